This is an optimization exercise on Yosys and OpenROAD, whose aim is small area and a short achievable clock period, not a production implementation.
In this exercise RTL edits were held to simulation tests only and were not proved equivalent to the original.
The runs stand in the order in which they began. Some may have run side by side, so a run need not build on the results above it, and the first need not be the original design.
Not every run is shown, and edits may drop behaviour that the tests do not exercise.

`design/flow/design.v`:
```
`timescale 1ns / 1ps
module DilatedCausal1DConv #(
    parameter integer DILATION_FACTOR = 2,
    parameter integer KERNEL_SIZE = 3,
    parameter integer INPUT_CHANNELS = 16,
    parameter integer OUTPUT_CHANNELS = 16
)(
    input clk,
    input reset,
    input wire [INPUT_CHANNELS*8-1:0] x,  
    output reg [OUTPUT_CHANNELS*8-1:0] y,  
    input h_write,
    input [7:0] h_index_channel,
    input [7:0] h_index_filter,
    input [7:0] h_value    
    );
    localparam integer TAPS = DILATION_FACTOR*(KERNEL_SIZE-1) + 1;
    reg signed [7:0] h [0:INPUT_CHANNELS*KERNEL_SIZE-1];        
    reg signed [7:0] x_delay [0:INPUT_CHANNELS*TAPS-1];          
    reg signed [15:0] mul [0:INPUT_CHANNELS*KERNEL_SIZE-1];
    reg signed [15:0] sum [0:OUTPUT_CHANNELS-1];
    integer i,j;
    always @(posedge clk or posedge reset) begin
        if(reset) begin
        for(i = 0; i <= INPUT_CHANNELS-1; i= i+1) begin
            for (j = 0; j <= (DILATION_FACTOR*(KERNEL_SIZE-1)); j = j + 1) begin
                x_delay[i*TAPS+j] <= 8'sh0;
            end           
        end
    end
        else begin
        for(i = 0; i <= INPUT_CHANNELS-1; i= i+1) begin
            for(j=(DILATION_FACTOR*(KERNEL_SIZE-1)); j>0; j=j-1) begin
                x_delay[i*TAPS+j] <= x_delay[i*TAPS+j-1];
            end
            x_delay[i*TAPS] <= x[i*8 +: 8];
        end
    end
end
    always @ (posedge clk or posedge reset) begin  
        if(reset) begin
            for(i = 0; i <= INPUT_CHANNELS-1; i= i+1) begin
                for(j=0; j<KERNEL_SIZE; j=j+1) begin
                    h[i*KERNEL_SIZE+j] <= 8'd1 + j;
                end
            end
        end
        else begin
            for(i = 0; i <= INPUT_CHANNELS-1; i= i+1) begin
                for(j=0; j<KERNEL_SIZE; j=j+1) begin
                    if(h_write == 1 && h_index_channel == i && h_index_filter == j) begin
                        h[i*KERNEL_SIZE+j] <= h_value;
                    end
                end
            end
        end
    end    
always @(*) begin
    for(i = 0; i <= INPUT_CHANNELS-1; i= i+1) begin
        sum[i] = 0;
        for (j = 0; j < KERNEL_SIZE; j = j + 1) begin
            sum[i] = sum[i] + mul[i*KERNEL_SIZE+j];
        end
     end
end
always @(*) begin
    for(i = 0; i <= INPUT_CHANNELS-1; i= i+1) begin
        for(j=0; j< KERNEL_SIZE; j = j + 1) begin
            mul[i*KERNEL_SIZE+j] = x_delay[i*TAPS+DILATION_FACTOR * j] * h[i*KERNEL_SIZE+j];
        end
    end
end
always @(posedge clk or posedge reset) begin
    if (reset) begin
        for(i = 0; i <= OUTPUT_CHANNELS-1; i= i+1) begin
            y[i*8 +: 8] <= 8'sh0;
        end
    end
    else begin
        for(i = 0; i <= OUTPUT_CHANNELS-1; i= i+1) begin
            if(sum[i] >= 127) begin
                y[i*8 +: 8] <= 8'd127;
            end
            else if(sum[i] <=-128) begin
                y[i*8 +: 8] <= -8'd128;
            end
            else begin
                y[i*8 +: 8] <= sum[i][7:0];
            end
        end    
    end
end
endmodule
```
`design/flow/run.sh`:
```
#!/bin/bash
# synth_recipe.tcl (not shown) runs the flow's synth.tcl, then flattens the netlist and writes it again
# the make line also repeats each setting of config.mk as NAME=value (left out here)
make -C /OpenROAD-flow-scripts/flow DESIGN_CONFIG=/design/flow/config.mk WORK_HOME=/design/flow/orfs CLKGATE_MAP_FILE= SYNTH_SCRIPT=/design/flow/synth_recipe.tcl finish
```
`design/flow/config.mk`:
```
export PLATFORM = sky130hd
export DESIGN_NAME = DilatedCausal1DConv
export DESIGN_NICKNAME = DilatedCausal1DConv
export VERILOG_FILES = /design/flow/design.v
export SDC_FILE = /design/flow/constraint.sdc
export NUM_CORES = 4
export LEC_CHECK = 0
export CAP_MARGIN = 20
export CORE_MARGIN = 2
export CORE_UTILIZATION = 40
export SLEW_MARGIN = 20
```
`design/flow/constraint.sdc`:
```
create_clock -name core_clock -period 7.0 [get_ports {clk}]
set_input_delay 1.4000 -clock core_clock [delete_from_list [all_inputs] [get_ports {clk}]]
set_output_delay 1.4000 -clock core_clock [all_outputs]
set_load 0.01 [all_outputs]
```
==> summary.txt, run 1 <==
Global route
  • Vias in the first global route: roughly 110k
  • Grt ovf: 0
  • Largest net degree at the start of global routing: 140
  • First-pass GRT wire length: about 650,000 um
  • Initial antenna violation count: 32
  • GRT Total Usage: 20.36%

Clocking
  • Max clock buf depth: 4
  • Root Buffer: clkbuf_16
  • CTS buffer count: 165
  • Htree depth: 4
  • Reg clk slew, reported paths: 70 ps
  • Sink Count: between 1,000 and 1,500
  • Worst-Skew Late Latency: ~920 ps
  • CTS tree: yes
  • CTS Hold Bufs: 0

STA
  • Setup Viol. Count Final: 0
  • Final Hold Fails: 0
  • Max frequency: about 150 MHz
  • RSZ-0062 raised after global routing: yes
  • Period minus WS final: 6849 ps
  • Worst-margin pin slew: 1065 ps
  • Period Utilization, post-route: a little over nine tenths
  • Post-Route Skew: 44.62 ps
  • Hold slack: ~330 ps
  • Max-slew headroom: between 20% and 30%
  • Final max-slew violation count: 0

Route
  • WL final: roughly 400,000 um
  • 1st-pass router iterations: 5
  • Antenna-violating nets left: 0
  • # DRC: 0
  • DR WL/cell: around 18 um
  • DR iter-0 viols: 5,086
  • Vias: 101,400
  • Vias/cell: ~4.7

Finish
  • Commonest non-fill, non-tap cell in the layout: inv_1
  • Ratio of cells with drive above 1 in the final layout: 9.547%
  • # fillers: approximately 38,000
  • Layout area overhead: 12.16%
  • Most frequent cells in the layout: 4,115 x inv_1, 3,379 x fa_1, 1,620 x and2_1
  • Fin nets: about 21,000

Placed design
  • Final HPWL DP: 325,200 um
  • Port bufs: around 280
  • GP Congestion: 0.8546

Critical path
  • Setup crit start kind: flop
  • Worst setup EP type: flop
  • Crit Path Max Fanout: 9
  • Req. time, crit path: between 7000 and 8000 ps
  • CP arrival: between 7000 and 8000 ps
  • Critical path type: reg -> reg

Logic synthesis
  • Ys flop type: dfrtp_1
  • Synth Area per Inst: 10.52 um2
  • Syn Inst Count: about 15,000
  • Synthesized flop and latch total: 1,152
  • Post-synthesis cell type count: about 90
  • Post-synth EDFFs: 0
  • Asr flop ratio synth: between 90% and 100%
  • Ys Warns: 5
  • Seq/Total Area, Yosys: 18.12%
  • Mapped cell area: approximately 160,000 um2

Floorplan
  • FP Rows: about 230
  • Initial Util: between 40% and 50%
  • DIE AREA: a little over 400,000 um2
  • Die height: ~640 um
  • Die width: 635.5 um
  • CORE AREA: slightly below 400,000 um2
  • # IOs: approximately 280

Hold path
  • Worst hold path class: reg -> reg

Status
  • Status: no timing/DRC/antenna violations

Run
  • MaxCap Viol Count: 0
==> cell type report <==
cell class / count / area (um2) / area share (%)
Timing Repair Buffer: 787 / 6711 / 3.751
Antenna cell: 12 / 30.03 / 0.01678
Clock inverter: 84 / 937.1 / 0.5238
Multi-Input combinational cell: 9732 / 115400 / 64.48
Inverter: 4158 / 15660 / 8.755
Clock buffer: 217 / 4609 / 2.576
Tap cell: 5242 / 6559 / 3.666
Sequential cell: 1152 / 29030 / 16.23
==> routing by layer <==
metal,share of wire (%),up-vias,global-route usage [%]
li1,-,46090,-
met1,45,53060,28.38
met2,49,1800,34.25
met3,4.3,441,2.354
met4,2.5,4,4.377
met5,0.0056,-,0
==> flip-flops by register name, summed over array words and instances, names as in the netlist <==
signal and count:
x_delay 640, h 384, y 128
==> critical path, cell delays in order, from the launching register on <==
cell,delay (ps)
dfrtp_1,470
and2_1,190
fa_1,480
inv_1,50
fa_1,490
fa_1,550
inv_1,50
fa_1,500
inv_1,50
fa_1,490
fa_1,500
inv_1,50
fa_1,510
ha_2,280
or4_4,510
o21ai_2,80
or3_4,150
a21oi_2,40
or3b_4,360
or4_4,540
nor2b_4,160
or2_1,230
==> timing repair <==
action,CTS,global route
pin swaps,0,82
resized for setup,5,324
endpoints found under the setup margin,19,113
buffers inserted,0,80
==> synth_stat cells (all sizes together) (10+ instances only) <==
cell type,count,area (um2)
and2,1621,10140
or4,22,172.7
nor2b,38,245.2
nand2,1184,4444
xor2,87,762.0
mux2,356,4009
clkbuf,118,442.9
o31a,16,140.1
a21oi,127,639.4
o31ai,15,117.6
nor2,362,1359
a21o,59,449.2
o21a,66,496.7
o21ai,160,808.3
fa,3408,68230
or3,20,131.4
a31oi,13,81.33
o21bai,12,90.09
o211ai,16,120.1
clkinv,16,60.06
inv,4142,15550
xnor2,409,3582
nand4b,10,87.58
ha,1168,14610
nand2b,198,1239
dfrtp,1088,27230
dfstp,64,1682
nand3b,10,75.07
nor3,57,285.3
nor4,34,212.7
a211oi,27,212.7
nand3,46,230.2
nand4,22,137.6
and3,13,81.33
o22ai,14,87.58
==> worst paths after layout <==
path	start	to	slack, ps	cells past startpoint
setup / recovery	x_delay[20][2]	y[36]	150	21
max in group asynchronous	reset	y[26]	4300	4
setup reg to reg	x_delay[20][2]	y[36]	150	21
min in group asynchronous	reset	x_delay[63][0]	980	2
hold reg to reg	x_delay[61][1]	x_delay[62][1]	330	0
hold / removal	x_delay[61][1]	x_delay[62][1]	330	0
==> stage by stage <==
stage	area, um2	utilization, %	setup TNS, ps	instances	setup slack [ps]
after global routing	178900	45.11	-194.2	21380	-29.37
final	178900	45.12	0	21380	151.3
after detailed placement	171700	43.31	-91.10	20990	-31.47
after CTS	177300	44.71	0	21290	14.00
after global placement	171700	43.31	-46.37	20990	-14.36
after floorplan	159500	-	-	15160	-10250
==> cells by family (layout without fill, tap and decap cells) <==
group	Yosys count	count (layout)	synth area share [%]
compound gates	627	627	2.626
xor+xnor	496	496	2.723
fa+ha+maj	4576	4576	51.93
buf+inv	4276	5246	10.06
flops	1152	1152	18.12
mux	358	358	2.526
other cells	0	12	0
simple gates	3675	3675	12.00
Power of run 1 is not shown: the default activity estimate is doubtful for this run.
==> inputs of run 2 (changes only) <==
==> design/flow/design.v (replaced) <==
module DilatedCausal1DConv (
    input clk,
    input reset,
    input wire [127:0] x,
    output wire [127:0] y,
    input h_write,
    input [7:0] h_index_channel,
    input [7:0] h_index_filter,
    input [7:0] h_value
);
    reg [39:0] xd [0:15];      
    reg [23:0] h [0:15];       
    reg [7:0] ys [0:15];       
    reg [15:0] sg;             
    reg [15:0] ir;             
    wire [7:0] s8 [0:15];
    wire [15:0] sg_n, ir_n;
    integer i;
    always @(posedge clk or posedge reset) begin
        if (reset) begin
            for (i = 0; i < 16; i = i + 1) xd[i] <= 40'd0;
        end else begin
            for (i = 0; i < 16; i = i + 1) xd[i] <= {xd[i][31:0], x[8*i +: 8]};
        end
    end
    wire wr_ok = h_write && (h_index_channel[7:4] == 4'd0);
    always @(posedge clk or posedge reset) begin
        if (reset) begin
            for (i = 0; i < 16; i = i + 1) h[i] <= {8'd3, 8'd2, 8'd1};
        end else begin
            for (i = 0; i < 16; i = i + 1) begin
                if (wr_ok && h_index_channel[3:0] == i && h_index_filter == 8'd0) h[i][7:0]   <= h_value;
                if (wr_ok && h_index_channel[3:0] == i && h_index_filter == 8'd1) h[i][15:8]  <= h_value;
                if (wr_ok && h_index_channel[3:0] == i && h_index_filter == 8'd2) h[i][23:16] <= h_value;
            end
        end
    end
    genvar c;
    generate
        for (c = 0; c < 16; c = c + 1) begin : ch
            dc_mac u_mac (
                .a0(xd[c][7:0]), .a1(xd[c][23:16]), .a2(xd[c][39:32]),
                .b0(h[c][7:0]), .b1(h[c][15:8]), .b2(h[c][23:16]),
                .s8(s8[c]), .sg(sg_n[c]), .ir(ir_n[c])
            );
            assign y[8*c +: 8] = ir[c] ? ys[c] : {sg[c], {7{~sg[c]}}};
        end
    endgenerate
    always @(posedge clk or posedge reset) begin
        if (reset) begin
            for (i = 0; i < 16; i = i + 1) ys[i] <= 8'd0;
            sg <= 16'd0;
            ir <= 16'hffff;
        end else begin
            for (i = 0; i < 16; i = i + 1) ys[i] <= s8[i];
            sg <= sg_n;
            ir <= ir_n;
        end
    end
endmodule
module dc_mac (
    input  [7:0] a0, a1, a2,
    input  [7:0] b0, b1, b2,
    output [7:0] s8,
    output sg,
    output ir
);
    wire p1 = ~(a0[0] & b0[0]);
    wire p2 = ~(a0[0] & b0[1]);
    wire p3 = ~(a0[0] & b0[2]);
    wire p4 = ~(a0[0] & b0[3]);
    wire p5 = ~(a0[0] & b0[4]);
    wire p6 = ~(a0[0] & b0[5]);
    wire p7 = ~(a0[0] & b0[6]);
    wire p8 = a0[0] & b0[7];
    wire p9 = ~(a0[1] & b0[0]);
    wire p10 = ~(a0[1] & b0[1]);
    wire p11 = ~(a0[1] & b0[2]);
    wire p12 = ~(a0[1] & b0[3]);
    wire p13 = ~(a0[1] & b0[4]);
    wire p14 = ~(a0[1] & b0[5]);
    wire p15 = ~(a0[1] & b0[6]);
    wire p16 = a0[1] & b0[7];
    wire p17 = ~(a0[2] & b0[0]);
    wire p18 = ~(a0[2] & b0[1]);
    wire p19 = ~(a0[2] & b0[2]);
    wire p20 = ~(a0[2] & b0[3]);
    wire p21 = ~(a0[2] & b0[4]);
    wire p22 = ~(a0[2] & b0[5]);
    wire p23 = ~(a0[2] & b0[6]);
    wire p24 = a0[2] & b0[7];
    wire p25 = ~(a0[3] & b0[0]);
    wire p26 = ~(a0[3] & b0[1]);
    wire p27 = ~(a0[3] & b0[2]);
    wire p28 = ~(a0[3] & b0[3]);
    wire p29 = ~(a0[3] & b0[4]);
    wire p30 = ~(a0[3] & b0[5]);
    wire p31 = ~(a0[3] & b0[6]);
    wire p32 = a0[3] & b0[7];
    wire p33 = ~(a0[4] & b0[0]);
    wire p34 = ~(a0[4] & b0[1]);
    wire p35 = ~(a0[4] & b0[2]);
    wire p36 = ~(a0[4] & b0[3]);
    wire p37 = ~(a0[4] & b0[4]);
    wire p38 = ~(a0[4] & b0[5]);
    wire p39 = ~(a0[4] & b0[6]);
    wire p40 = a0[4] & b0[7];
    wire p41 = ~(a0[5] & b0[0]);
    wire p42 = ~(a0[5] & b0[1]);
    wire p43 = ~(a0[5] & b0[2]);
    wire p44 = ~(a0[5] & b0[3]);
    wire p45 = ~(a0[5] & b0[4]);
    wire p46 = ~(a0[5] & b0[5]);
    wire p47 = ~(a0[5] & b0[6]);
    wire p48 = a0[5] & b0[7];
    wire p49 = ~(a0[6] & b0[0]);
    wire p50 = ~(a0[6] & b0[1]);
    wire p51 = ~(a0[6] & b0[2]);
    wire p52 = ~(a0[6] & b0[3]);
    wire p53 = ~(a0[6] & b0[4]);
    wire p54 = ~(a0[6] & b0[5]);
    wire p55 = ~(a0[6] & b0[6]);
    wire p56 = a0[6] & b0[7];
    wire p57 = a0[7] & b0[0];
    wire p58 = a0[7] & b0[1];
    wire p59 = a0[7] & b0[2];
    wire p60 = a0[7] & b0[3];
    wire p61 = a0[7] & b0[4];
    wire p62 = a0[7] & b0[5];
    wire p63 = a0[7] & b0[6];
    wire p64 = ~(a0[7] & b0[7]);
    wire p65 = ~(a1[0] & b1[0]);
    wire p66 = ~(a1[0] & b1[1]);
    wire p67 = ~(a1[0] & b1[2]);
    wire p68 = ~(a1[0] & b1[3]);
    wire p69 = ~(a1[0] & b1[4]);
    wire p70 = ~(a1[0] & b1[5]);
    wire p71 = ~(a1[0] & b1[6]);
    wire p72 = a1[0] & b1[7];
    wire p73 = ~(a1[1] & b1[0]);
    wire p74 = ~(a1[1] & b1[1]);
    wire p75 = ~(a1[1] & b1[2]);
    wire p76 = ~(a1[1] & b1[3]);
    wire p77 = ~(a1[1] & b1[4]);
    wire p78 = ~(a1[1] & b1[5]);
    wire p79 = ~(a1[1] & b1[6]);
    wire p80 = a1[1] & b1[7];
    wire p81 = ~(a1[2] & b1[0]);
    wire p82 = ~(a1[2] & b1[1]);
    wire p83 = ~(a1[2] & b1[2]);
    wire p84 = ~(a1[2] & b1[3]);
    wire p85 = ~(a1[2] & b1[4]);
    wire p86 = ~(a1[2] & b1[5]);
    wire p87 = ~(a1[2] & b1[6]);
    wire p88 = a1[2] & b1[7];
    wire p89 = ~(a1[3] & b1[0]);
    wire p90 = ~(a1[3] & b1[1]);
    wire p91 = ~(a1[3] & b1[2]);
    wire p92 = ~(a1[3] & b1[3]);
    wire p93 = ~(a1[3] & b1[4]);
    wire p94 = ~(a1[3] & b1[5]);
    wire p95 = ~(a1[3] & b1[6]);
    wire p96 = a1[3] & b1[7];
    wire p97 = ~(a1[4] & b1[0]);
    wire p98 = ~(a1[4] & b1[1]);
    wire p99 = ~(a1[4] & b1[2]);
    wire p100 = ~(a1[4] & b1[3]);
    wire p101 = ~(a1[4] & b1[4]);
    wire p102 = ~(a1[4] & b1[5]);
    wire p103 = ~(a1[4] & b1[6]);
    wire p104 = a1[4] & b1[7];
    wire p105 = ~(a1[5] & b1[0]);
    wire p106 = ~(a1[5] & b1[1]);
    wire p107 = ~(a1[5] & b1[2]);
    wire p108 = ~(a1[5] & b1[3]);
    wire p109 = ~(a1[5] & b1[4]);
    wire p110 = ~(a1[5] & b1[5]);
    wire p111 = ~(a1[5] & b1[6]);
    wire p112 = a1[5] & b1[7];
    wire p113 = ~(a1[6] & b1[0]);
    wire p114 = ~(a1[6] & b1[1]);
    wire p115 = ~(a1[6] & b1[2]);
    wire p116 = ~(a1[6] & b1[3]);
    wire p117 = ~(a1[6] & b1[4]);
    wire p118 = ~(a1[6] & b1[5]);
    wire p119 = ~(a1[6] & b1[6]);
    wire p120 = a1[6] & b1[7];
    wire p121 = a1[7] & b1[0];
    wire p122 = a1[7] & b1[1];
    wire p123 = a1[7] & b1[2];
    wire p124 = a1[7] & b1[3];
    wire p125 = a1[7] & b1[4];
    wire p126 = a1[7] & b1[5];
    wire p127 = a1[7] & b1[6];
    wire p128 = ~(a1[7] & b1[7]);
    wire p129 = ~(a2[0] & b2[0]);
    wire p130 = ~(a2[0] & b2[1]);
    wire p131 = ~(a2[0] & b2[2]);
    wire p132 = ~(a2[0] & b2[3]);
    wire p133 = ~(a2[0] & b2[4]);
    wire p134 = ~(a2[0] & b2[5]);
    wire p135 = ~(a2[0] & b2[6]);
    wire p136 = a2[0] & b2[7];
    wire p137 = ~(a2[1] & b2[0]);
    wire p138 = ~(a2[1] & b2[1]);
    wire p139 = ~(a2[1] & b2[2]);
    wire p140 = ~(a2[1] & b2[3]);
    wire p141 = ~(a2[1] & b2[4]);
    wire p142 = ~(a2[1] & b2[5]);
    wire p143 = ~(a2[1] & b2[6]);
    wire p144 = a2[1] & b2[7];
    wire p145 = ~(a2[2] & b2[0]);
    wire p146 = ~(a2[2] & b2[1]);
    wire p147 = ~(a2[2] & b2[2]);
    wire p148 = ~(a2[2] & b2[3]);
    wire p149 = ~(a2[2] & b2[4]);
    wire p150 = ~(a2[2] & b2[5]);
    wire p151 = ~(a2[2] & b2[6]);
    wire p152 = a2[2] & b2[7];
    wire p153 = ~(a2[3] & b2[0]);
    wire p154 = ~(a2[3] & b2[1]);
    wire p155 = ~(a2[3] & b2[2]);
    wire p156 = ~(a2[3] & b2[3]);
    wire p157 = ~(a2[3] & b2[4]);
    wire p158 = ~(a2[3] & b2[5]);
    wire p159 = ~(a2[3] & b2[6]);
    wire p160 = a2[3] & b2[7];
    wire p161 = ~(a2[4] & b2[0]);
    wire p162 = ~(a2[4] & b2[1]);
    wire p163 = ~(a2[4] & b2[2]);
    wire p164 = ~(a2[4] & b2[3]);
    wire p165 = ~(a2[4] & b2[4]);
    wire p166 = ~(a2[4] & b2[5]);
    wire p167 = ~(a2[4] & b2[6]);
    wire p168 = a2[4] & b2[7];
    wire p169 = ~(a2[5] & b2[0]);
    wire p170 = ~(a2[5] & b2[1]);
    wire p171 = ~(a2[5] & b2[2]);
    wire p172 = ~(a2[5] & b2[3]);
    wire p173 = ~(a2[5] & b2[4]);
    wire p174 = ~(a2[5] & b2[5]);
    wire p175 = ~(a2[5] & b2[6]);
    wire p176 = a2[5] & b2[7];
    wire p177 = ~(a2[6] & b2[0]);
    wire p178 = ~(a2[6] & b2[1]);
    wire p179 = ~(a2[6] & b2[2]);
    wire p180 = ~(a2[6] & b2[3]);
    wire p181 = ~(a2[6] & b2[4]);
    wire p182 = ~(a2[6] & b2[5]);
    wire p183 = ~(a2[6] & b2[6]);
    wire p184 = a2[6] & b2[7];
    wire p185 = a2[7] & b2[0];
    wire p186 = a2[7] & b2[1];
    wire p187 = a2[7] & b2[2];
    wire p188 = a2[7] & b2[3];
    wire p189 = a2[7] & b2[4];
    wire p190 = a2[7] & b2[5];
    wire p191 = a2[7] & b2[6];
    wire p192 = ~(a2[7] & b2[7]);
    wire s193, c194;
    dc_fa u194 (.a(p1), .b(p65), .c(1'b1), .s(s193), .co(c194));
    wire s195, c196;
    dc_fa u196 (.a(p2), .b(p9), .c(p66), .s(s195), .co(c196));
    wire s197, c198;
    dc_fa u198 (.a(p73), .b(p130), .c(p137), .s(s197), .co(c198));
    wire s199, c200;
    dc_fa u200 (.a(c194), .b(s195), .c(1'b1), .s(s199), .co(c200));
    wire s201, c202;
    dc_fa u202 (.a(p3), .b(p10), .c(p17), .s(s201), .co(c202));
    wire s203, c204;
    dc_fa u204 (.a(p67), .b(p74), .c(p81), .s(s203), .co(c204));
    wire s205, c206;
    dc_fa u206 (.a(p131), .b(p138), .c(p145), .s(s205), .co(c206));
    wire s207, c208;
    dc_fa u208 (.a(c196), .b(c198), .c(s201), .s(s207), .co(c208));
    wire s209, c210;
    dc_fa u210 (.a(s203), .b(s205), .c(c200), .s(s209), .co(c210));
    wire s211, c212;
    dc_fa u212 (.a(p4), .b(p11), .c(p18), .s(s211), .co(c212));
    wire s213, c214;
    dc_fa u214 (.a(p25), .b(p68), .c(p75), .s(s213), .co(c214));
    wire s215, c216;
    dc_fa u216 (.a(p82), .b(p89), .c(p132), .s(s215), .co(c216));
    wire s217, c218;
    dc_fa u218 (.a(p139), .b(p146), .c(p153), .s(s217), .co(c218));
    wire s219, c220;
    dc_fa u220 (.a(c202), .b(c204), .c(c206), .s(s219), .co(c220));
    wire s221, c222;
    dc_fa u222 (.a(s211), .b(s213), .c(s215), .s(s221), .co(c222));
    wire s223, c224;
    dc_fa u224 (.a(s217), .b(c208), .c(s219), .s(s223), .co(c224));
    wire s225, c226;
    dc_fa u226 (.a(s221), .b(c210), .c(1'b1), .s(s225), .co(c226));
    wire s227, c228;
    dc_fa u228 (.a(p5), .b(p12), .c(p19), .s(s227), .co(c228));
    wire s229, c230;
    dc_fa u230 (.a(p26), .b(p33), .c(p69), .s(s229), .co(c230));
    wire s231, c232;
    dc_fa u232 (.a(p76), .b(p83), .c(p90), .s(s231), .co(c232));
    wire s233, c234;
    dc_fa u234 (.a(p97), .b(p133), .c(p140), .s(s233), .co(c234));
    wire s235, c236;
    dc_fa u236 (.a(p147), .b(p154), .c(p161), .s(s235), .co(c236));
    wire s237, c238;
    dc_fa u238 (.a(c212), .b(c214), .c(c216), .s(s237), .co(c238));
    wire s239, c240;
    dc_fa u240 (.a(c218), .b(s227), .c(s229), .s(s239), .co(c240));
    wire s241, c242;
    dc_fa u242 (.a(s231), .b(s233), .c(s235), .s(s241), .co(c242));
    wire s243, c244;
    dc_fa u244 (.a(c220), .b(c222), .c(s237), .s(s243), .co(c244));
    wire s245, c246;
    dc_fa u246 (.a(s239), .b(s241), .c(c224), .s(s245), .co(c246));
    wire s247, c248;
    dc_fa u248 (.a(s243), .b(c226), .c(1'b1), .s(s247), .co(c248));
    wire s249, c250;
    dc_fa u250 (.a(p6), .b(p13), .c(p20), .s(s249), .co(c250));
    wire s251, c252;
    dc_fa u252 (.a(p27), .b(p34), .c(p41), .s(s251), .co(c252));
    wire s253, c254;
    dc_fa u254 (.a(p70), .b(p77), .c(p84), .s(s253), .co(c254));
    wire s255, c256;
    dc_fa u256 (.a(p91), .b(p98), .c(p105), .s(s255), .co(c256));
    wire s257, c258;
    dc_fa u258 (.a(p134), .b(p141), .c(p148), .s(s257), .co(c258));
    wire s259, c260;
    dc_fa u260 (.a(p155), .b(p162), .c(p169), .s(s259), .co(c260));
    wire s261, c262;
    dc_fa u262 (.a(c228), .b(c230), .c(c232), .s(s261), .co(c262));
    wire s263, c264;
    dc_fa u264 (.a(c234), .b(c236), .c(s249), .s(s263), .co(c264));
    wire s265, c266;
    dc_fa u266 (.a(s251), .b(s253), .c(s255), .s(s265), .co(c266));
    wire s267, c268;
    dc_fa u268 (.a(s257), .b(s259), .c(c238), .s(s267), .co(c268));
    wire s269, c270;
    dc_fa u270 (.a(c240), .b(c242), .c(s261), .s(s269), .co(c270));
    wire s271, c272;
    dc_fa u272 (.a(s263), .b(s265), .c(c244), .s(s271), .co(c272));
    wire s273, c274;
    dc_fa u274 (.a(s267), .b(s269), .c(c246), .s(s273), .co(c274));
    wire s275, c276;
    dc_fa u276 (.a(s271), .b(c248), .c(1'b1), .s(s275), .co(c276));
    wire s277, c278;
    dc_fa u278 (.a(p7), .b(p14), .c(p21), .s(s277), .co(c278));
    wire s279, c280;
    dc_fa u280 (.a(p28), .b(p35), .c(p42), .s(s279), .co(c280));
    wire s281, c282;
    dc_fa u282 (.a(p49), .b(p71), .c(p78), .s(s281), .co(c282));
    wire s283, c284;
    dc_fa u284 (.a(p85), .b(p92), .c(p99), .s(s283), .co(c284));
    wire s285, c286;
    dc_fa u286 (.a(p106), .b(p113), .c(p135), .s(s285), .co(c286));
    wire s287, c288;
    dc_fa u288 (.a(p142), .b(p149), .c(p156), .s(s287), .co(c288));
    wire s289, c290;
    dc_fa u290 (.a(p163), .b(p170), .c(p177), .s(s289), .co(c290));
    wire s291, c292;
    dc_fa u292 (.a(c250), .b(c252), .c(c254), .s(s291), .co(c292));
    wire s293, c294;
    dc_fa u294 (.a(c256), .b(c258), .c(c260), .s(s293), .co(c294));
    wire s295, c296;
    dc_fa u296 (.a(s277), .b(s279), .c(s281), .s(s295), .co(c296));
    wire s297, c298;
    dc_fa u298 (.a(s283), .b(s285), .c(s287), .s(s297), .co(c298));
    wire s299, c300;
    dc_fa u300 (.a(s289), .b(c262), .c(c264), .s(s299), .co(c300));
    wire s301, c302;
    dc_fa u302 (.a(c266), .b(s291), .c(s293), .s(s301), .co(c302));
    wire s303, c304;
    dc_fa u304 (.a(s295), .b(s297), .c(c268), .s(s303), .co(c304));
    wire s305, c306;
    dc_fa u306 (.a(c270), .b(s299), .c(s301), .s(s305), .co(c306));
    wire s307, c308;
    dc_fa u308 (.a(c272), .b(s303), .c(s305), .s(s307), .co(c308));
    wire s309, c310;
    dc_fa u310 (.a(c274), .b(s307), .c(1'b1), .s(s309), .co(c310));
    wire s311, c312;
    dc_fa u312 (.a(p8), .b(p15), .c(p22), .s(s311), .co(c312));
    wire s313, c314;
    dc_fa u314 (.a(p29), .b(p36), .c(p43), .s(s313), .co(c314));
    wire s315, c316;
    dc_fa u316 (.a(p50), .b(p57), .c(p72), .s(s315), .co(c316));
    wire s317, c318;
    dc_fa u318 (.a(p79), .b(p86), .c(p93), .s(s317), .co(c318));
    wire s319, c320;
    dc_fa u320 (.a(p100), .b(p107), .c(p114), .s(s319), .co(c320));
    wire s321, c322;
    dc_fa u322 (.a(p121), .b(p136), .c(p143), .s(s321), .co(c322));
    wire s323, c324;
    dc_fa u324 (.a(p150), .b(p157), .c(p164), .s(s323), .co(c324));
    wire s325, c326;
    dc_fa u326 (.a(p171), .b(p178), .c(p185), .s(s325), .co(c326));
    wire s327, c328;
    dc_fa u328 (.a(c278), .b(c280), .c(c282), .s(s327), .co(c328));
    wire s329, c330;
    dc_fa u330 (.a(c284), .b(c286), .c(c288), .s(s329), .co(c330));
    wire s331, c332;
    dc_fa u332 (.a(c290), .b(s311), .c(s313), .s(s331), .co(c332));
    wire s333, c334;
    dc_fa u334 (.a(s315), .b(s317), .c(s319), .s(s333), .co(c334));
    wire s335, c336;
    dc_fa u336 (.a(s321), .b(s323), .c(s325), .s(s335), .co(c336));
    wire s337, c338;
    dc_fa u338 (.a(c292), .b(c294), .c(c296), .s(s337), .co(c338));
    wire s339, c340;
    dc_fa u340 (.a(c298), .b(s327), .c(s329), .s(s339), .co(c340));
    wire s341, c342;
    dc_fa u342 (.a(s331), .b(s333), .c(s335), .s(s341), .co(c342));
    wire s343, c344;
    dc_fa u344 (.a(c300), .b(c302), .c(s337), .s(s343), .co(c344));
    wire s345, c346;
    dc_fa u346 (.a(s339), .b(s341), .c(c304), .s(s345), .co(c346));
    wire s347, c348;
    dc_fa u348 (.a(c306), .b(s343), .c(s345), .s(s347), .co(c348));
    wire s349, c350;
    dc_fa u350 (.a(c308), .b(s347), .c(1'b1), .s(s349), .co(c350));
    wire s351, c352;
    dc_ha u352 (.a(p16), .b(p23), .s(s351), .co(c352));
    wire s353, c354;
    dc_fa u354 (.a(p30), .b(p37), .c(p44), .s(s353), .co(c354));
    wire s355, c356;
    dc_fa u356 (.a(p51), .b(p58), .c(p80), .s(s355), .co(c356));
    wire s357, c358;
    dc_fa u358 (.a(p87), .b(p94), .c(p101), .s(s357), .co(c358));
    wire s359, c360;
    dc_fa u360 (.a(p108), .b(p115), .c(p122), .s(s359), .co(c360));
    wire s361, c362;
    dc_fa u362 (.a(p144), .b(p151), .c(p158), .s(s361), .co(c362));
    wire s363, c364;
    dc_fa u364 (.a(p165), .b(p172), .c(p179), .s(s363), .co(c364));
    wire s365, c366;
    dc_fa u366 (.a(p186), .b(s351), .c(c312), .s(s365), .co(c366));
    wire s367, c368;
    dc_fa u368 (.a(c314), .b(c316), .c(c318), .s(s367), .co(c368));
    wire s369, c370;
    dc_fa u370 (.a(c320), .b(c322), .c(c324), .s(s369), .co(c370));
    wire s371, c372;
    dc_fa u372 (.a(c326), .b(s353), .c(s355), .s(s371), .co(c372));
    wire s373, c374;
    dc_fa u374 (.a(s357), .b(s359), .c(s361), .s(s373), .co(c374));
    wire s375, c376;
    dc_fa u376 (.a(s363), .b(c328), .c(c330), .s(s375), .co(c376));
    wire s377, c378;
    dc_fa u378 (.a(c332), .b(c334), .c(c336), .s(s377), .co(c378));
    wire s379, c380;
    dc_fa u380 (.a(s365), .b(s367), .c(s369), .s(s379), .co(c380));
    wire s381, c382;
    dc_fa u382 (.a(s371), .b(s373), .c(c338), .s(s381), .co(c382));
    wire s383, c384;
    dc_fa u384 (.a(c340), .b(s375), .c(c342), .s(s383), .co(c384));
    wire s385, c386;
    dc_fa u386 (.a(s377), .b(s379), .c(c344), .s(s385), .co(c386));
    wire s387, c388;
    dc_fa u388 (.a(s381), .b(s383), .c(c346), .s(s387), .co(c388));
    wire s389, c390;
    dc_fa u390 (.a(s385), .b(c348), .c(s387), .s(s389), .co(c390));
    wire s391, c392;
    dc_ha u392 (.a(p24), .b(p31), .s(s391), .co(c392));
    wire s393, c394;
    dc_fa u394 (.a(p38), .b(p45), .c(p52), .s(s393), .co(c394));
    wire s395, c396;
    dc_fa u396 (.a(p59), .b(p88), .c(p95), .s(s395), .co(c396));
    wire s397, c398;
    dc_fa u398 (.a(p102), .b(p109), .c(p116), .s(s397), .co(c398));
    wire s399, c400;
    dc_fa u400 (.a(p123), .b(p152), .c(p159), .s(s399), .co(c400));
    wire s401, c402;
    dc_fa u402 (.a(p166), .b(p173), .c(p180), .s(s401), .co(c402));
    wire s403, c404;
    dc_fa u404 (.a(p187), .b(c352), .c(s391), .s(s403), .co(c404));
    wire s405, c406;
    dc_fa u406 (.a(c354), .b(c356), .c(c358), .s(s405), .co(c406));
    wire s407, c408;
    dc_fa u408 (.a(c360), .b(c362), .c(c364), .s(s407), .co(c408));
    wire s409, c410;
    dc_fa u410 (.a(s393), .b(s395), .c(s397), .s(s409), .co(c410));
    wire s411, c412;
    dc_fa u412 (.a(s399), .b(s401), .c(s403), .s(s411), .co(c412));
    wire s413, c414;
    dc_fa u414 (.a(c366), .b(c368), .c(c370), .s(s413), .co(c414));
    wire s415, c416;
    dc_fa u416 (.a(c372), .b(c374), .c(s405), .s(s415), .co(c416));
    wire s417, c418;
    dc_fa u418 (.a(s407), .b(s409), .c(c376), .s(s417), .co(c418));
    wire s419, c420;
    dc_fa u420 (.a(s411), .b(c378), .c(c380), .s(s419), .co(c420));
    wire s421, c422;
    dc_fa u422 (.a(s413), .b(s415), .c(c382), .s(s421), .co(c422));
    wire s423, c424;
    dc_fa u424 (.a(s417), .b(c384), .c(s419), .s(s423), .co(c424));
    wire s425, c426;
    dc_fa u426 (.a(c386), .b(s421), .c(s423), .s(s425), .co(c426));
    wire s427, c428;
    dc_fa u428 (.a(c388), .b(s425), .c(1'b1), .s(s427), .co(c428));
    wire s429, c430;
    dc_fa u430 (.a(p32), .b(p39), .c(p46), .s(s429), .co(c430));
    wire s431, c432;
    dc_fa u432 (.a(p53), .b(p60), .c(p96), .s(s431), .co(c432));
    wire s433, c434;
    dc_fa u434 (.a(p103), .b(p110), .c(p117), .s(s433), .co(c434));
    wire s435, c436;
    dc_fa u436 (.a(p124), .b(p160), .c(p167), .s(s435), .co(c436));
    wire s437, c438;
    dc_fa u438 (.a(p174), .b(p181), .c(p188), .s(s437), .co(c438));
    wire s439, c440;
    dc_fa u440 (.a(c392), .b(c394), .c(c396), .s(s439), .co(c440));
    wire s441, c442;
    dc_fa u442 (.a(c398), .b(c400), .c(c402), .s(s441), .co(c442));
    wire s443, c444;
    dc_fa u444 (.a(s429), .b(s431), .c(s433), .s(s443), .co(c444));
    wire s445, c446;
    dc_fa u446 (.a(s435), .b(s437), .c(c404), .s(s445), .co(c446));
    wire s447, c448;
    dc_fa u448 (.a(c406), .b(c408), .c(c410), .s(s447), .co(c448));
    wire s449, c450;
    dc_fa u450 (.a(s439), .b(s441), .c(s443), .s(s449), .co(c450));
    wire s451, c452;
    dc_fa u452 (.a(c412), .b(s445), .c(c414), .s(s451), .co(c452));
    wire s453, c454;
    dc_fa u454 (.a(c416), .b(s447), .c(s449), .s(s453), .co(c454));
    wire s455, c456;
    dc_fa u456 (.a(c418), .b(c420), .c(s451), .s(s455), .co(c456));
    wire s457, c458;
    dc_fa u458 (.a(s453), .b(c422), .c(c424), .s(s457), .co(c458));
    wire s459, c460;
    dc_fa u460 (.a(s455), .b(c426), .c(s457), .s(s459), .co(c460));
    wire s461, c462;
    dc_fa u462 (.a(p40), .b(p47), .c(p54), .s(s461), .co(c462));
    wire s463, c464;
    dc_fa u464 (.a(p61), .b(p104), .c(p111), .s(s463), .co(c464));
    wire s465, c466;
    dc_fa u466 (.a(p118), .b(p125), .c(p168), .s(s465), .co(c466));
    wire s467, c468;
    dc_fa u468 (.a(p175), .b(p182), .c(p189), .s(s467), .co(c468));
    wire s469, c470;
    dc_fa u470 (.a(c430), .b(c432), .c(c434), .s(s469), .co(c470));
    wire s471, c472;
    dc_fa u472 (.a(c436), .b(c438), .c(s461), .s(s471), .co(c472));
    wire s473, c474;
    dc_fa u474 (.a(s463), .b(s465), .c(s467), .s(s473), .co(c474));
    wire s475, c476;
    dc_fa u476 (.a(c440), .b(c442), .c(c444), .s(s475), .co(c476));
    wire s477, c478;
    dc_fa u478 (.a(s469), .b(s471), .c(s473), .s(s477), .co(c478));
    wire s479, c480;
    dc_fa u480 (.a(c446), .b(c448), .c(c450), .s(s479), .co(c480));
    wire s481, c482;
    dc_fa u482 (.a(s475), .b(s477), .c(c452), .s(s481), .co(c482));
    wire s483, c484;
    dc_fa u484 (.a(c454), .b(s479), .c(s481), .s(s483), .co(c484));
    wire s485, c486;
    dc_fa u486 (.a(c456), .b(c458), .c(s483), .s(s485), .co(c486));
    wire s487, c488;
    dc_fa u488 (.a(p48), .b(p55), .c(p62), .s(s487), .co(c488));
    wire s489, c490;
    dc_fa u490 (.a(p112), .b(p119), .c(p126), .s(s489), .co(c490));
    wire s491, c492;
    dc_fa u492 (.a(p176), .b(p183), .c(p190), .s(s491), .co(c492));
    wire s493, c494;
    dc_fa u494 (.a(c462), .b(c464), .c(c466), .s(s493), .co(c494));
    wire s495, c496;
    dc_fa u496 (.a(c468), .b(s487), .c(s489), .s(s495), .co(c496));
    wire s497, c498;
    dc_fa u498 (.a(s491), .b(c470), .c(c472), .s(s497), .co(c498));
    wire s499, c500;
    dc_fa u500 (.a(c474), .b(s493), .c(s495), .s(s499), .co(c500));
    wire s501, c502;
    dc_fa u502 (.a(c476), .b(c478), .c(s497), .s(s501), .co(c502));
    wire s503, c504;
    dc_fa u504 (.a(s499), .b(c480), .c(s501), .s(s503), .co(c504));
    wire s505, c506;
    dc_fa u506 (.a(c482), .b(s503), .c(c484), .s(s505), .co(c506));
    wire s507, c508;
    dc_fa u508 (.a(p56), .b(p63), .c(p120), .s(s507), .co(c508));
    wire s509, c510;
    dc_fa u510 (.a(p127), .b(p184), .c(p191), .s(s509), .co(c510));
    wire s511, c512;
    dc_fa u512 (.a(c488), .b(c490), .c(c492), .s(s511), .co(c512));
    wire s513, c514;
    dc_fa u514 (.a(s507), .b(s509), .c(c494), .s(s513), .co(c514));
    wire s515, c516;
    dc_fa u516 (.a(c496), .b(s511), .c(c498), .s(s515), .co(c516));
    wire s517, c518;
    dc_fa u518 (.a(s513), .b(c500), .c(c502), .s(s517), .co(c518));
    wire s519, c520;
    dc_fa u520 (.a(s515), .b(c504), .c(s517), .s(s519), .co(c520));
    wire s521, c522;
    dc_fa u522 (.a(p64), .b(p128), .c(p192), .s(s521), .co(c522));
    wire s523, c524;
    dc_fa u524 (.a(c508), .b(c510), .c(s521), .s(s523), .co(c524));
    wire s525, c526;
    dc_fa u526 (.a(c512), .b(s523), .c(c514), .s(s525), .co(c526));
    wire s527, c528;
    dc_fa u528 (.a(c516), .b(s525), .c(c518), .s(s527), .co(c528));
    wire s529 = ~c522;
    wire s530 = ~(s529 ^ c524);
    wire s531 = ~(s530 ^ c526);
    wire [15:0] ra = {~c528, ~c520, ~c506, ~c486, ~c460, ~c428, ~c390, ~c350, ~c310, ~c276, ~s273, ~s245, ~s223, ~s207, ~s197, ~p129};
    wire [15:0] rb = {~s531, ~s527, ~s519, ~s505, ~s485, ~s459, ~s427, ~s389, ~s349, ~s309, ~s275, ~s247, ~s225, ~s209, ~s199, ~s193};
    wire [15:0] g = ra & rb;
    wire [15:0] p = ra ^ rb;
    wire [15:0] t = ra | rb;
    wire [7:0] cy;
    assign cy[0] = 1'b0;
    assign cy[1] = (g[0]);
    assign cy[2] = (g[1]) | (g[0] & p[1]);
    assign cy[3] = (g[2]) | (g[1] & p[2]) | (g[0] & p[1] & p[2]);
    assign cy[4] = (g[3]) | (g[2] & p[3]) | (g[1] & p[2] & p[3]) | (g[0] & p[1] & p[2] & p[3]);
    assign cy[5] = (g[4]) | (g[3] & p[4]) | (g[2] & p[3] & p[4]) | (g[1] & p[2] & p[3] & p[4]) | (g[0] & p[1] & p[2] & p[3] & p[4]);
    assign cy[6] = (g[5]) | (g[4] & p[5]) | (g[3] & p[4] & p[5]) | (g[2] & p[3] & p[4] & p[5]) | (g[1] & p[2] & p[3] & p[4] & p[5]) | (g[0] & p[1] & p[2] & p[3] & p[4] & p[5]);
    assign cy[7] = (g[6]) | (g[5] & p[6]) | (g[4] & p[5] & p[6]) | (g[3] & p[4] & p[5] & p[6]) | (g[2] & p[3] & p[4] & p[5] & p[6]) | (g[1] & p[2] & p[3] & p[4] & p[5] & p[6]) | (g[0] & p[1] & p[2] & p[3] & p[4] & p[5] & p[6]);
    assign s8 = p[7:0] ^ cy[7:0];
    wire gh = (g[14]) | (g[13] & p[14]) | (g[12] & p[13] & p[14]) | (g[11] & p[12] & p[13] & p[14]) | (g[10] & p[11] & p[12] & p[13] & p[14]) | (g[9] & p[10] & p[11] & p[12] & p[13] & p[14]) | (g[8] & p[9] & p[10] & p[11] & p[12] & p[13] & p[14]) | (g[7] & p[8] & p[9] & p[10] & p[11] & p[12] & p[13] & p[14]);
    wire ph = &p[14:7];
    assign sg = p[15] ^ (gh | (ph & cy[7]));
    wire e0 = (p[7] ~^ 1'b0) & (p[8] ~^ t[7]) & (p[9] ~^ t[8]) & (p[10] ~^ t[9]) & (p[11] ~^ t[10]) & (p[12] ~^ t[11]) & (p[13] ~^ t[12]) & (p[14] ~^ t[13]) & (p[15] ~^ t[14]);
    wire e1 = &p[15:7];
    wire e2 = (p[7] ~^ 1'b0) & (p[8] ^ t[7]) & (p[9] ^ g[8]) & (p[10] ^ g[9]) & (p[11] ^ g[10]) & (p[12] ^ g[11]) & (p[13] ^ g[12]) & (p[14] ^ g[13]) & (p[15] ^ g[14]);
    assign ir = cy[7] ? (e1 | e2) : (e0 | e1);
endmodule
module dc_fa (input a, input b, input c, output s, output co);
    assign s = a ^ b ^ c;
    assign co = (a & b) | (a & c) | (b & c);
endmodule
module dc_hn (input a, input b, output s, output co);
    assign s = ~(a ^ b);
    assign co = a | b;
endmodule
module dc_ha (input a, input b, output s, output co);
    assign s = a ^ b;
    assign co = a & b;
endmodule
--- a/design/flow/config.mk
+++ b/design/flow/config.mk
@@ -10,2 +10,3 @@
 export CORE_UTILIZATION = 40
 export SLEW_MARGIN = 20
+export SYNTH_HIERARCHICAL = 1
==> run 2 against run 1 <==
Against the previous run: wire length decreased by 17%; critical path depth decreased by 5; non-clock buffer count decreased by 465; still clean on timing, DRC and antenna; die area decreased by 26%; critical endpoint is now sg[7]; final cell count decreased by 34%.
==> summary.txt, run 2 <==
Finish
  • Most frequent cells in the layout: 2,688 x fa_1, 2,460 x nand2_1, 1,104 x dfrtp_1 (was 4,115 x inv_1, 3,379 x fa_1, 1,620 x and2_1)
  • # fillers: 26,960 (was 37,660)
  • Commonest non-fill, non-tap cell in the layout: fa_1 (was inv_1)
  • Fin nets: 13,340 (was 20,730)
  • Area occupied by registers: 29,730 um2 (was 29,030 um2)
  • Max reg flops: 640 (unchanged)
  • Layout area overhead: 10.51% (was 12.16%)
  • Regs by FF count: xd (640), h (384), ys (128) (was x_delay (640), h (384), y (128))
  • Top reg by flops: xd (was x_delay)
  • Multi-input gate area: 85,710 um2 (was 115,400 um2)
  • Ratio of cells with drive above 1 in the final layout: 8.110% (was 9.547%)

STA
  • Worst-margin pin slew: 1021 ps (was 1065 ps)
  • Setup Viol. Count Final: 0 (unchanged)
  • Final Hold Fails: 0 (unchanged)
  • Max-slew headroom: 31.43% (was 28.76%)
  • Final max-slew violation count: 0 (unchanged)
  • Post-Route Skew: 48.55 ps (was 44.62 ps)
  • RSZ-0062 raised after global routing: no (was yes)
  • Period minus WS final: 5824 ps (was 6849 ps)
  • Setup TNS: 0 ps (unchanged)
  • Period Utilization, post-route: 83.21% (was 97.84%)
  • Max frequency: 171.7 MHz (was 146.0 MHz)

Global route
  • First-pass GRT wire length: 521,000 um (was 646,000 um)
  • Grt ovf: 0 (unchanged)
  • Vias in the first global route: 85,360 (was 112,000)
  • Initial antenna violation count: 30 (was 32)
  • GRT Total Usage: 22.83% (was 20.36%)
  • Largest net degree at the start of global routing: 149 (was 140)

Logic synthesis
  • Most frequent cell after synthesis: fa_1 (was inv_1)
  • Top cell type's share of synthesized area: 45.50% (was 42.77%)
  • Post-synth EDFFs: 0 (unchanged)
  • Asr flop ratio synth: 100.0% (unchanged)
  • Synth Area per Inst: 12.12 um2 (was 10.52 um2)
  • Synth top cells by count: 2,688 x fa_1, 2,460 x nand2_1, 1,104 x dfrtp_1 (was 4,142 x inv_1, 3,408 x fa_1, 1,621 x and2_1)
  • Ys flop type: dfrtp_1 (unchanged)
  • Synthesized flop and latch total: 1,184 (was 1,152)
  • Mapped cell area: 118,300 um2 (was 159,500 um2)
  • Synth area leaders: fa_1 46%, dfrtp_1 23%, nand2_1 7.8% (was fa_1 43%, dfrtp_1 17%, inv_1 9.7%)
  • Ys Warns: 13 (was 5)
  • Synth area leader: fa_1 (unchanged)
  • Post-synthesis cell type count: 46 (was 89)
  • Syn Inst Count: 9,760 (was 15,160)
  • Seq/Total Area, Yosys: 25.14% (was 18.12%)

Clocking
  • Root Buffer: clkbuf_16 (unchanged)
  • Sink Count: 1,184 (was 1,152)
  • CTS tree: yes (unchanged)
  • Reg clk slew, reported paths: 60 ps (was 70 ps)
  • CTS Hold Bufs: 0 (unchanged)
  • CTS resizes: 0 (was 5)
  • Htree depth: 4 (unchanged)
  • Post CTS Setup Buffer Count: 0 (unchanged)
  • CTS buffer count: 152 (was 165)
  • Worst-Skew Late Latency: 840 ps (was 920 ps)
  • Max clock buf depth: 4 (unchanged)

Route
  • # DRC: 0 (unchanged)
  • 1st-pass router iterations: 6 (was 5)
  • WL final: 329,800 um (was 395,200 um)
  • DR iter-0 viols: 5,078 (was 5,086)
  • DR WL/cell: 23.46 um (was 18.48 um)
  • Vias: 73,750 (was 101,400)
  • Antenna-violating nets left: 0 (unchanged)
  • Vias/cell: 5.247 (was 4.742)

Status
  • Status: no timing/DRC/antenna violations (unchanged)

Run
  • MaxCap Viol Count: 0 (unchanged)

Critical path
  • CP max stage cell: fa_1 (unchanged)
  • Worst-path cell chain: and2_1 > fa_1 > fa_1 > fa_1 > fa_1 > fa_1 > fa_1 > fa_1 > inv_1 > ha_1 > ha_1 > a31oi_1 > o221ai_1 > nor2b_1 > a311oi_2 > xnor2_1 (was and2_1 > fa_1 > inv_1 > fa_1 > fa_1 > inv_1 > fa_1 > inv_1 > fa_1 > fa_1 > inv_1 > fa_1 > ha_2 > or4_4 > o21ai_2 > or3_4 > a21oi_2 > or3b_4 > or4_4 > nor2b_4 > or2_1)
  • Largest stage delay, worst path: 590 ps (was 550 ps)
  • Critical path type: reg -> reg (unchanged)
  • Req. time, crit path: 7730 ps (was 7790 ps)
  • Crit Path Max Fanout: 9 (unchanged)
  • CP arrival: 6560 ps (was 7640 ps)
  • Worst setup EP type: flop (unchanged)
  • Most common cell type on the critical path: fa_1 (unchanged)
  • Setup crit start kind: flop (unchanged)

Placed design
  • GP Congestion: 0.9567 (was 0.8546)
  • Final HPWL DP: 262,300 um (was 325,200 um)
  • Port bufs: 282 (unchanged)

Floorplan
  • CORE AREA: 294,100 um2 (was 396,500 um2)
  • Initial Util: 40.22% (about the same)
  • Die height: 547.8 um (was 635.5 um)
  • Die width: 547.8 um (was 635.5 um)
  • DIE AREA: 300,000 um2 (was 403,800 um2)
  • FP Rows: 199 (was 231)
  • # IOs: 283 (unchanged)

Hold path
  • Worst hold path class: reg -> reg (unchanged)
run 2: changes by cell type after synthesis, moves of 221 or more:
cell | previous run | this run
inv_1 | 4142 | 513
nand2_1 | 1184 | 2460
and2_1 | 1621 | 688
fa_1 | 3408 | 2688
ha_1 | 1168 | 496
nor2_1 | 362 | 84
clkbuf_1 | 118 | 339
run 2: path summary, 6_finish.rpt:
path	from	to	slack, ps	depth (start not counted)
worst max-delay path	xd[7][0]	sg[7]	1180	16
worst min-delay path	xd[13][27]	xd[13][35]	320	0
worst max register to register	xd[7][0]	sg[7]	1180	16
worst min register to register	xd[13][27]	xd[13][35]	320	0
max in group asynchronous	reset	ys[7][1]	4400	5
min in group asynchronous	reset	ys[6][6]	920	2
run 2: routing by layer:
metal	GRT usage, %	share of wire (%)	up-vias
li1	-	-	30650
met1	30.25	41	39860
met2	38.00	49	2567
met3	2.993	5.6	679
met4	9.372	4.5	6
met5	0	0.012	-
run 2: cell type report:
| class | count | share of cell area (%) |
|---|---|---|
| antenna | 14 | 0.02681 |
| sequential | 1184 | 22.75 |
| multi-input combinational | 7828 | 65.58 |
| clock inverter | 69 | 0.7295 |
| timing repair buffer | 322 | 2.451 |
| tap | 3919 | 3.752 |
| inverter | 513 | 1.476 |
| clock buffer | 207 | 3.239 |
run 2: worst max-delay path, delay by kind of cell (launching register included):
family / cells / cell delay [ps]
adders and majority gates: 9 / 4050
DFF: 1 / 550
AOI/OAI and AO/OA: 3 / 500
and+or+nand+nor: 2 / 430
xor gates and xnor gates: 1 / 170
buffers and inverters: 1 / 50
run 2: per-stage QoR:
stage          instances  area (um2)  hold WS [ps]  setup slack (ps)  util (%)
2_1_floorplan       9872      118700         331.2            -10690         -
3_3_place_gp       13770      125500         331.0              1204     42.66
3_5_place_dp       13770      125500         334.7              1185     42.66
4_1_cts            14040      130600         310.0              1190     44.43
5_1_grt            14050      130700         329.2             932.7     44.44
6_report           14060      130700         316.8              1176     44.44
run 2: Yosys stat by module (local to each module, per instance):
module               area [um2]  copies in the design  cells inside
dc_ha                     12.51                    32             1
dc_fa                     20.02                  2656             1
DilatedCausal1DConv       35990                     1          1872
dc_mac                     1794                    16           325
run 2: kinds of logic after synthesis:
kind of cell | Yosys count | synth area share, %
compound gates | 368 | 2.285
other cells | 16 | 0.05078
buf+inv | 860 | 2.749
simple gates | 3460 | 12.96
flops | 1184 | 25.14
fa+ha+maj | 3184 | 50.75
xor+xnor | 288 | 2.234
mux | 400 | 3.834
Power of run 2 is not shown: the default activity estimate is doubtful for this run.
==> inputs of run 3 (changes only) <==
--- a/design/flow/design.v
+++ b/design/flow/design.v
@@ -11,9 +11,6 @@
     reg [39:0] xd [0:15];      
     reg [23:0] h [0:15];       
-    reg [7:0] ys [0:15];       
-    reg [15:0] sg;             
-    reg [15:0] ir;             
-    wire [7:0] s8 [0:15];
-    wire [15:0] sg_n, ir_n;
+    reg [24:0] rv [0:15];   
+    wire [24:0] rn [0:15];
     integer i;
     always @(posedge clk or posedge reset) begin
@@ -36,4 +33,11 @@
         end
     end
+    always @(posedge clk or posedge reset) begin
+        if (reset) begin
+            for (i = 0; i < 16; i = i + 1) rv[i] <= 25'b0010101010101010100000011;
+        end else begin
+            for (i = 0; i < 16; i = i + 1) rv[i] <= rn[i];
+        end
+    end
     genvar c;
     generate
@@ -42,27 +46,14 @@
                 .a0(xd[c][7:0]), .a1(xd[c][23:16]), .a2(xd[c][39:32]),
                 .b0(h[c][7:0]), .b1(h[c][15:8]), .b2(h[c][23:16]),
-                .s8(s8[c]), .sg(sg_n[c]), .ir(ir_n[c])
+                .r(rn[c])
             );
-            assign y[8*c +: 8] = ir[c] ? ys[c] : {sg[c], {7{~sg[c]}}};
+            dc_out u_out (.r(rv[c]), .y(y[8*c +: 8]));
         end
     endgenerate
-    always @(posedge clk or posedge reset) begin
-        if (reset) begin
-            for (i = 0; i < 16; i = i + 1) ys[i] <= 8'd0;
-            sg <= 16'd0;
-            ir <= 16'hffff;
-        end else begin
-            for (i = 0; i < 16; i = i + 1) ys[i] <= s8[i];
-            sg <= sg_n;
-            ir <= ir_n;
-        end
-    end
 endmodule
 module dc_mac (
     input  [7:0] a0, a1, a2,
     input  [7:0] b0, b1, b2,
-    output [7:0] s8,
-    output sg,
-    output ir
+    output [24:0] r
 );
     wire p1 = ~(a0[0] & b0[0]);
@@ -259,87 +250,87 @@
     wire p192 = ~(a2[7] & b2[7]);
     wire s193, c194;
-    dc_fa u194 (.a(p1), .b(p65), .c(1'b1), .s(s193), .co(c194));
+    dc_fa u194 (.a(p65), .b(p1), .c(p129), .s(s193), .co(c194));
     wire s195, c196;
-    dc_fa u196 (.a(p2), .b(p9), .c(p66), .s(s195), .co(c196));
+    dc_fa u196 (.a(p2), .b(p73), .c(p9), .s(s195), .co(c196));
     wire s197, c198;
-    dc_fa u198 (.a(p73), .b(p130), .c(p137), .s(s197), .co(c198));
+    dc_fa u198 (.a(p66), .b(p130), .c(p137), .s(s197), .co(c198));
     wire s199, c200;
-    dc_fa u200 (.a(c194), .b(s195), .c(1'b1), .s(s199), .co(c200));
+    dc_fa u200 (.a(c194), .b(s195), .c(s197), .s(s199), .co(c200));
     wire s201, c202;
-    dc_fa u202 (.a(p3), .b(p10), .c(p17), .s(s201), .co(c202));
+    dc_fa u202 (.a(p3), .b(p10), .c(p67), .s(s201), .co(c202));
     wire s203, c204;
-    dc_fa u204 (.a(p67), .b(p74), .c(p81), .s(s203), .co(c204));
+    dc_fa u204 (.a(p81), .b(p131), .c(p17), .s(s203), .co(c204));
     wire s205, c206;
-    dc_fa u206 (.a(p131), .b(p138), .c(p145), .s(s205), .co(c206));
+    dc_fa u206 (.a(p74), .b(p138), .c(p145), .s(s205), .co(c206));
     wire s207, c208;
-    dc_fa u208 (.a(c196), .b(c198), .c(s201), .s(s207), .co(c208));
+    dc_fa u208 (.a(s201), .b(c196), .c(c198), .s(s207), .co(c208));
     wire s209, c210;
-    dc_fa u210 (.a(s203), .b(s205), .c(c200), .s(s209), .co(c210));
+    dc_fa u210 (.a(s203), .b(s205), .c(s207), .s(s209), .co(c210));
     wire s211, c212;
     dc_fa u212 (.a(p4), .b(p11), .c(p18), .s(s211), .co(c212));
     wire s213, c214;
-    dc_fa u214 (.a(p25), .b(p68), .c(p75), .s(s213), .co(c214));
+    dc_fa u214 (.a(p68), .b(p75), .c(p89), .s(s213), .co(c214));
     wire s215, c216;
-    dc_fa u216 (.a(p82), .b(p89), .c(p132), .s(s215), .co(c216));
+    dc_fa u216 (.a(p132), .b(p139), .c(p25), .s(s215), .co(c216));
     wire s217, c218;
-    dc_fa u218 (.a(p139), .b(p146), .c(p153), .s(s217), .co(c218));
+    dc_fa u218 (.a(p82), .b(p146), .c(p153), .s(s217), .co(c218));
     wire s219, c220;
-    dc_fa u220 (.a(c202), .b(c204), .c(c206), .s(s219), .co(c220));
+    dc_fa u220 (.a(c202), .b(s211), .c(s213), .s(s219), .co(c220));
     wire s221, c222;
-    dc_fa u222 (.a(s211), .b(s213), .c(s215), .s(s221), .co(c222));
+    dc_fa u222 (.a(c204), .b(c206), .c(s215), .s(s221), .co(c222));
     wire s223, c224;
-    dc_fa u224 (.a(s217), .b(c208), .c(s219), .s(s223), .co(c224));
+    dc_fa u224 (.a(s217), .b(s219), .c(c208), .s(s223), .co(c224));
     wire s225, c226;
-    dc_fa u226 (.a(s221), .b(c210), .c(1'b1), .s(s225), .co(c226));
+    dc_fa u226 (.a(s221), .b(c210), .c(s223), .s(s225), .co(c226));
     wire s227, c228;
     dc_fa u228 (.a(p5), .b(p12), .c(p19), .s(s227), .co(c228));
     wire s229, c230;
-    dc_fa u230 (.a(p26), .b(p33), .c(p69), .s(s229), .co(c230));
+    dc_fa u230 (.a(p26), .b(p69), .c(p76), .s(s229), .co(c230));
     wire s231, c232;
-    dc_fa u232 (.a(p76), .b(p83), .c(p90), .s(s231), .co(c232));
+    dc_fa u232 (.a(p83), .b(p97), .c(p133), .s(s231), .co(c232));
     wire s233, c234;
-    dc_fa u234 (.a(p97), .b(p133), .c(p140), .s(s233), .co(c234));
+    dc_fa u234 (.a(p140), .b(p147), .c(p33), .s(s233), .co(c234));
     wire s235, c236;
-    dc_fa u236 (.a(p147), .b(p154), .c(p161), .s(s235), .co(c236));
+    dc_fa u236 (.a(p90), .b(p154), .c(p161), .s(s235), .co(c236));
     wire s237, c238;
-    dc_fa u238 (.a(c212), .b(c214), .c(c216), .s(s237), .co(c238));
+    dc_fa u238 (.a(c212), .b(c214), .c(s227), .s(s237), .co(c238));
     wire s239, c240;
-    dc_fa u240 (.a(c218), .b(s227), .c(s229), .s(s239), .co(c240));
+    dc_fa u240 (.a(s229), .b(s231), .c(c216), .s(s239), .co(c240));
     wire s241, c242;
-    dc_fa u242 (.a(s231), .b(s233), .c(s235), .s(s241), .co(c242));
+    dc_fa u242 (.a(c218), .b(s233), .c(s235), .s(s241), .co(c242));
     wire s243, c244;
-    dc_fa u244 (.a(c220), .b(c222), .c(s237), .s(s243), .co(c244));
+    dc_fa u244 (.a(c220), .b(s237), .c(s239), .s(s243), .co(c244));
     wire s245, c246;
-    dc_fa u246 (.a(s239), .b(s241), .c(c224), .s(s245), .co(c246));
+    dc_fa u246 (.a(c222), .b(s241), .c(c224), .s(s245), .co(c246));
     wire s247, c248;
-    dc_fa u248 (.a(s243), .b(c226), .c(1'b1), .s(s247), .co(c248));
+    dc_fa u248 (.a(s243), .b(c226), .c(s245), .s(s247), .co(c248));
     wire s249, c250;
     dc_fa u250 (.a(p6), .b(p13), .c(p20), .s(s249), .co(c250));
     wire s251, c252;
-    dc_fa u252 (.a(p27), .b(p34), .c(p41), .s(s251), .co(c252));
+    dc_fa u252 (.a(p27), .b(p34), .c(p70), .s(s251), .co(c252));
     wire s253, c254;
-    dc_fa u254 (.a(p70), .b(p77), .c(p84), .s(s253), .co(c254));
+    dc_fa u254 (.a(p77), .b(p84), .c(p91), .s(s253), .co(c254));
     wire s255, c256;
-    dc_fa u256 (.a(p91), .b(p98), .c(p105), .s(s255), .co(c256));
+    dc_fa u256 (.a(p105), .b(p134), .c(p141), .s(s255), .co(c256));
     wire s257, c258;
-    dc_fa u258 (.a(p134), .b(p141), .c(p148), .s(s257), .co(c258));
+    dc_fa u258 (.a(p148), .b(p155), .c(p41), .s(s257), .co(c258));
     wire s259, c260;
-    dc_fa u260 (.a(p155), .b(p162), .c(p169), .s(s259), .co(c260));
+    dc_fa u260 (.a(p98), .b(p162), .c(p169), .s(s259), .co(c260));
     wire s261, c262;
     dc_fa u262 (.a(c228), .b(c230), .c(c232), .s(s261), .co(c262));
     wire s263, c264;
-    dc_fa u264 (.a(c234), .b(c236), .c(s249), .s(s263), .co(c264));
+    dc_fa u264 (.a(s249), .b(s251), .c(s253), .s(s263), .co(c264));
     wire s265, c266;
-    dc_fa u266 (.a(s251), .b(s253), .c(s255), .s(s265), .co(c266));
+    dc_fa u266 (.a(s255), .b(c234), .c(c236), .s(s265), .co(c266));
     wire s267, c268;
     dc_fa u268 (.a(s257), .b(s259), .c(c238), .s(s267), .co(c268));
     wire s269, c270;
-    dc_fa u270 (.a(c240), .b(c242), .c(s261), .s(s269), .co(c270));
+    dc_fa u270 (.a(s261), .b(s263), .c(c240), .s(s269), .co(c270));
     wire s271, c272;
-    dc_fa u272 (.a(s263), .b(s265), .c(c244), .s(s271), .co(c272));
+    dc_fa u272 (.a(s265), .b(c242), .c(s267), .s(s271), .co(c272));
     wire s273, c274;
-    dc_fa u274 (.a(s267), .b(s269), .c(c246), .s(s273), .co(c274));
+    dc_fa u274 (.a(c244), .b(s269), .c(c246), .s(s273), .co(c274));
     wire s275, c276;
-    dc_fa u276 (.a(s271), .b(c248), .c(1'b1), .s(s275), .co(c276));
+    dc_fa u276 (.a(s271), .b(s273), .c(c248), .s(s275), .co(c276));
     wire s277, c278;
     dc_fa u278 (.a(p7), .b(p14), .c(p21), .s(s277), .co(c278));
@@ -347,33 +338,33 @@
     dc_fa u280 (.a(p28), .b(p35), .c(p42), .s(s279), .co(c280));
     wire s281, c282;
-    dc_fa u282 (.a(p49), .b(p71), .c(p78), .s(s281), .co(c282));
+    dc_fa u282 (.a(p71), .b(p78), .c(p85), .s(s281), .co(c282));
     wire s283, c284;
-    dc_fa u284 (.a(p85), .b(p92), .c(p99), .s(s283), .co(c284));
+    dc_fa u284 (.a(p92), .b(p99), .c(p113), .s(s283), .co(c284));
     wire s285, c286;
-    dc_fa u286 (.a(p106), .b(p113), .c(p135), .s(s285), .co(c286));
+    dc_fa u286 (.a(p135), .b(p142), .c(p149), .s(s285), .co(c286));
     wire s287, c288;
-    dc_fa u288 (.a(p142), .b(p149), .c(p156), .s(s287), .co(c288));
+    dc_fa u288 (.a(p156), .b(p163), .c(p49), .s(s287), .co(c288));
     wire s289, c290;
-    dc_fa u290 (.a(p163), .b(p170), .c(p177), .s(s289), .co(c290));
+    dc_fa u290 (.a(p106), .b(p170), .c(p177), .s(s289), .co(c290));
     wire s291, c292;
     dc_fa u292 (.a(c250), .b(c252), .c(c254), .s(s291), .co(c292));
     wire s293, c294;
-    dc_fa u294 (.a(c256), .b(c258), .c(c260), .s(s293), .co(c294));
+    dc_fa u294 (.a(c256), .b(s277), .c(s279), .s(s293), .co(c294));
     wire s295, c296;
-    dc_fa u296 (.a(s277), .b(s279), .c(s281), .s(s295), .co(c296));
+    dc_fa u296 (.a(s281), .b(s283), .c(s285), .s(s295), .co(c296));
     wire s297, c298;
-    dc_fa u298 (.a(s283), .b(s285), .c(s287), .s(s297), .co(c298));
+    dc_fa u298 (.a(c258), .b(c260), .c(s287), .s(s297), .co(c298));
     wire s299, c300;
     dc_fa u300 (.a(s289), .b(c262), .c(c264), .s(s299), .co(c300));
     wire s301, c302;
-    dc_fa u302 (.a(c266), .b(s291), .c(s293), .s(s301), .co(c302));
+    dc_fa u302 (.a(s291), .b(s293), .c(s295), .s(s301), .co(c302));
     wire s303, c304;
-    dc_fa u304 (.a(s295), .b(s297), .c(c268), .s(s303), .co(c304));
+    dc_fa u304 (.a(c266), .b(s297), .c(c268), .s(s303), .co(c304));
     wire s305, c306;
-    dc_fa u306 (.a(c270), .b(s299), .c(s301), .s(s305), .co(c306));
+    dc_fa u306 (.a(s299), .b(c270), .c(s301), .s(s305), .co(c306));
     wire s307, c308;
     dc_fa u308 (.a(c272), .b(s303), .c(s305), .s(s307), .co(c308));
     wire s309, c310;
-    dc_fa u310 (.a(c274), .b(s307), .c(1'b1), .s(s309), .co(c310));
+    dc_fa u310 (.a(c274), .b(s307), .c(c276), .s(s309), .co(c310));
     wire s311, c312;
     dc_fa u312 (.a(p8), .b(p15), .c(p22), .s(s311), .co(c312));
@@ -381,31 +372,31 @@
     dc_fa u314 (.a(p29), .b(p36), .c(p43), .s(s313), .co(c314));
     wire s315, c316;
-    dc_fa u316 (.a(p50), .b(p57), .c(p72), .s(s315), .co(c316));
+    dc_fa u316 (.a(p50), .b(p72), .c(p79), .s(s315), .co(c316));
     wire s317, c318;
-    dc_fa u318 (.a(p79), .b(p86), .c(p93), .s(s317), .co(c318));
+    dc_fa u318 (.a(p86), .b(p93), .c(p100), .s(s317), .co(c318));
     wire s319, c320;
-    dc_fa u320 (.a(p100), .b(p107), .c(p114), .s(s319), .co(c320));
+    dc_fa u320 (.a(p107), .b(p121), .c(p136), .s(s319), .co(c320));
     wire s321, c322;
-    dc_fa u322 (.a(p121), .b(p136), .c(p143), .s(s321), .co(c322));
+    dc_fa u322 (.a(p143), .b(p150), .c(p157), .s(s321), .co(c322));
     wire s323, c324;
-    dc_fa u324 (.a(p150), .b(p157), .c(p164), .s(s323), .co(c324));
+    dc_fa u324 (.a(p164), .b(p171), .c(p57), .s(s323), .co(c324));
     wire s325, c326;
-    dc_fa u326 (.a(p171), .b(p178), .c(p185), .s(s325), .co(c326));
+    dc_fa u326 (.a(p114), .b(p178), .c(p185), .s(s325), .co(c326));
     wire s327, c328;
     dc_fa u328 (.a(c278), .b(c280), .c(c282), .s(s327), .co(c328));
     wire s329, c330;
-    dc_fa u330 (.a(c284), .b(c286), .c(c288), .s(s329), .co(c330));
+    dc_fa u330 (.a(c284), .b(c286), .c(s311), .s(s329), .co(c330));
     wire s331, c332;
-    dc_fa u332 (.a(c290), .b(s311), .c(s313), .s(s331), .co(c332));
+    dc_fa u332 (.a(s313), .b(s315), .c(s317), .s(s331), .co(c332));
     wire s333, c334;
-    dc_fa u334 (.a(s315), .b(s317), .c(s319), .s(s333), .co(c334));
+    dc_fa u334 (.a(s319), .b(s321), .c(c288), .s(s333), .co(c334));
     wire s335, c336;
-    dc_fa u336 (.a(s321), .b(s323), .c(s325), .s(s335), .co(c336));
+    dc_fa u336 (.a(c290), .b(s323), .c(s325), .s(s335), .co(c336));
     wire s337, c338;
     dc_fa u338 (.a(c292), .b(c294), .c(c296), .s(s337), .co(c338));
     wire s339, c340;
-    dc_fa u340 (.a(c298), .b(s327), .c(s329), .s(s339), .co(c340));
+    dc_fa u340 (.a(s327), .b(s329), .c(s331), .s(s339), .co(c340));
     wire s341, c342;
-    dc_fa u342 (.a(s331), .b(s333), .c(s335), .s(s341), .co(c342));
+    dc_fa u342 (.a(s333), .b(c298), .c(s335), .s(s341), .co(c342));
     wire s343, c344;
     dc_fa u344 (.a(c300), .b(c302), .c(s337), .s(s343), .co(c344));
@@ -425,31 +416,31 @@
     dc_fa u358 (.a(p87), .b(p94), .c(p101), .s(s357), .co(c358));
     wire s359, c360;
-    dc_fa u360 (.a(p108), .b(p115), .c(p122), .s(s359), .co(c360));
+    dc_fa u360 (.a(p108), .b(p115), .c(p144), .s(s359), .co(c360));
     wire s361, c362;
-    dc_fa u362 (.a(p144), .b(p151), .c(p158), .s(s361), .co(c362));
+    dc_fa u362 (.a(p151), .b(p158), .c(p165), .s(s361), .co(c362));
     wire s363, c364;
-    dc_fa u364 (.a(p165), .b(p172), .c(p179), .s(s363), .co(c364));
+    dc_fa u364 (.a(p172), .b(p179), .c(p122), .s(s363), .co(c364));
     wire s365, c366;
-    dc_fa u366 (.a(p186), .b(s351), .c(c312), .s(s365), .co(c366));
+    dc_fa u366 (.a(p186), .b(c312), .c(c314), .s(s365), .co(c366));
     wire s367, c368;
-    dc_fa u368 (.a(c314), .b(c316), .c(c318), .s(s367), .co(c368));
+    dc_fa u368 (.a(c316), .b(c318), .c(c320), .s(s367), .co(c368));
     wire s369, c370;
-    dc_fa u370 (.a(c320), .b(c322), .c(c324), .s(s369), .co(c370));
+    dc_fa u370 (.a(c322), .b(s351), .c(s353), .s(s369), .co(c370));
     wire s371, c372;
-    dc_fa u372 (.a(c326), .b(s353), .c(s355), .s(s371), .co(c372));
+    dc_fa u372 (.a(s355), .b(s357), .c(s359), .s(s371), .co(c372));
     wire s373, c374;
-    dc_fa u374 (.a(s357), .b(s359), .c(s361), .s(s373), .co(c374));
+    dc_fa u374 (.a(s361), .b(c324), .c(c326), .s(s373), .co(c374));
     wire s375, c376;
     dc_fa u376 (.a(s363), .b(c328), .c(c330), .s(s375), .co(c376));
     wire s377, c378;
-    dc_fa u378 (.a(c332), .b(c334), .c(c336), .s(s377), .co(c378));
+    dc_fa u378 (.a(c332), .b(s365), .c(s367), .s(s377), .co(c378));
     wire s379, c380;
-    dc_fa u380 (.a(s365), .b(s367), .c(s369), .s(s379), .co(c380));
+    dc_fa u380 (.a(s369), .b(s371), .c(c334), .s(s379), .co(c380));
     wire s381, c382;
-    dc_fa u382 (.a(s371), .b(s373), .c(c338), .s(s381), .co(c382));
+    dc_fa u382 (.a(s373), .b(c336), .c(c338), .s(s381), .co(c382));
     wire s383, c384;
-    dc_fa u384 (.a(c340), .b(s375), .c(c342), .s(s383), .co(c384));
+    dc_fa u384 (.a(c340), .b(s375), .c(s377), .s(s383), .co(c384));
     wire s385, c386;
-    dc_fa u386 (.a(s377), .b(s379), .c(c344), .s(s385), .co(c386));
+    dc_fa u386 (.a(s379), .b(c342), .c(c344), .s(s385), .co(c386));
     wire s387, c388;
     dc_fa u388 (.a(s381), .b(s383), .c(c346), .s(s387), .co(c388));
@@ -469,25 +460,25 @@
     dc_fa u402 (.a(p166), .b(p173), .c(p180), .s(s401), .co(c402));
     wire s403, c404;
-    dc_fa u404 (.a(p187), .b(c352), .c(s391), .s(s403), .co(c404));
+    dc_fa u404 (.a(p187), .b(c352), .c(c354), .s(s403), .co(c404));
     wire s405, c406;
-    dc_fa u406 (.a(c354), .b(c356), .c(c358), .s(s405), .co(c406));
+    dc_fa u406 (.a(c356), .b(c358), .c(c360), .s(s405), .co(c406));
     wire s407, c408;
-    dc_fa u408 (.a(c360), .b(c362), .c(c364), .s(s407), .co(c408));
+    dc_fa u408 (.a(c362), .b(s391), .c(s393), .s(s407), .co(c408));
     wire s409, c410;
-    dc_fa u410 (.a(s393), .b(s395), .c(s397), .s(s409), .co(c410));
+    dc_fa u410 (.a(s395), .b(s397), .c(s399), .s(s409), .co(c410));
     wire s411, c412;
-    dc_fa u412 (.a(s399), .b(s401), .c(s403), .s(s411), .co(c412));
+    dc_fa u412 (.a(s401), .b(c364), .c(c366), .s(s411), .co(c412));
     wire s413, c414;
-    dc_fa u414 (.a(c366), .b(c368), .c(c370), .s(s413), .co(c414));
+    dc_fa u414 (.a(c368), .b(c370), .c(c372), .s(s413), .co(c414));
     wire s415, c416;
-    dc_fa u416 (.a(c372), .b(c374), .c(s405), .s(s415), .co(c416));
+    dc_fa u416 (.a(s403), .b(s405), .c(s407), .s(s415), .co(c416));
     wire s417, c418;
-    dc_fa u418 (.a(s407), .b(s409), .c(c376), .s(s417), .co(c418));
+    dc_fa u418 (.a(s409), .b(c374), .c(c376), .s(s417), .co(c418));
     wire s419, c420;
-    dc_fa u420 (.a(s411), .b(c378), .c(c380), .s(s419), .co(c420));
+    dc_fa u420 (.a(c378), .b(s411), .c(s413), .s(s419), .co(c420));
     wire s421, c422;
-    dc_fa u422 (.a(s413), .b(s415), .c(c382), .s(s421), .co(c422));
+    dc_fa u422 (.a(c380), .b(s415), .c(c382), .s(s421), .co(c422));
     wire s423, c424;
-    dc_fa u424 (.a(s417), .b(c384), .c(s419), .s(s423), .co(c424));
+    dc_fa u424 (.a(c384), .b(s417), .c(s419), .s(s423), .co(c424));
     wire s425, c426;
     dc_fa u426 (.a(c386), .b(s421), .c(s423), .s(s425), .co(c426));
@@ -517,5 +508,5 @@
     dc_fa u450 (.a(s439), .b(s441), .c(s443), .s(s449), .co(c450));
     wire s451, c452;
-    dc_fa u452 (.a(c412), .b(s445), .c(c414), .s(s451), .co(c452));
+    dc_fa u452 (.a(c412), .b(c414), .c(s445), .s(s451), .co(c452));
     wire s453, c454;
     dc_fa u454 (.a(c416), .b(s447), .c(s449), .s(s453), .co(c454));
@@ -549,7 +540,7 @@
     dc_fa u482 (.a(s475), .b(s477), .c(c452), .s(s481), .co(c482));
     wire s483, c484;
-    dc_fa u484 (.a(c454), .b(s479), .c(s481), .s(s483), .co(c484));
+    dc_fa u484 (.a(c454), .b(s479), .c(c456), .s(s483), .co(c484));
     wire s485, c486;
-    dc_fa u486 (.a(c456), .b(c458), .c(s483), .s(s485), .co(c486));
+    dc_fa u486 (.a(s481), .b(c458), .c(s483), .s(s485), .co(c486));
     wire s487, c488;
     dc_fa u488 (.a(p48), .b(p55), .c(p62), .s(s487), .co(c488));
@@ -597,6 +588,13 @@
     wire s530 = ~(s529 ^ c524);
     wire s531 = ~(s530 ^ c526);
-    wire [15:0] ra = {~c528, ~c520, ~c506, ~c486, ~c460, ~c428, ~c390, ~c350, ~c310, ~c276, ~s273, ~s245, ~s223, ~s207, ~s197, ~p129};
-    wire [15:0] rb = {~s531, ~s527, ~s519, ~s505, ~s485, ~s459, ~s427, ~s389, ~s349, ~s309, ~s275, ~s247, ~s225, ~s209, ~s199, ~s193};
+    wire s532 = ~(s531 ^ c528);
+    assign r = {s532, s527, c520, s519, c506, s505, c486, s485, c460, s459, c428, s427, c390, s389, c350, s349, c310, s309, s275, s247, s225, s209, c200, s199, s193};
+endmodule
+module dc_out (
+    input  [24:0] r,
+    output [7:0] y
+);
+    wire [15:0] ra = {~r[24], ~r[22], ~r[20], ~r[18], ~r[16], ~r[14], ~r[12], ~r[10], ~r[8], ~r[7], ~r[6], ~r[5], ~r[4], ~r[2], ~r[1], ~r[0]};
+    wire [15:0] rb = {1'b0, ~r[23], ~r[21], ~r[19], ~r[17], ~r[15], ~r[13], ~r[11], ~r[9], 1'b0, 1'b0, 1'b0, 1'b0, ~r[3], 1'b0, 1'b0};
     wire [15:0] g = ra & rb;
     wire [15:0] p = ra ^ rb;
@@ -611,12 +609,13 @@
     assign cy[6] = (g[5]) | (g[4] & p[5]) | (g[3] & p[4] & p[5]) | (g[2] & p[3] & p[4] & p[5]) | (g[1] & p[2] & p[3] & p[4] & p[5]) | (g[0] & p[1] & p[2] & p[3] & p[4] & p[5]);
     assign cy[7] = (g[6]) | (g[5] & p[6]) | (g[4] & p[5] & p[6]) | (g[3] & p[4] & p[5] & p[6]) | (g[2] & p[3] & p[4] & p[5] & p[6]) | (g[1] & p[2] & p[3] & p[4] & p[5] & p[6]) | (g[0] & p[1] & p[2] & p[3] & p[4] & p[5] & p[6]);
-    assign s8 = p[7:0] ^ cy[7:0];
+    wire [7:0] s8 = p[7:0] ^ cy[7:0];
     wire gh = (g[14]) | (g[13] & p[14]) | (g[12] & p[13] & p[14]) | (g[11] & p[12] & p[13] & p[14]) | (g[10] & p[11] & p[12] & p[13] & p[14]) | (g[9] & p[10] & p[11] & p[12] & p[13] & p[14]) | (g[8] & p[9] & p[10] & p[11] & p[12] & p[13] & p[14]) | (g[7] & p[8] & p[9] & p[10] & p[11] & p[12] & p[13] & p[14]);
     wire ph = &p[14:7];
-    assign sg = p[15] ^ (gh | (ph & cy[7]));
+    wire sg = p[15] ^ (gh | (ph & cy[7]));
     wire e0 = (p[7] ~^ 1'b0) & (p[8] ~^ t[7]) & (p[9] ~^ t[8]) & (p[10] ~^ t[9]) & (p[11] ~^ t[10]) & (p[12] ~^ t[11]) & (p[13] ~^ t[12]) & (p[14] ~^ t[13]) & (p[15] ~^ t[14]);
     wire e1 = &p[15:7];
     wire e2 = (p[7] ~^ 1'b0) & (p[8] ^ t[7]) & (p[9] ^ g[8]) & (p[10] ^ g[9]) & (p[11] ^ g[10]) & (p[12] ^ g[11]) & (p[13] ^ g[12]) & (p[14] ^ g[13]) & (p[15] ^ g[14]);
-    assign ir = cy[7] ? (e1 | e2) : (e0 | e1);
+    wire ir = cy[7] ? (e1 | e2) : (e0 | e1);
+    assign y = ir ? s8 : {sg, {7{~sg}}};
 endmodule
 module dc_fa (input a, input b, input c, output s, output co);
@@ -624,8 +623,4 @@
     assign co = (a & b) | (a & c) | (b & c);
 endmodule
-module dc_hn (input a, input b, output s, output co);
-    assign s = ~(a ^ b);
-    assign co = a | b;
-endmodule
 module dc_ha (input a, input b, output s, output co);
     assign s = a ^ b;
==> run 3 against run 2 <==
Against the previous run: still clean; clock skew down 20 ps; core utilization shrank 1.0 points; final cell count fell by 0.51%; synthesized cell count up 1.8%; global-route usage is 1.2 points lower; worst hold slack improved by 16 ps; critical path type is now reg -> out.
==> summary.txt, run 3 <==
Logic synthesis
  • Largest family of logic cells by synthesized area: adder cells (unchanged)
  • Simple-gate share of the synthesized area: 12.16% (was 12.96%)
  • Asr flop ratio synth: 100.0% (unchanged)
  • Ys flop type: dfrtp_1 (unchanged)
  • Ys Warns: 13 (unchanged)
  • Seq/Total Area, Yosys: 28.54% (was 25.14%)
  • Mapped cell area: 125,800 um2 (was 118,300 um2)
  • Post-synth EDFFs: 0 (unchanged)
  • Synth area leader: fa_1 (unchanged)
  • XOR/XNOR Fraction of Synth Area: 1.654% (was 2.234%)
  • Mux share of post-synthesis cell area: 4.518% (was 3.834%)
  • Post-Synth Adder-Cell Area: 46.96% (was 50.75%)
  • Synth area leaders: fa_1 43%, dfrtp_1 24%, nand2_1 7.2% (was fa_1 46%, dfrtp_1 23%, nand2_1 7.8%)
  • Synth top cells by count: 2,672 x fa_1, 2,428 x nand2_1, 1,200 x dfrtp_1 (was 2,688 x fa_1, 2,460 x nand2_1, 1,104 x dfrtp_1)
  • Synth Area per Inst: 12.67 um2 (was 12.12 um2)
  • Syn Inst Count: 9,934 (was 9,760)
  • Synthesized flop and latch total: 1,424 (was 1,184)
  • Post-synthesis cell type count: 46 (unchanged)
  • Compound-Gate Fraction of Synth Area: 0.9704% (was 2.285%)
  • Top cell type's share of synthesized area: 42.51% (was 45.50%)
  • Most frequent cell after synthesis: fa_1 (unchanged)

Route
  • Vias: 73,200 (was 73,750)
  • Antenna-violating nets left: 0 (unchanged)
  • WL final: 330,600 um (was 329,800 um)
  • # DRC: 0 (unchanged)
  • DR iter-0 viols: 5,145 (was 5,078)
  • 1st-pass router iterations: 7 (was 6)
  • Vias/cell: 5.235 (was 5.247)
  • DR WL/cell: 23.64 um (was 23.46 um)

Global route
  • Largest net degree at the start of global routing: 161 (was 149)
  • First-pass GRT wire length: 522,800 um (was 521,000 um)
  • Vias in the first global route: 85,450 (was 85,360)
  • GRT Total Usage: 21.59% (was 22.83%)
  • Initial antenna violation count: 21 (was 30)
  • Grt ovf: 0 (unchanged)

Placed design
  • Port bufs: 282 (unchanged)
  • Placed cell count: 13,640 (was 13,770)
  • Final HPWL DP: 255,900 um (was 262,300 um)
  • GP Congestion: 0.9251 (was 0.9567)

Clocking
  • Max clock buf depth: 4 (unchanged)
  • Sink Count: 1,424 (was 1,184)
  • Root Buffer: clkbuf_16 (unchanged)
  • CTS buffer count: 176 (was 152)
  • Reg clk slew, reported paths: 60 ps (about the same)
  • Post CTS Setup Buffer Count: 0 (unchanged)
  • CTS Hold Bufs: 0 (unchanged)
  • CTS tree: yes (unchanged)
  • CTS resizes: 0 (unchanged)
  • Worst-Skew Late Latency: 850 ps (was 840 ps)
  • Htree depth: 4 (unchanged)

Status
  • Status: no timing/DRC/antenna violations (unchanged)

Critical path
  • CP max stage cell: xnor2_2 (was fa_1)
  • CP arrival: 4100 ps (was 6560 ps)
  • Worst Reg-to-Reg Cells: 8 (was 16)
  • Worst setup EP type: output port (was flop)
  • Register-to-register setup slack: 2530 ps (was 1180 ps)
  • Critical path type: reg -> out (was reg -> reg)
  • Setup crit start kind: flop (unchanged)
  • Worst-path cell chain: inv_1 > ha_1 > ha_1 > ha_1 > ha_1 > ha_1 > a221oi_1 > o21ai_1 > xnor2_2 > mux2_4 > clkdlybuf4s50_1 (was and2_1 > fa_1 > fa_1 > fa_1 > fa_1 > fa_1 > fa_1 > fa_1 > inv_1 > ha_1 > ha_1 > a31oi_1 > o221ai_1 > nor2b_1 > a311oi_2 > xnor2_1)
  • R2r endpoint: rv[7][13] (was sg[7])
  • Worst flop-to-flop path startpoint: xd[7][6] (was xd[7][0])
  • Req. time, crit path: 5600 ps (was 7730 ps)
  • Most common cell type on the critical path: ha_1 (was fa_1)
  • Largest stage delay, worst path: 610 ps (was 590 ps)
  • CP startpoint: rv[13][2] (was xd[7][0])
  • Crit Path Max Fanout: 8 (was 9)

Floorplan
  • Die height: 564.9 um (was 547.8 um)
  • # IOs: 283 (unchanged)
  • FP Rows: 205 (was 199)
  • Initial Util: 40.28% (was 40.22%)
  • DIE AREA: 319,100 um2 (was 300,000 um2)
  • CORE AREA: 312,400 um2 (was 294,100 um2)
  • Die width: 564.9 um (was 547.8 um)

Finish
  • Max reg flops: 640 (unchanged)
  • Final Util: 43.43% (was 44.44%)
  • Regs by FF count: xd (640), rv (400), h (384) (was xd (640), h (384), ys (128))
  • Top reg by flops: xd (unchanged)
  • Non-filler cells, final: 13,980 (was 14,060)
  • Fin nets: 12,950 (was 13,340)
  • Layout area overhead: 7.814% (was 10.51%)
  • Ratio of cells with drive above 1 in the final layout: 11.15% (was 8.110%)
  • Most frequent cells in the layout: 2,672 x fa_1, 2,428 x nand2_1, 1,200 x dfrtp_1 (was 2,688 x fa_1, 2,460 x nand2_1, 1,104 x dfrtp_1)
  • Commonest non-fill, non-tap cell in the layout: fa_1 (unchanged)

STA
  • Worst-margin pin slew: 1107 ps (was 1021 ps)
  • Final Hold Fails: 0 (unchanged)
  • Max-slew headroom: 26.22% (was 31.43%)
  • Period minus WS final: 5502 ps (was 5824 ps)
  • Final max-slew violation count: 0 (unchanged)
  • Post-Route Skew: 28.50 ps (was 48.55 ps)
  • Setup Viol. Count Final: 0 (unchanged)
  • Period Utilization, post-route: 78.60% (was 83.21%)
  • Setup TNS: 0 ps (unchanged)
  • Max frequency: 181.7 MHz (was 171.7 MHz)
  • RSZ-0062 raised after global routing: no (unchanged)

Run
  • MaxCap Viol Count: 0 (unchanged)

Hold path
  • Hold Path Depth: 0 (unchanged)
  • Hold Startpoint: xd[9][29] (was xd[13][27])
  • Hold EP: xd[9][37] (was xd[13][35])
  • Worst hold path class: reg -> reg (unchanged)
## run 3: cell types whose count changed after synthesis, sizes merged, moves of 37 or more
cell	delta
nor2	-63
dfrtp	+96
xnor2	-144
clkbuf	-299
nor2b	-37
dfstp	+144
a21o	-112
ha	-48
xor2	+80
inv	-80
mux2i	+112
buf	+724
## run 3: routing by layer
metal,vias up,wire [um],global-route usage (%)
met5,-,68,0
met2,2920,160400,35.38
met4,8,15840,9.404
li1,29720,-,-
met1,39790,132000,28.36
met3,771,22300,3.624
## run 3: area by class of cell
type	count	area, um2
clock buffers	232	4867
repair buffers	323	3218
inverters	433	1629
flip-flops and latches	1424	35910
fillers	28420	176700
diodes	16	40.04
multi-input cells	7321	83530
well taps	4140	5180
clock inverters	95	1291
## run 3: worst max-delay path: cells and delay by family (launching register included)
kind / cells / cell delay (ps)
AOI/OAI and AO/OA: 2 / 460
xor gates and xnor gates: 1 / 610
adders and majority gates: 5 / 1010
buffers and inverters: 2 / 580
DFF: 1 / 320
muxes: 1 / 280
## run 3: kinds of logic after synthesis
family / Yosys count
other: 16
xor gates and xnor gates: 224
buffers and inverters: 1205
adders and majority gates: 3120
DFF: 1424
and+or+nand+nor: 3305
AOI/OAI and AO/OA: 128
muxes: 512
## run 3: worst max path at each step
stage	to	slack (ps)	cells after the start
floorplan	h[0][10]	-13930	1
global placement	h[10][22]	1790	6
detailed placement	y[111]	2230	11
CTS	y[111]	1290	11
global route	y[111]	1180	11
finish	y[111]	1500	11
## run 3: stage by stage
step | instance area, um2 | hold slack [ps] | worst slack, ps
after global routing | 135700 | 335.0 | 1182
after floorplan | 125900 | 331.2 | -13930
after CTS | 135600 | 327.8 | 1293
after global placement | 129400 | 331.1 | 1794
after detailed placement | 129500 | 334.7 | 2225
final | 135700 | 333.1 | 1498
## run 3: modules after synthesis (local to each module, per instance)
module               cells  area (um2)  flip-flops and latches  copies in the design
DilatedCausal1DConv   1950       41320                    1424                     1
dc_mac                 241        1144                       0                    16
dc_out                  90       790.8                       0                    16
dc_fa                    1       20.02                       0                  2656
dc_ha                    1       12.51                       0                    32
Power of run 3 is not shown: the default activity estimate is doubtful for this run.
==> inputs of run 4 (changes only) <==
==> design/flow/design.v (replaced) <==
module DilatedCausal1DConv (
    input clk,
    input reset,
    input wire [127:0] x,
    output wire [127:0] y,
    input h_write,
    input [7:0] h_index_channel,
    input [7:0] h_index_filter,
    input [7:0] h_value
);
    reg [39:0] xd [0:15];      
    reg [23:0] h [0:15];       
    reg [24:0] rv [0:15];   
    wire [24:0] rn [0:15];
    integer i;
    always @(posedge clk or posedge reset) begin
        if (reset) begin
            for (i = 0; i < 16; i = i + 1) xd[i] <= 40'd0;
        end else begin
            for (i = 0; i < 16; i = i + 1) xd[i] <= {xd[i][31:0], x[8*i +: 8]};
        end
    end
    localparam [23:0] HINV = {8'd3, 8'd2, 8'd1};
    wire wr_ok = h_write && (h_index_channel[7:4] == 4'd0);
    always @(posedge clk or posedge reset) begin
        if (reset) begin
            for (i = 0; i < 16; i = i + 1) h[i] <= 24'd0;
        end else begin
            for (i = 0; i < 16; i = i + 1) begin
                if (wr_ok && h_index_channel[3:0] == i && h_index_filter == 8'd0) h[i][7:0]   <= h_value ^ HINV[7:0];
                if (wr_ok && h_index_channel[3:0] == i && h_index_filter == 8'd1) h[i][15:8]  <= h_value ^ HINV[15:8];
                if (wr_ok && h_index_channel[3:0] == i && h_index_filter == 8'd2) h[i][23:16] <= h_value ^ HINV[23:16];
            end
        end
    end
    always @(posedge clk or posedge reset) begin
        if (reset) begin
            for (i = 0; i < 16; i = i + 1) rv[i] <= 25'd0;
        end else begin
            for (i = 0; i < 16; i = i + 1) rv[i] <= rn[i];
        end
    end
    genvar c;
    generate
        for (c = 0; c < 16; c = c + 1) begin : ch
            dc_mac u_mac (
                .a0(xd[c][7:0]), .a1(xd[c][23:16]), .a2(xd[c][39:32]),
                .b0(h[c][7:0]), .b1(h[c][15:8]), .b2(h[c][23:16]),
                .r(rn[c])
            );
            dc_out u_out (.r(rv[c]), .y(y[8*c +: 8]));
        end
    endgenerate
endmodule
module dc_mac (
    input  [7:0] a0, a1, a2,
    input  [7:0] b0, b1, b2,
    output [24:0] r
);
    wire p1 = ~(a0[0] & ~b0[0]);
    wire p2 = ~(a0[0] & b0[1]);
    wire p3 = ~(a0[0] & b0[2]);
    wire p4 = ~(a0[0] & b0[3]);
    wire p5 = ~(a0[0] & b0[4]);
    wire p6 = ~(a0[0] & b0[5]);
    wire p7 = ~(a0[0] & b0[6]);
    wire p8 = a0[0] & b0[7];
    wire p9 = ~(a0[1] & ~b0[0]);
    wire p10 = ~(a0[1] & b0[1]);
    wire p11 = ~(a0[1] & b0[2]);
    wire p12 = ~(a0[1] & b0[3]);
    wire p13 = ~(a0[1] & b0[4]);
    wire p14 = ~(a0[1] & b0[5]);
    wire p15 = ~(a0[1] & b0[6]);
    wire p16 = a0[1] & b0[7];
    wire p17 = ~(a0[2] & ~b0[0]);
    wire p18 = ~(a0[2] & b0[1]);
    wire p19 = ~(a0[2] & b0[2]);
    wire p20 = ~(a0[2] & b0[3]);
    wire p21 = ~(a0[2] & b0[4]);
    wire p22 = ~(a0[2] & b0[5]);
    wire p23 = ~(a0[2] & b0[6]);
    wire p24 = a0[2] & b0[7];
    wire p25 = ~(a0[3] & ~b0[0]);
    wire p26 = ~(a0[3] & b0[1]);
    wire p27 = ~(a0[3] & b0[2]);
    wire p28 = ~(a0[3] & b0[3]);
    wire p29 = ~(a0[3] & b0[4]);
    wire p30 = ~(a0[3] & b0[5]);
    wire p31 = ~(a0[3] & b0[6]);
    wire p32 = a0[3] & b0[7];
    wire p33 = ~(a0[4] & ~b0[0]);
    wire p34 = ~(a0[4] & b0[1]);
    wire p35 = ~(a0[4] & b0[2]);
    wire p36 = ~(a0[4] & b0[3]);
    wire p37 = ~(a0[4] & b0[4]);
    wire p38 = ~(a0[4] & b0[5]);
    wire p39 = ~(a0[4] & b0[6]);
    wire p40 = a0[4] & b0[7];
    wire p41 = ~(a0[5] & ~b0[0]);
    wire p42 = ~(a0[5] & b0[1]);
    wire p43 = ~(a0[5] & b0[2]);
    wire p44 = ~(a0[5] & b0[3]);
    wire p45 = ~(a0[5] & b0[4]);
    wire p46 = ~(a0[5] & b0[5]);
    wire p47 = ~(a0[5] & b0[6]);
    wire p48 = a0[5] & b0[7];
    wire p49 = ~(a0[6] & ~b0[0]);
    wire p50 = ~(a0[6] & b0[1]);
    wire p51 = ~(a0[6] & b0[2]);
    wire p52 = ~(a0[6] & b0[3]);
    wire p53 = ~(a0[6] & b0[4]);
    wire p54 = ~(a0[6] & b0[5]);
    wire p55 = ~(a0[6] & b0[6]);
    wire p56 = a0[6] & b0[7];
    wire p57 = a0[7] & ~b0[0];
    wire p58 = a0[7] & b0[1];
    wire p59 = a0[7] & b0[2];
    wire p60 = a0[7] & b0[3];
    wire p61 = a0[7] & b0[4];
    wire p62 = a0[7] & b0[5];
    wire p63 = a0[7] & b0[6];
    wire p64 = ~(a0[7] & b0[7]);
    wire p65 = ~(a1[0] & b1[0]);
    wire p66 = ~(a1[0] & ~b1[1]);
    wire p67 = ~(a1[0] & b1[2]);
    wire p68 = ~(a1[0] & b1[3]);
    wire p69 = ~(a1[0] & b1[4]);
    wire p70 = ~(a1[0] & b1[5]);
    wire p71 = ~(a1[0] & b1[6]);
    wire p72 = a1[0] & b1[7];
    wire p73 = ~(a1[1] & b1[0]);
    wire p74 = ~(a1[1] & ~b1[1]);
    wire p75 = ~(a1[1] & b1[2]);
    wire p76 = ~(a1[1] & b1[3]);
    wire p77 = ~(a1[1] & b1[4]);
    wire p78 = ~(a1[1] & b1[5]);
    wire p79 = ~(a1[1] & b1[6]);
    wire p80 = a1[1] & b1[7];
    wire p81 = ~(a1[2] & b1[0]);
    wire p82 = ~(a1[2] & ~b1[1]);
    wire p83 = ~(a1[2] & b1[2]);
    wire p84 = ~(a1[2] & b1[3]);
    wire p85 = ~(a1[2] & b1[4]);
    wire p86 = ~(a1[2] & b1[5]);
    wire p87 = ~(a1[2] & b1[6]);
    wire p88 = a1[2] & b1[7];
    wire p89 = ~(a1[3] & b1[0]);
    wire p90 = ~(a1[3] & ~b1[1]);
    wire p91 = ~(a1[3] & b1[2]);
    wire p92 = ~(a1[3] & b1[3]);
    wire p93 = ~(a1[3] & b1[4]);
    wire p94 = ~(a1[3] & b1[5]);
    wire p95 = ~(a1[3] & b1[6]);
    wire p96 = a1[3] & b1[7];
    wire p97 = ~(a1[4] & b1[0]);
    wire p98 = ~(a1[4] & ~b1[1]);
    wire p99 = ~(a1[4] & b1[2]);
    wire p100 = ~(a1[4] & b1[3]);
    wire p101 = ~(a1[4] & b1[4]);
    wire p102 = ~(a1[4] & b1[5]);
    wire p103 = ~(a1[4] & b1[6]);
    wire p104 = a1[4] & b1[7];
    wire p105 = ~(a1[5] & b1[0]);
    wire p106 = ~(a1[5] & ~b1[1]);
    wire p107 = ~(a1[5] & b1[2]);
    wire p108 = ~(a1[5] & b1[3]);
    wire p109 = ~(a1[5] & b1[4]);
    wire p110 = ~(a1[5] & b1[5]);
    wire p111 = ~(a1[5] & b1[6]);
    wire p112 = a1[5] & b1[7];
    wire p113 = ~(a1[6] & b1[0]);
    wire p114 = ~(a1[6] & ~b1[1]);
    wire p115 = ~(a1[6] & b1[2]);
    wire p116 = ~(a1[6] & b1[3]);
    wire p117 = ~(a1[6] & b1[4]);
    wire p118 = ~(a1[6] & b1[5]);
    wire p119 = ~(a1[6] & b1[6]);
    wire p120 = a1[6] & b1[7];
    wire p121 = a1[7] & b1[0];
    wire p122 = a1[7] & ~b1[1];
    wire p123 = a1[7] & b1[2];
    wire p124 = a1[7] & b1[3];
    wire p125 = a1[7] & b1[4];
    wire p126 = a1[7] & b1[5];
    wire p127 = a1[7] & b1[6];
    wire p128 = ~(a1[7] & b1[7]);
    wire p129 = ~(a2[0] & ~b2[0]);
    wire p130 = ~(a2[0] & ~b2[1]);
    wire p131 = ~(a2[0] & b2[2]);
    wire p132 = ~(a2[0] & b2[3]);
    wire p133 = ~(a2[0] & b2[4]);
    wire p134 = ~(a2[0] & b2[5]);
    wire p135 = ~(a2[0] & b2[6]);
    wire p136 = a2[0] & b2[7];
    wire p137 = ~(a2[1] & ~b2[0]);
    wire p138 = ~(a2[1] & ~b2[1]);
    wire p139 = ~(a2[1] & b2[2]);
    wire p140 = ~(a2[1] & b2[3]);
    wire p141 = ~(a2[1] & b2[4]);
    wire p142 = ~(a2[1] & b2[5]);
    wire p143 = ~(a2[1] & b2[6]);
    wire p144 = a2[1] & b2[7];
    wire p145 = ~(a2[2] & ~b2[0]);
    wire p146 = ~(a2[2] & ~b2[1]);
    wire p147 = ~(a2[2] & b2[2]);
    wire p148 = ~(a2[2] & b2[3]);
    wire p149 = ~(a2[2] & b2[4]);
    wire p150 = ~(a2[2] & b2[5]);
    wire p151 = ~(a2[2] & b2[6]);
    wire p152 = a2[2] & b2[7];
    wire p153 = ~(a2[3] & ~b2[0]);
    wire p154 = ~(a2[3] & ~b2[1]);
    wire p155 = ~(a2[3] & b2[2]);
    wire p156 = ~(a2[3] & b2[3]);
    wire p157 = ~(a2[3] & b2[4]);
    wire p158 = ~(a2[3] & b2[5]);
    wire p159 = ~(a2[3] & b2[6]);
    wire p160 = a2[3] & b2[7];
    wire p161 = ~(a2[4] & ~b2[0]);
    wire p162 = ~(a2[4] & ~b2[1]);
    wire p163 = ~(a2[4] & b2[2]);
    wire p164 = ~(a2[4] & b2[3]);
    wire p165 = ~(a2[4] & b2[4]);
    wire p166 = ~(a2[4] & b2[5]);
    wire p167 = ~(a2[4] & b2[6]);
    wire p168 = a2[4] & b2[7];
    wire p169 = ~(a2[5] & ~b2[0]);
    wire p170 = ~(a2[5] & ~b2[1]);
    wire p171 = ~(a2[5] & b2[2]);
    wire p172 = ~(a2[5] & b2[3]);
    wire p173 = ~(a2[5] & b2[4]);
    wire p174 = ~(a2[5] & b2[5]);
    wire p175 = ~(a2[5] & b2[6]);
    wire p176 = a2[5] & b2[7];
    wire p177 = ~(a2[6] & ~b2[0]);
    wire p178 = ~(a2[6] & ~b2[1]);
    wire p179 = ~(a2[6] & b2[2]);
    wire p180 = ~(a2[6] & b2[3]);
    wire p181 = ~(a2[6] & b2[4]);
    wire p182 = ~(a2[6] & b2[5]);
    wire p183 = ~(a2[6] & b2[6]);
    wire p184 = a2[6] & b2[7];
    wire p185 = a2[7] & ~b2[0];
    wire p186 = a2[7] & ~b2[1];
    wire p187 = a2[7] & b2[2];
    wire p188 = a2[7] & b2[3];
    wire p189 = a2[7] & b2[4];
    wire p190 = a2[7] & b2[5];
    wire p191 = a2[7] & b2[6];
    wire p192 = ~(a2[7] & b2[7]);
    wire s193, c194;
    dc_fa u194 (.a(p1), .b(p65), .c(p129), .s(s193), .co(c194));
    wire s195, c196;
    dc_fa u196 (.a(p2), .b(p9), .c(p66), .s(s195), .co(c196));
    wire s197, c198;
    dc_fa u198 (.a(p73), .b(p130), .c(p137), .s(s197), .co(c198));
    wire s199, c200;
    dc_fa u200 (.a(c194), .b(s195), .c(s197), .s(s199), .co(c200));
    wire s201, c202;
    dc_fa u202 (.a(p3), .b(p10), .c(p17), .s(s201), .co(c202));
    wire s203, c204;
    dc_fa u204 (.a(p67), .b(p74), .c(p81), .s(s203), .co(c204));
    wire s205, c206;
    dc_fa u206 (.a(p131), .b(p138), .c(p145), .s(s205), .co(c206));
    wire s207, c208;
    dc_fa u208 (.a(c196), .b(c198), .c(s201), .s(s207), .co(c208));
    wire s209, c210;
    dc_fa u210 (.a(s203), .b(s205), .c(c200), .s(s209), .co(c210));
    wire s211, c212;
    dc_fa u212 (.a(s207), .b(s209), .c(1'b1), .s(s211), .co(c212));
    wire s213, c214;
    dc_fa u214 (.a(p4), .b(p11), .c(p18), .s(s213), .co(c214));
    wire s215, c216;
    dc_fa u216 (.a(p25), .b(p68), .c(p75), .s(s215), .co(c216));
    wire s217, c218;
    dc_fa u218 (.a(p82), .b(p89), .c(p132), .s(s217), .co(c218));
    wire s219, c220;
    dc_fa u220 (.a(p139), .b(p146), .c(p153), .s(s219), .co(c220));
    wire s221, c222;
    dc_fa u222 (.a(c202), .b(c204), .c(c206), .s(s221), .co(c222));
    wire s223, c224;
    dc_fa u224 (.a(s213), .b(s215), .c(s217), .s(s223), .co(c224));
    wire s225, c226;
    dc_fa u226 (.a(s219), .b(c208), .c(s221), .s(s225), .co(c226));
    wire s227, c228;
    dc_fa u228 (.a(s223), .b(c210), .c(s225), .s(s227), .co(c228));
    wire s229, c230;
    dc_fa u230 (.a(c212), .b(s227), .c(1'b1), .s(s229), .co(c230));
    wire s231, c232;
    dc_fa u232 (.a(p5), .b(p12), .c(p19), .s(s231), .co(c232));
    wire s233, c234;
    dc_fa u234 (.a(p26), .b(p33), .c(p69), .s(s233), .co(c234));
    wire s235, c236;
    dc_fa u236 (.a(p76), .b(p83), .c(p90), .s(s235), .co(c236));
    wire s237, c238;
    dc_fa u238 (.a(p97), .b(p133), .c(p140), .s(s237), .co(c238));
    wire s239, c240;
    dc_fa u240 (.a(p147), .b(p154), .c(p161), .s(s239), .co(c240));
    wire s241, c242;
    dc_fa u242 (.a(c214), .b(c216), .c(c218), .s(s241), .co(c242));
    wire s243, c244;
    dc_fa u244 (.a(c220), .b(s231), .c(s233), .s(s243), .co(c244));
    wire s245, c246;
    dc_fa u246 (.a(s235), .b(s237), .c(s239), .s(s245), .co(c246));
    wire s247, c248;
    dc_fa u248 (.a(c222), .b(c224), .c(s241), .s(s247), .co(c248));
    wire s249, c250;
    dc_fa u250 (.a(s243), .b(s245), .c(c226), .s(s249), .co(c250));
    wire s251, c252;
    dc_fa u252 (.a(s247), .b(c228), .c(s249), .s(s251), .co(c252));
    wire s253, c254;
    dc_fa u254 (.a(c230), .b(s251), .c(1'b1), .s(s253), .co(c254));
    wire s255, c256;
    dc_fa u256 (.a(p6), .b(p13), .c(p20), .s(s255), .co(c256));
    wire s257, c258;
    dc_fa u258 (.a(p27), .b(p34), .c(p41), .s(s257), .co(c258));
    wire s259, c260;
    dc_fa u260 (.a(p70), .b(p77), .c(p84), .s(s259), .co(c260));
    wire s261, c262;
    dc_fa u262 (.a(p91), .b(p98), .c(p105), .s(s261), .co(c262));
    wire s263, c264;
    dc_fa u264 (.a(p134), .b(p141), .c(p148), .s(s263), .co(c264));
    wire s265, c266;
    dc_fa u266 (.a(p155), .b(p162), .c(p169), .s(s265), .co(c266));
    wire s267, c268;
    dc_fa u268 (.a(c232), .b(c234), .c(c236), .s(s267), .co(c268));
    wire s269, c270;
    dc_fa u270 (.a(c238), .b(c240), .c(s255), .s(s269), .co(c270));
    wire s271, c272;
    dc_fa u272 (.a(s257), .b(s259), .c(s261), .s(s271), .co(c272));
    wire s273, c274;
    dc_fa u274 (.a(s263), .b(s265), .c(c242), .s(s273), .co(c274));
    wire s275, c276;
    dc_fa u276 (.a(c244), .b(c246), .c(s267), .s(s275), .co(c276));
    wire s277, c278;
    dc_fa u278 (.a(s269), .b(s271), .c(c248), .s(s277), .co(c278));
    wire s279, c280;
    dc_fa u280 (.a(s273), .b(s275), .c(c250), .s(s279), .co(c280));
    wire s281, c282;
    dc_fa u282 (.a(s277), .b(c252), .c(s279), .s(s281), .co(c282));
    wire s283, c284;
    dc_fa u284 (.a(c254), .b(s281), .c(1'b1), .s(s283), .co(c284));
    wire s285, c286;
    dc_fa u286 (.a(p7), .b(p14), .c(p21), .s(s285), .co(c286));
    wire s287, c288;
    dc_fa u288 (.a(p28), .b(p35), .c(p42), .s(s287), .co(c288));
    wire s289, c290;
    dc_fa u290 (.a(p49), .b(p71), .c(p78), .s(s289), .co(c290));
    wire s291, c292;
    dc_fa u292 (.a(p85), .b(p92), .c(p99), .s(s291), .co(c292));
    wire s293, c294;
    dc_fa u294 (.a(p106), .b(p113), .c(p135), .s(s293), .co(c294));
    wire s295, c296;
    dc_fa u296 (.a(p142), .b(p149), .c(p156), .s(s295), .co(c296));
    wire s297, c298;
    dc_fa u298 (.a(p163), .b(p170), .c(p177), .s(s297), .co(c298));
    wire s299, c300;
    dc_fa u300 (.a(c256), .b(c258), .c(c260), .s(s299), .co(c300));
    wire s301, c302;
    dc_fa u302 (.a(c262), .b(c264), .c(c266), .s(s301), .co(c302));
    wire s303, c304;
    dc_fa u304 (.a(s285), .b(s287), .c(s289), .s(s303), .co(c304));
    wire s305, c306;
    dc_fa u306 (.a(s291), .b(s293), .c(s295), .s(s305), .co(c306));
    wire s307, c308;
    dc_fa u308 (.a(s297), .b(c268), .c(c270), .s(s307), .co(c308));
    wire s309, c310;
    dc_fa u310 (.a(c272), .b(s299), .c(s301), .s(s309), .co(c310));
    wire s311, c312;
    dc_fa u312 (.a(s303), .b(s305), .c(c274), .s(s311), .co(c312));
    wire s313, c314;
    dc_fa u314 (.a(c276), .b(s307), .c(s309), .s(s313), .co(c314));
    wire s315, c316;
    dc_fa u316 (.a(c278), .b(s311), .c(s313), .s(s315), .co(c316));
    wire s317, c318;
    dc_fa u318 (.a(c280), .b(s315), .c(c282), .s(s317), .co(c318));
    wire s319, c320;
    dc_fa u320 (.a(p8), .b(p15), .c(p22), .s(s319), .co(c320));
    wire s321, c322;
    dc_fa u322 (.a(p29), .b(p36), .c(p43), .s(s321), .co(c322));
    wire s323, c324;
    dc_fa u324 (.a(p50), .b(p57), .c(p72), .s(s323), .co(c324));
    wire s325, c326;
    dc_fa u326 (.a(p79), .b(p86), .c(p93), .s(s325), .co(c326));
    wire s327, c328;
    dc_fa u328 (.a(p100), .b(p107), .c(p114), .s(s327), .co(c328));
    wire s329, c330;
    dc_fa u330 (.a(p121), .b(p136), .c(p143), .s(s329), .co(c330));
    wire s331, c332;
    dc_fa u332 (.a(p150), .b(p157), .c(p164), .s(s331), .co(c332));
    wire s333, c334;
    dc_fa u334 (.a(p171), .b(p178), .c(p185), .s(s333), .co(c334));
    wire s335, c336;
    dc_fa u336 (.a(c286), .b(c288), .c(c290), .s(s335), .co(c336));
    wire s337, c338;
    dc_fa u338 (.a(c292), .b(c294), .c(c296), .s(s337), .co(c338));
    wire s339, c340;
    dc_fa u340 (.a(c298), .b(s319), .c(s321), .s(s339), .co(c340));
    wire s341, c342;
    dc_fa u342 (.a(s323), .b(s325), .c(s327), .s(s341), .co(c342));
    wire s343, c344;
    dc_fa u344 (.a(s329), .b(s331), .c(s333), .s(s343), .co(c344));
    wire s345, c346;
    dc_fa u346 (.a(c300), .b(c302), .c(c304), .s(s345), .co(c346));
    wire s347, c348;
    dc_fa u348 (.a(c306), .b(s335), .c(s337), .s(s347), .co(c348));
    wire s349, c350;
    dc_fa u350 (.a(s339), .b(s341), .c(s343), .s(s349), .co(c350));
    wire s351, c352;
    dc_fa u352 (.a(c308), .b(c310), .c(s345), .s(s351), .co(c352));
    wire s353, c354;
    dc_fa u354 (.a(s347), .b(s349), .c(c312), .s(s353), .co(c354));
    wire s355, c356;
    dc_fa u356 (.a(c314), .b(s351), .c(s353), .s(s355), .co(c356));
    wire s357, c358;
    dc_fa u358 (.a(c316), .b(s355), .c(1'b1), .s(s357), .co(c358));
    wire s359, c360;
    dc_ha u360 (.a(p16), .b(p23), .s(s359), .co(c360));
    wire s361, c362;
    dc_fa u362 (.a(p30), .b(p37), .c(p44), .s(s361), .co(c362));
    wire s363, c364;
    dc_fa u364 (.a(p51), .b(p58), .c(p80), .s(s363), .co(c364));
    wire s365, c366;
    dc_fa u366 (.a(p87), .b(p94), .c(p101), .s(s365), .co(c366));
    wire s367, c368;
    dc_fa u368 (.a(p108), .b(p115), .c(p122), .s(s367), .co(c368));
    wire s369, c370;
    dc_fa u370 (.a(p144), .b(p151), .c(p158), .s(s369), .co(c370));
    wire s371, c372;
    dc_fa u372 (.a(p165), .b(p172), .c(p179), .s(s371), .co(c372));
    wire s373, c374;
    dc_fa u374 (.a(p186), .b(c320), .c(c322), .s(s373), .co(c374));
    wire s375, c376;
    dc_fa u376 (.a(c324), .b(c326), .c(c328), .s(s375), .co(c376));
    wire s377, c378;
    dc_fa u378 (.a(c330), .b(c332), .c(c334), .s(s377), .co(c378));
    wire s379, c380;
    dc_fa u380 (.a(s359), .b(s361), .c(s363), .s(s379), .co(c380));
    wire s381, c382;
    dc_fa u382 (.a(s365), .b(s367), .c(s369), .s(s381), .co(c382));
    wire s383, c384;
    dc_fa u384 (.a(s371), .b(c336), .c(c338), .s(s383), .co(c384));
    wire s385, c386;
    dc_fa u386 (.a(c340), .b(c342), .c(c344), .s(s385), .co(c386));
    wire s387, c388;
    dc_fa u388 (.a(s373), .b(s375), .c(s377), .s(s387), .co(c388));
    wire s389, c390;
    dc_fa u390 (.a(s379), .b(s381), .c(c346), .s(s389), .co(c390));
    wire s391, c392;
    dc_fa u392 (.a(c348), .b(s383), .c(c350), .s(s391), .co(c392));
    wire s393, c394;
    dc_fa u394 (.a(s385), .b(s387), .c(c352), .s(s393), .co(c394));
    wire s395, c396;
    dc_fa u396 (.a(s389), .b(s391), .c(c354), .s(s395), .co(c396));
    wire s397, c398;
    dc_fa u398 (.a(s393), .b(c356), .c(s395), .s(s397), .co(c398));
    wire s399, c400;
    dc_ha u400 (.a(p24), .b(p31), .s(s399), .co(c400));
    wire s401, c402;
    dc_fa u402 (.a(p38), .b(p45), .c(p52), .s(s401), .co(c402));
    wire s403, c404;
    dc_fa u404 (.a(p59), .b(p88), .c(p95), .s(s403), .co(c404));
    wire s405, c406;
    dc_fa u406 (.a(p102), .b(p109), .c(p116), .s(s405), .co(c406));
    wire s407, c408;
    dc_fa u408 (.a(p123), .b(p152), .c(p159), .s(s407), .co(c408));
    wire s409, c410;
    dc_fa u410 (.a(p166), .b(p173), .c(p180), .s(s409), .co(c410));
    wire s411, c412;
    dc_fa u412 (.a(p187), .b(c360), .c(c362), .s(s411), .co(c412));
    wire s413, c414;
    dc_fa u414 (.a(c364), .b(c366), .c(c368), .s(s413), .co(c414));
    wire s415, c416;
    dc_fa u416 (.a(c370), .b(c372), .c(s399), .s(s415), .co(c416));
    wire s417, c418;
    dc_fa u418 (.a(s401), .b(s403), .c(s405), .s(s417), .co(c418));
    wire s419, c420;
    dc_fa u420 (.a(s407), .b(s409), .c(c374), .s(s419), .co(c420));
    wire s421, c422;
    dc_fa u422 (.a(c376), .b(c378), .c(c380), .s(s421), .co(c422));
    wire s423, c424;
    dc_fa u424 (.a(c382), .b(s411), .c(s413), .s(s423), .co(c424));
    wire s425, c426;
    dc_fa u426 (.a(s415), .b(s417), .c(c384), .s(s425), .co(c426));
    wire s427, c428;
    dc_fa u428 (.a(c386), .b(c388), .c(s419), .s(s427), .co(c428));
    wire s429, c430;
    dc_fa u430 (.a(s421), .b(s423), .c(c390), .s(s429), .co(c430));
    wire s431, c432;
    dc_fa u432 (.a(s425), .b(c392), .c(s427), .s(s431), .co(c432));
    wire s433, c434;
    dc_fa u434 (.a(c394), .b(s429), .c(s431), .s(s433), .co(c434));
    wire s435, c436;
    dc_fa u436 (.a(c396), .b(s433), .c(1'b1), .s(s435), .co(c436));
    wire s437, c438;
    dc_fa u438 (.a(p32), .b(p39), .c(p46), .s(s437), .co(c438));
    wire s439, c440;
    dc_fa u440 (.a(p53), .b(p60), .c(p96), .s(s439), .co(c440));
    wire s441, c442;
    dc_fa u442 (.a(p103), .b(p110), .c(p117), .s(s441), .co(c442));
    wire s443, c444;
    dc_fa u444 (.a(p124), .b(p160), .c(p167), .s(s443), .co(c444));
    wire s445, c446;
    dc_fa u446 (.a(p174), .b(p181), .c(p188), .s(s445), .co(c446));
    wire s447, c448;
    dc_fa u448 (.a(c400), .b(c402), .c(c404), .s(s447), .co(c448));
    wire s449, c450;
    dc_fa u450 (.a(c406), .b(c408), .c(c410), .s(s449), .co(c450));
    wire s451, c452;
    dc_fa u452 (.a(s437), .b(s439), .c(s441), .s(s451), .co(c452));
    wire s453, c454;
    dc_fa u454 (.a(s443), .b(s445), .c(c412), .s(s453), .co(c454));
    wire s455, c456;
    dc_fa u456 (.a(c414), .b(c416), .c(c418), .s(s455), .co(c456));
    wire s457, c458;
    dc_fa u458 (.a(s447), .b(s449), .c(s451), .s(s457), .co(c458));
    wire s459, c460;
    dc_fa u460 (.a(c420), .b(c422), .c(c424), .s(s459), .co(c460));
    wire s461, c462;
    dc_fa u462 (.a(s453), .b(s455), .c(s457), .s(s461), .co(c462));
    wire s463, c464;
    dc_fa u464 (.a(c426), .b(c428), .c(s459), .s(s463), .co(c464));
    wire s465, c466;
    dc_fa u466 (.a(s461), .b(c430), .c(c432), .s(s465), .co(c466));
    wire s467, c468;
    dc_fa u468 (.a(s463), .b(c434), .c(s465), .s(s467), .co(c468));
    wire s469, c470;
    dc_fa u470 (.a(p40), .b(p47), .c(p54), .s(s469), .co(c470));
    wire s471, c472;
    dc_fa u472 (.a(p61), .b(p104), .c(p111), .s(s471), .co(c472));
    wire s473, c474;
    dc_fa u474 (.a(p118), .b(p125), .c(p168), .s(s473), .co(c474));
    wire s475, c476;
    dc_fa u476 (.a(p175), .b(p182), .c(p189), .s(s475), .co(c476));
    wire s477, c478;
    dc_fa u478 (.a(c438), .b(c440), .c(c442), .s(s477), .co(c478));
    wire s479, c480;
    dc_fa u480 (.a(c444), .b(c446), .c(s469), .s(s479), .co(c480));
    wire s481, c482;
    dc_fa u482 (.a(s471), .b(s473), .c(s475), .s(s481), .co(c482));
    wire s483, c484;
    dc_fa u484 (.a(c448), .b(c450), .c(c452), .s(s483), .co(c484));
    wire s485, c486;
    dc_fa u486 (.a(s477), .b(s479), .c(s481), .s(s485), .co(c486));
    wire s487, c488;
    dc_fa u488 (.a(c454), .b(c456), .c(c458), .s(s487), .co(c488));
    wire s489, c490;
    dc_fa u490 (.a(s483), .b(s485), .c(c460), .s(s489), .co(c490));
    wire s491, c492;
    dc_fa u492 (.a(c462), .b(s487), .c(c464), .s(s491), .co(c492));
    wire s493, c494;
    dc_fa u494 (.a(s489), .b(c466), .c(s491), .s(s493), .co(c494));
    wire s495, c496;
    dc_fa u496 (.a(p48), .b(p55), .c(p62), .s(s495), .co(c496));
    wire s497, c498;
    dc_fa u498 (.a(p112), .b(p119), .c(p126), .s(s497), .co(c498));
    wire s499, c500;
    dc_fa u500 (.a(p176), .b(p183), .c(p190), .s(s499), .co(c500));
    wire s501, c502;
    dc_fa u502 (.a(c470), .b(c472), .c(c474), .s(s501), .co(c502));
    wire s503, c504;
    dc_fa u504 (.a(c476), .b(s495), .c(s497), .s(s503), .co(c504));
    wire s505, c506;
    dc_fa u506 (.a(s499), .b(c478), .c(c480), .s(s505), .co(c506));
    wire s507, c508;
    dc_fa u508 (.a(c482), .b(s501), .c(s503), .s(s507), .co(c508));
    wire s509, c510;
    dc_fa u510 (.a(c484), .b(c486), .c(s505), .s(s509), .co(c510));
    wire s511, c512;
    dc_fa u512 (.a(s507), .b(c488), .c(s509), .s(s511), .co(c512));
    wire s513, c514;
    dc_fa u514 (.a(c490), .b(s511), .c(c492), .s(s513), .co(c514));
    wire s515, c516;
    dc_fa u516 (.a(p56), .b(p63), .c(p120), .s(s515), .co(c516));
    wire s517, c518;
    dc_fa u518 (.a(p127), .b(p184), .c(p191), .s(s517), .co(c518));
    wire s519, c520;
    dc_fa u520 (.a(c496), .b(c498), .c(c500), .s(s519), .co(c520));
    wire s521, c522;
    dc_fa u522 (.a(s515), .b(s517), .c(c502), .s(s521), .co(c522));
    wire s523, c524;
    dc_fa u524 (.a(c504), .b(s519), .c(c506), .s(s523), .co(c524));
    wire s525, c526;
    dc_fa u526 (.a(s521), .b(c508), .c(c510), .s(s525), .co(c526));
    wire s527, c528;
    dc_fa u528 (.a(s523), .b(c512), .c(s525), .s(s527), .co(c528));
    wire s529, c530;
    dc_fa u530 (.a(p64), .b(p128), .c(p192), .s(s529), .co(c530));
    wire s531, c532;
    dc_fa u532 (.a(c516), .b(c518), .c(s529), .s(s531), .co(c532));
    wire s533, c534;
    dc_fa u534 (.a(c520), .b(s531), .c(c522), .s(s533), .co(c534));
    wire s535, c536;
    dc_fa u536 (.a(c524), .b(s533), .c(c526), .s(s535), .co(c536));
    wire s537 = ~c530;
    wire s538 = ~(s537 ^ c532);
    wire s539 = ~(s538 ^ c534);
    wire s540 = ~(s539 ^ c536);
    assign r = {s540, s535, ~c528, s527, ~c514, s513, ~c494, s493, ~c468, s467, ~c436, s435, ~c398, s397, ~c358, s357, ~c318, s317, c284, ~s283, ~s253, ~s229, ~s211, ~s199, ~s193};
endmodule
module dc_out (
    input  [24:0] r,
    output [7:0] y
);
    wire [15:0] ra = {~r[24], r[22], r[20], r[18], r[16], r[14], r[12], r[10], r[8], ~r[6], r[5], r[4], r[3], r[2], r[1], r[0]};
    wire [15:0] rb = {1'b0, ~r[23], ~r[21], ~r[19], ~r[17], ~r[15], ~r[13], ~r[11], ~r[9], ~r[7], 1'b0, 1'b0, 1'b0, 1'b0, 1'b0, 1'b0};
    wire [15:0] g = ra & rb;
    wire [15:0] p = ra ^ rb;
    wire [15:0] t = ra | rb;
    wire [7:0] cy;
    assign cy[0] = 1'b0;
    assign cy[1] = (g[0]);
    assign cy[2] = (g[1]) | (g[0] & p[1]);
    assign cy[3] = (g[2]) | (g[1] & p[2]) | (g[0] & p[1] & p[2]);
    assign cy[4] = (g[3]) | (g[2] & p[3]) | (g[1] & p[2] & p[3]) | (g[0] & p[1] & p[2] & p[3]);
    assign cy[5] = (g[4]) | (g[3] & p[4]) | (g[2] & p[3] & p[4]) | (g[1] & p[2] & p[3] & p[4]) | (g[0] & p[1] & p[2] & p[3] & p[4]);
    assign cy[6] = (g[5]) | (g[4] & p[5]) | (g[3] & p[4] & p[5]) | (g[2] & p[3] & p[4] & p[5]) | (g[1] & p[2] & p[3] & p[4] & p[5]) | (g[0] & p[1] & p[2] & p[3] & p[4] & p[5]);
    assign cy[7] = (g[6]) | (g[5] & p[6]) | (g[4] & p[5] & p[6]) | (g[3] & p[4] & p[5] & p[6]) | (g[2] & p[3] & p[4] & p[5] & p[6]) | (g[1] & p[2] & p[3] & p[4] & p[5] & p[6]) | (g[0] & p[1] & p[2] & p[3] & p[4] & p[5] & p[6]);
    wire [7:0] s8 = p[7:0] ^ cy[7:0];
    wire gh = (g[14]) | (g[13] & p[14]) | (g[12] & p[13] & p[14]) | (g[11] & p[12] & p[13] & p[14]) | (g[10] & p[11] & p[12] & p[13] & p[14]) | (g[9] & p[10] & p[11] & p[12] & p[13] & p[14]) | (g[8] & p[9] & p[10] & p[11] & p[12] & p[13] & p[14]) | (g[7] & p[8] & p[9] & p[10] & p[11] & p[12] & p[13] & p[14]);
    wire ph = &p[14:7];
    wire sg = p[15] ^ (gh | (ph & cy[7]));
    wire e0 = (p[7] ~^ 1'b0) & (p[8] ~^ t[7]) & (p[9] ~^ t[8]) & (p[10] ~^ t[9]) & (p[11] ~^ t[10]) & (p[12] ~^ t[11]) & (p[13] ~^ t[12]) & (p[14] ~^ t[13]) & (p[15] ~^ t[14]);
    wire e1 = &p[15:7];
    wire e2 = (p[7] ~^ 1'b0) & (p[8] ^ t[7]) & (p[9] ^ g[8]) & (p[10] ^ g[9]) & (p[11] ^ g[10]) & (p[12] ^ g[11]) & (p[13] ^ g[12]) & (p[14] ^ g[13]) & (p[15] ^ g[14]);
    wire ir = cy[7] ? (e1 | e2) : (e0 | e1);
    assign y = ir ? s8 : {sg, {7{~sg}}};
endmodule
module dc_fa (input a, input b, input c, output s, output co);
    assign s = a ^ b ^ c;
    assign co = (a & b) | (a & c) | (b & c);
endmodule
module dc_ha (input a, input b, output s, output co);
    assign s = a ^ b;
    assign co = a & b;
endmodule
==> run 4 against run 3 <==
Against the previous run: still clean; clock-buffer cell count decreased by 8; synthesized cell count increased by 2.2%; fmax increased by 3.4%; worst setup slack improved by 180 ps; first-iteration DRC count increased by 9.0%; worst hold slack got worse by 18 ps; critical path type unchanged.
==> summary.txt, run 4 <==
Status
  • Status: no timing/DRC/antenna violations (unchanged)

Finish
  • Commonest non-fill, non-tap cell in the layout: fa_1 (unchanged)
  • Layout area overhead: 9.281% (was 7.814%)
  • Ratio of cells with drive above 1 in the final layout: 9.216% (was 11.15%)
  • Top reg by flops: xd (unchanged)
  • Max reg flops: 640 (unchanged)
  • Regs by FF count: xd (640), rv (400), h (384) (unchanged)
  • # fillers: 29,010 (was 28,420)
  • Multi-input gate area: 87,490 um2 (was 83,530 um2)
  • Area occupied by registers: 35,630 um2 (was 35,910 um2)
  • Final Util: 43.94% (was 43.43%)
  • Most frequent cells in the layout: 2,736 x fa_1, 2,032 x nand2_1, 1,424 x dfrtp_1 (was 2,672 x fa_1, 2,428 x nand2_1, 1,200 x dfrtp_1)
  • Fin nets: 13,520 (was 12,950)

STA
  • Worst-margin pin slew: 1079 ps (was 1107 ps)
  • Post-Route Skew: 47.83 ps (was 28.50 ps)
  • Max-slew headroom: 28.05% (was 26.22%)
  • Final max-slew violation count: 0 (unchanged)
  • Setup TNS: 0 ps (unchanged)
  • Setup Viol. Count Final: 0 (unchanged)
  • RSZ-0062 raised after global routing: no (unchanged)
  • Period Utilization, post-route: 76.05% (was 78.60%)
  • Period minus WS final: 5324 ps (was 5502 ps)
  • Max frequency: 187.8 MHz (was 181.7 MHz)
  • Setup ws final: 1676 ps (was 1498 ps)
  • Final Hold Fails: 0 (unchanged)

Clocking
  • Worst-Skew Late Latency: 870 ps (was 850 ps)
  • Htree depth: 4 (unchanged)
  • Max clock buf depth: 4 (unchanged)
  • CTS buffer count: 174 (was 176)
  • CTS tree: yes (unchanged)
  • CTS resizes: 0 (unchanged)
  • CTS Hold Bufs: 0 (unchanged)
  • Reg clk slew, reported paths: 50 ps (was 60 ps)
  • Post CTS Setup Buffer Count: 0 (unchanged)
  • Root Buffer: clkbuf_16 (unchanged)
  • Sink Count: 1,424 (unchanged)

Route
  • Vias/cell: 5.279 (was 5.235)
  • DR WL/cell: 23.50 um (was 23.64 um)
  • # DRC: 0 (unchanged)
  • Vias: 76,990 (was 73,200)
  • Antenna-violating nets left: 0 (unchanged)
  • 1st-pass router iterations: 6 (was 7)
  • WL final: 342,800 um (was 330,600 um)
  • DR iter-0 viols: 5,607 (was 5,145)

Critical path
  • Worst flop-to-flop path startpoint: xd[13][3] (was xd[7][6])
  • Crit Path Max Fanout: 11 (was 8)
  • CP startpoint: rv[7][18] (was rv[13][2])
  • Setup crit start kind: flop (unchanged)
  • Register-to-register setup slack: 2570 ps (was 2530 ps)
  • Setup crit end: y[63] (was y[111])
  • Worst setup EP type: output port (unchanged)
  • Worst Reg-to-Reg Cells: 8 (unchanged)
  • Critical path type: reg -> out (unchanged)
  • CP arrival: 3920 ps (was 4100 ps)
  • Req. time, crit path: 5600 ps (about the same)
  • R2r endpoint: rv[13][13] (was rv[7][13])

Global route
  • GRT Total Usage: 21.93% (was 21.59%)
  • Vias in the first global route: 89,270 (was 85,450)
  • First-pass GRT wire length: 541,800 um (was 522,800 um)
  • Largest net degree at the start of global routing: 157 (was 161)
  • Initial antenna violation count: 30 (was 21)
  • Grt ovf: 0 (unchanged)

Logic synthesis
  • Top cell type's share of synthesized area: 42.83% (was 42.51%)
  • Syn Inst Count: 10,150 (was 9,934)
  • Synth area leader: fa_1 (unchanged)
  • Synthesized flop and latch total: 1,424 (unchanged)
  • Synth top cells by count: 2,736 x fa_1, 2,032 x nand2_1, 1,424 x dfrtp_1 (was 2,672 x fa_1, 2,428 x nand2_1, 1,200 x dfrtp_1)
  • Seq/Total Area, Yosys: 27.86% (was 28.54%)
  • Ys flop type: dfrtp_1 (unchanged)
  • Ys Warns: 13 (unchanged)
  • Post-synth EDFFs: 0 (unchanged)
  • Asr flop ratio synth: 100.0% (unchanged)
  • Synth Area per Inst: 12.60 um2 (was 12.67 um2)
  • Mapped cell area: 127,900 um2 (was 125,800 um2)
  • Post-synthesis cell type count: 61 (was 46)
  • Most frequent cell after synthesis: fa_1 (unchanged)
  • Synth area leaders: fa_1 43%, dfrtp_1 28%, nand2_1 6.0% (was fa_1 43%, dfrtp_1 24%, nand2_1 7.2%)

Floorplan
  • Initial Util: 40.21% (was 40.28%)
  • DIE AREA: 324,300 um2 (was 319,100 um2)
  • CORE AREA: 318,100 um2 (was 312,400 um2)
  • Die height: 569.4 um (was 564.9 um)
  • Die width: 569.4 um (was 564.9 um)
  • # IOs: 283 (unchanged)
  • FP Rows: 207 (was 205)

Placed design
  • Pre-CTS setup slack: 2560 ps (was 2225 ps)
  • Final HPWL DP: 268,100 um (was 255,900 um)
  • Port bufs: 282 (unchanged)
  • GP Congestion: 0.9667 (was 0.9251)

Hold path
  • Worst hold path class: reg -> reg (unchanged)
  • Hold Startpoint: xd[7][29] (was xd[9][29])

Run
  • MaxCap Viol Count: 0 (unchanged)
==> run 4: critical path, stage by stage (launching register included) <==
cell and delay (ps):
dfrtp_1 350, inv_1 50, ha_1 350, xnor2_1 150, or3_1 320, nor3_2 770
and3b_1 260, or3_1 350, clkdlybuf4s50_1 500
==> run 4: cell families (layout without fill, tap and decap cells) <==
kind of cell | Yosys count | count (layout) | share of synthesized area [%]
adders and majority gates | 3120 | 3120 | 46.59
AOI/OAI and AO/OA | 308 | 308 | 1.581
muxes | 342 | 342 | 3.010
buffers and inverters | 1030 | 1183 | 3.960
other | 16 | 117 | 0.04696
DFF | 1424 | 1424 | 27.86
and+or+nand+nor | 3719 | 3719 | 15.64
xor gates and xnor gates | 192 | 192 | 1.315
==> run 4: how the worst min path moves through the flow <==
stage | end | slack, ps | depth (start not counted)
finish | xd[7][37] | 320 | 0
global route | xd[7][37] | 330 | 0
CTS | xd[7][37] | 320 | 0
detailed placement | xd[10][17] | 330 | 0
global placement | xd[9][38] | 330 | 0
floorplan | xd[0][16] | 330 | 0
==> run 4: area by class of cell <==
type                       count  share of cell area [%]
antenna                       21                 0.03760
multi-input combinational   7777                   62.60
timing repair buffer         318                   2.303
clock buffer                 224                   3.458
tap                         4180                   3.742
clock inverter                90                  0.8783
sequential                  1424                   25.50
inverter                     551                   1.483
==> run 4: per-layer routing <==
| layer | global-route usage (%) | routed length, um |
|---|---|---|
| met1 | 28.89 | 137200 |
| met2 | 35.67 | 165400 |
| met3 | 3.791 | 23900 |
| met4 | 9.621 | 16250 |
| met5 | 0 | 13 |
==> run 4: stage by stage <==
step,cell area [um2],cells,hold slack [ps]
after global placement,133600,14250,331.0
after detailed placement,133600,14250,334.7
final,139800,14590,315.1
after floorplan,128200,10230,331.2
after global routing,139800,14580,326.2
after CTS,139700,14560,317.3
==> run 4: Yosys stat by module, one instance, submodules excluded <==
module | times used | flip-flops and latches | area [um2] | cells
DilatedCausal1DConv | 1 | 1424 | 41090 | 2039
dc_mac | 16 | 0 | 1116 | 232
dc_out | 16 | 0 | 880.8 | 103
dc_fa | 2720 | 0 | 20.02 | 1
dc_ha | 32 | 0 | 12.51 | 1
Power of run 4 is not shown: the default activity estimate is doubtful for this run.
==> inputs of run 5 (changes only) <==
--- a/design/flow/config.mk
+++ b/design/flow/config.mk
@@ -9,4 +9,5 @@
 export CORE_MARGIN = 2
 export CORE_UTILIZATION = 40
+export SETUP_SLACK_MARGIN = 2.5
 export SLEW_MARGIN = 20
 export SYNTH_HIERARCHICAL = 1
==> run 5 against run 4 <==
Against the previous run: the layout now fails its checks (antenna violations); synthesized cell count did not move; global-route usage rose by 0.26 points; sequential share of layout area fell by 0.69 points; largest cell class unchanged; die area did not move; final cell count rose by 1.5%; core utilization rose by 1.2 points; worst hold slack barely moved; non-clock buffer count rose by 211.
==> summary.txt, run 5 <==
STA
  • Worst-margin pin slew: 1094 ps (was 1079 ps)
  • Final Hold Fails: 0 (unchanged)
  • Setup Viol. Count Final: 0 (unchanged)
  • Final max-slew violation count: 0 (unchanged)
  • Max-slew headroom: 27.10% (was 28.05%)
  • Max frequency: 207.4 MHz (was 187.8 MHz)
  • Post-Route Skew: 45.30 ps (was 47.83 ps)
  • RSZ-0062 raised after global routing: yes (was no)
  • Setup TNS: 0 ps (unchanged)
  • Period minus WS final: 4821 ps (was 5324 ps)
  • Period Utilization, post-route: 68.88% (was 76.05%)

Logic synthesis
  • Post-synth EDFFs: 0 (unchanged)
  • Ys Warns: 13 (unchanged)
  • Ys flop type: dfrtp_1 (unchanged)
  • Syn Inst Count: 10,150 (unchanged)
  • Post-synthesis cell type count: 61 (unchanged)
  • Synthesized flop and latch total: 1,424 (unchanged)
  • Synth area leader: fa_1 (unchanged)
  • Synth area leaders: fa_1 43%, dfrtp_1 28%, nand2_1 6.0% (unchanged)
  • Synth top cells by count: 2,736 x fa_1, 2,032 x nand2_1, 1,424 x dfrtp_1 (unchanged)
  • Asr flop ratio synth: 100.0% (unchanged)
  • Most frequent cell after synthesis: fa_1 (unchanged)
  • Mapped cell area: 127,900 um2 (unchanged)
  • Synth Area per Inst: 12.60 um2 (unchanged)
  • Top cell type's share of synthesized area: 42.83% (unchanged)
  • Seq/Total Area, Yosys: 27.86% (unchanged)

Finish
  • Top reg by flops: xd (unchanged)
  • Regs by FF count: xd (640), rv (400), h (384) (unchanged)
  • Fin nets: 13,730 (was 13,520)
  • Commonest non-fill, non-tap cell in the layout: fa_1 (unchanged)
  • Ratio of cells with drive above 1 in the final layout: 13.56% (was 9.216%)
  • Layout area overhead: 12.33% (was 9.281%)
  • Most frequent cells in the layout: 2,736 x fa_1, 2,017 x nand2_1, 1,416 x dfrtp_1 (was 2,736 x fa_1, 2,032 x nand2_1, 1,424 x dfrtp_1)
  • Max reg flops: 640 (unchanged)

Critical path
  • CP max stage cell: or4b_4 (was nor3_2)
  • Worst-path cell chain: inv_1 > ha_2 > inv_2 > fa_1 > and4bb_2 > nand2_2 > nor3_4 > buf_12 > or4b_4 > buf_6 > nand4_4 > buf_6 (was inv_1 > ha_1 > xnor2_1 > or3_1 > nor3_2 > and3b_1 > or3_1 > clkdlybuf4s50_1)
  • Req. time, crit path: 5600 ps (about the same)
  • Largest stage delay, worst path: 590 ps (was 770 ps)
  • Crit path max-delay family: simple AND/OR/NAND/NOR gates (unchanged)
  • Crit Path Max Fanout: 5 (was 11)
  • WP buf/inv: 5 (was 2)
  • Critical path type: reg -> out (unchanged)
  • Most common cell type on the critical path: buf_6 (was or3_1)
  • CP arrival: 3420 ps (was 3920 ps)
  • Setup crit start kind: flop (unchanged)
  • Worst setup EP type: output port (unchanged)

Placed design
  • Final HPWL DP: 268,100 um (unchanged)
  • GP Congestion: 0.9667 (unchanged)
  • Port bufs: 282 (unchanged)

Global route
  • Vias in the first global route: 90,570 (was 89,270)
  • Grt ovf: 0 (unchanged)
  • GRT Total Usage: 22.18% (was 21.93%)
  • First-pass GRT wire length: 548,600 um (was 541,800 um)
  • Largest net degree at the start of global routing: 157 (unchanged)
  • Initial antenna violation count: 30 (unchanged)

Route
  • Met2 wire len: 169,000 um (was 165,400 um)
  • WL met1: 138,800 um (was 137,200 um)
  • Antenna-violating nets left: 1 (was 0)
  • Vias/cell: 5.277 (was 5.279)
  • WL final: 347,400 um (was 342,800 um)
  • Max layer used: met5 (unchanged)
  • Vias: 78,110 (was 76,990)
  • DR iter-0 viols: 5,724 (was 5,607)
  • Met3 WL: 23,440 um (was 23,900 um)
  • 1st-pass router iterations: 6 (unchanged)
  • # DRC: 0 (unchanged)
  • DR WL/cell: 23.47 um (was 23.50 um)

Floorplan
  • Die height: 569.4 um (unchanged)
  • Die width: 569.4 um (unchanged)
  • # IOs: 283 (unchanged)
  • Initial Util: 40.21% (unchanged)
  • FP Rows: 207 (unchanged)
  • DIE AREA: 324,300 um2 (unchanged)
  • CORE AREA: 318,100 um2 (unchanged)

Clocking
  • Reg clk slew, reported paths: 60 ps (was 50 ps)
  • Root Buffer: clkbuf_16 (unchanged)
  • Sink Count: 1,424 (unchanged)
  • Htree depth: 4 (unchanged)
  • CTS tree: yes (unchanged)
  • Worst-Skew Late Latency: 870 ps (about the same)
  • Max clock buf depth: 4 (unchanged)
  • CTS buffer count: 174 (unchanged)

Hold path
  • Worst hold path class: reg -> reg (unchanged)

Status
  • Failed Checks: antenna violations
  • Status: failed layout checks (was no timing/DRC/antenna violations)

Run
  • MaxCap Viol Count: 0 (unchanged)
-- run 5: cell counts after synthesis --
No cell type changed its count.
-- run 5: per-module statistics from Yosys, one instance, submodules excluded --
| module | cells | copies in the design |
|---|---|---|
| dc_out | 103 | 16 |
| dc_mac | 232 | 16 |
| dc_fa | 1 | 2720 |
| dc_ha | 1 | 32 |
| DilatedCausal1DConv | 2039 | 1 |
-- run 5: worst paths after layout --
path	startpoint	to	slack, ps	cells past startpoint
hold / removal	xd[7][29]	xd[7][37]	320	0
min in group asynchronous	reset	xd[3][9]	1040	2
setup / recovery	rv[11][21]	y[91]	2180	12
max in group asynchronous	reset	xd[14][1]	4280	4
setup reg to reg	xd[2][3]	rv[2][13]	2620	8
hold reg to reg	xd[7][29]	xd[7][37]	320	0
-- run 5: cells by family after synthesis --
| logic type | after synthesis | synth area share (%) |
|---|---|---|
| muxes | 342 | 3.010 |
| xor gates and xnor gates | 192 | 1.315 |
| AOI/OAI and AO/OA | 308 | 1.581 |
| buffers and inverters | 1030 | 3.960 |
| other | 16 | 0.04696 |
| adders and majority gates | 3120 | 46.59 |
| DFF | 1424 | 27.86 |
| and+or+nand+nor | 3719 | 15.64 |
-- run 5: layout make-up --
type                            instances  area, um2
Tap cell                             4180       5230
Inverter                              551       2072
Antenna cell                           29      72.57
Sequential cell                      1424      35640
Multi-Input combinational cell       7777      89250
Timing Repair Buffer                  529       5330
Clock inverter                         90       1227
Fill cell                           28660     174400
Clock buffer                          224       4833
-- run 5: what timing repair did --
| action | in CTS | in global routing |
|---|---|---|
| hold buffers | 0 | 0 |
| hold endpoints to repair | 0 | 0 |
| pin swaps | 132 | 86 |
| resized for setup | 808 | 183 |
| buffers inserted | 163 | 48 |
| endpoints found under the setup margin | 128 | 132 |
-- run 5: per-layer routing --
| layer | vias to the layer above | global-route usage [%] |
|---|---|---|
| li1 | 32050 | - |
| met1 | 42390 | 29.10 |
| met2 | 2909 | 36.19 |
| met3 | 765 | 3.882 |
| met4 | 2 | 9.740 |
| met5 | - | 0 |
-- run 5: through the flow --
stage,setup slack [ps],hold WS [ps],instances,area [um2],util [%]
after floorplan,-14110,331.2,10230,128200,-
after global placement,2570,331.0,14250,133600,42.01
after detailed placement,2560,334.7,14250,133600,42.02
after CTS,2097,317.3,14730,142400,44.76
after global routing,2054,326.2,14790,143600,45.16
final,2179,315.2,14800,143700,45.17
-- run 5: worst reg2reg max path, cell delays in order, from the launching register on --
cell and delay (ps):
dfrtp_1 680, nand2_1 170, fa_1 530, fa_1 410
fa_1 470, fa_1 580, fa_1 430, fa_1 520
fa_1 410
Power of run 5 is not shown: the default activity estimate is doubtful for this run.
==> inputs of run 6 (changes only) <==
--- a/design/flow/design.v
+++ b/design/flow/design.v
@@ -598,5 +598,23 @@
     wire s539 = ~(s538 ^ c534);
     wire s540 = ~(s539 ^ c536);
-    assign r = {s540, s535, ~c528, s527, ~c514, s513, ~c494, s493, ~c468, s467, ~c436, s435, ~c398, s397, ~c358, s357, ~c318, s317, c284, ~s283, ~s253, ~s229, ~s211, ~s199, ~s193};
+    wire pp541, nt542;
+    dc_ha u542 (.a(c284), .b(s317), .s(pp541), .co(nt542));
+    wire pp543, nt544;
+    dc_ha u544 (.a(c318), .b(s357), .s(pp543), .co(nt544));
+    wire pp545, nt546;
+    dc_ha u546 (.a(c358), .b(s397), .s(pp545), .co(nt546));
+    wire pp547, nt548;
+    dc_ha u548 (.a(c398), .b(s435), .s(pp547), .co(nt548));
+    wire pp549, nt550;
+    dc_ha u550 (.a(c436), .b(s467), .s(pp549), .co(nt550));
+    wire pp551, nt552;
+    dc_ha u552 (.a(c468), .b(s493), .s(pp551), .co(nt552));
+    wire pp553, nt554;
+    dc_ha u554 (.a(c494), .b(s513), .s(pp553), .co(nt554));
+    wire pp555, nt556;
+    dc_ha u556 (.a(c514), .b(s527), .s(pp555), .co(nt556));
+    wire pp557, nt558;
+    dc_ha u558 (.a(c528), .b(s535), .s(pp557), .co(nt558));
+    assign r = {s540, nt558, ~pp557, nt556, ~pp555, nt554, ~pp553, nt552, ~pp551, nt550, ~pp549, nt548, ~pp547, nt546, ~pp545, nt544, ~pp543, nt542, pp541, ~s283, ~s253, ~s229, ~s211, ~s199, ~s193};
 endmodule
 module dc_out (
@@ -604,10 +622,9 @@
     output [7:0] y
 );
-    wire [15:0] ra = {~r[24], r[22], r[20], r[18], r[16], r[14], r[12], r[10], r[8], ~r[6], r[5], r[4], r[3], r[2], r[1], r[0]};
-    wire [15:0] rb = {1'b0, ~r[23], ~r[21], ~r[19], ~r[17], ~r[15], ~r[13], ~r[11], ~r[9], ~r[7], 1'b0, 1'b0, 1'b0, 1'b0, 1'b0, 1'b0};
-    wire [15:0] g = ra & rb;
-    wire [15:0] p = ra ^ rb;
-    wire [15:0] t = ra | rb;
+    wire [15:0] g = {1'b0, (~r[23] & ~~r[22]), (~r[21] & ~~r[20]), (~r[19] & ~~r[18]), (~r[17] & ~~r[16]), (~r[15] & ~~r[14]), (~r[13] & ~~r[12]), (~r[11] & ~~r[10]), (~r[9] & ~~r[8]), (~r[7] & ~r[6]), 1'b0, 1'b0, 1'b0, 1'b0, 1'b0, 1'b0};
+    wire [15:0] p = {~r[24], ~r[22], ~r[20], ~r[18], ~r[16], ~r[14], ~r[12], ~r[10], ~r[8], r[6], r[5], r[4], r[3], r[2], r[1], r[0]};
+    wire [15:0] t = {~r[24], ~r[23], ~r[21], ~r[19], ~r[17], ~r[15], ~r[13], ~r[11], ~r[9], ~r[7], r[5], r[4], r[3], r[2], r[1], r[0]};
     wire [7:0] cy;
+    wire c15, ir;
     assign cy[0] = 1'b0;
     assign cy[1] = (g[0]);
@@ -618,12 +635,14 @@
     assign cy[6] = (g[5]) | (g[4] & p[5]) | (g[3] & p[4] & p[5]) | (g[2] & p[3] & p[4] & p[5]) | (g[1] & p[2] & p[3] & p[4] & p[5]) | (g[0] & p[1] & p[2] & p[3] & p[4] & p[5]);
     assign cy[7] = (g[6]) | (g[5] & p[6]) | (g[4] & p[5] & p[6]) | (g[3] & p[4] & p[5] & p[6]) | (g[2] & p[3] & p[4] & p[5] & p[6]) | (g[1] & p[2] & p[3] & p[4] & p[5] & p[6]) | (g[0] & p[1] & p[2] & p[3] & p[4] & p[5] & p[6]);
-    wire [7:0] s8 = p[7:0] ^ cy[7:0];
     wire gh = (g[14]) | (g[13] & p[14]) | (g[12] & p[13] & p[14]) | (g[11] & p[12] & p[13] & p[14]) | (g[10] & p[11] & p[12] & p[13] & p[14]) | (g[9] & p[10] & p[11] & p[12] & p[13] & p[14]) | (g[8] & p[9] & p[10] & p[11] & p[12] & p[13] & p[14]) | (g[7] & p[8] & p[9] & p[10] & p[11] & p[12] & p[13] & p[14]);
     wire ph = &p[14:7];
-    wire sg = p[15] ^ (gh | (ph & cy[7]));
+    assign c15 = gh | (ph & cy[7]);
+    wire c7 = cy[7];
     wire e0 = (p[7] ~^ 1'b0) & (p[8] ~^ t[7]) & (p[9] ~^ t[8]) & (p[10] ~^ t[9]) & (p[11] ~^ t[10]) & (p[12] ~^ t[11]) & (p[13] ~^ t[12]) & (p[14] ~^ t[13]) & (p[15] ~^ t[14]);
     wire e1 = &p[15:7];
     wire e2 = (p[7] ~^ 1'b0) & (p[8] ^ t[7]) & (p[9] ^ g[8]) & (p[10] ^ g[9]) & (p[11] ^ g[10]) & (p[12] ^ g[11]) & (p[13] ^ g[12]) & (p[14] ^ g[13]) & (p[15] ^ g[14]);
-    wire ir = cy[7] ? (e1 | e2) : (e0 | e1);
+    assign ir = c7 ? (e1 | e2) : (e0 | e1);
+    wire [7:0] s8 = p[7:0] ^ cy[7:0];
+    wire sg = p[15] ^ c15;
     assign y = ir ? s8 : {sg, {7{~sg}}};
 endmodule
==> design/flow/flow/run.sh (new file) <==
#!/bin/bash
set -euo pipefail
export BUFFER_PORTS_ARGS="-buffer_cell sky130_fd_sc_hd__buf_4"
bash standard.sh finish > standard.log 2>&1
==> design/flow/standard.sh (new file) <==
#!/bin/bash
# synth_recipe.tcl (not shown) runs the flow's synth.tcl, then flattens the netlist and writes it again
# the make line also repeats each setting of config.mk as NAME=value (left out here)
make -C /OpenROAD-flow-scripts/flow DESIGN_CONFIG=/design/flow/config.mk WORK_HOME=/design/flow/orfs CLKGATE_MAP_FILE= SYNTH_SCRIPT=/design/flow/synth_recipe.tcl "${@:-finish}"
--- a/design/flow/config.mk
+++ b/design/flow/config.mk
@@ -9,5 +9,4 @@
 export CORE_MARGIN = 2
 export CORE_UTILIZATION = 40
-export SETUP_SLACK_MARGIN = 2.5
 export SLEW_MARGIN = 20
 export SYNTH_HIERARCHICAL = 1
removed: design/flow/run.sh
==> run 6 against run 5 <==
Against the previous run: the run now finishes clean; critical path type unchanged; final cell count down 5.2%; die area down 3.8%; sequential share of layout area up 1.7 points; fmax up 2.0%; cell area down 6.5%; synthesized area down 3.8%.
==> summary.txt, run 6 <==
Logic synthesis
  • Post-synthesis cell type count: 59 (was 61)
  • Ys Warns: 13 (unchanged)
  • Most frequent cell after synthesis: fa_1 (unchanged)
  • XOR/XNOR Fraction of Synth Area: 1.367% (was 1.315%)
  • Seq/Total Area, Yosys: 28.97% (was 27.86%)
  • Synth area leaders: fa_1 44%, dfrtp_1 29%, nand2_1 6.1% (was fa_1 43%, dfrtp_1 28%, nand2_1 6.0%)
  • Simple-gate share of the synthesized area: 13.90% (was 15.64%)
  • Compound-Gate Fraction of Synth Area: 2.523% (was 1.581%)
  • Top cell type's share of synthesized area: 44.27% (was 42.83%)
  • Synth area leader: fa_1 (unchanged)
  • Syn Inst Count: 9,639 (was 10,150)
  • Post-synth EDFFs: 0 (unchanged)
  • Mux share of post-synthesis cell area: 3.130% (was 3.010%)
  • Ys flop type: dfrtp_1 (unchanged)
  • Synthesized flop and latch total: 1,424 (unchanged)
  • Asr flop ratio synth: 100.0% (unchanged)
  • Post-Synth Adder-Cell Area: 46.87% (was 46.59%)
  • Mapped cell area: 123,000 um2 (was 127,900 um2)
  • Synth Area per Inst: 12.76 um2 (was 12.60 um2)
  • Synth top cells by count: 2,720 x fa_1, 2,000 x nand2_1, 1,424 x dfrtp_1 (was 2,736 x fa_1, 2,032 x nand2_1, 1,424 x dfrtp_1)
  • Largest family of logic cells by synthesized area: adder cells (unchanged)

Finish
  • Commonest non-fill, non-tap cell in the layout: fa_1 (unchanged)
  • Max reg flops: 640 (unchanged)
  • Layout area overhead: 9.192% (was 12.33%)
  • Top reg by flops: xd (unchanged)
  • # fillers: 28,060 (was 28,660)
  • Ratio of cells with drive above 1 in the final layout: 10.91% (was 13.56%)
  • Most frequent cells in the layout: 2,720 x fa_1, 2,000 x nand2_1, 1,424 x dfrtp_1 (was 2,736 x fa_1, 2,017 x nand2_1, 1,416 x dfrtp_1)
  • Fin nets: 12,910 (was 13,730)
  • Final Util: 43.92% (was 45.17%)
  • Regs by FF count: xd (640), rv (400), h (384) (unchanged)

Route
  • # DRC: 0 (unchanged)
  • WL met1: 132,900 um (was 138,800 um)
  • Max layer used: met5 (unchanged)
  • Met2 wire len: 154,900 um (was 169,000 um)
  • DR iter-0 viols: 5,225 (was 5,724)
  • Met3 WL: 20,720 um (was 23,440 um)
  • Vias: 73,360 (was 78,110)
  • Vias/cell: 5.230 (was 5.277)
  • 1st-pass router iterations: 6 (unchanged)
  • DR WL/cell: 23.23 um (was 23.47 um)
  • Antenna-violating nets left: 0 (was 1)
  • WL final: 325,800 um (was 347,400 um)

Floorplan
  • # IOs: 283 (unchanged)
  • Die width: 558.5 um (was 569.4 um)
  • DIE AREA: 312,000 um2 (was 324,300 um2)
  • FP Rows: 203 (was 207)
  • Die height: 558.5 um (was 569.4 um)
  • CORE AREA: 305,800 um2 (was 318,100 um2)
  • Initial Util: 40.22% (was 40.21%)

STA
  • Final Hold Fails: 0 (unchanged)
  • Max frequency: 211.6 MHz (was 207.4 MHz)
  • Period Utilization, post-route: 67.53% (was 68.88%)
  • Hold slack: 287.9 ps (was 315.2 ps)
  • Final max-slew violation count: 0 (unchanged)
  • Setup TNS: 0 ps (unchanged)
  • Setup Viol. Count Final: 0 (unchanged)
  • Worst-margin pin slew: 1145 ps (was 1094 ps)
  • Post-Route Skew: 60.96 ps (was 45.30 ps)
  • Setup ws final: 2273 ps (was 2179 ps)
  • Max-slew headroom: 23.48% (was 27.10%)
  • RSZ-0062 raised after global routing: no (was yes)
  • Period minus WS final: 4727 ps (was 4821 ps)

Placed design
  • GP Congestion: 0.9420 (was 0.9667)
  • Final HPWL DP: 259,200 um (was 268,100 um)
  • Port bufs: 282 (unchanged)
  • Pre-CTS setup slack: 2163 ps (was 2560 ps)

Clocking
  • CTS tree: yes (unchanged)
  • Worst-Skew Late Latency: 870 ps (about the same)
  • CTS buffer count: 173 (was 174)
  • Reg clk slew, reported paths: 60 ps (about the same)
  • Max clock buf depth: 4 (unchanged)
  • CTS resizes: 0 (was 808)
  • CTS Hold Bufs: 0 (unchanged)
  • Htree depth: 4 (unchanged)
  • Sink Count: 1,424 (unchanged)
  • Root Buffer: clkbuf_16 (unchanged)
  • Post CTS Setup Buffer Count: 0 (was 163)

Run
  • MaxCap Viol Count: 0 (unchanged)

Global route
  • Grt ovf: 0 (unchanged)
  • Largest net degree at the start of global routing: 156 (was 157)
  • Vias in the first global route: 85,360 (was 90,570)
  • Initial antenna violation count: 34 (was 30)
  • First-pass GRT wire length: 518,600 um (was 548,600 um)
  • GRT Total Usage: 21.91% (was 22.18%)

Critical path
  • Critical path type: reg -> out (unchanged)
  • Req. time, crit path: 5600 ps (about the same)
  • Setup crit start kind: flop (unchanged)
  • Worst Reg-to-Reg Cells: 9 (was 8)
  • Worst setup EP type: output port (unchanged)
  • CP arrival: 3330 ps (was 3420 ps)
  • Crit Path Max Fanout: 8 (was 5)

Hold path
  • Hold Path Depth: 0 (unchanged)
  • Worst hold path class: reg -> reg (unchanged)

Status
  • Status: no timing/DRC/antenna violations (was failed layout checks)
-- run 6: cell count changes after synthesis, sizes merged, moves of 112 or more --
cell / change
inv: -208
nand3b: -112
o21ai: -128
nor2: +112
ha: -128
a21o: +144
-- run 6: cell type report --
cell class              instances  area, um2  area share (%)
diodes                         14      35.03         0.02608
clock inverters                86       1150          0.8561
flip-flops and latches       1424      35630           26.53
multi-input cells            7521      83750           62.35
clock buffers                 225       4835           3.600
well taps                    4100       5130           3.819
inverters                     343       1291          0.9614
repair buffers                315       2490           1.854
-- run 6: final timing paths --
kind | from | to | slack, ps
setup / recovery | rv[7][18] | y[63] | 2270
hold / removal | xd[2][12] | xd[2][20] | 290
setup reg to reg | h[13][2] | rv[13][6] | 2320
hold reg to reg | xd[2][12] | xd[2][20] | 290
max in group asynchronous | reset | rv[9][23] | 4600
min in group asynchronous | reset | h[2][11] | 630
-- run 6: worst max-delay path: stages, from the launching register on --
cell and delay (ps):
dfrtp_1 440, inv_1 130, ha_1 230, or2_0 200, a221o_1 270, o211ai_2 180, a211o_2 160, a21oi_2 120
a21oi_1 540, buf_4 240
-- run 6: per-module statistics from Yosys (local to each module, per instance) --
| module | cells | area [um2] | copies in the design | flip-flops and latches |
|---|---|---|---|---|
| dc_out | 62 | 462.9 | 16 | 0 |
| dc_ha | 1 | 12.51 | 176 | 0 |
| dc_mac | 232 | 1116 | 16 | 0 |
| DilatedCausal1DConv | 2039 | 41090 | 1 | 1424 |
| dc_fa | 1 | 20.02 | 2720 | 0 |
-- run 6: kinds of logic (layout without fill, tap and decap cells) --
logic type               count (synthesis)  after routing
flip-flops                            1424           1424
AND/OR/NAND/NOR                       3543           3543
XOR/XNOR                               192            192
adder cells (fa/ha/maj)               2976           2976
buffers and inverters                  774            969
multiplexers                           342            342
other                                   16            110
AO/OA/AOI/OAI                          372            372
-- run 6: per-layer routing --
layer  up-vias  global-route usage [%]
li1      30030                       -
met1     39950                   29.53
met2      2709                   34.90
met3       667                   3.422
met4         8                   10.30
met5         -                       0
-- run 6: metrics by stage --
stage	instance area [um2]	std cells
6_report	134300	14030
5_1_grt	134300	14030
4_1_cts	134300	14010
3_5_place_dp	128300	13700
3_3_place_gp	128300	13700
2_1_floorplan	123300	9719
Power of run 6 is not shown: the default activity estimate is doubtful for this run.
==> inputs of run 7 (changes only) <==
--- a/design/flow/design.v
+++ b/design/flow/design.v
@@ -36,5 +36,5 @@
     always @(posedge clk or posedge reset) begin
         if (reset) begin
-            for (i = 0; i < 16; i = i + 1) rv[i] <= 25'd0;
+            for (i = 0; i < 16; i = i + 1) rv[i] <= 25'b0000000000000000000111111;
         end else begin
             for (i = 0; i < 16; i = i + 1) rv[i] <= rn[i];
@@ -616,5 +616,5 @@
     wire pp557, nt558;
     dc_ha u558 (.a(c528), .b(s535), .s(pp557), .co(nt558));
-    assign r = {s540, nt558, ~pp557, nt556, ~pp555, nt554, ~pp553, nt552, ~pp551, nt550, ~pp549, nt548, ~pp547, nt546, ~pp545, nt544, ~pp543, nt542, pp541, ~s283, ~s253, ~s229, ~s211, ~s199, ~s193};
+    assign r = {s540, nt558, ~pp557, nt556, ~pp555, nt554, ~pp553, nt552, ~pp551, nt550, ~pp549, nt548, ~pp547, nt546, ~pp545, nt544, ~pp543, nt542, pp541, s283, s253, s229, s211, s199, s193};
 endmodule
 module dc_out (
@@ -623,6 +623,6 @@
 );
     wire [15:0] g = {1'b0, (~r[23] & ~~r[22]), (~r[21] & ~~r[20]), (~r[19] & ~~r[18]), (~r[17] & ~~r[16]), (~r[15] & ~~r[14]), (~r[13] & ~~r[12]), (~r[11] & ~~r[10]), (~r[9] & ~~r[8]), (~r[7] & ~r[6]), 1'b0, 1'b0, 1'b0, 1'b0, 1'b0, 1'b0};
-    wire [15:0] p = {~r[24], ~r[22], ~r[20], ~r[18], ~r[16], ~r[14], ~r[12], ~r[10], ~r[8], r[6], r[5], r[4], r[3], r[2], r[1], r[0]};
-    wire [15:0] t = {~r[24], ~r[23], ~r[21], ~r[19], ~r[17], ~r[15], ~r[13], ~r[11], ~r[9], ~r[7], r[5], r[4], r[3], r[2], r[1], r[0]};
+    wire [15:0] p = {~r[24], ~r[22], ~r[20], ~r[18], ~r[16], ~r[14], ~r[12], ~r[10], ~r[8], r[6], ~r[5], ~r[4], ~r[3], ~r[2], ~r[1], ~r[0]};
+    wire [15:0] t = {~r[24], ~r[23], ~r[21], ~r[19], ~r[17], ~r[15], ~r[13], ~r[11], ~r[9], ~r[7], ~r[5], ~r[4], ~r[3], ~r[2], ~r[1], ~r[0]};
     wire [7:0] cy;
     wire c15, ir;
--- a/design/flow/config.mk
+++ b/design/flow/config.mk
@@ -9,4 +9,5 @@
 export CORE_MARGIN = 2
 export CORE_UTILIZATION = 40
+export SETUP_SLACK_MARGIN = 2.5
 export SLEW_MARGIN = 20
 export SYNTH_HIERARCHICAL = 1
==> run 7 against run 6 <==
Against the previous run: synthesized area up 0.41%; core utilization up 1.6 points; die area up 0.41%; still clean; final cell count up 3.6%.
==> summary.txt, run 7 <==
Placed design
  • Pre-CTS setup slack: 2339 ps (was 2163 ps)
  • GP Congestion: 0.9383 (was 0.9420)
  • Final HPWL DP: 263,000 um (was 259,200 um)
  • Port bufs: 282 (unchanged)
  • Placed cell count: 13,720 (was 13,700)

Clocking
  • Worst-Skew Late Latency: 880 ps (was 870 ps)
  • Max clock buf depth: 4 (unchanged)
  • CTS buffer count: 176 (was 173)
  • CTS tree: yes (unchanged)
  • Htree depth: 4 (unchanged)
  • Reg clk slew, reported paths: 60 ps (about the same)
  • Root Buffer: clkbuf_16 (unchanged)
  • Sink Count: 1,424 (unchanged)

Hold path
  • Worst hold path class: reg -> reg (unchanged)

STA
  • Final Hold Fails: 0 (unchanged)
  • Period minus WS final: 4479 ps (was 4727 ps)
  • Post-Route Skew: 63.75 ps (was 60.96 ps)
  • Period Utilization, post-route: 63.98% (was 67.53%)
  • Worst-margin pin slew: 1219 ps (was 1145 ps)
  • Max-slew headroom: 18.29% (was 23.48%)
  • RSZ-0062 raised after global routing: yes (was no)
  • Setup ws final: 2521 ps (was 2273 ps)
  • Final max-slew violation count: 0 (unchanged)
  • Setup Viol. Count Final: 0 (unchanged)
  • Max frequency: 223.3 MHz (was 211.6 MHz)
  • Setup TNS: 0 ps (unchanged)

Route
  • 1st-pass router iterations: 6 (unchanged)
  • Vias/cell: 5.212 (was 5.230)
  • DR iter-0 viols: 5,382 (was 5,225)
  • DR WL/cell: 23.45 um (was 23.23 um)
  • # DRC: 0 (unchanged)
  • WL final: 340,600 um (was 325,800 um)
  • Antenna-violating nets left: 0 (unchanged)
  • Vias: 75,720 (was 73,360)

Finish
  • Regs by FF count: xd (640), rv (400), h (384) (unchanged)
  • Fin nets: 13,380 (was 12,910)
  • Ratio of cells with drive above 1 in the final layout: 25.64% (was 10.91%)
  • Max reg flops: 640 (unchanged)
  • Most frequent cells in the layout: 2,515 x fa_1, 2,025 x nand2_1, 721 x dfrtp_2 (was 2,720 x fa_1, 2,000 x nand2_1, 1,424 x dfrtp_1)
  • Commonest non-fill, non-tap cell in the layout: fa_1 (unchanged)
  • Layout area overhead: 13.62% (was 9.192%)
  • Top reg by flops: xd (unchanged)
  • Non-filler cells, final: 14,530 (was 14,030)

Global route
  • Largest net degree at the start of global routing: 144 (was 156)
  • Vias in the first global route: 85,860 (was 85,360)
  • First-pass GRT wire length: 529,300 um (was 518,600 um)
  • Grt ovf: 0 (unchanged)
  • Initial antenna violation count: 39 (was 34)
  • GRT Total Usage: 22.06% (was 21.91%)

Critical path
  • Setup crit start kind: flop (unchanged)
  • Register-to-register setup slack: 2520 ps (was 2320 ps)
  • Crit Path Max Fanout: 7 (was 8)
  • Critical path type: reg -> reg (was reg -> out)
  • Worst setup EP type: flop (was output port)
  • CP arrival: 5190 ps (was 3330 ps)
  • Req. time, crit path: 7710 ps (was 5600 ps)

Logic synthesis
  • Post-synth EDFFs: 0 (unchanged)
  • Synth Area per Inst: 12.71 um2 (was 12.76 um2)
  • Syn Inst Count: 9,719 (was 9,639)
  • Synth area leader: fa_1 (unchanged)
  • Ys flop type: dfrtp_1 (unchanged)
  • Seq/Total Area, Yosys: 28.95% (was 28.97%)
  • Synth top cells by count: 2,720 x fa_1, 2,032 x nand2_1, 1,328 x dfrtp_1 (was 2,720 x fa_1, 2,000 x nand2_1, 1,424 x dfrtp_1)
  • Top cell type's share of synthesized area: 44.09% (was 44.27%)
  • Most frequent cell after synthesis: fa_1 (unchanged)
  • Ys Warns: 13 (unchanged)
  • Mapped cell area: 123,500 um2 (was 123,000 um2)
  • Synthesized flop and latch total: 1,424 (unchanged)
  • Asr flop ratio synth: 100.0% (unchanged)
  • Post-synthesis cell type count: 60 (was 59)
  • Synth area leaders: fa_1 44%, dfrtp_1 27%, nand2_1 6.2% (was fa_1 44%, dfrtp_1 29%, nand2_1 6.1%)

Status
  • Status: no timing/DRC/antenna violations (unchanged)

Floorplan
  • CORE AREA: 308,100 um2 (was 305,800 um2)
  • Initial Util: 40.09% (was 40.22%)
  • FP Rows: 204 (was 203)
  • # IOs: 283 (unchanged)
  • Die width: 559.7 um (was 558.5 um)
  • DIE AREA: 313,200 um2 (was 312,000 um2)
  • Die height: 559.7 um (was 558.5 um)

Run
  • MaxCap Viol Count: 0 (unchanged)
[run 7: cell count changes after synthesis, sizes merged, moves of 32 or more]
| cell | change |
|---|---|
| a21o | -144 |
| buf | +96 |
| dfrtp | -96 |
| dfstp | +96 |
| inv | -96 |
| nand2 | +32 |
| nor2 | +32 |
| o21ai | +112 |
[run 7: kinds of logic after synthesis]
| group | count (synthesis) | share of synthesized area (%) |
|---|---|---|
| adder cells (fa/ha/maj) | 2976 | 46.68 |
| other | 16 | 0.04863 |
| XOR/XNOR | 192 | 1.362 |
| flip-flops | 1424 | 28.95 |
| multiplexers | 342 | 3.117 |
| buffers and inverters | 774 | 3.469 |
| AND/OR/NAND/NOR | 3639 | 14.13 |
| AO/OA/AOI/OAI | 356 | 2.237 |
[run 7: metal layers]
layer  GRT usage, %  share of wire (%)  vias up
li1               -                  -    31130
met1          29.75                 40    40940
met2          36.02                 49     2916
met3          3.312                6.6      708
met4          8.583                4.5       18
met5              0              0.036        -
[run 7: worst paths after layout]
| check | from | endpoint | cells past startpoint |
|---|---|---|---|
| setup / recovery | xd[7][0] | rv[7][12] | 10 |
| hold / removal | xd[14][27] | xd[14][35] | 0 |
| setup reg to reg | xd[7][0] | rv[7][12] | 10 |
| hold reg to reg | xd[14][27] | xd[14][35] | 0 |
| max in group asynchronous | reset | xd[15][5] | 4 |
| min in group asynchronous | reset | xd[2][0] | 2 |
[run 7: through the flow]
stage | utilization, % | instance area (um2) | hold slack, ps
6_report | 45.55 | 140300 | 332.5
5_1_grt | 45.55 | 140300 | 333.8
4_1_cts | 44.02 | 135600 | 331.0
3_5_place_dp | 41.62 | 128200 | 334.7
3_3_place_gp | 41.62 | 128200 | 331.4
2_1_floorplan | - | 123800 | 331.2
[run 7: worst max-delay path, stage by stage, from the launching register on]
cell and delay, ps:
dfrtp_2 450, and2_1 200, fa_2 630, fa_2 460
fa_1 440, fa_1 400, fa_1 540, fa_1 440
fa_1 470, ha_1 280, inv_1 30
[run 7: per-module statistics from Yosys, one instance, submodules excluded]
module / copies in the design / flops+latches / cell area, um2
DilatedCausal1DConv: 1 / 1424 / 41210
dc_fa: 2720 / 0 / 20.02
dc_ha: 176 / 0 / 12.51
dc_mac: 16 / 0 / 1139
dc_out: 16 / 0 / 464.2
[run 7: area by class of cell]
class                           count  area (um2)
Multi-Input combinational cell   7601       84930
Tap cell                         4120        5155
Fill cell                       27610      167700
Sequential cell                  1424       36660
Timing Repair Buffer              801        6454
Inverter                          247       930.9
Clock inverter                     80        1105
Antenna cell                       15       37.54
Clock buffer                      240        5067
[run 7: timing repair]
item / 4_1_cts / 5_1_grt
resized for setup: 461 / 664
setup buffers: 68 / 406
endpoints found under the setup margin: 107 / 204
pin swaps: 7 / 120
hold buffers: 0 / 0
Power of run 7 is not shown: the default activity estimate is doubtful for this run.
==> inputs of run 8 (changes only) <==
--- a/design/flow/config.mk
+++ b/design/flow/config.mk
@@ -12,2 +12,3 @@
 export SLEW_MARGIN = 20
 export SYNTH_HIERARCHICAL = 1
+export TNS_END_PERCENT = 0
==> run 8 against run 7 <==
Against the previous run: synthesized cell count is the same; wire length shrank 2.6%; sequential share of layout area grew 0.61 points; core utilization shrank 1.3 points; via count shrank 2.5%; fmax shrank 0.67%; worst hold slack gained 4.2 ps; global-route usage shrank 0.14 points; critical endpoint is now rv[9][12]; largest cell class unchanged.
==> summary.txt, run 8 <==
Status
  • Status: no timing/DRC/antenna violations (unchanged)

Global route
  • Largest net degree at the start of global routing: 144 (unchanged)
  • Vias in the first global route: 85,470 (was 85,860)
  • Initial antenna violation count: 37 (was 39)
  • First-pass GRT wire length: 526,400 um (was 529,300 um)
  • Grt ovf: 0 (unchanged)
  • GRT Total Usage: 21.92% (was 22.06%)

Logic synthesis
  • Mapped cell area: 123,500 um2 (unchanged)
  • Most frequent cell after synthesis: fa_1 (unchanged)
  • Ys Warns: 13 (unchanged)
  • Synth Area per Inst: 12.71 um2 (unchanged)
  • Seq/Total Area, Yosys: 28.95% (unchanged)
  • Synth top cells by count: 2,720 x fa_1, 2,032 x nand2_1, 1,328 x dfrtp_1 (unchanged)
  • Syn Inst Count: 9,719 (unchanged)
  • Post-synthesis cell type count: 60 (unchanged)
  • Top cell type's share of synthesized area: 44.09% (unchanged)
  • Ys flop type: dfrtp_1 (unchanged)
  • Synth area leaders: fa_1 44%, dfrtp_1 27%, nand2_1 6.2% (unchanged)
  • Synth area leader: fa_1 (unchanged)
  • Synthesized flop and latch total: 1,424 (unchanged)
  • Asr flop ratio synth: 100.0% (unchanged)
  • Post-synth EDFFs: 0 (unchanged)

Route
  • Vias: 73,850 (was 75,720)
  • Antenna-violating nets left: 0 (unchanged)
  • Max layer used: met5 (unchanged)
  • Vias/cell: 5.218 (was 5.212)
  • WL met1: 134,600 um (was 137,400 um)
  • WL final: 331,900 um (was 340,600 um)
  • 1st-pass router iterations: 6 (unchanged)
  • DR iter-0 viols: 5,282 (was 5,382)
  • Met2 wire len: 161,800 um (was 165,500 um)
  • Met3 WL: 20,910 um (was 22,350 um)
  • DR WL/cell: 23.45 um (about the same)
  • # DRC: 0 (unchanged)

Finish
  • # fillers: 27,880 (was 27,610)
  • Most frequent cells in the layout: 2,687 x fa_1, 2,029 x nand2_1, 779 x dfrtp_1 (was 2,515 x fa_1, 2,025 x nand2_1, 721 x dfrtp_2)
  • Commonest non-fill, non-tap cell in the layout: fa_1 (unchanged)
  • Final Util: 44.24% (was 45.55%)
  • Fin nets: 13,010 (was 13,380)
  • Max reg flops: 640 (unchanged)
  • Layout area overhead: 10.36% (was 13.62%)
  • Top reg by flops: xd (unchanged)
  • Regs by FF count: xd (640), rv (400), h (384) (unchanged)
  • Ratio of cells with drive above 1 in the final layout: 18.91% (was 25.64%)
  • Area occupied by registers: 36,440 um2 (was 36,660 um2)
  • Multi-input gate area: 84,130 um2 (was 84,930 um2)
  • Post-layout instance area: 136,300 um2 (was 140,300 um2)

Floorplan
  • Die height: 559.7 um (unchanged)
  • Initial Util: 40.09% (unchanged)
  • Die width: 559.7 um (unchanged)
  • FP Rows: 204 (unchanged)
  • CORE AREA: 308,100 um2 (unchanged)
  • # IOs: 283 (unchanged)
  • DIE AREA: 313,200 um2 (unchanged)

Clocking
  • CTS buffer count: 176 (unchanged)
  • Max clock buf depth: 4 (unchanged)
  • Worst-Skew Late Latency: 880 ps (about the same)
  • CTS tree: yes (unchanged)
  • Htree depth: 4 (unchanged)
  • Reg clk slew, reported paths: 60 ps (about the same)
  • Sink Count: 1,424 (unchanged)
  • CTS Hold Bufs: 0 (unchanged)
  • Root Buffer: clkbuf_16 (unchanged)

STA
  • RSZ-0062 raised after global routing: yes (unchanged)
  • Worst-margin pin slew: 1218 ps (was 1219 ps)
  • Period minus WS final: 4509 ps (was 4479 ps)
  • Final max-slew violation count: 0 (unchanged)
  • Period Utilization, post-route: 64.41% (was 63.98%)
  • Post-Route Skew: 61.16 ps (was 63.75 ps)
  • Setup Viol. Count Final: 0 (unchanged)
  • Max-slew headroom: 18.34% (was 18.29%)
  • Setup ws final: 2491 ps (was 2521 ps)
  • Setup TNS: 0 ps (unchanged)
  • Final Hold Fails: 0 (unchanged)
  • Max frequency: 221.8 MHz (was 223.3 MHz)

Critical path
  • CP arrival: 5260 ps (was 5190 ps)
  • Critical path type: reg -> reg (unchanged)
  • Setup crit start kind: flop (unchanged)
  • Req. time, crit path: 7760 ps (was 7710 ps)
  • Worst setup EP type: flop (unchanged)
  • Crit Path Max Fanout: 9 (was 7)

Placed design
  • Port bufs: 282 (unchanged)
  • Post-DP Area: 128,200 um2 (unchanged)
  • GP Congestion: 0.9383 (unchanged)
  • Final HPWL DP: 263,000 um (unchanged)
  • Pre-CTS setup slack: 2339 ps (unchanged)

Hold path
  • Worst hold path class: reg -> reg (unchanged)

Run
  • MaxCap Viol Count: 0 (unchanged)
run 8: Yosys stat by module, one instance, submodules excluded:
| module | times used | cell area (um2) |
|---|---|---|
| dc_ha | 176 | 12.51 |
| DilatedCausal1DConv | 1 | 41210 |
| dc_mac | 16 | 1139 |
| dc_out | 16 | 464.2 |
| dc_fa | 2720 | 20.02 |
run 8: what timing repair did:
item                                    4_1_cts  5_1_grt
hold endpoints to repair                      0        0
buffers inserted                              4       94
gates resized for setup                      34      632
endpoints found under the setup margin      107      280
pin swaps                                     2        5
run 8: metrics by stage:
| stage | instances | hold slack, ps |
|---|---|---|
| 2_1_floorplan | 9799 | 331.2 |
| 3_3_place_gp | 13720 | 331.4 |
| 3_5_place_dp | 13720 | 334.7 |
| 4_1_cts | 14040 | 331.1 |
| 5_1_grt | 14150 | 333.8 |
| 6_report | 14150 | 336.8 |
run 8: kinds of logic after synthesis:
family	share of synthesized area, %
other	0.04863
muxes	3.117
adders and majority gates	46.68
and+or+nand+nor	14.13
buffers and inverters	3.469
xor gates and xnor gates	1.362
AOI/OAI and AO/OA	2.237
DFF	28.95
run 8: routing by layer:
layer  global-route usage [%]  vias to the layer above
met4                    8.460                       18
met3                    3.253                      637
li1                         -                    30360
met1                    29.62                    40120
met5                        0                        -
met2                    35.79                     2711
run 8: worst paths after layout:
path,startpoint,end,slack (ps),cells past startpoint
setup / recovery,h[9][21],rv[9][12],2490,10
hold / removal,xd[3][28],xd[3][36],340,0
setup reg to reg,h[9][21],rv[9][12],2490,10
hold reg to reg,xd[3][28],xd[3][36],340,0
max in group asynchronous,reset,xd[15][5],4540,4
min in group asynchronous,reset,xd[2][0],710,2
run 8: final cells by class:
| type | instances | share of cell area [%] |
|---|---|---|
| inverters | 247 | 0.6830 |
| multi-input cells | 7601 | 61.72 |
| clock buffers | 240 | 3.718 |
| well taps | 4120 | 3.782 |
| repair buffers | 425 | 2.523 |
| flip-flops and latches | 1424 | 26.74 |
| diodes | 15 | 0.02754 |
| clock inverters | 80 | 0.8105 |
run 8: worst max-delay path: stages (launching register included):
cell and delay [ps]:
dfrtp_1 550, nand2_1 150, fa_1 540, fa_1 450
fa_1 410, fa_1 610, fa_1 450, fa_1 520
fa_1 430, ha_1 280, inv_1 40
Power of run 8 is not shown: the default activity estimate is doubtful for this run.
==> inputs of run 9 (changes only) <==
--- a/design/flow/config.mk
+++ b/design/flow/config.mk
@@ -8,5 +8,6 @@
 export CAP_MARGIN = 20
 export CORE_MARGIN = 2
-export CORE_UTILIZATION = 40
+export CORE_UTILIZATION = 55
+export PLACE_DENSITY = 0.65
 export SETUP_SLACK_MARGIN = 2.5
 export SLEW_MARGIN = 20
==> run 9 against run 8 <==
Against the previous run: still clean on timing, DRC and antenna; sequential share of layout area grew 0.41 points; core utilization increased by 16 points; global-route usage grew 7.0 points; register-to-register slack hardly changed; via count is 0.18% lower; fmax is 0.27% higher; critical path depth stayed put; clock skew is 22 ps lower; non-clock buffer count shrank 19; worst setup slack better by 12 ps; worst hold slack lost 7.3 ps; critical endpoint is now rv[11][12]; largest cell class unchanged; highest routed layer unchanged.
==> summary.txt, run 9 <==
Status
  • Status: no timing/DRC/antenna violations (unchanged)

Logic synthesis
  • Asr flop ratio synth: 100.0% (unchanged)
  • Synthesized flop and latch total: 1,424 (unchanged)
  • Top cell type's share of synthesized area: 44.09% (unchanged)
  • Ys Warns: 13 (unchanged)
  • Seq/Total Area, Yosys: 28.95% (unchanged)
  • Post-synthesis cell type count: 60 (unchanged)
  • Most frequent cell after synthesis: fa_1 (unchanged)
  • Post-synth EDFFs: 0 (unchanged)
  • Synth area leaders: fa_1 44%, dfrtp_1 27%, nand2_1 6.2% (unchanged)
  • Synth area leader: fa_1 (unchanged)
  • Synth top cells by count: 2,720 x fa_1, 2,032 x nand2_1, 1,328 x dfrtp_1 (unchanged)
  • Syn Inst Count: 9,719 (unchanged)
  • Mapped cell area: 123,500 um2 (unchanged)
  • Synth Area per Inst: 12.71 um2 (unchanged)
  • Ys flop type: dfrtp_1 (unchanged)

Finish
  • Layout area overhead: 8.731% (was 10.36%)
  • Commonest non-fill, non-tap cell in the layout: fa_1 (unchanged)
  • Regs by FF count: xd (640), rv (400), h (384) (unchanged)
  • Max reg flops: 640 (unchanged)
  • Multi-input gate area: 84,040 um2 (was 84,130 um2)
  • # fillers: 17,650 (was 27,880)
  • Area occupied by registers: 36,460 um2 (was 36,440 um2)
  • Most frequent cells in the layout: 2,707 x fa_1, 2,031 x nand2_1, 767 x dfrtp_1 (was 2,687 x fa_1, 2,029 x nand2_1, 779 x dfrtp_1)
  • Non-filler cells, final: 12,970 (was 14,150)
  • Top reg by flops: xd (unchanged)
  • Fin nets: 12,980 (was 13,010)
  • Ratio of cells with drive above 1 in the final layout: 18.45% (was 18.91%)

STA
  • Worst-margin pin slew: 1191 ps (was 1218 ps)
  • Setup Viol. Count Final: 0 (unchanged)
  • Final max-slew violation count: 0 (unchanged)
  • Max-slew headroom: 20.40% (was 18.34%)
  • Final Hold Fails: 0 (unchanged)
  • RSZ-0062 raised after global routing: yes (unchanged)
  • Post-Route Skew: 39.00 ps (was 61.16 ps)
  • Period minus WS final: 4497 ps (was 4509 ps)
  • Max frequency: 222.4 MHz (was 221.8 MHz)
  • Period Utilization, post-route: 64.24% (was 64.41%)
  • Setup TNS: 0 ps (unchanged)

Floorplan
  • CORE AREA: 222,700 um2 (was 308,100 um2)
  • DIE AREA: 228,400 um2 (was 313,200 um2)
  • Die height: 477.9 um (was 559.7 um)
  • FP Rows: 173 (was 204)
  • Initial Util: 55.45% (was 40.09%)
  • # IOs: 283 (unchanged)
  • Die width: 477.9 um (was 559.7 um)

Route
  • Vias: 73,710 (was 73,850)
  • Antenna-violating nets left: 0 (unchanged)
  • Vias/cell: 5.684 (was 5.218)
  • DR iter-0 viols: 5,720 (was 5,282)
  • WL final: 314,800 um (was 331,900 um)
  • DR WL/cell: 24.27 um (was 23.45 um)
  • # DRC: 0 (unchanged)
  • 1st-pass router iterations: 7 (was 6)

Critical path
  • CP max stage cell: fa_1 (unchanged)
  • Setup crit start kind: flop (unchanged)
  • Largest stage delay, worst path: 560 ps (was 610 ps)
  • CP startpoint: xd[11][0] (was h[9][21])
  • Crit path max-delay family: adder cells (unchanged)
  • Worst-path cell chain: and2_1 > fa_1 > fa_1 > fa_1 > fa_1 > fa_1 > fa_1 > fa_1 > ha_1 > inv_1 (was nand2_1 > fa_1 > fa_1 > fa_1 > fa_1 > fa_1 > fa_1 > fa_1 > ha_1 > inv_1)
  • Critical path type: reg -> reg (unchanged)
  • Req. time, crit path: 7740 ps (was 7760 ps)
  • Worst flop-to-flop path startpoint: xd[11][0] (was h[9][21])
  • CP arrival: 5240 ps (was 5260 ps)
  • WP buf/inv: 1 (unchanged)
  • Worst setup EP type: flop (unchanged)
  • Most common cell type on the critical path: fa_1 (unchanged)
  • Crit Path Max Fanout: 9 (unchanged)

Placed design
  • Port bufs: 282 (unchanged)
  • GP Congestion: 0.9624 (was 0.9383)
  • Final HPWL DP: 246,200 um (was 263,000 um)
  • Placed cell count: 12,560 (was 13,720)

Clocking
  • Root Buffer: clkbuf_16 (unchanged)
  • Max clock buf depth: 3 (was 4)
  • CTS buffer count: 165 (was 176)
  • Htree depth: 4 (unchanged)
  • Reg clk slew, reported paths: 60 ps (about the same)
  • CTS tree: yes (unchanged)
  • Sink Count: 1,424 (unchanged)
  • Worst-Skew Late Latency: 860 ps (was 880 ps)

Hold path
  • Hold Startpoint: xd[3][15] (was xd[3][28])
  • Worst hold path class: reg -> reg (unchanged)

Global route
  • Grt ovf: 0 (unchanged)
  • Initial antenna violation count: 35 (was 37)
  • Largest net degree at the start of global routing: 160 (was 144)
  • GRT Total Usage: 28.90% (was 21.92%)
  • First-pass GRT wire length: 500,100 um (was 526,400 um)
  • Vias in the first global route: 84,040 (was 85,470)

Run
  • MaxCap Viol Count: 0 (unchanged)
-- run 9: cell counts after synthesis --
Identical to the previous run, type by type.
-- run 9: logic make-up after synthesis --
group / after synthesis / synth area share [%]
fa+ha+maj: 2976 / 46.68
other cells: 16 / 0.04863
buf+inv: 774 / 3.469
simple gates: 3639 / 14.13
mux: 342 / 3.117
xor+xnor: 192 / 1.362
flops: 1424 / 28.95
compound gates: 356 / 2.237
-- run 9: worst paths after layout --
check	endpoint	slack [ps]	cells past startpoint
min in group asynchronous	xd[2][0]	530	2
hold reg to reg	xd[3][23]	330	0
hold / removal	xd[3][23]	330	0
setup / recovery	rv[11][12]	2500	10
setup reg to reg	rv[11][12]	2500	10
max in group asynchronous	xd[15][33]	4600	4
-- run 9: Yosys stat by module (local to each module, per instance) --
module / flip-flops and latches / cells / copies in the design
DilatedCausal1DConv: 1424 / 2039 / 1
dc_mac: 0 / 232 / 16
dc_out: 0 / 67 / 16
dc_fa: 0 / 1 / 2720
dc_ha: 0 / 1 / 176
-- run 9: area by class of cell --
cell class / count / area share, %
diodes: 15 / 0.02795
flip-flops and latches: 1424 / 27.15
inverters: 247 / 0.6932
clock inverters: 84 / 0.9364
clock buffers: 217 / 3.445
repair buffers: 406 / 2.398
multi-input cells: 7601 / 62.58
well taps: 2975 / 2.772
-- run 9: through the flow --
stage	utilization (%)	hold WS (ps)	setup slack, ps	instance area [um2]
after global placement	56.86	331.1	2364	126700
final	60.29	329.5	2503	134300
after detailed placement	56.86	334.7	2299	126700
after CTS	59.51	333.7	2367	132600
after floorplan	-	331.2	-14030	123800
after global routing	60.29	338.1	2388	134300
-- run 9: repair_timing --
item,CTS,global route
pin swaps,0,8
hold buffers,0,0
gates resized for setup,22,625
hold endpoints to repair,0,0
buffers inserted,0,93
endpoints found under the setup margin,88,263
-- run 9: per-layer routing --
layer | vias up | track usage, % | share of wire [%]
met4 | 22 | 12.32 | 4.8
met1 | 39920 | 40.15 | 40
met2 | 2743 | 45.62 | 48
met3 | 746 | 4.834 | 6.7
met5 | - | 0 | 0.050
li1 | 30280 | - | -
Power of run 9 is not shown: the default activity estimate is doubtful for this run.
==> inputs of run 10 (changes only) <==
--- a/design/flow/config.mk
+++ b/design/flow/config.mk
@@ -10,5 +10,5 @@
 export CORE_UTILIZATION = 55
 export PLACE_DENSITY = 0.65
-export SETUP_SLACK_MARGIN = 2.5
+export SETUP_SLACK_MARGIN = 3.0
 export SLEW_MARGIN = 20
 export SYNTH_HIERARCHICAL = 1
==> run 10 against run 9 <==
Against the previous run: still clean on timing, DRC and antenna; first-iteration DRC count rose by 9.8%; sequential share of layout area fell by 0.86 points; global-route usage rose by 1.2 points; synthesized cell count did not move; wire length rose by 4.1%; clock-buffer cell count did not move; cell area rose by 3.8%; worst hold slack improved by 0.80 ps; critical path type unchanged; critical endpoint is now rv[10][6]; largest cell class unchanged.
==> summary.txt, run 10 <==
Route
  • DR iter-0 viols: 6,283 (was 5,720)
  • Antenna-violating nets left: 0 (unchanged)
  • Vias: 76,210 (was 73,710)
  • Vias/cell: 5.667 (was 5.684)
  • WL final: 327,800 um (was 314,800 um)
  • DR WL/cell: 24.38 um (was 24.27 um)
  • 1st-pass router iterations: 6 (was 7)
  • # DRC: 0 (unchanged)

Logic synthesis
  • Syn Inst Count: 9,719 (unchanged)
  • Post-synth EDFFs: 0 (unchanged)
  • Synth area leaders: fa_1 44%, dfrtp_1 27%, nand2_1 6.2% (unchanged)
  • Post-synthesis cell type count: 60 (unchanged)
  • Asr flop ratio synth: 100.0% (unchanged)
  • Most frequent cell after synthesis: fa_1 (unchanged)
  • Ys Warns: 13 (unchanged)
  • Seq/Total Area, Yosys: 28.95% (unchanged)
  • Synthesized flop and latch total: 1,424 (unchanged)
  • Ys flop type: dfrtp_1 (unchanged)
  • Top cell type's share of synthesized area: 44.09% (unchanged)
  • Mapped cell area: 123,500 um2 (unchanged)
  • Synth Area per Inst: 12.71 um2 (unchanged)
  • Synth top cells by count: 2,720 x fa_1, 2,032 x nand2_1, 1,328 x dfrtp_1 (unchanged)
  • Synth area leader: fa_1 (unchanged)

Finish
  • Top reg by flops: xd (unchanged)
  • Ratio of cells with drive above 1 in the final layout: 26.71% (was 18.45%)
  • Fin nets: 13,450 (was 12,980)
  • Regs by FF count: xd (640), rv (400), h (384) (unchanged)
  • Commonest non-fill, non-tap cell in the layout: fa_1 (unchanged)
  • Most frequent cells in the layout: 2,453 x fa_1, 2,029 x nand2_1, 799 x buf_4 (was 2,707 x fa_1, 2,031 x nand2_1, 767 x dfrtp_1)
  • Max reg flops: 640 (unchanged)
  • Layout area overhead: 12.89% (was 8.731%)
  • Non-filler cells, final: 13,450 (was 12,970)

Placed design
  • Placed cell count: 12,560 (unchanged)
  • Pre-CTS setup slack: 2299 ps (unchanged)
  • Final HPWL DP: 246,200 um (unchanged)
  • Port bufs: 282 (unchanged)
  • GP Congestion: 0.9624 (unchanged)

Floorplan
  • # IOs: 283 (unchanged)
  • Initial Util: 55.45% (unchanged)
  • Die height: 477.9 um (unchanged)
  • CORE AREA: 222,700 um2 (unchanged)
  • FP Rows: 173 (unchanged)
  • DIE AREA: 228,400 um2 (unchanged)
  • Die width: 477.9 um (unchanged)

Critical path
  • Setup crit start kind: flop (unchanged)
  • R2r endpoint: rv[10][6] (was rv[11][12])
  • CP arrival: 5150 ps (was 5240 ps)
  • Req. time, crit path: 7740 ps (about the same)
  • Worst setup EP type: flop (unchanged)
  • Worst Reg-to-Reg Cells: 10 (unchanged)
  • Register-to-register setup slack: 2580 ps (was 2500 ps)
  • Critical path type: reg -> reg (unchanged)
  • Worst flop-to-flop path startpoint: h[10][0] (was xd[11][0])
  • Crit Path Max Fanout: 5 (was 9)

Clocking
  • Sink Count: 1,424 (unchanged)
  • CTS Hold Bufs: 0 (unchanged)
  • Root Buffer: clkbuf_16 (unchanged)
  • Worst-Skew Late Latency: 860 ps (about the same)
  • Max clock buf depth: 3 (unchanged)
  • CTS tree: yes (unchanged)
  • CTS buffer count: 165 (unchanged)
  • Reg clk slew, reported paths: 60 ps (about the same)
  • Htree depth: 4 (unchanged)

STA
  • Period Utilization, post-route: 63.11% (was 64.24%)
  • Max-slew headroom: 22.06% (was 20.40%)
  • Setup TNS: 0 ps (unchanged)
  • Final max-slew violation count: 0 (unchanged)
  • Period minus WS final: 4418 ps (was 4497 ps)
  • Worst-margin pin slew: 1167 ps (was 1191 ps)
  • RSZ-0062 raised after global routing: yes (unchanged)
  • Final Hold Fails: 0 (unchanged)
  • Hold slack: 330.3 ps (was 329.5 ps)
  • Setup Viol. Count Final: 0 (unchanged)
  • Post-Route Skew: 37.20 ps (was 39.00 ps)
  • Max frequency: 226.4 MHz (was 222.4 MHz)
  • Setup ws final: 2582 ps (was 2503 ps)

Global route
  • Grt ovf: 0 (unchanged)
  • First-pass GRT wire length: 518,600 um (was 500,100 um)
  • Largest net degree at the start of global routing: 160 (unchanged)
  • Vias in the first global route: 87,080 (was 84,040)
  • GRT Total Usage: 30.09% (was 28.90%)
  • Initial antenna violation count: 33 (was 35)

Hold path
  • Hold EP: xd[3][23] (unchanged)
  • Worst hold path class: reg -> reg (unchanged)
  • Hold Startpoint: xd[3][15] (unchanged)
  • Hold Path Depth: 0 (unchanged)

Run
  • MaxCap Viol Count: 0 (unchanged)

Status
  • Status: no timing/DRC/antenna violations (unchanged)
[run 10: how the worst max path moves through the flow]
stage          slack (ps)         to  cells after the start  startpoint
2_1_floorplan      -14030    h[0][0]                      1       reset
3_3_place_gp         2360  rv[6][12]                     10    xd[6][0]
3_5_place_dp         2300  rv[0][12]                     10    xd[0][0]
4_1_cts              2630      y[92]                      9  rv[11][18]
5_1_grt              2500   rv[7][6]                     10     h[7][0]
6_report             2580  rv[10][6]                     10    h[10][0]
[run 10: layer usage]
layer	up-vias	share of wire [%]	track usage, %
li1	31240	-	-
met1	41180	40	41.22
met4	14	4.9	13.04
met5	-	0.031	0
met2	2997	48	47.63
met3	784	7.1	5.532
[run 10: repair_timing]
action                                  in CTS  in global routing
setup buffers                              502                 66
pin swaps                                  119                 27
gates resized for setup                   1128                 65
endpoints found under the setup margin     421                444
[run 10: modules after synthesis (local to each module, per instance)]
module / cell area (um2) / times used / flops+latches / cells
dc_out: 464.2 / 16 / 0 / 67
dc_ha: 12.51 / 176 / 0 / 1
DilatedCausal1DConv: 41210 / 1 / 1424 / 2039
dc_mac: 1139 / 16 / 0 / 232
dc_fa: 20.02 / 2720 / 0 / 1
[run 10: kinds of logic (layout without fill, tap and decap cells)]
| logic type | Yosys count | after routing | share of synthesized area, % |
|---|---|---|---|
| simple gates | 3639 | 3639 | 14.13 |
| fa+ha+maj | 2976 | 2976 | 46.68 |
| flops | 1424 | 1424 | 28.95 |
| buf+inv | 774 | 1429 | 3.469 |
| compound gates | 356 | 356 | 2.237 |
| mux | 342 | 342 | 3.117 |
| xor+xnor | 192 | 192 | 1.362 |
| other cells | 16 | 115 | 0.04863 |
[run 10: cell type report]
cell class,instances,area (um2)
Clock inverter,84,1257
Timing Repair Buffer,881,7109
Inverter,247,930.9
Antenna cell,19,47.55
Fill cell,17200,83310
Tap cell,2975,3722
Sequential cell,1424,36650
Clock buffer,217,4626
Multi-Input combinational cell,7601,85080
[run 10: through the flow]
stage                     instance area [um2]  utilization [%]
after floorplan                        123800                -
after global placement                 126700            56.86
after detailed placement               126700            56.86
after CTS                              138700            62.28
after global routing                   139400            62.59
final                                  139400            62.60
[run 10: critical path, cell delays in order (launching register included)]
cell and delay (ps):
dfrtp_2 450, buf_2 180, nand2b_1 160, fa_1 420, fa_1 570, fa_1 440, fa_1 420, fa_1 500
fa_1 430, fa_1 440, ha_1 300
Power of run 10 is not shown: the default activity estimate is doubtful for this run.
==> inputs of run 11 (changes only) <==
==> design/flow/flow/run.sh (replaced) <==
#!/bin/bash
set -euo pipefail
export BUFFER_PORTS_ARGS="-buffer_cell sky130_fd_sc_hd__buf_2"
bash standard.sh finish > standard.log 2>&1
--- a/design/flow/config.mk
+++ b/design/flow/config.mk
@@ -8,7 +8,7 @@
 export CAP_MARGIN = 20
 export CORE_MARGIN = 2
-export CORE_UTILIZATION = 55
-export PLACE_DENSITY = 0.65
-export SETUP_SLACK_MARGIN = 3.0
+export CORE_UTILIZATION = 62
+export PLACE_DENSITY = 0.72
+export SETUP_SLACK_MARGIN = 2.5
 export SLEW_MARGIN = 20
 export SYNTH_HIERARCHICAL = 1
==> run 11 against run 10 <==
Against the previous run: critical path depth did not move; register-to-register slack got worse by 120 ps; worst setup slack worse by 120 ps; wire length decreased by 4.0%; cell area decreased by 5.1%; still clean; critical path type unchanged; sequential share of layout area up 1.1 points; flip-flop and latch count is the same; highest routed layer unchanged; synthesized cell count unchanged.
==> summary.txt, run 11 <==
Critical path
  • CP arrival: 5250 ps (was 5150 ps)
  • R2r endpoint: rv[6][12] (was rv[10][6])
  • Setup crit start kind: flop (unchanged)
  • Register-to-register setup slack: 2460 ps (was 2580 ps)
  • Crit Path Max Fanout: 9 (was 5)
  • CP startpoint: xd[6][22] (was h[10][0])
  • Worst setup EP type: flop (unchanged)
  • Critical path type: reg -> reg (unchanged)
  • Worst Reg-to-Reg Cells: 10 (unchanged)
  • Req. time, crit path: 7710 ps (was 7740 ps)
  • Worst flop-to-flop path startpoint: xd[6][22] (was h[10][0])

Logic synthesis
  • Synth Area per Inst: 12.71 um2 (unchanged)
  • Synth area leader: fa_1 (unchanged)
  • Ys flop type: dfrtp_1 (unchanged)
  • Syn Inst Count: 9,719 (unchanged)
  • Asr flop ratio synth: 100.0% (unchanged)
  • Ys Warns: 13 (unchanged)
  • Synth top cells by count: 2,720 x fa_1, 2,032 x nand2_1, 1,328 x dfrtp_1 (unchanged)
  • Post-synthesis cell type count: 60 (unchanged)
  • Synth area leaders: fa_1 44%, dfrtp_1 27%, nand2_1 6.2% (unchanged)
  • Synthesized flop and latch total: 1,424 (unchanged)
  • Post-synth EDFFs: 0 (unchanged)
  • Most frequent cell after synthesis: fa_1 (unchanged)
  • Top cell type's share of synthesized area: 44.09% (unchanged)
  • Seq/Total Area, Yosys: 28.95% (unchanged)
  • Mapped cell area: 123,500 um2 (unchanged)

Placed design
  • GP Congestion: 0.9655 (was 0.9624)
  • Port bufs: 282 (unchanged)
  • Final HPWL DP: 245,600 um (was 246,200 um)

Global route
  • Initial antenna violation count: 41 (was 33)
  • First-pass GRT wire length: 502,400 um (was 518,600 um)
  • Met3 usage: 6.136% (was 5.532%)
  • Vias in the first global route: 85,520 (was 87,080)
  • Largest net degree at the start of global routing: 139 (was 160)
  • GRT Total Usage: 32.85% (was 30.09%)
  • Busiest grt layer: met2 (unchanged)
  • Global routing met2 resource utilization: 52.34% (was 47.63%)
  • Grt ovf: 0 (unchanged)
  • Met1 global-route usage: 43.62% (was 41.22%)

Hold path
  • Worst hold path class: reg -> reg (unchanged)
  • Hold Startpoint: xd[4][24] (was xd[3][15])
  • Hold Path Depth: 0 (unchanged)
  • Hold EP: xd[4][32] (was xd[3][23])

Floorplan
  • FP Rows: 163 (was 173)
  • # IOs: 283 (unchanged)
  • Die height: 450.3 um (was 477.9 um)
  • DIE AREA: 202,800 um2 (was 228,400 um2)
  • Die width: 450.3 um (was 477.9 um)
  • Initial Util: 62.50% (was 55.45%)
  • CORE AREA: 197,600 um2 (was 222,700 um2)

STA
  • Setup Viol. Count Final: 0 (unchanged)
  • Final max-slew violation count: 0 (unchanged)
  • Max-slew headroom: 24.51% (was 22.06%)
  • Period Utilization, post-route: 64.85% (was 63.11%)
  • Final Hold Fails: 0 (unchanged)
  • Worst-margin pin slew: 1130 ps (was 1167 ps)
  • Period minus WS final: 4540 ps (was 4418 ps)
  • Post-Route Skew: 39.59 ps (was 37.20 ps)
  • Max frequency: 220.3 MHz (was 226.4 MHz)
  • RSZ-0062 raised after global routing: yes (unchanged)
  • Setup TNS: 0 ps (unchanged)

Finish
  • Layout area overhead: 7.157% (was 12.89%)
  • Top reg by flops: xd (unchanged)
  • Regs by FF count: xd (640), rv (400), h (384) (unchanged)
  • Most frequent cells in the layout: 2,714 x fa_1, 2,030 x nand2_1, 912 x dfrtp_1 (was 2,453 x fa_1, 2,029 x nand2_1, 799 x buf_4)
  • Ratio of cells with drive above 1 in the final layout: 16.41% (was 26.71%)
  • Max reg flops: 640 (unchanged)
  • Multi-input gate area: 83,980 um2 (was 85,080 um2)
  • Area occupied by registers: 36,270 um2 (was 36,650 um2)
  • # fillers: 14,310 (was 17,200)
  • Fin nets: 12,930 (was 13,450)
  • Commonest non-fill, non-tap cell in the layout: fa_1 (unchanged)

Route
  • DR WL/cell: 24.98 um (was 24.38 um)
  • DR iter-0 viols: 6,061 (was 6,283)
  • # DRC: 0 (unchanged)
  • WL final: 314,800 um (was 327,800 um)
  • Vias/cell: 5.899 (was 5.667)
  • Antenna-violating nets left: 0 (unchanged)
  • Vias: 74,340 (was 76,210)
  • 1st-pass router iterations: 8 (was 6)

Status
  • Status: no timing/DRC/antenna violations (unchanged)

Run
  • MaxCap Viol Count: 0 (unchanged)

Clocking
  • Root Buffer: clkbuf_16 (unchanged)
  • Reg clk slew, reported paths: 60 ps (about the same)
  • CTS Hold Bufs: 0 (unchanged)
  • Max clock buf depth: 3 (unchanged)
  • Sink Count: 1,424 (unchanged)
  • Htree depth: 4 (unchanged)
  • CTS buffer count: 159 (was 165)
  • CTS tree: yes (unchanged)
  • Worst-Skew Late Latency: 840 ps (was 860 ps)
[run 11: cell count changes in the layout (fill, tap and decap cells not counted), moves of 256 or more]
cell     before   now
buf_4       799    85
dfrtp_2     718   416
dfrtp_1     610   912
fa_2        267     6
fa_1       2453  2714
buf_2        18   274
[run 11: worst max-delay path by stage]
stage / endpoint / cells after the start
after floorplan: h[0][0] / 1
after global placement: rv[10][12] / 10
after detailed placement: rv[5][12] / 10
after CTS: y[49] / 10
after global routing: y[101] / 10
final: rv[6][12] / 10
[run 11: kinds of logic after synthesis]
family / synth area share [%]
buffers and inverters: 3.469
adders and majority gates: 46.68
xor gates and xnor gates: 1.362
muxes: 3.117
DFF: 28.95
AOI/OAI and AO/OA: 2.237
and+or+nand+nor: 14.13
other: 0.04863
[run 11: cell type report]
cell class / instances / share of cell area (%)
multi-input combinational: 7601 / 63.45
sequential: 1424 / 27.41
clock buffer: 206 / 3.337
tap: 2640 / 2.496
timing repair buffer: 368 / 1.643
clock inverter: 88 / 0.9057
inverter: 247 / 0.7034
antenna: 27 / 0.05105
[run 11: what timing repair did]
action / 4_1_cts / 5_1_grt
setup endpoints to repair: 93 / 259
gates cloned: 0 / 0
pin swaps: 0 / 4
resized for setup: 38 / 452
buffers inserted: 0 / 47
[run 11: through the flow]
stage	worst slack, ps	util (%)	hold WS, ps	instances	instance area, um2
after floorplan	-14030	-	331.2	9799	123800
after detailed placement	2325	63.54	334.7	12230	125600
after global routing	2362	66.96	318.5	12600	132300
after global placement	2354	63.54	331.5	12230	125600
after CTS	2385	66.39	316.0	12530	131200
final	2460	66.97	323.2	12600	132300
[run 11: critical path, cell delays in order, from the launching register on]
cell	delay, ps
dfrtp_1	600
nand2_1	140
fa_1	530
fa_1	450
fa_1	470
fa_1	480
fa_1	540
fa_1	440
fa_1	470
ha_1	280
inv_1	30
[run 11: Yosys stat by module, one instance, submodules excluded]
module / copies in the design / flops+latches / area (um2) / cells inside
DilatedCausal1DConv: 1 / 1424 / 41210 / 2039
dc_ha: 176 / 0 / 12.51 / 1
dc_mac: 16 / 0 / 1139 / 232
dc_out: 16 / 0 / 464.2 / 67
dc_fa: 2720 / 0 / 20.02 / 1
[run 11: routing by layer]
| layer | up-vias | part of all wire [%] | routed length (um) |
|---|---|---|---|
| li1 | 30210 | - | - |
| met3 | 814 | 7.3 | 23060 |
| met1 | 40040 | 38 | 119000 |
| met2 | 3267 | 49 | 154700 |
| met4 | 10 | 5.7 | 17940 |
| met5 | - | 0.020 | 64 |
Power of run 11 is not shown: the default activity estimate is doubtful for this run.
==> inputs of run 12 (changes only) <==
==> design/flow/flow/run.sh (replaced) <==
#!/bin/bash
set -euo pipefail
export BUFFER_PORTS_ARGS="-buffer_cell sky130_fd_sc_hd__buf_4"
bash standard.sh finish > standard.log 2>&1
--- a/design/flow/config.mk
+++ b/design/flow/config.mk
@@ -8,7 +8,7 @@
 export CAP_MARGIN = 20
 export CORE_MARGIN = 2
-export CORE_UTILIZATION = 62
-export PLACE_DENSITY = 0.72
-export SETUP_SLACK_MARGIN = 2.5
+export CORE_UTILIZATION = 55
+export PLACE_DENSITY = 0.65
+export SETUP_SLACK_MARGIN = 2.2
 export SLEW_MARGIN = 20
 export SYNTH_HIERARCHICAL = 1
==> run 12 against run 11 <==
Against the previous run: still clean on timing, DRC and antenna; core utilization shrank 7.4 points; cell area rose by 0.19%; clock skew fell by 2.8 ps; worst hold slack improved by 3.9 ps; non-clock buffer count decreased by 55; die area grew 13%; highest routed layer unchanged; largest cell class unchanged.
==> summary.txt, run 12 <==
Logic synthesis
  • Ys flop type: dfrtp_1 (unchanged)
  • Post-Synth Adder-Cell Area: 46.68% (unchanged)
  • Synth top cells by count: 2,720 x fa_1, 2,032 x nand2_1, 1,328 x dfrtp_1 (unchanged)
  • Synth area leaders: fa_1 44%, dfrtp_1 27%, nand2_1 6.2% (unchanged)
  • Post-synth EDFFs: 0 (unchanged)
  • Ys Warns: 13 (unchanged)
  • Most frequent cell after synthesis: fa_1 (unchanged)
  • Largest family of logic cells by synthesized area: adder cells (unchanged)
  • Synth area leader: fa_1 (unchanged)
  • Compound-Gate Fraction of Synth Area: 2.237% (unchanged)
  • Synthesized flop and latch total: 1,424 (unchanged)
  • Post-synthesis cell type count: 60 (unchanged)
  • Synth Area per Inst: 12.71 um2 (unchanged)
  • Mux share of post-synthesis cell area: 3.117% (unchanged)
  • Simple-gate share of the synthesized area: 14.13% (unchanged)
  • Top cell type's share of synthesized area: 44.09% (unchanged)
  • XOR/XNOR Fraction of Synth Area: 1.362% (unchanged)
  • Syn Inst Count: 9,719 (unchanged)
  • Asr flop ratio synth: 100.0% (unchanged)
  • Mapped cell area: 123,500 um2 (unchanged)
  • Seq/Total Area, Yosys: 28.95% (unchanged)

Clocking
  • CTS tree: yes (unchanged)
  • Reg clk slew, reported paths: 60 ps (about the same)
  • Worst-Skew Late Latency: 860 ps (was 840 ps)
  • Root Buffer: clkbuf_16 (unchanged)
  • Max clock buf depth: 3 (unchanged)
  • Sink Count: 1,424 (unchanged)
  • CTS buffer count: 165 (was 159)
  • Htree depth: 4 (unchanged)
  • Post CTS Setup Buffer Count: 0 (unchanged)

STA
  • Period Utilization, post-route: 67.98% (was 64.85%)
  • RSZ-0062 raised after global routing: yes (unchanged)
  • Post-Route Skew: 36.77 ps (was 39.59 ps)
  • Setup Viol. Count Final: 0 (unchanged)
  • Period minus WS final: 4759 ps (was 4540 ps)
  • Worst-margin pin slew: 1209 ps (was 1130 ps)
  • Hold slack: 327.1 ps (was 323.2 ps)
  • Final max-slew violation count: 0 (unchanged)
  • Max-slew headroom: 19.21% (was 24.51%)
  • Setup TNS: 0 ps (unchanged)
  • Max frequency: 210.1 MHz (was 220.3 MHz)
  • Final Hold Fails: 0 (unchanged)

Hold path
  • Hold Startpoint: xd[3][15] (was xd[4][24])
  • Worst hold path class: reg -> reg (unchanged)

Finish
  • Ratio of cells with drive above 1 in the final layout: 11.34% (was 16.41%)
  • Regs by FF count: xd (640), rv (400), h (384) (unchanged)
  • Commonest non-fill, non-tap cell in the layout: fa_1 (unchanged)
  • # fillers: 17,840 (was 14,310)
  • Non-filler cells, final: 12,880 (was 12,600)
  • Top reg by flops: xd (unchanged)
  • Most frequent cells in the layout: 2,720 x fa_1, 2,032 x nand2_1, 1,328 x dfrtp_1 (was 2,714 x fa_1, 2,030 x nand2_1, 912 x dfrtp_1)
  • Final Util: 59.53% (was 66.97%)
  • Max reg flops: 640 (unchanged)
  • Layout area overhead: 7.356% (was 7.157%)
  • Fin nets: 12,880 (was 12,930)

Critical path
  • Worst setup EP type: output port (was flop)
  • WP buf/inv: 1 (unchanged)
  • Critical path type: reg -> out (was reg -> reg)
  • CP arrival: 3360 ps (was 5250 ps)
  • Largest stage delay, worst path: 700 ps (was 600 ps)
  • Req. time, crit path: 5600 ps (was 7710 ps)
  • CP max stage cell: o21ai_0 (was dfrtp_1)
  • Worst flop-to-flop path startpoint: xd[0][0] (was xd[6][22])
  • Worst-path cell chain: xor2_1 > nand3_1 > o21a_2 > o41ai_4 > nor2_1 > o21ai_0 > buf_4 (was nand2_1 > fa_1 > fa_1 > fa_1 > fa_1 > fa_1 > fa_1 > fa_1 > ha_1 > inv_1)
  • CP startpoint: rv[11][24] (was xd[6][22])
  • Crit Path Max Fanout: 7 (was 9)
  • Crit path max-delay family: compound AO/OA/AOI/OAI gates (was adder cells)
  • Setup crit start kind: flop (unchanged)

Global route
  • Vias in the first global route: 84,030 (was 85,520)
  • Largest net degree at the start of global routing: 160 (was 139)
  • Grt ovf: 0 (unchanged)
  • First-pass GRT wire length: 500,100 um (was 502,400 um)
  • Initial antenna violation count: 36 (was 41)
  • GRT Total Usage: 28.91% (was 32.85%)

Placed design
  • Placed cell count: 12,560 (was 12,230)
  • Final HPWL DP: 246,200 um (was 245,600 um)
  • Port bufs: 282 (unchanged)
  • GP Congestion: 0.9624 (was 0.9655)

Run
  • MaxCap Viol Count: 0 (unchanged)

Route
  • Antenna-violating nets left: 0 (unchanged)
  • Vias/cell: 5.693 (was 5.899)
  • DR iter-0 viols: 5,880 (was 6,061)
  • DR WL/cell: 24.30 um (was 24.98 um)
  • 1st-pass router iterations: 6 (was 8)
  • # DRC: 0 (unchanged)
  • WL final: 312,900 um (was 314,800 um)
  • Vias: 73,330 (was 74,340)

Floorplan
  • # IOs: 283 (unchanged)
  • Die width: 477.9 um (was 450.3 um)
  • Die height: 477.9 um (was 450.3 um)
  • FP Rows: 173 (was 163)
  • Initial Util: 55.45% (was 62.50%)
  • CORE AREA: 222,700 um2 (was 197,600 um2)
  • DIE AREA: 228,400 um2 (was 202,800 um2)

Status
  • Status: no timing/DRC/antenna violations (unchanged)
[run 12: cell counts after synthesis]
Identical to the previous run, type by type.
[run 12: layout make-up]
type / instances / area, um2 / share of cell area [%]
Antenna cell: 18 / 45.04 / 0.03397
Clock buffer: 217 / 4626 / 3.489
Clock inverter: 84 / 1257 / 0.9484
Inverter: 247 / 930.9 / 0.7021
Multi-Input combinational cell: 7601 / 83790 / 63.20
Sequential cell: 1424 / 35750 / 26.97
Tap cell: 2975 / 3722 / 2.807
Timing Repair Buffer: 313 / 2462 / 1.857
[run 12: worst paths after layout]
check | depth (start not counted) | slack [ps] | to
hold reg to reg | 0 | 330 | xd[3][23]
setup reg to reg | 10 | 2350 | rv[0][12]
min in group asynchronous | 2 | 530 | xd[2][0]
hold / removal | 0 | 330 | xd[3][23]
max in group asynchronous | 4 | 4620 | h[15][8]
setup / recovery | 7 | 2240 | y[90]
[run 12: what timing repair did]
action                                 CTS  global route
hold buffers                             0             0
endpoints found under the hold margin    0             0
setup endpoints to repair                0            15
resized for setup                        0             2
[run 12: routing by layer]
metal | GRT usage (%) | up-vias | routed length (um)
li1 | - | 30100 | -
met1 | 40.15 | 39840 | 127200
met2 | 45.62 | 2643 | 150800
met3 | 4.842 | 723 | 19800
met4 | 12.32 | 22 | 14940
met5 | 0 | - | 152
[run 12: metrics by stage]
stage	instance area [um2]	setup WS [ps]
final	132600	2241
after global routing	132600	2136
after CTS	132500	2284
after detailed placement	126700	2299
after global placement	126700	2364
after floorplan	123800	-14030
[run 12: modules after synthesis, one instance, submodules excluded]
module	area, um2	flops+latches	cells
dc_out	464.2	0	67
DilatedCausal1DConv	41210	1424	2039
dc_fa	20.02	0	1
dc_mac	1139	0	232
dc_ha	12.51	0	1
[run 12: kinds of logic (layout without fill, tap and decap cells)]
group                      after synthesis  count (layout)
xor gates and xnor gates               192             192
buffers and inverters                  774             861
AOI/OAI and AO/OA                      356             356
muxes                                  342             342
DFF                                   1424            1424
adders and majority gates             2976            2976
other                                   16             114
and+or+nand+nor                       3639            3639
Power of run 12 is not shown: the default activity estimate is doubtful for this run.
==> inputs of run 13 (changes only) <==
--- a/design/flow/design.v
+++ b/design/flow/design.v
@@ -598,23 +598,32 @@
     wire s539 = ~(s538 ^ c534);
     wire s540 = ~(s539 ^ c536);
-    wire pp541, nt542;
-    dc_ha u542 (.a(c284), .b(s317), .s(pp541), .co(nt542));
-    wire pp543, nt544;
-    dc_ha u544 (.a(c318), .b(s357), .s(pp543), .co(nt544));
-    wire pp545, nt546;
-    dc_ha u546 (.a(c358), .b(s397), .s(pp545), .co(nt546));
-    wire pp547, nt548;
-    dc_ha u548 (.a(c398), .b(s435), .s(pp547), .co(nt548));
-    wire pp549, nt550;
-    dc_ha u550 (.a(c436), .b(s467), .s(pp549), .co(nt550));
-    wire pp551, nt552;
-    dc_ha u552 (.a(c468), .b(s493), .s(pp551), .co(nt552));
-    wire pp553, nt554;
-    dc_ha u554 (.a(c494), .b(s513), .s(pp553), .co(nt554));
-    wire pp555, nt556;
-    dc_ha u556 (.a(c514), .b(s527), .s(pp555), .co(nt556));
-    wire pp557, nt558;
-    dc_ha u558 (.a(c528), .b(s535), .s(pp557), .co(nt558));
-    assign r = {s540, nt558, ~pp557, nt556, ~pp555, nt554, ~pp553, nt552, ~pp551, nt550, ~pp549, nt548, ~pp547, nt546, ~pp545, nt544, ~pp543, nt542, pp541, s283, s253, s229, s211, s199, s193};
+    wire pp541, gg542;
+    dc_xor u542 (.a(c284), .b(s317), .y(pp541));
+    dc_nor u543 (.a(c284), .b(s317), .y(gg542));
+    wire pp544, gg545;
+    dc_xor u545 (.a(c318), .b(s357), .y(pp544));
+    dc_nor u546 (.a(c318), .b(s357), .y(gg545));
+    wire pp547, gg548;
+    dc_xor u548 (.a(c358), .b(s397), .y(pp547));
+    dc_nor u549 (.a(c358), .b(s397), .y(gg548));
+    wire pp550, gg551;
+    dc_xor u551 (.a(c398), .b(s435), .y(pp550));
+    dc_nor u552 (.a(c398), .b(s435), .y(gg551));
+    wire pp553, gg554;
+    dc_xor u554 (.a(c436), .b(s467), .y(pp553));
+    dc_nor u555 (.a(c436), .b(s467), .y(gg554));
+    wire pp556, gg557;
+    dc_xor u557 (.a(c468), .b(s493), .y(pp556));
+    dc_nor u558 (.a(c468), .b(s493), .y(gg557));
+    wire pp559, gg560;
+    dc_xor u560 (.a(c494), .b(s513), .y(pp559));
+    dc_nor u561 (.a(c494), .b(s513), .y(gg560));
+    wire pp562, gg563;
+    dc_xor u563 (.a(c514), .b(s527), .y(pp562));
+    dc_nor u564 (.a(c514), .b(s527), .y(gg563));
+    wire pp565, gg566;
+    dc_xor u566 (.a(c528), .b(s535), .y(pp565));
+    dc_nor u567 (.a(c528), .b(s535), .y(gg566));
+    assign r = {~s540, gg566, pp565, gg563, pp562, gg560, pp559, gg557, pp556, gg554, pp553, gg551, pp550, gg548, pp547, gg545, pp544, gg542, pp541, s283, s253, s229, s211, s199, s193};
 endmodule
 module dc_out (
@@ -622,7 +631,7 @@
     output [7:0] y
 );
-    wire [15:0] g = {1'b0, (~r[23] & ~~r[22]), (~r[21] & ~~r[20]), (~r[19] & ~~r[18]), (~r[17] & ~~r[16]), (~r[15] & ~~r[14]), (~r[13] & ~~r[12]), (~r[11] & ~~r[10]), (~r[9] & ~~r[8]), (~r[7] & ~r[6]), 1'b0, 1'b0, 1'b0, 1'b0, 1'b0, 1'b0};
-    wire [15:0] p = {~r[24], ~r[22], ~r[20], ~r[18], ~r[16], ~r[14], ~r[12], ~r[10], ~r[8], r[6], ~r[5], ~r[4], ~r[3], ~r[2], ~r[1], ~r[0]};
-    wire [15:0] t = {~r[24], ~r[23], ~r[21], ~r[19], ~r[17], ~r[15], ~r[13], ~r[11], ~r[9], ~r[7], ~r[5], ~r[4], ~r[3], ~r[2], ~r[1], ~r[0]};
+    wire [15:0] g = {1'b0, r[23], r[21], r[19], r[17], r[15], r[13], r[11], r[9], r[7], 1'b0, 1'b0, 1'b0, 1'b0, 1'b0, 1'b0};
+    wire [15:0] p = {r[24], r[22], r[20], r[18], r[16], r[14], r[12], r[10], r[8], r[6], ~r[5], ~r[4], ~r[3], ~r[2], ~r[1], ~r[0]};
+    wire [15:0] t = {r[24], (r[22] | r[23]), (r[20] | r[21]), (r[18] | r[19]), (r[16] | r[17]), (r[14] | r[15]), (r[12] | r[13]), (r[10] | r[11]), (r[8] | r[9]), (r[6] | r[7]), ~r[5], ~r[4], ~r[3], ~r[2], ~r[1], ~r[0]};
     wire [7:0] cy;
     wire c15, ir;
@@ -655,2 +664,8 @@
     assign co = a & b;
 endmodule
+module dc_xor (input a, input b, output y);
+    assign y = a ^ b;
+endmodule
+module dc_nor (input a, input b, output y);
+    assign y = ~(a | b);
+endmodule
--- a/design/flow/config.mk
+++ b/design/flow/config.mk
@@ -10,5 +10,5 @@
 export CORE_UTILIZATION = 55
 export PLACE_DENSITY = 0.65
-export SETUP_SLACK_MARGIN = 2.2
+export SETUP_SLACK_MARGIN = 2.5
 export SLEW_MARGIN = 20
 export SYNTH_HIERARCHICAL = 1
==> run 13 against run 12 <==
Against the previous run: still clean on timing, DRC and antenna; cell area about the same; worst hold slack improved by 5.8 ps; clock-buffer cell count decreased by 5; global-route usage about the same; fmax increased by 4.2%; via count increased by 0.29%; register-to-register slack improved by 80 ps; core utilization decreased by 0.45 points; clock skew decreased by 8.7 ps; final cell count decreased by 0.85%; highest routed layer unchanged.
==> summary.txt, run 13 <==
Status
  • Status: no timing/DRC/antenna violations (unchanged)

Clocking
  • CTS buffer count: 162 (was 165)
  • Root Buffer: clkbuf_16 (unchanged)
  • Sink Count: 1,424 (unchanged)
  • Max clock buf depth: 3 (unchanged)
  • Reg clk slew, reported paths: 60 ps (about the same)
  • Htree depth: 4 (unchanged)
  • CTS tree: yes (unchanged)
  • Worst-Skew Late Latency: 820 ps (was 860 ps)

Critical path
  • Crit path max-delay family: adder cells (was compound AO/OA/AOI/OAI gates)
  • Req. time, crit path: 7690 ps (was 5600 ps)
  • CP arrival: 5260 ps (was 3360 ps)
  • Largest stage delay, worst path: 560 ps (was 700 ps)
  • Setup crit start kind: flop (unchanged)
  • WP buf/inv: 0 (was 1)
  • Critical path type: reg -> reg (was reg -> out)
  • Most common cell type on the critical path: fa_1
  • Crit Path Max Fanout: 9 (was 7)
  • Worst setup EP type: flop (was output port)
  • CP max stage cell: fa_1 (was o21ai_0)
  • Worst-path cell chain: and2_1 > fa_1 > fa_1 > fa_1 > fa_1 > fa_1 > fa_1 > fa_1 > xor2_1 (was xor2_1 > nand3_1 > o21a_2 > o41ai_4 > nor2_1 > o21ai_0 > buf_4)

Finish
  • Max reg flops: 640 (unchanged)
  • Most frequent cells in the layout: 2,720 x fa_1, 2,032 x nand2_1, 1,320 x dfrtp_1 (was 2,720 x fa_1, 2,032 x nand2_1, 1,328 x dfrtp_1)
  • Final Util: 59.08% (was 59.53%)
  • Post-layout instance area: 132,500 um2 (was 132,600 um2)
  • Top reg by flops: xd (unchanged)
  • # fillers: 17,890 (was 17,840)
  • Commonest non-fill, non-tap cell in the layout: fa_1 (unchanged)
  • Regs by FF count: xd (640), rv (400), h (384) (unchanged)
  • Fin nets: 12,620 (was 12,880)
  • Layout area overhead: 7.109% (was 7.356%)
  • Ratio of cells with drive above 1 in the final layout: 12.25% (was 11.34%)

STA
  • RSZ-0062 raised after global routing: yes (unchanged)
  • Setup Viol. Count Final: 0 (unchanged)
  • Setup TNS: 0 ps (unchanged)
  • Final max-slew violation count: 0 (unchanged)
  • Worst-margin pin slew: 1155 ps (was 1209 ps)
  • Post-Route Skew: 28.07 ps (was 36.77 ps)
  • Period minus WS final: 4565 ps (was 4759 ps)
  • Max-slew headroom: 22.97% (was 19.21%)
  • Period Utilization, post-route: 65.22% (was 67.98%)
  • Max frequency: 219.0 MHz (was 210.1 MHz)
  • Final Hold Fails: 0 (unchanged)

Route
  • WL final: 312,900 um (about the same)
  • Vias: 73,540 (was 73,330)
  • Vias/cell: 5.759 (was 5.693)
  • Antenna-violating nets left: 0 (unchanged)
  • 1st-pass router iterations: 6 (unchanged)
  • # DRC: 0 (unchanged)
  • DR WL/cell: 24.50 um (was 24.30 um)
  • DR iter-0 viols: 5,941 (was 5,880)

Logic synthesis
  • Seq/Total Area, Yosys: 28.91% (was 28.95%)
  • Synth top cells by count: 2,720 x fa_1, 2,032 x nand2_1, 1,328 x dfrtp_1 (unchanged)
  • Ys flop type: dfrtp_1 (unchanged)
  • Top cell type's share of synthesized area: 44.02% (was 44.09%)
  • Ys Warns: 13 (unchanged)
  • Most frequent cell after synthesis: fa_1 (unchanged)
  • Synth area leaders: fa_1 44%, dfrtp_1 27%, nand2_1 6.2% (unchanged)
  • Post-synth EDFFs: 0 (unchanged)
  • Mapped cell area: 123,700 um2 (was 123,500 um2)
  • Asr flop ratio synth: 100.0% (unchanged)
  • Synth area leader: fa_1 (unchanged)
  • Post-synthesis cell type count: 56 (was 60)
  • Synth Area per Inst: 12.79 um2 (was 12.71 um2)
  • Synthesized flop and latch total: 1,424 (unchanged)
  • Syn Inst Count: 9,671 (was 9,719)

Floorplan
  • # IOs: 283 (unchanged)
  • Die height: 478.2 um (was 477.9 um)
  • FP Rows: 174 (was 173)
  • CORE AREA: 224,200 um2 (was 222,700 um2)
  • DIE AREA: 228,700 um2 (was 228,400 um2)
  • Die width: 478.2 um (was 477.9 um)
  • Initial Util: 55.16% (was 55.45%)

Run
  • MaxCap Viol Count: 0 (unchanged)

Placed design
  • Port bufs: 282 (unchanged)
  • Post-DP Area: 126,200 um2 (was 126,700 um2)
  • Final HPWL DP: 245,400 um (was 246,200 um)
  • GP Congestion: 0.9587 (was 0.9624)

Global route
  • First-pass GRT wire length: 500,700 um (was 500,100 um)
  • Initial antenna violation count: 25 (was 36)
  • Largest net degree at the start of global routing: 152 (was 160)
  • Vias in the first global route: 84,260 (was 84,030)
  • Grt ovf: 0 (unchanged)
  • GRT Total Usage: 28.91% (about the same)

Hold path
  • Worst hold path class: reg -> reg (unchanged)
-- run 13: layout make-up --
class	count	area, um2	area share, %
inverter	39	150.1	0.1133
multi-input combinational	7665	84290	63.62
clock buffer	212	4578	3.456
sequential	1424	35760	27.00
antenna	18	45.04	0.03400
timing repair buffer	328	2675	2.019
clock inverter	91	1234	0.9312
tap	2992	3744	2.826
-- run 13: through the flow --
stage | setup WS (ps) | cells | hold slack [ps]
floorplan | -14030 | 9751 | 331.2
global placement | 2430 | 12430 | 331.3
detailed placement | 2437 | 12430 | 334.7
CTS | 2374 | 12740 | 329.1
global route | 2336 | 12760 | 327.5
finish | 2435 | 12770 | 332.9
-- run 13: kinds of logic (layout without fill, tap and decap cells) --
kind of cell               after synthesis  after routing  share of synthesized area, %
AOI/OAI and AO/OA                      356            356                         2.169
xor gates and xnor gates               240            240                         1.699
adders and majority gates             2848           2848                         45.32
buffers and inverters                  662            670                         3.415
DFF                                   1424           1424                         28.91
muxes                                  470            470                         4.213
other                                   16            114                       0.04856
and+or+nand+nor                       3655           3655                         14.23
-- run 13: repair_timing --
| action | in CTS | in global routing |
|---|---|---|
| hold buffers | 0 | 0 |
| pin swaps | 3 | 7 |
| buffers inserted | 2 | 12 |
| setup endpoints to repair | 74 | 197 |
| gates resized for setup | 13 | 39 |
-- run 13: routing by layer --
metal  track usage (%)  up-vias  routed length, um
met3             5.207      761              21680
met2             45.76     2943             152000
met4             12.93       14              15290
li1                  -    29990                  -
met5                 0        -                 90
met1             39.53    39830             123800
-- run 13: worst paths after layout --
| path | from | endpoint | slack [ps] | cells past startpoint |
|---|---|---|---|---|
| hold reg to reg | xd[4][10] | xd[4][18] | 330 | 0 |
| setup / recovery | xd[8][0] | rv[8][12] | 2430 | 9 |
| max in group asynchronous | reset | rv[12][23] | 4590 | 4 |
| min in group asynchronous | reset | xd[3][5] | 700 | 2 |
| setup reg to reg | xd[8][0] | rv[8][12] | 2430 | 9 |
| hold / removal | xd[4][10] | xd[4][18] | 330 | 0 |
-- run 13: modules after synthesis, one instance, submodules excluded --
module	flops+latches	area (um2)	times used	cells inside
dc_nor	0	3.754	144	1
dc_fa	0	20.02	2720	1
DilatedCausal1DConv	1424	41210	1	2039
dc_xor	0	8.758	144	1
dc_out	0	452.9	16	56
dc_mac	0	1161	16	231
dc_ha	0	12.51	32	1
-- run 13: worst reg2reg max path, cell delays in order (launching register included) --
cell     delay (ps)
dfrtp_1         530
and2_1          260
fa_1            560
fa_1            460
fa_1            470
fa_1            560
fa_1            420
fa_1            490
fa_1            520
xor2_1          180
Power of run 13 is not shown: the default activity estimate is doubtful for this run.
==> inputs of run 14 (changes only) <==
==> design/flow/flow/run.sh (replaced) <==
#!/bin/bash
set -euo pipefail
export BUFFER_PORTS_ARGS="-buffer_cell sky130_fd_sc_hd__buf_2"
bash standard.sh finish > standard.log 2>&1
--- a/design/flow/config.mk
+++ b/design/flow/config.mk
@@ -8,7 +8,7 @@
 export CAP_MARGIN = 20
 export CORE_MARGIN = 2
-export CORE_UTILIZATION = 55
-export PLACE_DENSITY = 0.65
-export SETUP_SLACK_MARGIN = 2.5
+export CORE_UTILIZATION = 60
+export PLACE_DENSITY = 0.7
+export SETUP_SLACK_MARGIN = 2.7
 export SLEW_MARGIN = 20
 export SYNTH_HIERARCHICAL = 1
==> run 14 against run 13 <==
Against the previous run: non-clock buffer count is 54 higher; cell area is 0.16% higher; synthesized cell count stayed put; via count is 0.17% higher; synthesized area stayed put.
==> summary.txt, run 14 <==
Logic synthesis
  • Most frequent cell after synthesis: fa_1 (unchanged)
  • Top cell type's share of synthesized area: 44.02% (unchanged)
  • Ys Warns: 13 (unchanged)
  • Synth top cells by count: 2,720 x fa_1, 2,032 x nand2_1, 1,328 x dfrtp_1 (unchanged)
  • Synth area leaders: fa_1 44%, dfrtp_1 27%, nand2_1 6.2% (unchanged)
  • Mapped cell area: 123,700 um2 (unchanged)
  • Asr flop ratio synth: 100.0% (unchanged)
  • Post-synthesis cell type count: 56 (unchanged)
  • Synth Area per Inst: 12.79 um2 (unchanged)
  • Seq/Total Area, Yosys: 28.91% (unchanged)
  • Synth area leader: fa_1 (unchanged)
  • Post-synth EDFFs: 0 (unchanged)
  • Ys flop type: dfrtp_1 (unchanged)
  • Synthesized flop and latch total: 1,424 (unchanged)
  • Syn Inst Count: 9,671 (unchanged)

Global route
  • Grt ovf: 0 (unchanged)
  • Largest net degree at the start of global routing: 154 (was 152)
  • Vias in the first global route: 84,180 (was 84,260)
  • First-pass GRT wire length: 495,500 um (was 500,700 um)
  • GRT Total Usage: 31.31% (was 28.91%)
  • Initial antenna violation count: 34 (was 25)

Critical path
  • Req. time, crit path: 7700 ps (was 7690 ps)
  • CP arrival: 5110 ps (was 5260 ps)
  • Setup crit start kind: flop (unchanged)
  • Critical path type: reg -> reg (unchanged)
  • Worst setup EP type: flop (unchanged)
  • Crit Path Max Fanout: 8 (was 9)

Route
  • WL final: 309,700 um (was 312,900 um)
  • Vias: 73,670 (was 73,540)
  • # DRC: 0 (unchanged)
  • DR iter-0 viols: 5,862 (was 5,941)
  • 1st-pass router iterations: 5 (was 6)
  • Vias/cell: 5.884 (was 5.759)
  • Antenna-violating nets left: 0 (unchanged)
  • DR WL/cell: 24.73 um (was 24.50 um)

Finish
  • Multi-input gate area: 84,520 um2 (was 84,290 um2)
  • Non-filler cells, final: 12,520 (was 12,770)
  • Max reg flops: 640 (unchanged)
  • Ratio of cells with drive above 1 in the final layout: 17.90% (was 12.25%)
  • Regs by FF count: xd (640), rv (400), h (384) (unchanged)
  • # fillers: 15,240 (was 17,890)
  • Area occupied by registers: 36,370 um2 (was 35,760 um2)
  • Commonest non-fill, non-tap cell in the layout: fa_1 (unchanged)
  • Layout area overhead: 7.276% (was 7.109%)
  • Top reg by flops: xd (unchanged)
  • Most frequent cells in the layout: 2,712 x fa_1, 2,032 x nand2_1, 837 x dfrtp_1 (was 2,720 x fa_1, 2,032 x nand2_1, 1,320 x dfrtp_1)
  • Fin nets: 12,680 (was 12,620)

Status
  • Status: no timing/DRC/antenna violations (unchanged)

STA
  • Max-slew headroom: 22.46% (was 22.97%)
  • Final max-slew violation count: 0 (unchanged)
  • Setup Viol. Count Final: 0 (unchanged)
  • Post-Route Skew: 29.99 ps (was 28.07 ps)
  • Worst-margin pin slew: 1157 ps (was 1155 ps)
  • Period minus WS final: 4411 ps (was 4565 ps)
  • Max frequency: 226.7 MHz (was 219.0 MHz)
  • Final Hold Fails: 0 (unchanged)
  • Period Utilization, post-route: 63.01% (was 65.22%)
  • RSZ-0062 raised after global routing: yes (unchanged)
  • Setup TNS: 0 ps (unchanged)

Clocking
  • Reg clk slew, reported paths: 60 ps (about the same)
  • Worst-Skew Late Latency: 840 ps (was 820 ps)
  • CTS tree: yes (unchanged)
  • Htree depth: 4 (unchanged)
  • Root Buffer: clkbuf_16 (unchanged)
  • Max clock buf depth: 3 (unchanged)
  • CTS buffer count: 162 (unchanged)
  • CTS Hold Bufs: 0 (unchanged)
  • Sink Count: 1,424 (unchanged)

Floorplan
  • Initial Util: 60.40% (was 55.16%)
  • # IOs: 283 (unchanged)
  • CORE AREA: 204,800 um2 (was 224,200 um2)
  • FP Rows: 166 (was 174)
  • DIE AREA: 209,800 um2 (was 228,700 um2)
  • Die height: 458.0 um (was 478.2 um)
  • Die width: 458.0 um (was 478.2 um)

Placed design
  • Final HPWL DP: 242,000 um (was 245,400 um)
  • GP Congestion: 0.9525 (was 0.9587)
  • Placed cell count: 12,130 (was 12,430)
  • Port bufs: 282 (unchanged)

Run
  • MaxCap Viol Count: 0 (unchanged)

Hold path
  • Worst hold path class: reg -> reg (unchanged)
==> run 14: cell counts after synthesis <==
No cell type changed its count.
==> run 14: worst max-delay path, cell delays in order, from the launching register on <==
cell     delay (ps)
dfrtp_1         470
and2_1          220
fa_1            490
fa_1            500
fa_1            420
fa_1            580
fa_1            450
fa_1            540
fa_1            460
xor2_1          180
==> run 14: cells by family (layout without fill, tap and decap cells) <==
family | count (synthesis) | in the layout | synth area share [%]
AO/OA/AOI/OAI | 356 | 356 | 2.169
XOR/XNOR | 240 | 240 | 1.699
adder cells (fa/ha/maj) | 2848 | 2848 | 45.32
buffers and inverters | 662 | 724 | 3.415
flip-flops | 1424 | 1424 | 28.91
multiplexers | 470 | 470 | 4.213
other | 16 | 115 | 0.04856
AND/OR/NAND/NOR | 3655 | 3655 | 14.23
==> run 14: final cells by class <==
| class | count | share of cell area [%] |
|---|---|---|
| Timing Repair Buffer | 382 | 1.874 |
| Inverter | 39 | 0.1132 |
| Sequential cell | 1424 | 27.41 |
| Multi-Input combinational cell | 7665 | 63.70 |
| Tap cell | 2688 | 2.535 |
| Clock buffer | 222 | 3.509 |
| Antenna cell | 19 | 0.03583 |
| Clock inverter | 81 | 0.8213 |
==> run 14: modules after synthesis (local to each module, per instance), a selection <==
| module | times used | flip-flops and latches | cell area (um2) |
|---|---|---|---|
| dc_ha | 32 | 0 | 12.51 |
| dc_fa | 2720 | 0 | 20.02 |
| dc_nor | 144 | 0 | 3.754 |
| dc_mac | 16 | 0 | 1161 |
| dc_out | 16 | 0 | 452.9 |
| DilatedCausal1DConv | 1 | 1424 | 41210 |
==> run 14: per-stage QoR <==
stage	hold WS, ps	instance area, um2	setup slack (ps)	utilization (%)
floorplan	331.2	124000	-14030	-
detailed placement	334.7	125100	2477	61.09
CTS	332.1	131500	2537	64.22
global placement	331.2	125100	2534	61.09
global route	339.6	132700	2485	64.78
finish	336.9	132700	2589	64.79
==> run 14: timing repair <==
| action | CTS | global route |
|---|---|---|
| setup endpoints to repair | 251 | 352 |
| cloned | 0 | 0 |
| pin swaps | 10 | 12 |
| resized for setup | 103 | 488 |
| buffers inserted | 21 | 43 |
==> run 14: final timing paths <==
path / from / endpoint / slack (ps) / depth (start not counted)
max: xd[1][32] / rv[1][12] / 2590 / 9
max reg2reg: xd[1][32] / rv[1][12] / 2590 / 9
max in group asynchronous: reset / xd[9][3] / 4640 / 4
min: xd[2][12] / xd[2][20] / 340 / 0
min in group asynchronous: reset / xd[3][2] / 750 / 2
min reg2reg: xd[2][12] / xd[2][20] / 340 / 0
==> run 14: metal layers <==
layer,GRT usage [%],wire length [um],vias to the layer above
met5,0,80,-
met2,50.24,152700,2967
met4,14.53,16140,12
met3,5.212,21740,738
li1,-,-,30110
met1,42.43,119000,39840
Power of run 14 is not shown: the default activity estimate is doubtful for this run.
==> inputs of run 15 (changes only) <==
==> design/flow/flow/run.sh (replaced) <==
#!/bin/bash
set -euo pipefail
export BUFFER_PORTS_ARGS="-buffer_cell sky130_fd_sc_hd__buf_4"
bash standard.sh finish > standard.log 2>&1
--- a/design/flow/config.mk
+++ b/design/flow/config.mk
@@ -8,7 +8,8 @@
 export CAP_MARGIN = 20
 export CORE_MARGIN = 2
-export CORE_UTILIZATION = 60
-export PLACE_DENSITY = 0.7
-export SETUP_SLACK_MARGIN = 2.7
+export CORE_UTILIZATION = 55
+export CTS_BUF_LIST = sky130_fd_sc_hd__clkbuf_8
+export PLACE_DENSITY = 0.65
+export SETUP_SLACK_MARGIN = 2.5
 export SLEW_MARGIN = 20
 export SYNTH_HIERARCHICAL = 1
==> run 15 against run 14 <==
Against the previous run: worst hold slack worse by 29 ps; clock-buffer cell count up 122; fmax down 4.4%; core utilization down 5.6 points; worst setup slack worse by 200 ps; final cell count up 3.4%; die area up 9.0%; synthesized cell count unchanged; clock skew up 34 ps; wire length up 1.8%; still clean on timing, DRC and antenna; flip-flop and latch count unchanged; non-clock buffer count down 49.
==> summary.txt, run 15 <==
Status
  • Status: no timing/DRC/antenna violations (unchanged)

Critical path
  • CP arrival: 3210 ps (was 5110 ps)
  • Setup crit start kind: flop (unchanged)
  • Crit Path Max Fanout: 8 (unchanged)
  • Req. time, crit path: 5600 ps (was 7700 ps)
  • Worst setup EP type: output port (was flop)
  • Register-to-register setup slack: 2430 ps (was 2590 ps)
  • Critical path type: reg -> out (was reg -> reg)

STA
  • Post-Route Skew: 63.59 ps (was 29.99 ps)
  • Final max-slew violation count: 0 (unchanged)
  • Period Utilization, post-route: 65.91% (was 63.01%)
  • Final Hold Fails: 0 (unchanged)
  • Period minus WS final: 4614 ps (was 4411 ps)
  • Hold slack: 308.1 ps (was 336.9 ps)
  • Setup TNS: 0 ps (unchanged)
  • RSZ-0062 raised after global routing: yes (unchanged)
  • Max-slew headroom: 24.97% (was 22.46%)
  • Setup Viol. Count Final: 0 (unchanged)
  • Worst-margin pin slew: 1126 ps (was 1157 ps)
  • Max frequency: 216.8 MHz (was 226.7 MHz)

Logic synthesis
  • Post-synthesis cell type count: 56 (unchanged)
  • Ys Warns: 13 (unchanged)
  • Post-synth EDFFs: 0 (unchanged)
  • Mapped cell area: 123,700 um2 (unchanged)
  • Most frequent cell after synthesis: fa_1 (unchanged)
  • Synthesized flop and latch total: 1,424 (unchanged)
  • Synth top cells by count: 2,720 x fa_1, 2,032 x nand2_1, 1,328 x dfrtp_1 (unchanged)
  • Syn Inst Count: 9,671 (unchanged)
  • Ys flop type: dfrtp_1 (unchanged)
  • Synth area leaders: fa_1 44%, dfrtp_1 27%, nand2_1 6.2% (unchanged)
  • Top cell type's share of synthesized area: 44.02% (unchanged)
  • Asr flop ratio synth: 100.0% (unchanged)
  • Seq/Total Area, Yosys: 28.91% (unchanged)
  • Synth Area per Inst: 12.79 um2 (unchanged)
  • Synth area leader: fa_1 (unchanged)

Floorplan
  • FP Rows: 174 (was 166)
  • DIE AREA: 228,700 um2 (was 209,800 um2)
  • # IOs: 283 (unchanged)
  • Die width: 478.2 um (was 458.0 um)
  • Die height: 478.2 um (was 458.0 um)
  • CORE AREA: 224,200 um2 (was 204,800 um2)
  • Initial Util: 55.16% (was 60.40%)

Run
  • MaxCap Viol Count: 0 (unchanged)

Global route
  • First-pass GRT wire length: 504,900 um (was 495,500 um)
  • Grt ovf: 0 (unchanged)
  • Initial antenna violation count: 29 (was 34)
  • Largest net degree at the start of global routing: 152 (was 154)
  • GRT Total Usage: 29.13% (was 31.31%)
  • Vias in the first global route: 85,340 (was 84,180)

Clocking
  • Root Buffer: clkbuf_8 (was clkbuf_16)
  • CTS tree: yes (unchanged)
  • Worst-Skew Late Latency: 1080 ps (was 840 ps)
  • Sink Count: 1,424 (unchanged)
  • Reg clk slew, reported paths: 60 ps (about the same)
  • CTS buffer count: 275 (was 162)
  • Max clock buf depth: 4 (was 3)
  • CTS Hold Bufs: 0 (unchanged)
  • Htree depth: 5 (was 4)

Route
  • # DRC: 0 (unchanged)
  • Vias: 74,380 (was 73,670)
  • WL final: 315,200 um (was 309,700 um)
  • 1st-pass router iterations: 5 (unchanged)
  • DR iter-0 viols: 5,877 (was 5,862)
  • DR WL/cell: 24.34 um (was 24.73 um)
  • Vias/cell: 5.744 (was 5.884)
  • Antenna-violating nets left: 0 (unchanged)

Finish
  • Multi-input gate area: 84,620 um2 (was 84,520 um2)
  • Ratio of cells with drive above 1 in the final layout: 13.48% (was 17.90%)
  • Most frequent cells in the layout: 2,720 x fa_1, 2,032 x nand2_1, 1,320 x dfrtp_1 (was 2,712 x fa_1, 2,032 x nand2_1, 837 x dfrtp_1)
  • # fillers: 17,960 (was 15,240)
  • Regs by FF count: xd (640), rv (400), h (384) (unchanged)
  • Layout area overhead: 7.311% (was 7.276%)
  • Commonest non-fill, non-tap cell in the layout: fa_1 (unchanged)
  • Top reg by flops: xd (unchanged)
  • Fin nets: 12,740 (was 12,680)
  • Max reg flops: 640 (unchanged)
  • Area occupied by registers: 35,760 um2 (was 36,370 um2)

Hold path
  • Worst hold path class: reg -> reg (unchanged)

Placed design
  • Port bufs: 282 (unchanged)
  • GP Congestion: 0.9587 (was 0.9525)
  • Final HPWL DP: 245,400 um (was 242,000 um)
[run 15: cell counts after synthesis]
No cell type changed its count.
[run 15: per-layer routing]
layer | share of wire [%] | GRT usage, % | up-vias
li1 | - | - | 30260
met1 | 39 | 39.85 | 40160
met2 | 48 | 45.92 | 3073
met3 | 7.0 | 4.971 | 867
met4 | 5.4 | 13.82 | 20
met5 | 0.044 | 0 | -
[run 15: worst max-delay path: stages, from the launching register on]
cell and delay [ps]:
dfrtp_2 480, o21a_1 220, o21ai_1 280, a2111oi_4 140, a211oi_4 260, buf_12 200
mux2i_4 360, buf_4 180
[run 15: through the flow]
stage / worst slack [ps] / util [%] / area [um2] / cells
2_1_floorplan: -14030 / - / 124000 / 9751
3_3_place_gp: 2430 / 56.26 / 126200 / 12430
3_5_place_dp: 2437 / 56.26 / 126200 / 12430
4_1_cts: 2325 / 59.08 / 132500 / 12920
5_1_grt: 2262 / 59.18 / 132700 / 12940
6_report: 2386 / 59.19 / 132700 / 12950
[run 15: final cells by class]
type / instances / share of cell area, %
Multi-Input combinational cell: 7665 / 63.76
Sequential cell: 1424 / 26.95
Clock buffer: 344 / 3.567
Tap cell: 2992 / 2.821
Timing Repair Buffer: 333 / 2.072
Clock inverter: 134 / 0.6919
Inverter: 39 / 0.1131
Antenna cell: 18 / 0.03394
[run 15: worst paths after layout]
check	startpoint	endpoint	depth (start not counted)
min reg2reg	xd[10][14]	xd[10][22]	0
max in group asynchronous	reset	xd[12][4]	4
max	rv[10][8]	y[80]	7
min	xd[10][14]	xd[10][22]	0
min in group asynchronous	reset	xd[3][5]	2
max reg2reg	xd[11][2]	rv[11][12]	9
[run 15: logic make-up after synthesis]
group | Yosys count | synth area share, %
simple gates | 3655 | 14.23
flops | 1424 | 28.91
other cells | 16 | 0.04856
mux | 470 | 4.213
xor+xnor | 240 | 1.699
buf+inv | 662 | 3.415
compound gates | 356 | 2.169
fa+ha+maj | 2848 | 45.32
[run 15: Yosys stat by module, one instance, submodules excluded]
module,flops+latches,times used,cells inside
dc_xor,0,144,1
DilatedCausal1DConv,1424,1,2039
dc_out,0,16,56
dc_fa,0,2720,1
dc_mac,0,16,231
dc_ha,0,32,1
dc_nor,0,144,1
[run 15: repair_timing]
action / 4_1_cts / 5_1_grt
pin swaps: 11 / 9
resized for setup: 75 / 30
setup endpoints to repair: 142 / 214
setup buffers: 9 / 10
hold endpoints to repair: 0 / 0
Power of run 15 is not shown: the default activity estimate is doubtful for this run.
==> inputs of run 16 (changes only) <==
==> design/flow/flow/run.sh (replaced) <==
#!/bin/bash
set -euo pipefail
export BUFFER_PORTS_ARGS="-buffer_cell sky130_fd_sc_hd__buf_2"
bash standard.sh finish > standard.log 2>&1
--- a/design/flow/config.mk
+++ b/design/flow/config.mk
@@ -8,8 +8,7 @@
 export CAP_MARGIN = 20
 export CORE_MARGIN = 2
-export CORE_UTILIZATION = 55
-export CTS_BUF_LIST = sky130_fd_sc_hd__clkbuf_8
-export PLACE_DENSITY = 0.65
-export SETUP_SLACK_MARGIN = 2.5
+export CORE_UTILIZATION = 65
+export PLACE_DENSITY = 0.75
+export SETUP_SLACK_MARGIN = 2.8
 export SLEW_MARGIN = 20
 export SYNTH_HIERARCHICAL = 1
==> run 16 against run 15 <==
Against the previous run: critical endpoint is now rv[8][8]; worst setup slack better by 250 ps; register-to-register slack better by 210 ps; fmax up 5.7%; via count up 1.6%; wire length up 0.34%.
==> summary.txt, run 16 <==
Critical path
  • Crit Path Max Fanout: 6 (was 8)
  • Worst setup EP type: flop (was output port)
  • CP arrival: 5090 ps (was 3210 ps)
  • Req. time, crit path: 7730 ps (was 5600 ps)
  • Critical path type: reg -> reg (was reg -> out)
  • Setup crit start kind: flop (unchanged)

STA
  • Final Hold Fails: 0 (unchanged)
  • Max-slew headroom: 20.22% (was 24.97%)
  • Setup Viol. Count Final: 0 (unchanged)
  • Period minus WS final: 4365 ps (was 4614 ps)
  • Period Utilization, post-route: 62.36% (was 65.91%)
  • RSZ-0062 raised after global routing: yes (unchanged)
  • Setup TNS: 0 ps (unchanged)
  • Final max-slew violation count: 0 (unchanged)
  • Worst-margin pin slew: 1197 ps (was 1126 ps)
  • Post-Route Skew: 31.86 ps (was 63.59 ps)
  • Max frequency: 229.1 MHz (was 216.8 MHz)

Logic synthesis
  • Synth area leader: fa_1 (unchanged)
  • Mux share of post-synthesis cell area: 4.213% (unchanged)
  • Asr flop ratio synth: 100.0% (unchanged)
  • Simple-gate share of the synthesized area: 14.23% (unchanged)
  • Synthesized flop and latch total: 1,424 (unchanged)
  • Ys flop type: dfrtp_1 (unchanged)
  • Seq/Total Area, Yosys: 28.91% (unchanged)
  • Synth top cells by count: 2,720 x fa_1, 2,032 x nand2_1, 1,328 x dfrtp_1 (unchanged)
  • XOR/XNOR Fraction of Synth Area: 1.699% (unchanged)
  • Post-Synth Adder-Cell Area: 45.32% (unchanged)
  • Mapped cell area: 123,700 um2 (unchanged)
  • Top cell type's share of synthesized area: 44.02% (unchanged)
  • Synth Area per Inst: 12.79 um2 (unchanged)
  • Most frequent cell after synthesis: fa_1 (unchanged)
  • Syn Inst Count: 9,671 (unchanged)
  • Post-synth EDFFs: 0 (unchanged)
  • Synth area leaders: fa_1 44%, dfrtp_1 27%, nand2_1 6.2% (unchanged)
  • Largest family of logic cells by synthesized area: adder cells (unchanged)
  • Compound-Gate Fraction of Synth Area: 2.169% (unchanged)
  • Post-synthesis cell type count: 56 (unchanged)
  • Ys Warns: 13 (unchanged)

Finish
  • Top reg by flops: xd (unchanged)
  • # fillers: 12,960 (was 17,960)
  • Fin nets: 12,870 (was 12,740)
  • Ratio of cells with drive above 1 in the final layout: 22.67% (was 13.48%)
  • Regs by FF count: xd (640), rv (400), h (384) (unchanged)
  • Layout area overhead: 9.094% (was 7.311%)
  • Post-layout instance area: 134,900 um2 (was 132,700 um2)
  • Commonest non-fill, non-tap cell in the layout: fa_1 (unchanged)
  • Max reg flops: 640 (unchanged)
  • Most frequent cells in the layout: 2,629 x fa_1, 2,031 x nand2_1, 700 x dfrtp_2 (was 2,720 x fa_1, 2,032 x nand2_1, 1,320 x dfrtp_1)

Global route
  • Largest net degree at the start of global routing: 154 (was 152)
  • GRT Total Usage: 34.27% (was 29.13%)
  • Grt ovf: 0 (unchanged)
  • First-pass GRT wire length: 496,700 um (was 504,900 um)
  • Initial antenna violation count: 25 (was 29)
  • Vias in the first global route: 84,930 (was 85,340)

Floorplan
  • CORE AREA: 189,600 um2 (was 224,200 um2)
  • DIE AREA: 193,800 um2 (was 228,700 um2)
  • Die width: 440.2 um (was 478.2 um)
  • # IOs: 283 (unchanged)
  • Die height: 440.2 um (was 478.2 um)
  • Initial Util: 65.24% (was 55.16%)
  • FP Rows: 160 (was 174)

Route
  • DR WL/cell: 25.23 um (was 24.34 um)
  • # DRC: 0 (unchanged)
  • 1st-pass router iterations: 5 (unchanged)
  • DR iter-0 viols: 6,168 (was 5,877)
  • Vias: 75,570 (was 74,380)
  • Vias/cell: 6.029 (was 5.744)
  • WL final: 316,200 um (was 315,200 um)
  • Antenna-violating nets left: 0 (unchanged)

Clocking
  • Reg clk slew, reported paths: 70 ps (was 60 ps)
  • Worst-Skew Late Latency: 850 ps (was 1080 ps)
  • CTS tree: yes (unchanged)
  • Root Buffer: clkbuf_16 (was clkbuf_8)
  • Sink Count: 1,424 (unchanged)
  • CTS buffer count: 161 (was 275)
  • Htree depth: 4 (was 5)
  • CTS Hold Bufs: 0 (unchanged)
  • Max clock buf depth: 3 (was 4)

Placed design
  • Final HPWL DP: 241,000 um (was 245,400 um)
  • Post-DP Area: 124,900 um2 (was 126,200 um2)
  • Port bufs: 282 (unchanged)
  • GP Congestion: 0.9765 (was 0.9587)

Status
  • Status: no timing/DRC/antenna violations (unchanged)

Run
  • MaxCap Viol Count: 0 (unchanged)

Hold path
  • Worst hold path class: reg -> reg (unchanged)
## run 16: logic make-up (layout without fill, tap and decap cells)
group | after synthesis | in the layout
AOI/OAI and AO/OA | 356 | 356
xor gates and xnor gates | 240 | 240
adders and majority gates | 2848 | 2848
buffers and inverters | 662 | 909
DFF | 1424 | 1424
muxes | 470 | 470
other | 16 | 122
and+or+nand+nor | 3655 | 3655
## run 16: area by class of cell
class / instances / area (um2) / area share, %
Multi-Input combinational cell: 7665 / 85130 / 63.09
Sequential cell: 1424 / 36630 / 27.15
Clock buffer: 203 / 4428 / 3.282
Timing Repair Buffer: 573 / 4061 / 3.010
Tap cell: 2511 / 3142 / 2.328
Clock inverter: 94 / 1323 / 0.9801
Inverter: 39 / 150.1 / 0.1113
Antenna cell: 26 / 65.06 / 0.04822
## run 16: worst paths after layout
kind	start	to	slack, ps	cells after the start
max	xd[8][0]	rv[8][8]	2640	12
min reg2reg	xd[12][25]	xd[12][33]	320	0
max in group asynchronous	reset	rv[13][1]	4610	4
max reg2reg	xd[8][0]	rv[8][8]	2640	12
min in group asynchronous	reset	xd[2][16]	680	2
min	xd[12][25]	xd[12][33]	320	0
## run 16: modules after synthesis (local to each module, per instance)
module	times used	flip-flops and latches	cells	cell area, um2
DilatedCausal1DConv	1	1424	2039	41210
dc_fa	2720	0	1	20.02
dc_ha	32	0	1	12.51
dc_mac	16	0	231	1161
dc_nor	144	0	1	3.754
dc_out	16	0	56	452.9
dc_xor	144	0	1	8.758
## run 16: critical path: stages (launching register included)
cell	delay (ps)
dfrtp_2	460
buf_4	160
buf_4	110
buf_4	100
nand2_1	70
fa_1	460
fa_1	440
fa_1	380
fa_1	410
fa_1	540
fa_1	440
fa_1	500
xor2_1	180
## run 16: layer usage
| layer | up-vias | routed length [um] | GRT usage (%) |
|---|---|---|---|
| li1 | 30490 | - | - |
| met1 | 40660 | 117700 | 46.22 |
| met2 | 3486 | 155200 | 54.61 |
| met3 | 929 | 24130 | 5.837 |
| met4 | 12 | 19130 | 17.44 |
| met5 | - | 76 | 0 |
## run 16: per-stage QoR
| step | std cells | utilization [%] | hold slack [ps] | worst slack, ps |
|---|---|---|---|---|
| 2_1_floorplan | 9751 | - | 331.2 | -14030 |
| 3_3_place_gp | 11950 | 65.87 | 331.2 | 2535 |
| 3_5_place_dp | 11950 | 65.87 | 334.7 | 2473 |
| 4_1_cts | 12310 | 69.85 | 328.1 | 2616 |
| 5_1_grt | 12530 | 71.17 | 344.7 | 2553 |
| 6_report | 12540 | 71.17 | 324.2 | 2635 |
## run 16: repair_timing
| action | in CTS | in global routing |
|---|---|---|
| pin swaps | 23 | 48 |
| buffers inserted | 60 | 198 |
| gates resized for setup | 496 | 443 |
| endpoints found under the setup margin | 323 | 379 |
Power of run 16 is not shown: the default activity estimate is doubtful for this run.

what the ideal ports hide:
In the flow no input, the clock included, has a driving cell. The finished layouts below were timed again as built, in two steps.
Step 1: set_driving_cell puts a clkbuf_16 on clk and a buf_2 on each other input, an assumption about the parent block.
Step 2 moves the port delays by t, midway between the first and last clock arrival at a register: inputs arrive t later, outputs are due t later. That takes back most of the time a late clock gives input paths.
Three values: ideal ports, drivers, drivers and shift; two values: the first two.
run | t, ns | setup slack, ns | worst register clock-pin slew, ns
run 1 | 0.978 | 0.151 / 0.151 / 0.151 | 0.07 / 0.07
run 2 | 0.920 | 1.176 / 1.176 / 1.176 | 0.07 / 0.07
run 3 | 0.931 | 1.498 / 1.404 / 2.218 | 0.07 / 0.07
run 4 | 0.942 | 1.676 / 1.579 / 2.520 | 0.07 / 0.07
run 5 | 0.941 | 2.179 / 2.083 / 2.602 | 0.07 / 0.07
run 6 | 0.943 | 2.273 / 2.170 / 2.127 | 0.07 / 0.07
run 7 | 0.944 | 2.521 / 2.477 / 2.521 | 0.07 / 0.07
run 8 | 0.940 | 2.491 / 2.420 / 2.491 | 0.07 / 0.07
run 9 | 0.940 | 2.503 / 2.421 / 2.503 | 0.07 / 0.07
run 10 | 0.935 | 2.582 / 2.572 / 2.582 | 0.07 / 0.07
run 11 | 0.911 | 2.460 / 2.400 / 2.460 | 0.08 / 0.08
run 12 | 0.938 | 2.241 / 2.140 / 2.345 | 0.07 / 0.07
run 13 | 0.901 | 2.435 / 2.345 / 2.435 | 0.07 / 0.07
run 14 | 0.905 | 2.589 / 2.527 / 2.589 | 0.07 / 0.07
run 15 | 1.130 | 2.386 / 2.299 / 2.425 | 0.07 / 0.07
run 16 | 0.932 | 2.635 / 2.556 / 2.635 | 0.07 / 0.07
The setup slack of run 6, which loses most, moves by -0.103 ns with the drivers and by -0.146 ns with both steps.
